This design comes from an exercise in tuning for small area on the open sky130 flow, not from production work. RTL that was checked went through simulation tests only; none was proved equivalent to the original. Order is by start time. A run may have started before the one above it ended, and the first run may already hold edits. Not every run is shown, and edits may drop behaviour that the tests do not exercise. The RTL of runs 2 and 3 was laid out without a check of its function. No activity file was given, so power comes from the tool's default toggle rates.

$ cat flow/config.mk
export PLATFORM = sky130hd
export DESIGN_NAME = lasd_cpu
export DESIGN_NICKNAME = lasd_cpu
export VERILOG_FILES = /design/flow/design.v
export SDC_FILE = /design/flow/constraint.sdc
export NUM_CORES = 4
export LEC_CHECK = 0
export CAP_MARGIN = 20
export CORE_MARGIN = 2
export CORE_UTILIZATION = 30
export SLEW_MARGIN = 20
$ cat flow/constraint.sdc
create_clock -name core_clock -period 10.0 [get_ports {clk}]
set_input_delay 2.0000 -clock core_clock [delete_from_list [all_inputs] [get_ports {clk}]]
set_output_delay 2.0000 -clock core_clock [all_outputs]
set_load 0.01 [all_outputs]
$ cat flow/run.sh
#!/bin/bash
# synth_recipe.tcl (not shown) runs the flow's synth.tcl, then flattens the netlist and writes it again
# the make line also repeats each setting of config.mk as NAME=value (left out here)
make -C /OpenROAD-flow-scripts/flow DESIGN_CONFIG=/design/flow/config.mk WORK_HOME=/design/flow/orfs CLKGATE_MAP_FILE= SYNTH_SCRIPT=/design/flow/synth_recipe.tcl finish
$ cat flow/design.v
module mux_2x1 #(parameter N=8) 
(input [N-1:0] it0,it1, 
input sel, 
output[N-1:0] out);
assign out = (sel==1'b1)?it1:it0;  
endmodule
module mux_4x1 #(parameter N=12) 
(input [N-1:0] it0,it1, it2, it3,
input [1:0] sel, 
output reg [N-1:0] out);
always @(*) begin
case(sel)
2'b00 : out = it0;
2'b01 : out = it1;
2'b10 : out = it2;
2'b11 : out = it3;
default : out = 0;
endcase
end
endmodule
module ULA (input [7:0] SrcA, SrcB,
input [2:0] ULAControl,
output Z,
output reg [7:0] ULAResult);
always @(*) begin		
	case (ULAControl)  
		3'b000 : ULAResult <= SrcA + SrcB; 
		3'b001 : ULAResult <= SrcA + (~SrcB) +1;
		3'b010 : ULAResult <= SrcA & SrcB;  
		3'b011: ULAResult <= SrcA | SrcB;  
      3'b100: ULAResult <= SrcA ^ SrcB;
		3'b101 : ULAResult <= (SrcA<SrcB)?1:0;
		3'b110 : ULAResult <= SrcA >> SrcB;  
		default :	ULAResult = 0;
	endcase
end
assign Z = (ULAResult==1'b0)?1:0;
endmodule
module ControlUnit (input [6:0] OP, Funct7,
input [2:0] Funct3,
output reg [2:0] ULAControl,
output reg ULASrc, RegWrite, MemWrite,Branch, Jump, Jr,
output reg [1:0] ImmSrc, ResultSrc);
always @(*) begin
casex({OP,Funct3,Funct7})
17'b0110011_000_0000000 :{RegWrite,ImmSrc,ULASrc,ULAControl,MemWrite,ResultSrc,Branch,Jump, Jr} = 13'b1000000000000;
17'b0110011_000_0100000 :{RegWrite,ImmSrc,ULASrc,ULAControl,MemWrite,ResultSrc,Branch,Jump, Jr} = 13'b1000001000000;
17'b0110011_111_0000000 :{RegWrite,ImmSrc,ULASrc,ULAControl,MemWrite,ResultSrc,Branch,Jump, Jr} = 13'b1000010000000;
17'b0110011_110_0000000 :{RegWrite,ImmSrc,ULASrc,ULAControl,MemWrite,ResultSrc,Branch,Jump, Jr} = 13'b1000011000000;
17'b0110011_100_0000000 :{RegWrite,ImmSrc,ULASrc,ULAControl,MemWrite,ResultSrc,Branch,Jump, Jr} = 13'b1000100000000;
17'b0110011_010_0000000 :{RegWrite,ImmSrc,ULASrc,ULAControl,MemWrite,ResultSrc,Branch,Jump, Jr} = 13'b1000101000000;
17'b0010011_000_xxxxxxx :{RegWrite,ImmSrc,ULASrc,ULAControl,MemWrite,ResultSrc,Branch,Jump, Jr} = 13'b1001000000000;
17'b0000011_000_xxxxxxx :{RegWrite,ImmSrc,ULASrc,ULAControl,MemWrite,ResultSrc,Branch,Jump, Jr} = 13'b1001000001000;
17'b0100011_000_xxxxxxx :{RegWrite,ImmSrc,ULASrc,ULAControl,MemWrite,ResultSrc,Branch,Jump, Jr} = 13'b0011000100000;
17'b1100011_000_xxxxxxx :{RegWrite,ImmSrc,ULASrc,ULAControl,MemWrite,ResultSrc,Branch,Jump, Jr} = 13'b0100001000100;
17'b1101111_xxx_xxxxxxx :{RegWrite,ImmSrc,ULASrc,ULAControl,MemWrite,ResultSrc,Branch,Jump, Jr} = 13'b1110000010010;  
17'b0010011_110_xxxxxxx :{RegWrite,ImmSrc,ULASrc,ULAControl,MemWrite,ResultSrc,Branch,Jump, Jr} = 13'b1001011000000;  
17'b0010011_111_xxxxxxx :{RegWrite,ImmSrc,ULASrc,ULAControl,MemWrite,ResultSrc,Branch,Jump, Jr} = 13'b1001010000000; 
17'b0110011_101_0000000 :{RegWrite,ImmSrc,ULASrc,ULAControl,MemWrite,ResultSrc,Branch,Jump, Jr} = 13'b1000110000000; 
17'b1100111_000_xxxxxxx :{RegWrite,ImmSrc,ULASrc,ULAControl,MemWrite,ResultSrc,Branch,Jump, Jr} = 13'b0000000000011;  
default : {RegWrite,ImmSrc,ULASrc,ULAControl,MemWrite,ResultSrc,Branch,Jump, Jr} = 13'b0000_0000_0000_0;
endcase
end
endmodule
module Program_Counter(input clk,
input rst,
input[7:0] PCin,
output reg [7:0] PC);
always @ (posedge clk or negedge rst)
begin
	if(!rst)
	PC <=0;
	else
	PC <= PCin;
end
endmodule
module registrars_bank 
(input [7:0] wd3,
input [2:0] wa3,
input we3, clk,
input [2:0]  ra1, ra2,
input rst,
output [7:0] rd1, rd2,
output [7:0] saida_0, saida_1, saida_2, saida_3, saida_4, saida_5, saida_6, saida_7);
reg [7:0] register [7:0];
integer i;
always @ (posedge clk or negedge rst)
begin
		if (!rst)  
		begin
			for(i=0;i<8;i=i+1)
			begin
			register[i]<=0;
			end
		end
		else if (we3==1 && wa3 != 0)
			register[wa3]<=wd3;
		else 
		register[0] <=0;
end
 assign rd1 = register[ra1];
 assign rd2 = register[ra2];
 assign saida_0 = register[0];
 assign saida_1 = register[1];
 assign saida_2= register[2];
 assign saida_3= register[3];
 assign saida_4 = register[4];
 assign saida_5 = register[5];
 assign saida_6 = register[6];
 assign saida_7 = register[7];
 endmodule
module Data_mem (input [7:0] A, WD,
input rst, WE, clk,
output [7:0] RD);
reg [7:0] armazen [255:0];
integer i;
always @ (posedge clk or negedge rst)
begin
		if (!rst)  
		begin
			for(i=0;i<256;i=i+1)
			begin
			armazen[i]<=0;
			end
		end
		else if (WE==1)
			armazen[A]<=WD;
end
assign RD = armazen[A];
endmodule
module parallel_in
(input [7:0] Data_in,
input [7:0] Address, MemData,
output reg [7:0] RegData);
always @ (*)
begin
	if(Address == 	8'hFF)
	RegData <= Data_in;
	else
	RegData <= MemData;
end	
endmodule	
module parallel_out
(input [7:0] RegData,
input [7:0] Address,
input EN, clk,
input rst,
output reg [7:0] Data_Out);
wire enable;
always @ (posedge clk or negedge rst)
begin
	if(!rst)
		Data_Out <= 0;
	else if(EN == 1 && Address == 8'hFF)
		Data_Out <= RegData;
end	
endmodule	
`default_nettype none
module lasd_cpu (
input wire clk,
input wire rst_n,
output wire [7:0] instr_addr,
input wire [31:0] instr,
input wire [7:0] sw_in,
output wire [7:0] data_out,
output wire [7:0] reg_x1, reg_x2, reg_x3, reg_x4, reg_x5, reg_x6, reg_x7
);
wire w_ULASrc, w_RegWrite, w_MemWrite, w_Branch, w_PCSrc, w_Zero, clock, w_Jump, w_JR;
wire [1:0] w_ImmSrc, w_ResultSrc;
wire [2:0] w_ULAControl;
wire [7:0] w_PCp4, w_PC, w_rd1SrcA, w_rd2, w_SrcB, w_ULAResult, w_Wd3, w_RData, w_PCn, w_ImmPC, w_outJR;
wire [11:0] w_Imm12;
wire [7:0] w_Imm;
wire [31:0] w_Inst;
wire [7:0] w_DataOut, w_Data_in, w_RegData;
wire [7:0] w_x0;
assign clock = clk;
assign w_Inst = instr;
assign instr_addr = w_PC;
assign w_Data_in = sw_in;
assign data_out = w_DataOut;
assign w_Imm = w_Imm12[7:0];
mux_2x1 #(.N(8)) MuxJr (.it0(w_PC), .it1(w_rd1SrcA), .sel(w_JR), .out(w_outJR) );
assign w_ImmPC = w_Imm + w_outJR;
registrars_bank registradores(.wd3(w_Wd3), .wa3(w_Inst[9:7]), .we3(w_RegWrite), .clk(clock), .ra1(w_Inst[17:15]), .ra2(w_Inst[22:20]),
.rst(rst_n),
.rd1(w_rd1SrcA), .rd2(w_rd2), .saida_0(w_x0), .saida_1(reg_x1), .saida_2(reg_x2), .saida_3(reg_x3), .saida_4(reg_x4), .saida_5(reg_x5), .saida_6(reg_x6), .saida_7(reg_x7)  ) ;
assign w_PCp4 = w_PC+8'd4;
Program_Counter CONTADOR_PROGRAMA (.clk(clock), .rst(rst_n), .PCin(w_PCn), .PC(w_PC) );
ControlUnit unidade_controle (.OP(w_Inst[6:0]), .Funct7(w_Inst[31:25]),
.Funct3(w_Inst[14:12]),
.ULAControl(w_ULAControl[2:0]), .ImmSrc(w_ImmSrc),
.ULASrc(w_ULASrc), .RegWrite(w_RegWrite), .ResultSrc(w_ResultSrc), .MemWrite(w_MemWrite), .Branch(w_Branch), .Jump(w_Jump), .Jr(w_JR));
mux_4x1 #(.N(12)) MuxImmSrc (.it0(w_Inst[31:20]), .it1({w_Inst[31:25],w_Inst[11:7]}), .it2({w_Inst[7], w_Inst[30:25], w_Inst[11:8], 1'b0}), .it3({w_Inst[20], w_Inst[30:21], 1'b0}), .sel(w_ImmSrc), .out(w_Imm12) );
ULA ulinha (.SrcA(w_rd1SrcA), .SrcB(w_SrcB),
.ULAControl(w_ULAControl[2:0]),
.Z(w_Zero),
.ULAResult(w_ULAResult));
mux_2x1 #(.N(8)) MuxULASrc (.it0(w_rd2), .it1(w_Imm), .sel(w_ULASrc), .out(w_SrcB) );
Data_mem memoria_dados (.A(w_ULAResult), .WD(w_rd2), .rst(rst_n),.clk(clock),
.WE(w_MemWrite),.RD(w_RData));
mux_4x1 #(.N(8)) MuxResSrc (.it0(w_ULAResult), .it1(w_RegData), .it2(w_PCp4), .it3(8'h00), .sel(w_ResultSrc), .out(w_Wd3));
assign w_PCSrc = (w_Branch & w_Zero) | w_Jump;
mux_2x1 #(.N(8)) MuxPCSrc (.it0(w_PCp4), .it1(w_ImmPC), .sel(w_PCSrc), .out(w_PCn) );
parallel_out saida (.RegData(w_rd2), .Address(w_ULAResult), .EN(w_MemWrite), .clk(clock), .rst(rst_n),.Data_Out(w_DataOut));
parallel_in entrada (.Data_in(w_Data_in), .Address(w_ULAResult), .MemData(w_RData), .RegData(w_RegData));
endmodule
`default_nettype wire
==> results of run 1 <==
## power by group
part	switching, uW	total [uW]	internal, uW
combinational	2180	3030	847
clock	4390	10200	5790
sequential	52.5	8660	8610
total	6630	21900	15200
## metrics by stage
step	setup WS (ns)	utilization, %	instances	hold slack (ns)	area, um^2
after floorplan	1.74	-	10086	0.442	95400
after CTS	0.358	40.4	16201	0.475	128000
after global placement	-0.403	37.6	15722	0.453	119000
after detailed placement	-0.514	37.6	15723	0.463	119000
after global routing	0.125	40.4	16229	0.495	128000
final	0.242	40.5	16327	0.474	128000
## kinds of logic (layout without fill, tap and decap cells)
| kind of cell | count (synthesis) | after routing | synth area share, % |
|---|---|---|---|
| buffers and inverters | 853 | 2790 | 3.47 |
| adders and majority gates | 35 | 35 | 0.483 |
| and+or+nand+nor | 3495 | 3495 | 15.8 |
| other | 0 | 124 | 0 |
| muxes | 247 | 247 | 2.96 |
| xor gates and xnor gates | 15 | 15 | 0.138 |
| DFF | 2120 | 2120 | 55.6 |
| AOI/OAI and AO/OA | 3321 | 3321 | 21.5 |
## layout make-up
class / instances / area (um^2) / area share (%)
timing repair buffer: 2268 / 21100 / 16.4
tap: 4180 / 5230 / 4.07
clock inverter: 90 / 1080 / 0.841
clock buffer: 388 / 7820 / 6.09
inverter: 44 / 165 / 0.129
antenna: 124 / 310 / 0.242
sequential: 2120 / 53100 / 41.3
multi-input combinational: 7113 / 39700 / 30.9
## metal layers
metal  vias up  routed length (um)  track usage (%)
met2      8406              312000             64.8
met1     51271              298000             59.1
met4        40               87100             44.4
met3      2441              104000             20.6
met5         -                 364                0
li1      39960                   -                -
## registers in the layout, summed over array words and instances (netlist names)
name                    cells
CONTADOR_PROGRAMA.PC        8
memoria_dados.armazen    2040
registradores.register     64
saida.Data_Out              8
## layout by cell type (no fill, tap or decap), types with 30 or more instances in the layout
| cell type | synthesis | layout |
|---|---|---|
| a22o_1 | 87 | 87 |
| nor2_1 | 372 | 358 |
| a2111oi_0 | 36 | 32 |
| a32oi_1 | 167 | 167 |
| a222oi_1 | 53 | 53 |
| clkdlybuf4s50_1 | 0 | 110 |
| buf_12 | 0 | 299 |
| buf_4 | 3 | 1855 |
| a21oi_1 | 154 | 152 |
| a221oi_1 | 65 | 60 |
| inv_1 | 38 | 38 |
| ha_1 | 32 | 32 |
| mux2_2 | 191 | 191 |
| o22ai_1 | 58 | 52 |
| diode_2 | 0 | 124 |
| nor3_1 | 105 | 79 |
| nand2_1 | 2273 | 2270 |
| a32o_1 | 43 | 43 |
| clkbuf_8 | 0 | 53 |
| a22oi_1 | 422 | 422 |
| clkbuf_16 | 0 | 274 |
| and3_1 | 89 | 87 |
| nand3_1 | 222 | 222 |
| o21ai_0 | 1958 | 1957 |
| nand4_1 | 162 | 162 |
| clkbuf_1 | 669 | 61 |
| dfrtp_1 | 2120 | 2120 |
| mux2i_1 | 46 | 46 |
| clkinv_2 | 0 | 51 |
| a211oi_1 | 43 | 39 |
| and4_1 | 30 | 30 |
| nor4_1 | 90 | 64 |
## Yosys cell counts, drive strengths merged, types with 11 or more instances
| cell type | instances |
|---|---|
| and4 | 30 |
| a21oi | 158 |
| mux2i | 47 |
| nor3b | 11 |
| nand4 | 165 |
| nor3 | 105 |
| a2111oi | 37 |
| nand2b | 18 |
| a22oi | 422 |
| dfrtp | 2120 |
| ha | 32 |
| or4 | 26 |
| clkbuf | 669 |
| o22ai | 59 |
| a221o | 17 |
| a211oi | 44 |
| a32o | 43 |
| mux2 | 192 |
| xnor2 | 11 |
| nor2 | 374 |
| and3 | 89 |
| nor4 | 93 |
| a221oi | 65 |
| nand3 | 222 |
| a222oi | 53 |
| and2 | 23 |
| inv | 44 |
| o211ai | 25 |
| nand2 | 2273 |
| o21ai | 1977 |
| a32oi | 167 |
| a31oi | 24 |
| nor2b | 20 |
| buf | 140 |
| o2bb2ai | 21 |
| a22o | 87 |
| or3 | 16 |
## tightest hold or removal path: stages (launching register included)
cell	delay, ns
dfrtp_1	0.34
nand2_1	0.04
o21ai_0	0.06
## worst max-delay path by stage
stage               from                           end  slack (ns)  depth (start not counted)
4_1_cts        instr[12]  registradores.register[1][3]        0.36                         34
5_1_grt        instr[13]  registradores.register[6][2]        0.12                         34
2_1_floorplan  instr[12]  registradores.register[1][3]        1.74                         23
6_report       instr[12]  registradores.register[1][3]        0.24                         34
3_5_place_dp   instr[12]  registradores.register[1][3]       -0.51                         34
3_3_place_gp   instr[12]  registradores.register[4][3]       -0.40                         34
==> flow_metrics.py, run 1 <==
metrics = {
    "critical_path": {
        "rrSetupSlack_ns": 1.84,
        "crit_buf_inv": 13,
        "slowest_stage": "or4b_1",
        "end_kind": "flop",
        "worst_ep_arrival_time_ns": 10.57,
        "reg2regPathDepth": 33,
        "path_class": "primary input to flop",
        "path_max_fanout": 10,
        "rr_endpoint": "registradores.register[6][0]",
        "slowest_delay_ns": 0.64,
        "critPathTopFamily": "buffers and inverters",
        "crit_required_ns": 10.81,
        "worstReg2RegStart": "registradores.register[5][0]",
        "crit_path_start_kind": "primary input",
        "crit_top_cell": "buf_4",
    },
    "clock_tree": {
        "clk_pin_slew_worst_paths_ns": 0.06,
        "clock_latency_ns": 1.01,
        "cts_hold_buf": 0,
        "cts_tree": "yes",
        "postCtsResizedCells": 0,
        "htree_levels": 5,
        "postCtsSetupRepairBufs": 0,
        "clkSinkCount": 2120,
        "cts_root_buffer": "clkbuf_16",
        "cts_max_path_buffers": 4,
        "cts_buffers": 269,
    },
    "grt": {
        "grt_pass1_vias": 92169,
        "grt_first_pass_wirelength_um": 1010000,
        "antenna_found_initial": 156,
        "grtUsageTotal_pct": 48.7,
        "grt_max_degree": 161,
        "overflow": 0,
    },
    "drt": {
        "drt-pass1-iter-count": 9,
        "drt-initial-drc-count": 16577,
        "viasPerCell": 6.25,
        "routed_wl_um": 801000,
        "post_drt_wl_per_cell_um": 49.1,
        "num_vias": 102118,
        "drc": 0,
        "ant_nets": 0,
    },
    "run_status": {
        "status": "finished clean",
    },
    "min_path": {
        "worst_hold_path.endpoint": "memoria_dados.armazen[85][2]",
        "hp-start": "memoria_dados.armazen[85][2]",
        "whs_path_depth": 2,
        "hold_path.class": "flop to flop",
    },
    "sta": {
        "worstMarginPinSlew_ns": 1.26,
        "finalSetupViolations": 0,
        "fin_skew_ns": 0.106,
        "maxSlewViolCount": 0,
        "clock.fmax_ghz": 0.102,
        "period_minus_slack_ns": 9.76,
        "post-route-period-util_pct": 97.6,
        "final-hold-violation-count": 0,
        "setup_tns_ns": 0,
        "rsz0062_at_grt": "false",
        "maxSlewHeadroom_pct": 15.4,
    },
    "die": {
        "die_w_um": 568,
        "core_um2": 317000,
        "initial_core_util_pct": 30.1,
        "num_io_pins": 114,
        "die_height_um": 568,
        "rows": 207,
        "fp.dieArea_um2": 322000,
    },
    "final_layout": {
        "drive_gt1_share_pct": 24.3,
        "fin_nets": 11893,
        "nFillCells": 31866,
        "area_delta_synth_final_pct": 34.6,
    },
    "logic_synthesis": {
        "syn_inst": 10086,
        "synth-edff-count": 0,
        "netlist_top_cells_area": "dfrtp_1 56%, o21ai_0 10%, nand2_1 8.9%",
        "ys_ff_latch": 2120,
        "yosys_warnings": 11,
        "synth_cell_types": 103,
        "ys_seq_area_share_pct": 55.6,
        "synth_ff_type": "dfrtp_1",
        "netlist.area_leader.share_pct": 55.6,
        "syn_nets": 10163,
        "avgSynthCellArea_um2": 9.45,
        "async_reset_ff_share_pct": 100,
        "synth_area_leader_cell": "dfrtp_1",
        "syn_area_um2": 95400,
    },
    "place": {
        "dp_hpwl_um": 626000,
        "io_buffers": 111,
        "place_congestion": 1.13,
    },
    "power_and_ir_drop": {
        "p_total_uw": 21900,
        "vdd_drop_max_mv": 0.181,
        "power_density_nw_per_um2": 170,
        "leakage_uw": 0.0567,
    },
    "run": {
        "maxCapViolations": 0,
    },
}
==> inputs of run 2 (changes only) <==
==> flow/design.v (replaced) <==
module registrars_bank (
  input        clk,
  input        rst,
  input  [7:0] wd3,
  input  [2:0] wa3,
  input        we3,
  input  [2:0] ra1, ra2,
  output [7:0] rd1, rd2,
  output [7:0] saida_1, saida_2, saida_3, saida_4, saida_5, saida_6, saida_7);
  reg [7:0] x1, x2, x3, x4, x5, x6, x7;
  always @(posedge clk or negedge rst)
    if (!rst) begin
      x1 <= 8'd0; x2 <= 8'd0; x3 <= 8'd0; x4 <= 8'd0;
      x5 <= 8'd0; x6 <= 8'd0; x7 <= 8'd0;
    end else if (we3) begin
      case (wa3)
        3'd1: x1 <= wd3;
        3'd2: x2 <= wd3;
        3'd3: x3 <= wd3;
        3'd4: x4 <= wd3;
        3'd5: x5 <= wd3;
        3'd6: x6 <= wd3;
        3'd7: x7 <= wd3;
        default: ;
      endcase
    end
  wire [7:0] regs [0:7];
  assign regs[0] = 8'd0;
  assign regs[1] = x1; assign regs[2] = x2; assign regs[3] = x3;
  assign regs[4] = x4; assign regs[5] = x5; assign regs[6] = x6;
  assign regs[7] = x7;
  assign rd1 = regs[ra1];
  assign rd2 = regs[ra2];
  assign saida_1 = x1; assign saida_2 = x2; assign saida_3 = x3;
  assign saida_4 = x4; assign saida_5 = x5; assign saida_6 = x6;
  assign saida_7 = x7;
endmodule
module Data_mem (
  input        clk,
  input        rst,       
  input  [7:0] A,
  input  [7:0] WD,
  input        WE,
  input  [7:0] sw_in,
  output [7:0] RD);
  reg written;
  always @(posedge clk or negedge rst)
    if (!rst) written <= 1'b0;
    else if (WE) written <= 1'b1;
  wire clr = WE & ~written;
  wire [15:0] lo = 16'b1 << A[3:0];
  wire [15:0] hi = 16'b1 << A[7:4];
  wire [15:0] hi_rd = hi & {16{written}};
  wire [15:0] hi_wr = hi & {16{WE}};
  wire [8*255-1:0] mem;
  reg [7:0] rd_acc;
  integer j;
  genvar i;
  generate
    for (i = 0; i < 255; i = i + 1) begin : byte_g
      wire we   = lo[i % 16] & hi_wr[i / 16];
      wire hold = ~(we | clr);
      mem_byte u (.clk(clk), .we(we), .hold(hold), .d(WD),
        .q(mem[8*i +: 8]));
    end
  endgenerate
  always @(*) begin
    rd_acc = sw_in & {8{lo[15] & hi[15]}};
    for (j = 0; j < 255; j = j + 1)
      rd_acc = rd_acc | (mem[8*j +: 8] & {8{lo[j % 16] & hi_rd[j / 16]}});
  end
  assign RD = rd_acc;
endmodule
module mem_byte (
  input            clk,
  input            we,
  input            hold,
  input      [7:0] d,
  output reg [7:0] q);
  always @(posedge clk)
    q <= (d & {8{we}}) | (q & {8{hold}});
endmodule
`default_nettype none
module lasd_cpu (
input wire clk,
input wire rst_n,
output wire [7:0] instr_addr,
input wire [31:0] instr,
input wire [7:0] sw_in,
output wire [7:0] data_out,
output wire [7:0] reg_x1, reg_x2, reg_x3, reg_x4, reg_x5, reg_x6, reg_x7
);
wire [6:0] op = instr[6:0];
wire [2:0] f3 = instr[14:12];
wire [6:0] f7 = instr[31:25];
wire f3_0  = (f3 == 3'b000);
wire f7_0  = (f7 == 7'b0000000);
wire opR   = (op == 7'b0110011);
wire isR   = opR & ((f7_0 & (f3 != 3'b001) & (f3 != 3'b011)) |
                    ((f7 == 7'b0100000) & f3_0));
wire isI   = (op == 7'b0010011) & (f3_0 | (f3 == 3'b110) | (f3 == 3'b111));
wire isL   = (op == 7'b0000011) & f3_0;
wire isS   = (op == 7'b0100011) & f3_0;
wire isB   = (op == 7'b1100011) & f3_0;
wire isJ   = (op == 7'b1101111);
wire isJR  = (op == 7'b1100111) & f3_0;
wire imm_sb = op[5] & ~op[2];               
wire src_r  = op[5] & op[4];                
wire a_pc   = op[6] & (op[3] | ~op[2]);     
wire sub    = instr[30] | instr[13];        
wire [7:0] pc;
wire [7:0] r1, r2;
wire [7:0] imm;
assign imm[7:5] = instr[27:25];
assign imm[4:1] = imm_sb ? instr[11:8] : instr[24:21];
assign imm[0]   = imm_sb ? (~op[6] & instr[7]) : (~op[3] & instr[20]);
wire [7:0] b    = src_r ? r2 : imm;
wire [7:0] a    = a_pc ? pc : r1;
wire       cin  = src_r & sub;
wire [8:0] sum9 = {1'b0, a} + {1'b0, b ^ {8{cin}}} + {8'd0, cin};
wire [7:0] sum  = sum9[7:0];
wire       ltu  = ~sum9[8];
wire [7:0] srl  = (|b[7:3]) ? 8'd0 : (r1 >> b[2:0]);
reg [7:0] alu;
always @(*) begin
  case (f3)
    3'b111:  alu = r1 & b;
    3'b110:  alu = r1 | b;
    3'b100:  alu = r1 ^ b;
    3'b010:  alu = {7'd0, ltu};
    3'b101:  alu = srl;
    default: alu = sum;
  endcase
end
wire [7:0] pc4 = {pc[7:2] + 6'd1, pc[1:0]};
wire [7:0] ld;
Data_mem memoria_dados (.clk(clk), .rst(rst_n), .A(sum), .WD(r2), .WE(isS),
  .sw_in(sw_in), .RD(ld));
wire [7:0] wd = op[4] ? alu : (op[2] ? pc4 : ld);
wire       we = isR | isI | isL | isJ;
registrars_bank registradores (.clk(clk), .rst(rst_n), .wd3(wd),
  .wa3(instr[9:7]), .we3(we), .ra1(instr[17:15]), .ra2(instr[22:20]),
  .rd1(r1), .rd2(r2),
  .saida_1(reg_x1), .saida_2(reg_x2), .saida_3(reg_x3), .saida_4(reg_x4),
  .saida_5(reg_x5), .saida_6(reg_x6), .saida_7(reg_x7));
wire eq    = (r1 == r2);
wire taken = isJ | isJR | (isB & eq);
reg [7:0] pc_q;
reg [7:0] out_q;
always @(posedge clk or negedge rst_n)
  if (!rst_n) begin
    pc_q  <= 8'd0;
    out_q <= 8'd0;
  end else begin
    pc_q <= taken ? sum : pc4;
    if (isS & (sum == 8'hFF)) out_q <= r2;
  end
assign pc = pc_q;
assign instr_addr = pc_q;
assign data_out = out_q;
endmodule
`default_nettype wire
--- a/flow/config.mk
+++ b/flow/config.mk
@@ -9,3 +9,5 @@
 export CORE_MARGIN = 2
-export CORE_UTILIZATION = 30
+export CORE_UTILIZATION = 50
+export GPL_TIMING_DRIVEN = 0
 export SLEW_MARGIN = 20
+export SYNTH_HIERARCHICAL = 1
==> run 2 against run 1 <==
The flow now stops in global routing. Synthesized cell count shrank 21%. Area after synthesis shrank 9.8%.
==> flow_metrics.py, run 2 <==
metrics = {
    "die": {
        "die_w_um": 419,
        "num_io_pins": 114,
        "die_height_um": 419,
        "initial_core_util_pct": 50.2,
        "rows": 152,
    },
    "logic_synthesis": {
        "netlist.area_leader.share_pct": 47.5,
        "syn_area_um2": 86000,
        "synth_ff_type": "dfxtp_1",
        "synth_cell_types": 99,
        "syn_nets": 8045,
        "ys_ff_latch": 2113,
        "avgSynthCellArea_um2": 10.8,
        "syn_inst": 7978,
        "synth_area_leader_cell": "dfxtp_1",
        "synth-edff-count": 0,
        "synth_commonest_cells": "2123 x a22o_1, 2040 x dfxtp_1, 598 x nor2_1",
        "async_reset_ff_share_pct": 3.45,
        "yosysMostFrequentCell": "a22o_1",
        "yosys_warnings": 10,
        "ys_seq_area_share_pct": 49.6,
        "netlist_top_cells_area": "dfxtp_1 47%, a22o_1 22%, a22oi_1 3.9%",
    },
    "clock_tree": {
        "cts_buffers": 215,
        "cts_max_path_buffers": 3,
        "cts_root_buffer": "clkbuf_16",
        "htree_levels": 4,
        "clkSinkCount": 2113,
    },
    "place": {
        "dp_hpwl_um": 519000,
        "place_congestion": 1.43,
        "dp_cells": 10821,
        "pre_cts_slack_ns": -3.23,
        "io_buffers": 108,
    },
    "grt": {
        "grt_pass1_vias": 101295,
        "overflow": 1670,
        "grt_max_degree": 57,
        "grt_first_pass_wirelength_um": 1050000,
        "grtUsageTotal_pct": 86.7,
    },
    "run_status": {
        "firstError": "[ERROR GRT-0116] Global routing finished with congestion. Check the congestion regions in the DRC Viewer.",
        "status": "did not finish",
        "lastStage": "global routing",
    },
}
[run 2: cell count changes after synthesis, moves of 58 or more]
cell,delta
a21oi_1,-77
a22o_1,+2036
buf_2,+314
buf_6,+265
clkbuf_1,-495
dfrtp_1,-2047
dfxtp_1,+2040
mux2_2,-89
mux2i_1,+58
nand2_1,-2173
nand3_1,-86
nor2_1,+226
o21ai_0,-1915
[run 2: cells by family after synthesis]
logic type      count (synthesis)  synth area share (%)
compound gates               3260                  31.8
flops                        2113                  49.6
simple gates                 1416                  8.33
buf+inv                       929                  7.01
mux                           215                  2.66
fa+ha+maj                      25                 0.372
xor+xnor                       20                 0.212
[run 2: worst min-delay path by stage]
stage                                     start                                to  slack, ns  cells after the start
2_1_floorplan  memoria_dados.byte_g[121].u.q[5]  memoria_dados.byte_g[121].u.q[5]       0.43                      1
3_3_place_gp   memoria_dados.byte_g[217].u.q[5]  memoria_dados.byte_g[217].u.q[5]       0.44                      1
3_5_place_dp   memoria_dados.byte_g[121].u.q[5]  memoria_dados.byte_g[121].u.q[5]       0.45                      1
4_1_cts        memoria_dados.byte_g[121].u.q[5]  memoria_dados.byte_g[121].u.q[5]       0.46                      1
[run 2: Yosys stat by module, one instance, submodules excluded]
module / area, um^2 / copies in the design / flip-flops and latches
Data_mem: 17400 / 1 / 1
lasd_cpu: 2620 / 1 / 16
mem_byte: 246 / 255 / 8
registrars_bank: 3170 / 1 / 56
[run 2: power groups by stage]
stage / Combinational (uW) / Clock [uW] / Sequential, uW
4_1_cts: 3580 / 8430 / 8480
3_5_place_dp: 3450 / 0 / 8660
3_3_place_gp: 3150 / 0 / 8660
2_1_floorplan: 1260 / 0 / 8660
[run 2: through the flow]
stage	power [uW]	area (um^2)
after floorplan	9920	86500
after global placement	11800	90500
after detailed placement	12100	96300
after CTS	20500	105000
[run 2: what timing repair did]
action | CTS
cloned | 1
hold buffers | 0
buffers inserted | 13
setup endpoints to repair | 984
resized for setup | 274
pin swaps | 28
[run 2: routing by layer]
layer  overflow  GRT usage [%]
met5         24           68.7
met4        479           81.5
met3        198           80.9
met2        753           94.0
met1        216           87.7
==> inputs of run 3 (changes only) <==
--- a/flow/design.v
+++ b/flow/design.v
@@ -49,10 +49,11 @@
     else if (WE) written <= 1'b1;
-  wire clr = WE & ~written;
-  wire [15:0] lo = 16'b1 << A[3:0];
-  wire [15:0] hi = 16'b1 << A[7:4];
-  wire [15:0] hi_rd = hi & {16{written}};
+  wire clr_n = ~(WE & ~written);
+  wire [15:0] lo    = 16'b1 << A[3:0];
+  wire [15:0] hi    = 16'b1 << A[7:4];
+  wire [15:0] hi_rd = hi & {lo[15] | written, {15{written}}};
   wire [15:0] hi_wr = hi & {16{WE}};
-  wire [8*255-1:0] mem;
-  reg [7:0] rd_acc;
-  integer j;
+  wire [7:0] wd_n = ~WD;
+  wire [8*256-1:0] data_n;
+  assign data_n[8*255 +: 8] = ~sw_in;
+  wire [15:0] lo_n = ~lo;
   genvar i;
@@ -60,23 +61,69 @@
     for (i = 0; i < 255; i = i + 1) begin : byte_g
-      wire we   = lo[i % 16] & hi_wr[i / 16];
-      wire hold = ~(we | clr);
-      mem_byte u (.clk(clk), .we(we), .hold(hold), .d(WD),
-        .q(mem[8*i +: 8]));
+      wire we_n, hold_n;
+      mem_dec dec (.lo(lo[i % 16]), .hi_wr(hi_wr[i / 16]), .we_n(we_n));
+      mem_hold hld (.we_n(we_n), .clr_n(clr_n), .hold_n(hold_n));
+      mem_byte u (.clk(clk), .we_n(we_n), .hold_n(hold_n), .d_n(wd_n),
+        .q_n(data_n[8*i +: 8]));
     end
   endgenerate
-  always @(*) begin
-    rd_acc = sw_in & {8{lo[15] & hi[15]}};
-    for (j = 0; j < 255; j = j + 1)
-      rd_acc = rd_acc | (mem[8*j +: 8] & {8{lo[j % 16] & hi_rd[j / 16]}});
-  end
-  assign RD = rd_acc;
+  generate
+    for (i = 0; i < 8; i = i + 1) begin : rd_g
+      wire [15:0] grp_n;
+      genvar g, k;
+      for (g = 0; g < 16; g = g + 1) begin : grp_g
+        wire [15:0] col_n;
+        for (k = 0; k < 16; k = k + 1) begin : col_g
+          assign col_n[k] = data_n[8*(16*g + k) + i];
+        end
+        mem_rd_grp r (.lo_n(lo_n), .d_n(col_n), .hi(hi_rd[g]),
+          .y_n(grp_n[g]));
+      end
+      mem_rd_fin f (.y_n(grp_n), .q(RD[i]));
+    end
+  endgenerate
+endmodule
+module mem_dec (
+  input  lo, hi_wr,
+  output we_n);
+  assign we_n = ~(lo & hi_wr);
+endmodule
+module mem_hold (
+  input  we_n, clr_n,
+  output hold_n);
+  assign hold_n = ~(we_n & clr_n);
 endmodule
 module mem_byte (
-  input            clk,
-  input            we,
-  input            hold,
-  input      [7:0] d,
-  output reg [7:0] q);
+  input        clk,
+  input        we_n,
+  input        hold_n,
+  input  [7:0] d_n,
+  output [7:0] q_n);
+  genvar b;
+  generate
+    for (b = 0; b < 8; b = b + 1) begin : bit_g
+      mem_bit u (.clk(clk), .we_n(we_n), .hold_n(hold_n), .d_n(d_n[b]),
+        .q_n(q_n[b]));
+    end
+  endgenerate
+endmodule
+module mem_bit (
+  input      clk,
+  input      we_n,
+  input      hold_n,
+  input      d_n,
+  output reg q_n);
   always @(posedge clk)
-    q <= (d & {8{we}}) | (q & {8{hold}});
+    q_n <= (d_n | we_n) & (q_n | hold_n);
+endmodule
+module mem_rd_grp (
+  input  [15:0] lo_n,
+  input  [15:0] d_n,
+  input         hi,
+  output        y_n);
+  assign y_n = ~(hi & ~&(lo_n | d_n));
+endmodule
+module mem_rd_fin (
+  input  [15:0] y_n,
+  output        q);
+  assign q = ~&y_n;
 endmodule
@@ -122,2 +169,7 @@
 wire       ltu  = ~sum9[8];
+wire [7:0] imm_ls;
+assign imm_ls[7:5] = instr[27:25];
+assign imm_ls[4:1] = op[5] ? instr[11:8] : instr[24:21];
+assign imm_ls[0]   = op[5] ? instr[7] : instr[20];
+wire [7:0] addr = r1 + imm_ls;
 wire [7:0] srl  = (|b[7:3]) ? 8'd0 : (r1 >> b[2:0]);
@@ -136,3 +188,3 @@
 wire [7:0] ld;
-Data_mem memoria_dados (.clk(clk), .rst(rst_n), .A(sum), .WD(r2), .WE(isS),
+Data_mem memoria_dados (.clk(clk), .rst(rst_n), .A(addr), .WD(r2), .WE(isS),
   .sw_in(sw_in), .RD(ld));
@@ -155,3 +207,3 @@
     pc_q <= taken ? sum : pc4;
-    if (isS & (sum == 8'hFF)) out_q <= r2;
+    if (isS & (addr == 8'hFF)) out_q <= r2;
   end
--- a/flow/config.mk
+++ b/flow/config.mk
@@ -9,4 +9,4 @@
 export CORE_MARGIN = 2
-export CORE_UTILIZATION = 50
-export GPL_TIMING_DRIVEN = 0
+export CORE_UTILIZATION = 35
+export CTS_BUF_LIST = sky130_fd_sc_hd__clkbuf_4 sky130_fd_sc_hd__clkbuf_8
 export SLEW_MARGIN = 20
==> run 3 against run 2 <==
The run now finishes clean. Synthesized cell count decreased by 11%. Area after synthesis decreased by 10%.
==> flow_metrics.py, run 3 <==
metrics = {
    "clock_tree": {
        "clock_latency_ns": 1.11,
        "cts_buffers": 354,
        "cts_tree": "yes",
        "clk_pin_slew_worst_paths_ns": 0.06,
        "htree_levels": 5,
        "cts_hold_buf": 0,
        "postCtsSetupRepairBufs": 0,
        "cts_max_path_buffers": 4,
        "postCtsResizedCells": 0,
        "clkSinkCount": 2113,
        "cts_root_buffer": "clkbuf_8",
    },
    "grt": {
        "grt_max_degree": 149,
        "grt_pass1_vias": 64908,
        "grtUsageTotal_pct": 23.4,
        "antenna_found_initial": 8,
        "grt_first_pass_wirelength_um": 406000,
        "overflow": 0,
    },
    "drt": {
        "post_drt_wl_per_cell_um": 25.3,
        "drc": 0,
        "drt-initial-drc-count": 5462,
        "drt-pass1-iter-count": 7,
        "viasPerCell": 6.18,
        "num_vias": 67034,
        "ant_nets": 0,
        "routed_wl_um": 274000,
    },
    "critical_path": {
        "path_max_fanout": 37,
        "end_kind": "flop",
        "path_class": "primary input to flop",
        "worst_ep_arrival_time_ns": 9.30,
        "crit_path_start_kind": "primary input",
        "crit_required_ns": 10.90,
    },
    "min_path": {
        "hold_path.class": "flop to flop",
    },
    "place": {
        "dp_hpwl_um": 171000,
        "io_buffers": 111,
        "place_congestion": 0.919,
        "dp_cells": 10229,
    },
    "power_and_ir_drop": {
        "leakage_uw": 0.0358,
        "power_density_nw_per_um2": 223,
        "internal-power_uw": 14500,
        "vdd_drop_max_mv": 0.155,
        "p_clk_share_pct": 39.5,
        "seqPwrFrac_pct": 44.9,
        "swShare_pct": 28.8,
        "pwr-share-comb_pct": 15.6,
        "p_sw_uw": 5850,
    },
    "logic_synthesis": {
        "synthMuxAreaShare_pct": 2.02,
        "synth_xor_area_share_pct": 0.318,
        "syn_inst": 7129,
        "synth_commonest_cells": "2040 x dfxtp_1, 2040 x o22a_1, 1027 x o22ai_1",
        "ys_seq_area_share_pct": 55.3,
        "synth_simple_gate_area_share_pct": 8.40,
        "netlist.area_leader.share_pct": 52.9,
        "avgSynthCellArea_um2": 10.8,
        "async_reset_ff_share_pct": 3.45,
        "synth_fa_ha_area_share_pct": 0.554,
        "yosys_warnings": 10,
        "syn_nets": 7204,
        "ys_ff_latch": 2113,
        "netlist_top_cells_area": "dfxtp_1 53%, o22a_1 23%, o22ai_1 8.3%",
        "synth-edff-count": 0,
        "synth_cell_types": 81,
        "synth_area_leader_cell": "dfxtp_1",
        "synth_top_family_by_area": "compound AO/OA/AOI/OAI gates",
        "synth_ff_type": "dfxtp_1",
        "syn_area_um2": 77200,
        "synth-compound-area-share_pct": 32.8,
    },
    "sta": {
        "rsz0062_at_grt": "false",
        "fin_skew_ns": 0.0954,
        "period_minus_slack_ns": 8.40,
        "worstMarginPinSlew_ns": 1.12,
        "final-hold-violation-count": 0,
        "post-route-period-util_pct": 84.0,
        "finalSetupViolations": 0,
        "maxSlewViolCount": 0,
        "maxSlewHeadroom_pct": 25.2,
        "clock.fmax_ghz": 0.119,
        "setup_tns_ns": 0,
    },
    "final_layout": {
        "nFillCells": 20916,
        "largest-register": "memoria_dados.byte_g.u.bit_g.u.q_n",
        "largest_reg_flops": 2040,
        "multi_input_comb_area_um2": 34300,
        "fin_nets": 7791,
        "regArea_um2": 42700,
        "most-common-layout-cells": "2040 x o22a_1, 2040 x dfxtp_1, 1027 x o22ai_1",
        "stdcell_count": 10839,
        "drive_gt1_share_pct": 11.7,
        "area_delta_synth_final_pct": 18.0,
    },
    "die": {
        "fp.dieArea_um2": 224000,
        "initial_core_util_pct": 35.2,
        "rows": 172,
        "die_height_um": 474,
        "core_um2": 220000,
        "num_io_pins": 114,
        "die_w_um": 474,
    },
    "run_status": {
        "status": "finished clean",
    },
    "run": {
        "maxCapViolations": 0,
    },
}
## run 3: cell types whose count changed after synthesis, moves of 259 or more
| cell | change |
|---|---|
| buf_6 | -259 |
| o22ai_1 | +942 |
| o22a_1 | +2037 |
| nand2_1 | +581 |
| a22o_1 | -2120 |
| a22oi_1 | -441 |
| buf_2 | -372 |
## run 3: cell type report
class / instances / share of cell area [%]
inverter: 44 / 0.260
tap: 2871 / 3.95
antenna: 5 / 0.0137
clock inverter: 53 / 0.542
multi-input combinational: 4932 / 37.7
clock buffer: 550 / 7.55
sequential: 2113 / 46.9
timing repair buffer: 271 / 3.13
## run 3: critical path, stage by stage
cell,delay [ns]
clkdlybuf4s50_1,0.72
nor2b_1,0.71
a221oi_1,0.19
a221oi_1,0.67
ha_1,0.34
a211oi_1,0.09
nor2_1,0.17
a21oi_2,0.07
buf_4,0.21
and2b_1,0.32
nand2_4,0.42
buf_12,0.28
o22ai_1,0.20
nor2_1,0.18
nand4_1,0.29
nand2_1,0.16
nand4_1,0.34
or4_1,0.79
mux2_2,0.33
o22ai_1,0.14
a31oi_1,0.20
mux2_2,0.40
## run 3: metal layers
layer	GRT usage, %	vias up	routed length, um
met5	0	-	20
met4	11.5	4	12800
met3	4.19	612	20900
met2	36.5	2814	122000
met1	31.0	33437	118000
li1	-	30167	-
## run 3: per-module statistics from Yosys, one instance, submodules excluded, a selection
module           copies in the design  area [um^2]
mem_bit                          2040         28.8
mem_rd_fin                          8         32.5
mem_rd_grp                        128         75.1
mem_dec                           255         3.75
mem_hold                          255         3.75
Data_mem                            1          567
lasd_cpu                            1         2950
registrars_bank                     1         3170
## run 3: cell families after synthesis
family	Yosys count
xor+xnor	28
compound gates	3206
mux	142
flops	2113
buf+inv	84
simple gates	1523
fa+ha+maj	33
## run 3: final timing paths
path,startpoint,to,slack (ns),depth (start not counted)
worst max-delay path,instr[17],registradores.x1[0],1.60,22
worst min-delay path,memoria_dados.byte_g[58].u.bit_g[5].u.q_n,memoria_dados.byte_g[58].u.bit_g[5].u.q_n,0.46,1
worst max register to register,registradores.x4[1],registradores.x1[0],3.46,21
worst min register to register,memoria_dados.byte_g[58].u.bit_g[5].u.q_n,memoria_dados.byte_g[58].u.bit_g[5].u.q_n,0.46,1
max in group asynchronous,rst_n,registradores.x6[1],8.24,1
min in group asynchronous,rst_n,pc_q[7],1.11,1
## run 3: stage by stage
step                instance area, um^2  utilization [%]  total power (uW)  hold WS, ns  setup slack, ns
floorplan                         77200                -             11000        0.437            0.677
global placement                  83600             38.1             12300        0.443            0.792
detailed placement                83600             38.1             12400        0.451            0.764
CTS                               91000             41.5             20400        0.463             1.86
global route                      91000             41.5             21000        0.474             1.34
finish                            91000             41.5             20300        0.460             1.60
## run 3: power by group through the flow
| stage | Clock [uW] | Sequential [uW] | Combinational [uW] |
|---|---|---|---|
| finish | 8020 | 9120 | 3160 |
| CTS | 8150 | 9110 | 3100 |
| detailed placement | 0 | 9290 | 3090 |
| global route | 8520 | 9160 | 3300 |
| floorplan | 0 | 9230 | 1730 |
| global placement | 0 | 9280 | 3050 |
==> inputs of run 4 (changes only) <==
--- a/flow/design.v
+++ b/flow/design.v
@@ -52,3 +52,3 @@
   wire [15:0] hi    = 16'b1 << A[7:4];
-  wire [15:0] hi_rd = hi & {lo[15] | written, {15{written}}};
+  wire [15:0] hi_rd = hi & {16{written}};
   wire [15:0] hi_wr = hi & {16{WE}};
@@ -56,4 +56,5 @@
   wire [8*256-1:0] data_n;
+  wire [255:0]     sel_n;
   assign data_n[8*255 +: 8] = ~sw_in;
-  wire [15:0] lo_n = ~lo;
+  assign sel_n[255] = ~(lo[15] & hi[15]);
   genvar i;
@@ -62,3 +63,4 @@
       wire we_n, hold_n;
-      mem_dec dec (.lo(lo[i % 16]), .hi_wr(hi_wr[i / 16]), .we_n(we_n));
+      mem_dec dec (.lo(lo[i % 16]), .hi_wr(hi_wr[i / 16]),
+        .hi_rd(hi_rd[i / 16]), .we_n(we_n), .sel_n(sel_n[i]));
       mem_hold hld (.we_n(we_n), .clr_n(clr_n), .hold_n(hold_n));
@@ -70,13 +72,8 @@
     for (i = 0; i < 8; i = i + 1) begin : rd_g
-      wire [15:0] grp_n;
-      genvar g, k;
-      for (g = 0; g < 16; g = g + 1) begin : grp_g
-        wire [15:0] col_n;
-        for (k = 0; k < 16; k = k + 1) begin : col_g
-          assign col_n[k] = data_n[8*(16*g + k) + i];
-        end
-        mem_rd_grp r (.lo_n(lo_n), .d_n(col_n), .hi(hi_rd[g]),
-          .y_n(grp_n[g]));
+      wire [255:0] col_n;
+      genvar k;
+      for (k = 0; k < 256; k = k + 1) begin : col_g
+        assign col_n[k] = data_n[8*k + i];
       end
-      mem_rd_fin f (.y_n(grp_n), .q(RD[i]));
+      mem_rd_bit r (.s_n(sel_n), .d_n(col_n), .q(RD[i]));
     end
@@ -85,5 +82,6 @@
 module mem_dec (
-  input  lo, hi_wr,
-  output we_n);
-  assign we_n = ~(lo & hi_wr);
+  input  lo, hi_wr, hi_rd,
+  output we_n, sel_n);
+  assign we_n  = ~(lo & hi_wr);
+  assign sel_n = ~(lo & hi_rd);
 endmodule
@@ -117,13 +115,7 @@
 endmodule
-module mem_rd_grp (
-  input  [15:0] lo_n,
-  input  [15:0] d_n,
-  input         hi,
-  output        y_n);
-  assign y_n = ~(hi & ~&(lo_n | d_n));
-endmodule
-module mem_rd_fin (
-  input  [15:0] y_n,
-  output        q);
-  assign q = ~&y_n;
+module mem_rd_bit (
+  input  [255:0] s_n,
+  input  [255:0] d_n,
+  output         q);
+  assign q = ~&(s_n | d_n);
 endmodule
@@ -169,7 +161,2 @@
 wire       ltu  = ~sum9[8];
-wire [7:0] imm_ls;
-assign imm_ls[7:5] = instr[27:25];
-assign imm_ls[4:1] = op[5] ? instr[11:8] : instr[24:21];
-assign imm_ls[0]   = op[5] ? instr[7] : instr[20];
-wire [7:0] addr = r1 + imm_ls;
 wire [7:0] srl  = (|b[7:3]) ? 8'd0 : (r1 >> b[2:0]);
@@ -188,3 +175,3 @@
 wire [7:0] ld;
-Data_mem memoria_dados (.clk(clk), .rst(rst_n), .A(addr), .WD(r2), .WE(isS),
+Data_mem memoria_dados (.clk(clk), .rst(rst_n), .A(sum), .WD(r2), .WE(isS),
   .sw_in(sw_in), .RD(ld));
@@ -207,3 +194,3 @@
     pc_q <= taken ? sum : pc4;
-    if (isS & (addr == 8'hFF)) out_q <= r2;
+    if (isS & (sum == 8'hFF)) out_q <= r2;
   end
--- a/flow/config.mk
+++ b/flow/config.mk
@@ -10,3 +10,2 @@
 export CORE_UTILIZATION = 35
-export CTS_BUF_LIST = sky130_fd_sc_hd__clkbuf_4 sky130_fd_sc_hd__clkbuf_8
 export SLEW_MARGIN = 20
==> run 4 against run 3 <==
Highest routed layer unchanged. Critical path depth grew 4. Total power shrank 6.0%. Combinational power is 49% lower. Count of clock-buffer cells in the layout shrank 241. Largest power group unchanged.
==> flow_metrics.py, run 4 <==
metrics = {
    "drt": {
        "drt-pass1-iter-count": 8,
        "drt-initial-drc-count": 6470,
        "routed_wl_um": 273000,
        "ant_nets": 0,
        "num_vias": 66800,
        "viasPerCell": 6.23,
        "post_drt_wl_per_cell_um": 25.5,
        "drc": 0,
    },
    "place": {
        "io_buffers": 111,
        "place_congestion": 0.932,
        "dp_hpwl_um": 174000,
    },
    "final_layout": {
        "nFillCells": 20895,
        "most-common-layout-cells": "2040 x o22a_1, 2040 x dfxtp_1, 1028 x o22ai_1",
        "regArea_um2": 42700,
        "largest-register": "memoria_dados.byte_g.u.bit_g.u.q_n",
        "area_delta_synth_final_pct": 17.7,
        "multi_input_comb_area_um2": 34500,
        "fin_nets": 7748,
        "drive_gt1_share_pct": 8.68,
        "largest_reg_flops": 2040,
    },
    "sta": {
        "maxSlewHeadroom_pct": 19.2,
        "post-route-period-util_pct": 95.5,
        "final-hold-violation-count": 0,
        "setup_tns_ns": 0,
        "worstMarginPinSlew_ns": 1.21,
        "maxSlewViolCount": 0,
        "clock.fmax_ghz": 0.105,
        "period_minus_slack_ns": 9.55,
        "finalSetupViolations": 0,
        "rsz0062_at_grt": "false",
        "fin_skew_ns": 0.0476,
    },
    "die": {
        "die_height_um": 474,
        "fp.dieArea_um2": 225000,
        "core_um2": 220000,
        "rows": 172,
        "die_w_um": 474,
        "num_io_pins": 114,
        "initial_core_util_pct": 35.2,
    },
    "clock_tree": {
        "htree_levels": 4,
        "cts_tree": "yes",
        "clk_pin_slew_worst_paths_ns": 0.06,
        "cts_buffers": 215,
        "cts_root_buffer": "clkbuf_16",
        "clkSinkCount": 2113,
        "clock_latency_ns": 0.88,
        "cts_hold_buf": 0,
        "postCtsResizedCells": 0,
        "cts_max_path_buffers": 3,
        "postCtsSetupRepairBufs": 0,
    },
    "grt": {
        "grt_first_pass_wirelength_um": 404000,
        "grtUsageTotal_pct": 23.2,
        "overflow": 0,
        "grt_pass1_vias": 64246,
        "antenna_found_initial": 7,
        "grt_max_degree": 142,
    },
    "logic_synthesis": {
        "synth-edff-count": 0,
        "netlist_top_cells_area": "dfxtp_1 53%, o22a_1 23%, o22ai_1 8.3%",
        "async_reset_ff_share_pct": 3.45,
        "ys_seq_area_share_pct": 55.2,
        "synth_cell_types": 70,
        "synth_commonest_cells": "2040 x dfxtp_1, 2040 x o22a_1, 1028 x o22ai_1",
        "syn_nets": 7295,
        "netlist.area_leader.share_pct": 52.9,
        "synth_ff_type": "dfxtp_1",
        "synth_area_leader_cell": "dfxtp_1",
        "avgSynthCellArea_um2": 10.7,
        "ys_ff_latch": 2113,
        "syn_inst": 7228,
        "yosys_warnings": 10,
        "syn_area_um2": 77300,
    },
    "power_and_ir_drop": {
        "vdd_drop_max_mv": 0.156,
        "p_total_uw": 19100,
        "leakage_uw": 0.0354,
        "power_density_nw_per_um2": 210,
    },
    "run_status": {
        "status": "finished clean",
    },
    "run": {
        "maxCapViolations": 0,
    },
    "critical_path": {
        "path_class": "primary input to flop",
        "path_max_fanout": 14,
        "crit_path_start_kind": "primary input",
        "crit_required_ns": 10.75,
        "end_kind": "flop",
        "worst_ep_arrival_time_ns": 10.30,
        "rrSetupSlack_ns": 2.25,
    },
    "min_path": {
        "hold_path.class": "flop to flop",
    },
}
[run 4: cell types whose count changed after synthesis, moves of 5 or more]
cell	before	now
nand3_1	20	7
nand2_1	681	806
mux2_2	95	90
nor4_1	6	36
or4_1	8	0
inv_1	41	49
xnor2_1	16	8
ha_1	31	24
clkbuf_1	10	15
nand4_1	165	142
[run 4: through the flow]
step | std cells | hold slack, ns | util (%) | cell area (um^2) | setup WS [ns]
4_1_cts | 10725 | 0.464 | 41.4 | 91000 | 0.856
5_1_grt | 10727 | 0.474 | 41.4 | 91000 | 0.310
6_report | 10729 | 0.461 | 41.4 | 91000 | 0.450
2_1_floorplan | 7228 | 0.437 | - | 77300 | 1.38
3_3_place_gp | 10333 | 0.443 | 38.1 | 83600 | -0.0615
3_5_place_dp | 10335 | 0.451 | 38.1 | 83600 | -0.0601
[run 4: kinds of logic (layout without fill, tap and decap cells)]
family | Yosys count | after routing | share of synthesized area, %
xor+xnor | 18 | 18 | 0.204
mux | 139 | 139 | 1.98
other cells | 0 | 4 | 0
flops | 2113 | 2113 | 55.2
buf+inv | 87 | 713 | 0.539
simple gates | 1641 | 1641 | 8.92
fa+ha+maj | 25 | 25 | 0.415
compound gates | 3205 | 3205 | 32.7
[run 4: layout make-up]
class	count	area share, %
multi-input combinational	5028	37.9
antenna	4	0.0110
inverter	51	0.279
clock inverter	81	1.12
clock buffer	309	6.96
sequential	2113	46.9
timing repair buffer	272	2.86
tap	2871	3.95
[run 4: final timing paths]
kind,from,endpoint,cells after the start
worst max-delay path,instr[17],registradores.x1[1],26
worst min-delay path,memoria_dados.byte_g[232].u.bit_g[7].u.q_n,memoria_dados.byte_g[232].u.bit_g[7].u.q_n,1
worst max register to register,registradores.x7[4],registradores.x1[1],29
worst min register to register,memoria_dados.byte_g[232].u.bit_g[7].u.q_n,memoria_dados.byte_g[232].u.bit_g[7].u.q_n,1
max in group asynchronous,rst_n,registradores.x2[6],1
min in group asynchronous,rst_n,registradores.x4[3],1
[run 4: worst max-delay path: stages]
cell,delay [ns]
clkdlybuf4s50_1,0.70
nor2b_1,0.71
a221oi_1,0.20
a221oi_1,0.59
mux2_2,0.28
ha_1,0.30
a21oi_1,0.21
o31a_1,0.16
o21ai_0,0.11
a221o_1,0.31
a311oi_1,0.41
inv_1,0.18
and4_1,0.20
and2_2,0.45
buf_4,0.31
nand2_1,0.24
o22ai_1,0.14
nor2_1,0.16
nand4_1,0.24
nor4_1,1.00
buf_4,0.24
nand4_1,0.12
mux2_2,0.28
o21ai_0,0.20
a21oi_1,0.20
mux2_2,0.34
[run 4: metal layers]
| metal | vias up | global-route usage (%) | wire, um |
|---|---|---|---|
| li1 | 30159 | - | - |
| met1 | 33179 | 31.1 | 118000 |
| met2 | 2814 | 36.2 | 121000 |
| met3 | 642 | 4.34 | 21700 |
| met4 | 6 | 10.7 | 12500 |
| met5 | - | 0 | 38 |
[run 4: power breakdown]
group / internal (uW) / switching (uW) / leakage (uW)
registers: 8880 / 288 / 0.0176
clock network: 4840 / 3470 / 0.00363
logic: 578 / 1040 / 0.0142
[run 4: Yosys stat by module, one instance, submodules excluded, excerpt]
module	cell area, um^2	flops+latches
mem_rd_bit	1170	0
lasd_cpu	2710	16
mem_hold	3.75	0
registrars_bank	3170	56
mem_bit	28.8	1
Data_mem	434	1
mem_dec	7.51	0
==> inputs of run 5 (changes only) <==
--- a/flow/design.v
+++ b/flow/design.v
@@ -9,29 +9,45 @@
   output [7:0] saida_1, saida_2, saida_3, saida_4, saida_5, saida_6, saida_7);
-  reg [7:0] x1, x2, x3, x4, x5, x6, x7;
+  wire [8*8-1:0] x;
+  assign x[7:0] = 8'd0;
+  wire [7:0] wsel = {7'd0, we3} << wa3;
+  wire [7:0] sel1 = 8'd1 << ra1;
+  wire [7:0] sel2 = 8'd1 << ra2;
+  genvar k, b;
+  generate
+    for (k = 1; k < 8; k = k + 1) begin : reg_g
+      wire we = wsel[k];
+      wire hold = ~wsel[k];
+      for (b = 0; b < 8; b = b + 1) begin : bit_g
+        reg_bit u (.clk(clk), .rst(rst), .we(we), .hold(hold), .d(wd3[b]),
+          .q(x[8*k + b]));
+      end
+    end
+    for (b = 0; b < 8; b = b + 1) begin : rd_g
+      reg_rd_bit p1 (.s(sel1[7:1]), .d({x[56+b], x[48+b], x[40+b], x[32+b],
+        x[24+b], x[16+b], x[8+b]}), .q(rd1[b]));
+      reg_rd_bit p2 (.s(sel2[7:1]), .d({x[56+b], x[48+b], x[40+b], x[32+b],
+        x[24+b], x[16+b], x[8+b]}), .q(rd2[b]));
+    end
+  endgenerate
+  assign saida_1 = x[15:8];  assign saida_2 = x[23:16];
+  assign saida_3 = x[31:24]; assign saida_4 = x[39:32];
+  assign saida_5 = x[47:40]; assign saida_6 = x[55:48];
+  assign saida_7 = x[63:56];
+endmodule
+module reg_bit (
+  input      clk,
+  input      rst,
+  input      we,
+  input      hold,
+  input      d,
+  output reg q);
   always @(posedge clk or negedge rst)
-    if (!rst) begin
-      x1 <= 8'd0; x2 <= 8'd0; x3 <= 8'd0; x4 <= 8'd0;
-      x5 <= 8'd0; x6 <= 8'd0; x7 <= 8'd0;
-    end else if (we3) begin
-      case (wa3)
-        3'd1: x1 <= wd3;
-        3'd2: x2 <= wd3;
-        3'd3: x3 <= wd3;
-        3'd4: x4 <= wd3;
-        3'd5: x5 <= wd3;
-        3'd6: x6 <= wd3;
-        3'd7: x7 <= wd3;
-        default: ;
-      endcase
-    end
-  wire [7:0] regs [0:7];
-  assign regs[0] = 8'd0;
-  assign regs[1] = x1; assign regs[2] = x2; assign regs[3] = x3;
-  assign regs[4] = x4; assign regs[5] = x5; assign regs[6] = x6;
-  assign regs[7] = x7;
-  assign rd1 = regs[ra1];
-  assign rd2 = regs[ra2];
-  assign saida_1 = x1; assign saida_2 = x2; assign saida_3 = x3;
-  assign saida_4 = x4; assign saida_5 = x5; assign saida_6 = x6;
-  assign saida_7 = x7;
+    if (!rst) q <= 1'b0;
+    else q <= (d & we) | (q & hold);
+endmodule
+module reg_rd_bit (
+  input  [6:0] s,
+  input  [6:0] d,
+  output       q);
+  assign q = |(s & d);
 endmodule
@@ -52,3 +68,3 @@
   wire [15:0] hi    = 16'b1 << A[7:4];
-  wire [15:0] hi_rd = hi & {16{written}};
+  wire [15:0] hi_rd = hi & {lo[15] | written, {15{written}}};
   wire [15:0] hi_wr = hi & {16{WE}};
@@ -56,5 +72,4 @@
   wire [8*256-1:0] data_n;
-  wire [255:0]     sel_n;
   assign data_n[8*255 +: 8] = ~sw_in;
-  assign sel_n[255] = ~(lo[15] & hi[15]);
+  wire [15:0] lo_n = ~lo;
   genvar i;
@@ -63,4 +78,3 @@
       wire we_n, hold_n;
-      mem_dec dec (.lo(lo[i % 16]), .hi_wr(hi_wr[i / 16]),
-        .hi_rd(hi_rd[i / 16]), .we_n(we_n), .sel_n(sel_n[i]));
+      mem_dec dec (.lo(lo[i % 16]), .hi_wr(hi_wr[i / 16]), .we_n(we_n));
       mem_hold hld (.we_n(we_n), .clr_n(clr_n), .hold_n(hold_n));
@@ -72,8 +86,13 @@
     for (i = 0; i < 8; i = i + 1) begin : rd_g
-      wire [255:0] col_n;
-      genvar k;
-      for (k = 0; k < 256; k = k + 1) begin : col_g
-        assign col_n[k] = data_n[8*k + i];
+      wire [15:0] grp_n;
+      genvar g, k;
+      for (g = 0; g < 16; g = g + 1) begin : grp_g
+        wire [15:0] col_n;
+        for (k = 0; k < 16; k = k + 1) begin : col_g
+          assign col_n[k] = data_n[8*(16*g + k) + i];
+        end
+        mem_rd_grp r (.lo_n(lo_n), .d_n(col_n), .hi(hi_rd[g]),
+          .y_n(grp_n[g]));
       end
-      mem_rd_bit r (.s_n(sel_n), .d_n(col_n), .q(RD[i]));
+      mem_rd_fin f (.y_n(grp_n), .q(RD[i]));
     end
@@ -82,6 +101,5 @@
 module mem_dec (
-  input  lo, hi_wr, hi_rd,
-  output we_n, sel_n);
-  assign we_n  = ~(lo & hi_wr);
-  assign sel_n = ~(lo & hi_rd);
+  input  lo, hi_wr,
+  output we_n);
+  assign we_n = ~(lo & hi_wr);
 endmodule
@@ -115,7 +133,13 @@
 endmodule
-module mem_rd_bit (
-  input  [255:0] s_n,
-  input  [255:0] d_n,
-  output         q);
-  assign q = ~&(s_n | d_n);
+module mem_rd_grp (
+  input  [15:0] lo_n,
+  input  [15:0] d_n,
+  input         hi,
+  output        y_n);
+  assign y_n = ~(hi & ~&(lo_n | d_n));
+endmodule
+module mem_rd_fin (
+  input  [15:0] y_n,
+  output        q);
+  assign q = ~&y_n;
 endmodule
@@ -161,2 +185,7 @@
 wire       ltu  = ~sum9[8];
+wire [7:0] imm_ls;
+assign imm_ls[7:5] = instr[27:25];
+assign imm_ls[4:1] = op[5] ? instr[11:8] : instr[24:21];
+assign imm_ls[0]   = op[5] ? instr[7] : instr[20];
+wire [7:0] addr = r1 + imm_ls;
 wire [7:0] srl  = (|b[7:3]) ? 8'd0 : (r1 >> b[2:0]);
@@ -175,3 +204,3 @@
 wire [7:0] ld;
-Data_mem memoria_dados (.clk(clk), .rst(rst_n), .A(sum), .WD(r2), .WE(isS),
+Data_mem memoria_dados (.clk(clk), .rst(rst_n), .A(addr), .WD(r2), .WE(isS),
   .sw_in(sw_in), .RD(ld));
@@ -194,3 +223,3 @@
     pc_q <= taken ? sum : pc4;
-    if (isS & (sum == 8'hFF)) out_q <= r2;
+    if (isS & (addr == 8'hFF)) out_q <= r2;
   end
==> flow/flow/run.sh (new file) <==
#!/bin/bash
# Layout flow: the standard flow (standard.sh: the standard synthesis and
# ORFS place and route) with three changes to how the layout is made:
#  - ports are buffered with buf_1 instead of a delay cell,
#  - clock tree synthesis uses no dummy loads,
#  - clock tree buffers are clkbuf_16, with clusters of up to 32 sinks.
# Every tool's output is kept in a log file in this folder.
set -e
export BUFFER_PORTS_ARGS="-buffer_cell sky130_fd_sc_hd__buf_1"
export CTS_ARGS="-sink_clustering_enable -repair_clock_nets -dont_use_dummy_load -sink_clustering_size 32 -sink_clustering_max_diameter 80 -buf_list {sky130_fd_sc_hd__clkbuf_16}"
bash standard.sh > standard_flow.log 2>&1
==> flow/standard.sh (new file) <==
#!/bin/bash
# synth_recipe.tcl (not shown) runs the flow's synth.tcl, then flattens the netlist and writes it again
# the make line also repeats each setting of config.mk as NAME=value (left out here)
make -C /OpenROAD-flow-scripts/flow DESIGN_CONFIG=/design/flow/config.mk WORK_HOME=/design/flow/orfs CLKGATE_MAP_FILE= SYNTH_SCRIPT=/design/flow/synth_recipe.tcl "${@:-finish}"
removed: flow/run.sh
==> run 5 against run 4 <==
Core utilization is 2.4 points lower. Largest cell class unchanged. Critical endpoint is now registradores.reg_g[2].bit_g[0].u.q. Worst hold slack hardly changed. Sequential power is 0.5% lower. Final area is 6.6% lower. Still clean.
==> flow_metrics.py, run 5 <==
metrics = {
    "drt": {
        "drt-pass1-iter-count": 9,
        "num_vias": 65434,
        "routed_wl_um": 269000,
        "drt-initial-drc-count": 6725,
        "ant_nets": 0,
        "viasPerCell": 6.35,
        "drc": 0,
        "post_drt_wl_per_cell_um": 26.1,
    },
    "critical_path": {
        "path_max_fanout": 49,
        "crit_buf_inv": 2,
        "critPathTopFamily": "simple AND/OR/NAND/NOR gates",
        "path_class": "primary input to flop",
        "crit_required_ns": 10.69,
        "crit_top_cell": "nand4_1",
        "slowest_stage": "nand4_1",
        "end_kind": "flop",
        "crit_path_start_kind": "primary input",
        "worstPathCellList": "buf_1, nor3b_1, a222oi_1, nand3_1, ha_1, xnor2_2, nand4_1, buf_12, o22ai_1, nor2_1, nand4_1, nand2_1, nand4_1, or4_1, mux2_2, o22ai_1, a21oi_1, a22o_1",
        "worst_ep_arrival_time_ns": 9.38,
        "slowest_delay_ns": 1.09,
    },
    "clock_tree": {
        "clkSinkCount": 2113,
        "cts_root_buffer": "clkbuf_16",
        "cts_buffers": 109,
        "cts_hold_buf": 0,
        "htree_levels": 3,
        "postCtsResizedCells": 0,
        "clock_latency_ns": 0.84,
        "postCtsSetupRepairBufs": 0,
        "cts_max_path_buffers": 3,
        "clk_pin_slew_worst_paths_ns": 0.07,
        "cts_tree": "yes",
    },
    "sta": {
        "maxSlewHeadroom_pct": 17.3,
        "clock.fmax_ghz": 0.115,
        "fin_skew_ns": 0.116,
        "final-hold-violation-count": 0,
        "setup_tns_ns": 0,
        "post-route-period-util_pct": 86.9,
        "period_minus_slack_ns": 8.69,
        "rsz0062_at_grt": "false",
        "finalSetupViolations": 0,
        "worstMarginPinSlew_ns": 1.24,
        "maxSlewViolCount": 0,
    },
    "final_layout": {
        "fin_nets": 7520,
        "largest-register": "memoria_dados.byte_g.u.bit_g.u.q_n",
        "largest_reg_flops": 2040,
        "area_delta_synth_final_pct": 10.8,
        "most-common-layout-cells": "2040 x o22a_1, 2040 x dfxtp_1, 1028 x o22ai_1",
        "stdcell_count": 10299,
        "nFillCells": 21170,
        "drive_gt1_share_pct": 4.37,
        "reg_top3": "memoria_dados.byte_g.u.bit_g.u.q_n: 2040 flops, registradores.reg_g.bit_g.u.q: 56 flops",
    },
    "grt": {
        "grtUsageTotal_pct": 23.0,
        "antenna_found_initial": 6,
        "overflow": 0,
        "grt_pass1_vias": 62144,
        "grt_first_pass_wirelength_um": 398000,
        "grt_max_degree": 165,
    },
    "logic_synthesis": {
        "synthMuxAreaShare_pct": 0.663,
        "netlist.area_leader.share_pct": 53.3,
        "syn_area_um2": 76700,
        "ys_ff_latch": 2113,
        "netlist_top_cells_area": "dfxtp_1 53%, o22a_1 23%, o22ai_1 8.4%",
        "synth_commonest_cells": "2040 x dfxtp_1, 2040 x o22a_1, 1029 x o22ai_1",
        "synth_top_family_by_area": "compound AO/OA/AOI/OAI gates",
        "synth_simple_gate_area_share_pct": 8.61,
        "ys_seq_area_share_pct": 55.6,
        "synth_area_leader_cell": "dfxtp_1",
        "synth_ff_type": "dfxtp_1",
        "synth_fa_ha_area_share_pct": 0.558,
        "synth_xor_area_share_pct": 0.320,
        "syn_nets": 7191,
        "async_reset_ff_share_pct": 3.45,
        "avgSynthCellArea_um2": 10.8,
        "yosys_warnings": 10,
        "synth-edff-count": 0,
        "synth_cell_types": 75,
        "syn_inst": 7116,
        "synth-compound-area-share_pct": 33.8,
    },
    "die": {
        "num_io_pins": 114,
        "initial_core_util_pct": 35.3,
        "core_um2": 217000,
        "die_w_um": 472,
        "die_height_um": 472,
        "fp.dieArea_um2": 223000,
        "rows": 171,
    },
    "place": {
        "io_buffers": 111,
        "dp_hpwl_um": 172000,
        "dp_cells": 10188,
        "place_congestion": 0.925,
    },
    "min_path": {
        "hold_path.class": "flop to flop",
    },
    "run_status": {
        "status": "finished clean",
    },
    "power_and_ir_drop": {
        "power_density_nw_per_um2": 186,
        "leakage_uw": 0.0325,
        "vdd_drop_max_mv": 0.157,
    },
    "run": {
        "maxCapViolations": 0,
    },
}
-- run 5: path summary, 6_finish.rpt --
kind,startpoint,endpoint,slack [ns],depth (start not counted)
worst max register to register,registradores.reg_g[1].bit_g[0].u.q,registradores.reg_g[2].bit_g[0].u.q,2.57,17
worst max-delay path,instr[17],registradores.reg_g[2].bit_g[0].u.q,1.31,18
min in group asynchronous,rst_n,registradores.reg_g[2].bit_g[6].u.q,1.36,1
worst min-delay path,memoria_dados.byte_g[182].u.bit_g[3].u.q_n,memoria_dados.byte_g[182].u.bit_g[3].u.q_n,0.46,1
worst min register to register,memoria_dados.byte_g[182].u.bit_g[3].u.q_n,memoria_dados.byte_g[182].u.bit_g[3].u.q_n,0.46,1
max in group asynchronous,rst_n,pc_q[7],7.90,1
-- run 5: layer usage --
metal	share of wire, %	global-route usage, %
met3	7.1	3.19
met5	0.0048	0
met4	4.3	9.30
met1	44	31.8
met2	44	36.0
-- run 5: layout make-up --
type	instances	area, um^2	area share (%)
antenna	2	5.00	0.00589
timing repair buffer	246	1810	2.13
sequential	2113	42700	50.2
inverter	44	228	0.268
clock buffer	109	2730	3.21
tap	2854	3570	4.20
multi-input combinational	4931	34000	40.0
-- run 5: through the flow --
stage / setup WS [ns] / utilization [%] / power (uW) / cell area (um^2) / hold slack (ns)
global route: 1.13 / 39.1 / 16300 / 85000 / 0.473
floorplan: 0.707 / - / 10400 / 76700 / 0.437
global placement: 0.821 / 37.8 / 11300 / 82200 / 0.443
CTS: 1.54 / 39.1 / 15900 / 84900 / 0.465
finish: 1.31 / 39.1 / 15800 / 85000 / 0.461
detailed placement: 0.744 / 37.8 / 11400 / 82200 / 0.451
-- run 5: cells by family (layout without fill, tap and decap cells) --
family | count (synthesis) | after routing
AND/OR/NAND/NOR | 1544 | 1544
flip-flops | 2113 | 2113
buffers and inverters | 72 | 399
multiplexers | 45 | 45
XOR/XNOR | 28 | 28
AO/OA/AOI/OAI | 3281 | 3281
adder cells (fa/ha/maj) | 33 | 33
other | 0 | 2
-- run 5: power by group --
| part | internal (uW) | leakage [uW] | switching (uW) |
|---|---|---|---|
| logic | 705 | 0.0136 | 1410 |
| registers | 8850 | 0.0176 | 259 |
| clock network | 1930 | 0.00134 | 2670 |
| total | 11500 | 0.0325 | 4340 |
-- run 5: Yosys stat by module, one instance, submodules excluded, excerpt --
module           flip-flops and latches  cells inside  area (um^2)  times used
mem_hold                              0             1         3.75         255
mem_dec                               0             1         3.75         255
mem_rd_fin                            0             5         32.5           8
reg_rd_bit                            0             4         30.0          16
mem_rd_grp                            0            14         75.1         128
registrars_bank                       0            32          292           1
lasd_cpu                             16           369         2950           1
Data_mem                              1           117          567           1
==> inputs of run 6 (changes only) <==
==> flow/flow/run.sh (replaced) <==
#!/bin/bash
# Layout flow: the standard flow (standard.sh: the standard synthesis and
# ORFS place and route) with three changes to how the layout is made:
#  - ports are buffered with buf_1 instead of a delay cell,
#  - clock tree synthesis uses no dummy loads,
#  - clock tree buffers are clkbuf_8, with clusters of up to 16 sinks.
# Every tool's output is kept in a log file in this folder.
set -e
export BUFFER_PORTS_ARGS="-buffer_cell sky130_fd_sc_hd__buf_1"
export CTS_ARGS="-sink_clustering_enable -repair_clock_nets -dont_use_dummy_load -sink_clustering_size 16 -sink_clustering_max_diameter 60 -buf_list {sky130_fd_sc_hd__clkbuf_8}"
bash standard.sh > standard_flow.log 2>&1
==> run 6 against run 5 <==
Still clean on timing, DRC and antenna. Global-route usage increased by 0.14 points. Final area decreased by 0.53%. Flip-flop and latch count unchanged. Synthesized cell count unchanged. Sequential power about the same. Largest power group unchanged.
==> flow_metrics.py, run 6 <==
metrics = {
    "final_layout": {
        "reg_top3": "memoria_dados.byte_g.u.bit_g.u.q_n: 2040 flops, registradores.reg_g.bit_g.u.q: 56 flops",
        "fin_util_pct": 38.9,
        "final_area_um2": 84500,
        "drive_gt1_share_pct": 5.08,
        "largest-register": "memoria_dados.byte_g.u.bit_g.u.q_n",
        "area_delta_synth_final_pct": 10.2,
        "stdcell_count": 10359,
        "most-common-layout-cells": "2040 x o22a_1, 2040 x dfxtp_1, 1028 x o22ai_1",
        "nFillCells": 21222,
        "fin_nets": 7576,
        "largest_reg_flops": 2040,
    },
    "logic_synthesis": {
        "synth_cell_types": 75,
        "yosys_warnings": 10,
        "synth_area_leader_cell": "dfxtp_1",
        "ys_ff_latch": 2113,
        "ys_seq_area_share_pct": 55.6,
        "synth-edff-count": 0,
        "async_reset_ff_share_pct": 3.45,
        "netlist.area_leader.share_pct": 53.3,
        "syn_area_um2": 76700,
        "syn_nets": 7191,
        "syn_inst": 7116,
        "avgSynthCellArea_um2": 10.8,
        "synth_commonest_cells": "2040 x dfxtp_1, 2040 x o22a_1, 1029 x o22ai_1",
        "netlist_top_cells_area": "dfxtp_1 53%, o22a_1 23%, o22ai_1 8.4%",
        "synth_ff_type": "dfxtp_1",
    },
    "power_and_ir_drop": {
        "power_density_nw_per_um2": 182,
        "p_clk_share_pct": 27.0,
        "p_sw_uw": 4340,
        "pwr-share-comb_pct": 13.7,
        "vdd_drop_max_mv": 0.118,
        "seqPwrFrac_pct": 59.3,
        "leakage_uw": 0.0324,
        "internal-power_uw": 11000,
        "p_total_uw": 15400,
        "swShare_pct": 28.2,
    },
    "sta": {
        "finalSetupViolations": 0,
        "post-route-period-util_pct": 86.0,
        "period_minus_slack_ns": 8.60,
        "maxSlewViolCount": 0,
        "worstMarginPinSlew_ns": 1.25,
        "fin_skew_ns": 0.114,
        "setup_tns_ns": 0,
        "final-hold-violation-count": 0,
        "maxSlewHeadroom_pct": 16.6,
        "clock.fmax_ghz": 0.116,
        "rsz0062_at_grt": "false",
    },
    "place": {
        "dp_hpwl_um": 172000,
        "place_congestion": 0.925,
        "place_area_um2": 82200,
        "io_buffers": 111,
        "dp_cells": 10188,
    },
    "clock_tree": {
        "cts_root_buffer": "clkbuf_8",
        "postCtsResizedCells": 0,
        "cts_tree": "yes",
        "cts_max_path_buffers": 3,
        "clk_pin_slew_worst_paths_ns": 0.07,
        "cts_hold_buf": 0,
        "htree_levels": 4,
        "clock_latency_ns": 0.96,
        "postCtsSetupRepairBufs": 0,
        "clkSinkCount": 2113,
        "cts_buffers": 165,
    },
    "critical_path": {
        "worstPathCellList": "buf_1, nor3b_1, a222oi_1, nand3_1, ha_1, fa_1, xor2_2, nand4_1, buf_12, o22ai_1, nor2_1, nand4_1, nand2_1, nand4_1, or4_1, mux2_2, o22ai_1, a21oi_1, a22o_1",
        "end_kind": "flop",
        "path_max_fanout": 49,
        "worst_ep_arrival_time_ns": 9.46,
        "path_class": "primary input to flop",
        "rr_endpoint": "registradores.reg_g[2].bit_g[0].u.q",
        "rrSetupSlack_ns": 2.45,
        "crit_required_ns": 10.87,
        "slowest_delay_ns": 1.12,
        "critPathTopFamily": "simple AND/OR/NAND/NOR gates",
        "reg2regPathDepth": 17,
        "crit_top_cell": "nand4_1",
        "slowest_stage": "nand4_1",
        "worstReg2RegStart": "registradores.reg_g[1].bit_g[0].u.q",
        "crit_path_start_kind": "primary input",
        "crit_buf_inv": 2,
    },
    "die": {
        "initial_core_util_pct": 35.3,
        "num_io_pins": 114,
        "die_height_um": 472,
        "die_w_um": 472,
        "fp.dieArea_um2": 223000,
        "rows": 171,
        "core_um2": 217000,
    },
    "grt": {
        "grt_first_pass_wirelength_um": 399000,
        "antenna_found_initial": 8,
        "grt_max_degree": 165,
        "grtUsageTotal_pct": 23.1,
        "grt_pass1_vias": 62459,
        "overflow": 0,
    },
    "drt": {
        "routed_wl_um": 270000,
        "drt-pass1-iter-count": 8,
        "post_drt_wl_per_cell_um": 26.0,
        "viasPerCell": 6.34,
        "ant_nets": 0,
        "drt-initial-drc-count": 6900,
        "drc": 0,
        "num_vias": 65637,
    },
    "min_path": {
        "whs_path_depth": 1,
        "worst_hold_path.endpoint": "memoria_dados.byte_g[131].u.bit_g[1].u.q_n",
        "hp-start": "memoria_dados.byte_g[131].u.bit_g[1].u.q_n",
        "hold_path.class": "flop to flop",
    },
    "run": {
        "maxCapViolations": 0,
    },
    "run_status": {
        "status": "finished clean",
    },
}
==> run 6: per-layer routing <==
metal | part of all wire (%) | track usage [%] | vias up | routed length, um
met4 | 3.9 | 9.45 | 4 | 10600
met2 | 44 | 36.1 | 2732 | 120000
met3 | 7.4 | 3.60 | 527 | 20000
li1 | - | - | 29488 | -
met5 | 0.011 | 0 | - | 29
met1 | 44 | 31.9 | 32886 | 120000
==> run 6: power by group through the flow <==
stage / Combinational (uW) / Sequential (uW) / Clock, uW
5_1_grt: 2220 / 9160 / 4540
3_5_place_dp: 2060 / 9290 / 0
6_report: 2110 / 9110 / 4150
3_3_place_gp: 2030 / 9280 / 0
2_1_floorplan: 1210 / 9230 / 0
4_1_cts: 2070 / 9100 / 4250
==> run 6: worst max path at each step <==
stage	startpoint	to	slack, ns	cells past startpoint
4_1_cts	instr[15]	registradores.reg_g[2].bit_g[0].u.q	1.74	19
2_1_floorplan	instr[16]	registradores.reg_g[1].bit_g[2].u.q	0.71	18
5_1_grt	instr[15]	registradores.reg_g[5].bit_g[1].u.q	1.32	22
6_report	instr[17]	registradores.reg_g[2].bit_g[0].u.q	1.40	19
3_3_place_gp	instr[15]	registradores.reg_g[4].bit_g[0].u.q	0.82	19
3_5_place_dp	instr[15]	registradores.reg_g[2].bit_g[0].u.q	0.74	19
==> run 6: cell families (layout without fill, tap and decap cells) <==
group	after synthesis	count (layout)	synth area share, %
buf+inv	72	455	0.421
flops	2113	2113	55.6
other cells	0	6	0
fa+ha+maj	33	33	0.558
compound gates	3281	3281	33.8
xor+xnor	28	28	0.320
mux	45	45	0.663
simple gates	1544	1544	8.61
==> run 6: worst reg2reg max path, stage by stage (launching register included) <==
cell and delay (ns):
dfrtp_1 0.47, a222oi_1 0.42, nand3_1 0.43, ha_1 0.42, fa_1 0.47, xor2_2 0.81
nand4_1 1.12, buf_12 0.55, o22ai_1 0.28, nor2_1 0.09, nand4_1 0.22, nand2_1 0.10
nand4_1 0.41, or4_1 0.33, mux2_2 0.20, o22ai_1 0.07, a21oi_1 0.82, a22o_1 0.28
==> run 6: area by class of cell <==
cell class                      count  area, um^2  area share (%)
Antenna cell                        6        15.0          0.0178
Clock buffer                      165        2270            2.69
Inverter                           44         228           0.269
Multi-Input combinational cell   4931       34000            40.2
Sequential cell                  2113       42700            50.5
Tap cell                         2854        3570            4.23
Timing Repair Buffer              246        1810            2.14
==> run 6: per-module statistics from Yosys (local to each module, per instance), a selection <==
module           flops+latches  cell area [um^2]  copies in the design  cells inside
mem_bit                      1              28.8                  2040             2
Data_mem                     1               567                     1           117
lasd_cpu                    16              2950                     1           369
reg_rd_bit                   0              30.0                    16             4
registrars_bank              0               292                     1            32
mem_rd_fin                   0              32.5                     8             5
==> run 6: stage by stage <==
stage	setup slack [ns]	hold slack, ns
after global routing	1.32	0.481
after global placement	0.821	0.443
after CTS	1.74	0.463
after floorplan	0.707	0.437
after detailed placement	0.744	0.451
final	1.40	0.465
==> inputs of run 7 (changes only) <==
==> flow/flow/run.sh (replaced) <==
#!/bin/bash
# Layout flow: the standard flow (standard.sh: the standard synthesis and
# ORFS place and route) with three changes to how the layout is made:
#  - ports are buffered with buf_1 instead of a delay cell,
#  - clock tree synthesis uses no dummy loads,
#  - clock tree buffers are clkbuf_8, with clusters of up to 19 sinks.
# Every tool's output is kept in a log file in this folder.
set -e
export BUFFER_PORTS_ARGS="-buffer_cell sky130_fd_sc_hd__buf_1"
export CTS_ARGS="-sink_clustering_enable -repair_clock_nets -dont_use_dummy_load -sink_clustering_size 19 -sink_clustering_max_diameter 50 -buf_list {sky130_fd_sc_hd__clkbuf_8}"
bash standard.sh > standard_flow.log 2>&1
--- a/flow/config.mk
+++ b/flow/config.mk
@@ -7,6 +7,6 @@
 export LEC_CHECK = 0
-export CAP_MARGIN = 20
+export CAP_MARGIN = 10
 export CORE_MARGIN = 2
 export CORE_UTILIZATION = 35
-export SLEW_MARGIN = 20
+export SLEW_MARGIN = 10
 export SYNTH_HIERARCHICAL = 1
==> run 7 against run 6 <==
Still clean on timing, DRC and antenna. Sequential share of layout area decreased by 0.13 points. Worst hold slack got worse by 0.0038 ns. Clock skew decreased by 0.0044 ns. Die area unchanged. First-iteration DRC count decreased by 1.7%. Maximum frequency increased by 0.73%. Total power increased by 1.1%. Final area increased by 0.26%. Area after synthesis unchanged. Highest routed layer unchanged.
==> flow_metrics.py, run 7 <==
metrics = {
    "run_status": {
        "status": "finished clean",
    },
    "drt": {
        "num_vias": 65944,
        "ant_nets": 0,
        "drc": 0,
        "viasPerCell": 6.36,
        "drt-pass1-iter-count": 7,
        "routed_wl_um": 270000,
        "drt-initial-drc-count": 6784,
        "post_drt_wl_per_cell_um": 26.0,
    },
    "sta": {
        "final-hold-violation-count": 0,
        "worstMarginPinSlew_ns": 1.34,
        "maxSlewHeadroom_pct": 10.6,
        "finalSetupViolations": 0,
        "post-route-period-util_pct": 85.3,
        "maxSlewViolCount": 0,
        "clock.fmax_ghz": 0.117,
        "setup_tns_ns": 0,
        "fin_skew_ns": 0.109,
        "rsz0062_at_grt": "false",
        "period_minus_slack_ns": 8.53,
    },
    "logic_synthesis": {
        "netlist_top_cells_area": "dfxtp_1 53%, o22a_1 23%, o22ai_1 8.4%",
        "syn_inst": 7116,
        "syn_nets": 7191,
        "ys_seq_area_share_pct": 55.6,
        "avgSynthCellArea_um2": 10.8,
        "yosys_warnings": 10,
        "synth_area_leader_cell": "dfxtp_1",
        "synth_cell_types": 75,
        "synth_commonest_cells": "2040 x dfxtp_1, 2040 x o22a_1, 1029 x o22ai_1",
        "synth-edff-count": 0,
        "syn_area_um2": 76700,
        "async_reset_ff_share_pct": 3.45,
        "synth_ff_type": "dfxtp_1",
        "netlist.area_leader.share_pct": 53.3,
        "ys_ff_latch": 2113,
    },
    "final_layout": {
        "area_delta_synth_final_pct": 10.5,
        "drive_gt1_share_pct": 5.27,
        "largest_reg_flops": 2040,
        "largest-register": "memoria_dados.byte_g.u.bit_g.u.q_n",
        "final_area_um2": 84700,
        "most-common-layout-cells": "2040 x o22a_1, 2040 x dfxtp_1, 1029 x o22ai_1",
        "fin_nets": 7594,
        "reg_top3": "memoria_dados.byte_g.u.bit_g.u.q_n: 2040 flops, registradores.reg_g.bit_g.u.q: 56 flops",
    },
    "grt": {
        "grt_pass1_vias": 62779,
        "grtUsageTotal_pct": 23.1,
        "grt_max_degree": 165,
        "grt_first_pass_wirelength_um": 400000,
        "overflow": 0,
        "antenna_found_initial": 10,
    },
    "die": {
        "die_height_um": 472,
        "initial_core_util_pct": 35.3,
        "rows": 171,
        "num_io_pins": 114,
        "core_um2": 217000,
        "fp.dieArea_um2": 223000,
        "die_w_um": 472,
    },
    "power_and_ir_drop": {
        "swShare_pct": 28.1,
        "p_total_uw": 15500,
        "p_sw_uw": 4370,
        "internal-power_uw": 11200,
        "p_clk_share_pct": 27.8,
        "seqPwrFrac_pct": 58.6,
        "vdd_drop_max_mv": 0.104,
        "pwr-share-comb_pct": 13.5,
        "leakage_uw": 0.0325,
        "power_density_nw_per_um2": 183,
    },
    "clock_tree": {
        "postCtsSetupRepairBufs": 0,
        "clock_latency_ns": 0.98,
        "cts_buffers": 182,
        "htree_levels": 4,
        "cts_hold_buf": 0,
        "clk_pin_slew_worst_paths_ns": 0.06,
        "postCtsResizedCells": 0,
        "clkSinkCount": 2113,
        "cts_tree": "yes",
        "cts_max_path_buffers": 3,
        "cts_root_buffer": "clkbuf_8",
    },
    "critical_path": {
        "worstPathCellList": "buf_1, nor3b_1, a222oi_1, nand3_1, ha_1, fa_1, xor2_2, nand4_1, buf_4, o22ai_1, nor2_1, nand4_1, nand2_1, nand4_1, or4_1, mux2_2, o22ai_1, a21oi_1, a22o_1",
        "path_class": "primary input to flop",
        "end_kind": "flop",
        "crit_required_ns": 10.89,
        "worst_ep_arrival_time_ns": 9.42,
        "crit_path_start_kind": "primary input",
        "slowest_stage": "nand4_1",
        "crit_top_cell": "nand4_1",
        "slowest_delay_ns": 1.16,
        "path_max_fanout": 31,
    },
    "min_path": {
        "hold_path.class": "flop to flop",
    },
    "place": {
        "dp_hpwl_um": 172000,
        "place_area_um2": 82200,
        "io_buffers": 111,
        "place_congestion": 0.925,
    },
    "run": {
        "maxCapViolations": 0,
    },
}
==> run 7: cell counts after synthesis <==
Identical to the previous run, type by type.
==> run 7: per-layer routing <==
layer,up-vias,global-route usage [%],wire length [um]
met4,2,10.6,12500
met5,-,0,13
li1,29549,-,-
met3,585,3.22,19300
met1,33031,31.8,119000
met2,2777,36.0,119000
==> run 7: path summary, 6_finish.rpt <==
kind	from	depth (start not counted)	slack [ns]	endpoint
worst max-delay path	instr[17]	19	1.47	registradores.reg_g[2].bit_g[0].u.q
worst min-delay path	memoria_dados.byte_g[104].u.bit_g[7].u.q_n	1	0.46	memoria_dados.byte_g[104].u.bit_g[7].u.q_n
worst max register to register	registradores.reg_g[4].bit_g[0].u.q	17	2.52	registradores.reg_g[2].bit_g[0].u.q
worst min register to register	memoria_dados.byte_g[104].u.bit_g[7].u.q_n	1	0.46	memoria_dados.byte_g[104].u.bit_g[7].u.q_n
max in group asynchronous	rst_n	1	8.06	pc_q[0]
min in group asynchronous	rst_n	1	1.23	registradores.reg_g[1].bit_g[7].u.q
==> run 7: power by group through the flow <==
stage / combinational, uW / sequential, uW / clock [uW]
after floorplan: 1210 / 9230 / 0
after global placement: 2030 / 9280 / 0
after detailed placement: 2060 / 9290 / 0
after CTS: 2070 / 9100 / 4430
after global routing: 2210 / 9160 / 4720
final: 2100 / 9110 / 4330
==> run 7: kinds of logic (layout without fill, tap and decap cells) <==
| family | count (synthesis) | count (layout) | synth area share [%] |
|---|---|---|---|
| mux | 45 | 45 | 0.663 |
| fa+ha+maj | 33 | 33 | 0.558 |
| simple gates | 1544 | 1544 | 8.61 |
| flops | 2113 | 2113 | 55.6 |
| other cells | 0 | 3 | 0 |
| compound gates | 3281 | 3281 | 33.8 |
| xor+xnor | 28 | 28 | 0.320 |
| buf+inv | 72 | 473 | 0.421 |
==> run 7: stage by stage <==
step                hold slack [ns]  worst slack (ns)  std cells  utilization [%]
floorplan                     0.437             0.707       7116                -
global placement              0.443             0.821      10188             37.8
detailed placement            0.451             0.789      10189             37.8
CTS                           0.462              1.80      10371             39.0
global route                  0.473              1.33      10373             39.0
finish                        0.461              1.47      10374             39.0
==> run 7: area by class of cell <==
cell class | instances | area, um^2
Fill cell | 21315 | 133000
Sequential cell | 2113 | 42700
Multi-Input combinational cell | 4931 | 33900
Tap cell | 2854 | 3570
Clock buffer | 182 | 2500
Timing Repair Buffer | 247 | 1820
Inverter | 44 | 228
Antenna cell | 3 | 7.51
==> run 7: critical path: cells and delay by family <==
family,cells,cell delay [ns]
muxes,1,0.20
and+or+nand+nor,8,3.28
adders and majority gates,2,0.56
AOI/OAI and AO/OA,5,1.66
xor gates and xnor gates,1,0.84
buffers and inverters,2,0.83
==> run 7: modules after synthesis (local to each module, per instance), a selection <==
| module | times used | cell area, um^2 | cells | flops+latches |
|---|---|---|---|---|
| Data_mem | 1 | 567 | 117 | 1 |
| lasd_cpu | 1 | 2950 | 369 | 16 |
| mem_hold | 255 | 3.75 | 1 | 0 |
| mem_rd_grp | 128 | 75.1 | 14 | 0 |
| reg_bit | 56 | 33.8 | 2 | 1 |
| reg_rd_bit | 16 | 30.0 | 4 | 0 |
| registrars_bank | 1 | 292 | 32 | 0 |
==> inputs of run 8 (changes only) <==
--- a/flow/config.mk
+++ b/flow/config.mk
@@ -9,3 +9,4 @@
 export CORE_MARGIN = 2
-export CORE_UTILIZATION = 35
+export CORE_UTILIZATION = 40
+export GPL_TIMING_DRIVEN = 0
 export SLEW_MARGIN = 10
==> run 8 against run 7 <==
Still clean. Non-clock buffer count grew 10. Global-route usage grew 3.1 points. Total power shrank 0.42%. Via count shrank 0.12%. Worst hold slack is essentially flat.
==> flow_metrics.py, run 8 <==
metrics = {
    "run_status": {
        "status": "finished clean",
    },
    "final_layout": {
        "final_area_um2": 85200,
        "largest-register": "memoria_dados.byte_g.u.bit_g.u.q_n",
        "drive_gt1_share_pct": 5.39,
        "largest_reg_flops": 2040,
        "most-common-layout-cells": "2040 x o22a_1, 2040 x dfxtp_1, 1029 x o22ai_1",
        "fin_nets": 7596,
        "stdcell_count": 10036,
        "area_delta_synth_final_pct": 11.2,
        "reg_top3": "memoria_dados.byte_g.u.bit_g.u.q_n: 2040 flops, registradores.reg_g.bit_g.u.q: 56 flops",
    },
    "drt": {
        "drt-initial-drc-count": 6392,
        "topRoutingLayerUsed": "met5",
        "wl_met3_um": 20800,
        "drt-pass1-iter-count": 7,
        "viasPerCell": 6.56,
        "num_vias": 65862,
        "routed_wl_um": 268000,
        "wl_met1_um": 118000,
        "dr_wl_met2_um": 117000,
        "post_drt_wl_per_cell_um": 26.7,
        "ant_nets": 0,
        "drc": 0,
    },
    "power_and_ir_drop": {
        "power_density_nw_per_um2": 182,
        "vdd_drop_max_mv": 0.151,
        "leakage_uw": 0.0328,
    },
    "die": {
        "initial_core_util_pct": 40.3,
        "rows": 160,
        "core_um2": 190000,
        "die_height_um": 442,
        "fp.dieArea_um2": 195000,
        "die_w_um": 442,
        "num_io_pins": 114,
    },
    "clock_tree": {
        "cts_buffers": 174,
        "postCtsResizedCells": 0,
        "clk_pin_slew_worst_paths_ns": 0.06,
        "clock_latency_ns": 0.99,
        "cts_tree": "yes",
        "cts_max_path_buffers": 3,
        "htree_levels": 4,
        "cts_hold_buf": 0,
        "cts_root_buffer": "clkbuf_8",
        "clkSinkCount": 2113,
        "postCtsSetupRepairBufs": 0,
    },
    "critical_path": {
        "reg2regPathDepth": 19,
        "path_max_fanout": 48,
        "crit_required_ns": 10.81,
        "worst_ep_arrival_time_ns": 9.61,
        "end_kind": "flop",
        "path_class": "primary input to flop",
        "crit_path_start_kind": "primary input",
    },
    "logic_synthesis": {
        "netlist.area_leader.share_pct": 53.3,
        "avgSynthCellArea_um2": 10.8,
        "synth_simple_gate_area_share_pct": 8.61,
        "synth_cell_types": 75,
        "synth_area_leader_cell": "dfxtp_1",
        "synth-compound-area-share_pct": 33.8,
        "syn_nets": 7191,
        "ys_ff_latch": 2113,
        "syn_area_um2": 76700,
        "synth-edff-count": 0,
        "synth_xor_area_share_pct": 0.320,
        "ys_seq_area_share_pct": 55.6,
        "synth_commonest_cells": "2040 x dfxtp_1, 2040 x o22a_1, 1029 x o22ai_1",
        "synth_ff_type": "dfxtp_1",
        "synth_top_family_by_area": "compound AO/OA/AOI/OAI gates",
        "async_reset_ff_share_pct": 3.45,
        "netlist_top_cells_area": "dfxtp_1 53%, o22a_1 23%, o22ai_1 8.4%",
        "synth_fa_ha_area_share_pct": 0.558,
        "syn_inst": 7116,
        "synthMuxAreaShare_pct": 0.663,
        "yosys_warnings": 10,
    },
    "sta": {
        "worstMarginPinSlew_ns": 1.22,
        "finalHoldWorstSlack_ns": 0.461,
        "post-route-period-util_pct": 88.0,
        "clock.fmax_ghz": 0.114,
        "final-hold-violation-count": 0,
        "maxSlewHeadroom_pct": 18.9,
        "period_minus_slack_ns": 8.80,
        "rsz0062_at_grt": "false",
        "setup_tns_ns": 0,
        "finalSetupViolations": 0,
        "fin_skew_ns": 0.115,
        "maxSlewViolCount": 0,
    },
    "place": {
        "io_buffers": 110,
        "place_congestion": 0.951,
        "place_area_um2": 82800,
        "dp_cells": 9854,
        "dp_hpwl_um": 176000,
    },
    "grt": {
        "grt_pass1_vias": 62431,
        "antenna_found_initial": 11,
        "grt_first_pass_wirelength_um": 399000,
        "overflow": 0,
        "grtUsageTotal_pct": 26.3,
        "grt_max_degree": 109,
    },
    "run": {
        "maxCapViolations": 0,
    },
    "min_path": {
        "hold_path.class": "flop to flop",
        "whs_path_depth": 1,
    },
}
run 8: cell count changes in the layout (fill, tap and decap cells not counted), sizes merged:
| cell | before | now |
|---|---|---|
| clkbuf | 183 | 182 |
| buf | 246 | 249 |
| diode | 3 | 6 |
run 8: report_power, final:
| part | switching (uW) | total (uW) | internal, uW |
|---|---|---|---|
| registers | 257 | 9110 | 8850 |
| logic | 1390 | 2140 | 741 |
| clock network | 2680 | 4230 | 1550 |
run 8: cell type report:
type | count | area [um^2]
Timing Repair Buffer | 229 | 2660
Tap cell | 2511 | 3140
Multi-Input combinational cell | 4931 | 34000
Fill cell | 17845 | 105000
Sequential cell | 2113 | 42700
Clock buffer | 174 | 2390
Buffer | 28 | 158
Antenna cell | 6 | 15.0
Inverter | 44 | 230
run 8: per-stage QoR:
| step | total power (uW) | utilization [%] | setup slack (ns) |
|---|---|---|---|
| final | 15500 | 44.8 | 1.20 |
| after global routing | 16000 | 44.8 | 1.21 |
| after CTS | 15500 | 44.8 | 1.69 |
| after detailed placement | 11400 | 43.5 | 0.675 |
| after global placement | 11300 | 42.1 | -16.40 |
| after floorplan | 10400 | - | 0.707 |
run 8: per-module statistics from Yosys (local to each module, per instance), a selection:
module | cells | copies in the design | flops+latches | area [um^2]
Data_mem | 117 | 1 | 1 | 567
lasd_cpu | 369 | 1 | 16 | 2950
mem_bit | 2 | 2040 | 1 | 28.8
mem_dec | 1 | 255 | 0 | 3.75
mem_hold | 1 | 255 | 0 | 3.75
mem_rd_fin | 5 | 8 | 0 | 32.5
mem_rd_grp | 14 | 128 | 0 | 75.1
reg_bit | 2 | 56 | 1 | 33.8
reg_rd_bit | 4 | 16 | 0 | 30.0
registrars_bank | 32 | 1 | 0 | 292
run 8: worst max-delay path: stages:
cell,delay (ns)
buf_1,0.20
nor3b_1,0.86
a222oi_1,0.23
nand3_1,0.37
ha_1,0.30
fa_1,0.23
xor2_1,0.53
buf_2,0.43
nor2_1,0.22
nand3_4,0.56
buf_16,0.29
o22ai_1,0.19
nor2_1,0.27
nand4_1,0.38
nand2_1,0.18
nand4_1,0.34
or4_1,0.81
mux2_2,0.34
o22ai_1,0.17
a21oi_1,0.22
a22o_1,0.34
run 8: path summary, 6_finish.rpt:
path	start	to	slack, ns
min in group asynchronous	rst_n	out_q[5]	1.00
worst max register to register	registradores.reg_g[1].bit_g[0].u.q	registradores.reg_g[5].bit_g[0].u.q	2.38
worst max-delay path	instr[17]	registradores.reg_g[5].bit_g[0].u.q	1.20
worst min register to register	memoria_dados.byte_g[126].u.bit_g[4].u.q_n	memoria_dados.byte_g[126].u.bit_g[4].u.q_n	0.46
max in group asynchronous	rst_n	out_q[2]	8.38
worst min-delay path	memoria_dados.byte_g[126].u.bit_g[4].u.q_n	memoria_dados.byte_g[126].u.bit_g[4].u.q_n	0.46
run 8: layer usage:
| metal | vias up | track usage, % |
|---|---|---|
| met1 | 32969 | 36.0 |
| met3 | 561 | 4.80 |
| li1 | 29604 | - |
| met5 | - | 0 |
| met2 | 2724 | 40.5 |
| met4 | 4 | 11.5 |
run 8: cell families after synthesis:
group                    Yosys count
AO/OA/AOI/OAI                   3281
flip-flops                      2113
AND/OR/NAND/NOR                 1544
buffers and inverters             72
multiplexers                      45
adder cells (fa/ha/maj)           33
XOR/XNOR                          28
==> inputs of run 9 (changes only) <==
--- a/flow/design.v
+++ b/flow/design.v
@@ -138,3 +138,12 @@
   output        y_n);
-  assign y_n = ~(hi & ~&(lo_n | d_n));
+  wire [1:0] h;
+  mem_rd_half h0 (.lo_n(lo_n[7:0]),  .d_n(d_n[7:0]),  .y(h[0]));
+  mem_rd_half h1 (.lo_n(lo_n[15:8]), .d_n(d_n[15:8]), .y(h[1]));
+  assign y_n = ~(hi & (h[0] | h[1]));
+endmodule
+module mem_rd_half (
+  input  [7:0] lo_n,
+  input  [7:0] d_n,
+  output       y);
+  assign y = ~&(lo_n | d_n);
 endmodule
@@ -216,11 +225,15 @@
 reg [7:0] pc_q;
-reg [7:0] out_q;
 always @(posedge clk or negedge rst_n)
-  if (!rst_n) begin
-    pc_q  <= 8'd0;
-    out_q <= 8'd0;
-  end else begin
-    pc_q <= taken ? sum : pc4;
-    if (isS & (addr == 8'hFF)) out_q <= r2;
+  if (!rst_n) pc_q <= 8'd0;
+  else pc_q <= taken ? sum : pc4;
+wire       out_we = isS & (addr == 8'hFF);
+wire       out_hold = ~out_we;
+wire [7:0] out_q;
+genvar gi;
+generate
+  for (gi = 0; gi < 8; gi = gi + 1) begin : out_g
+    reg_bit u (.clk(clk), .rst(rst_n), .we(out_we), .hold(out_hold),
+      .d(r2[gi]), .q(out_q[gi]));
   end
+endgenerate
 assign pc = pc_q;
==> flow/flow/run.sh (replaced) <==
#!/bin/bash
# Layout flow: the standard flow (standard.sh: the standard synthesis and
# ORFS place and route) with three changes to how the layout is made:
#  - ports are buffered with buf_1 instead of a delay cell,
#  - clock tree synthesis uses no dummy loads,
#  - clock tree buffers are clkbuf_8, with clusters of up to 16 sinks.
# Every tool's output is kept in a log file in this folder.
set -e
export BUFFER_PORTS_ARGS="-buffer_cell sky130_fd_sc_hd__buf_1"
export CTS_ARGS="-sink_clustering_enable -repair_clock_nets -dont_use_dummy_load -sink_clustering_size 16 -sink_clustering_max_diameter 60 -buf_list {sky130_fd_sc_hd__clkbuf_8}"
bash standard.sh > standard_flow.log 2>&1
--- a/flow/config.mk
+++ b/flow/config.mk
@@ -7,7 +7,6 @@
 export LEC_CHECK = 0
-export CAP_MARGIN = 10
+export CAP_MARGIN = 20
 export CORE_MARGIN = 2
-export CORE_UTILIZATION = 40
-export GPL_TIMING_DRIVEN = 0
-export SLEW_MARGIN = 10
+export CORE_UTILIZATION = 35
+export SLEW_MARGIN = 20
 export SYNTH_HIERARCHICAL = 1
==> run 9 against run 8 <==
Still clean on timing, DRC and antenna. Via count fell by 1.4%. Register-to-register slack improved by 0.29 ns. Non-clock buffer count rose by 75. Clock skew shrank 0.0099 ns. Wire length rose by 0.92%. First-iteration DRC count shrank 1.6%. Maximum frequency increased by 2.9%. Clock power is 4% lower. Worst hold slack gained 0.0046 ns. Core utilization decreased by 5.8 points. Largest cell class unchanged.
==> flow_metrics.py, run 9 <==
metrics = {
    "die": {
        "initial_core_util_pct": 35.1,
        "die_height_um": 470,
        "core_um2": 217000,
        "fp.dieArea_um2": 221000,
        "die_w_um": 470,
        "num_io_pins": 114,
        "rows": 171,
    },
    "critical_path": {
        "reg2regPathDepth": 17,
        "critPathTopFamily": "simple AND/OR/NAND/NOR gates",
        "crit_required_ns": 10.82,
        "rrSetupSlack_ns": 2.67,
        "crit_path_start_kind": "primary input",
        "worstPathCellList": "buf_1, nor3b_1, a222oi_1, nand3_1, ha_1, a21o_1, a21oi_1, xnor2_2, and2b_1, nand3_4, o22ai_1, or4_1, o21ai_1, nand4_1, or4_1, nor2_1, a211oi_1, or3_1, o211a_1, a22o_1",
        "end_kind": "flop",
        "path_max_fanout": 18,
        "slowest_delay_ns": 0.83,
        "crit_top_cell": "or4_1",
        "rr_endpoint": "registradores.reg_g[7].bit_g[7].u.q",
        "path_class": "primary input to flop",
        "worst_ep_arrival_time_ns": 9.38,
        "worstReg2RegStart": "registradores.reg_g[1].bit_g[2].u.q",
        "crit_buf_inv": 1,
        "slowest_stage": "xnor2_2",
    },
    "run_status": {
        "status": "finished clean",
    },
    "logic_synthesis": {
        "synth_commonest_cells": "2040 x dfxtp_1, 2040 x o22a_1, 1029 x o22ai_1",
        "syn_nets": 6785,
        "avgSynthCellArea_um2": 11.3,
        "syn_inst": 6710,
        "netlist_top_cells_area": "dfxtp_1 54%, o22a_1 24%, o22ai_1 8.5%",
        "yosys_warnings": 10,
        "syn_area_um2": 76000,
        "synth-edff-count": 0,
        "synth_cell_types": 78,
        "ys_seq_area_share_pct": 56.2,
        "synth_area_leader_cell": "dfxtp_1",
        "async_reset_ff_share_pct": 3.45,
        "ys_ff_latch": 2113,
        "netlist.area_leader.share_pct": 53.8,
        "synth_ff_type": "dfxtp_1",
    },
    "final_layout": {
        "reg_top3": "memoria_dados.byte_g.u.bit_g.u.q_n: 2040 flops, registradores.reg_g.bit_g.u.q: 56 flops",
        "area_delta_synth_final_pct": 11.1,
        "most-common-layout-cells": "2040 x o22a_1, 2040 x dfxtp_1, 1029 x o22ai_1",
        "regArea_um2": 42700,
        "multi_input_comb_area_um2": 33300,
        "largest-register": "memoria_dados.byte_g.u.bit_g.u.q_n",
        "nFillCells": 21026,
        "largest_reg_flops": 2040,
        "drive_gt1_share_pct": 6.50,
        "fin_nets": 7251,
    },
    "sta": {
        "setup_tns_ns": 0,
        "rsz0062_at_grt": "false",
        "final.setup.worst_slack_ns": 1.44,
        "maxSlewViolCount": 0,
        "finalHoldWorstSlack_ns": 0.465,
        "final-hold-violation-count": 0,
        "clock.fmax_ghz": 0.117,
        "maxSlewHeadroom_pct": 19.2,
        "period_minus_slack_ns": 8.56,
        "post-route-period-util_pct": 85.6,
        "finalSetupViolations": 0,
        "worstMarginPinSlew_ns": 1.21,
        "fin_skew_ns": 0.105,
    },
    "drt": {
        "routed_wl_um": 271000,
        "drc": 0,
        "num_vias": 64922,
        "viasPerCell": 6.47,
        "post_drt_wl_per_cell_um": 27.0,
        "ant_nets": 0,
        "drt-pass1-iter-count": 7,
        "drt-initial-drc-count": 6288,
    },
    "clock_tree": {
        "postCtsSetupRepairBufs": 0,
        "clock_latency_ns": 0.99,
        "cts_root_buffer": "clkbuf_8",
        "cts_max_path_buffers": 3,
        "cts_tree": "yes",
        "cts_hold_buf": 0,
        "postCtsResizedCells": 0,
        "clkSinkCount": 2113,
        "clk_pin_slew_worst_paths_ns": 0.08,
        "htree_levels": 4,
        "cts_buffers": 158,
    },
    "min_path": {
        "whs_path_depth": 1,
        "hold_path.class": "flop to flop",
        "worst_hold_path.endpoint": "memoria_dados.byte_g[169].u.bit_g[6].u.q_n",
        "hp-start": "memoria_dados.byte_g[169].u.bit_g[6].u.q_n",
    },
    "place": {
        "dp_hpwl_um": 174000,
        "io_buffers": 111,
        "pre_cts_slack_ns": 0.829,
        "place_congestion": 0.925,
    },
    "run": {
        "maxCapViolations": 0,
    },
    "power_and_ir_drop": {
        "power_density_nw_per_um2": 177,
        "leakage_uw": 0.0329,
        "vdd_drop_max_mv": 0.130,
    },
    "grt": {
        "grtUsageTotal_pct": 23.3,
        "overflow": 0,
        "grt_first_pass_wirelength_um": 400000,
        "grt_max_degree": 153,
        "grt_pass1_vias": 61802,
        "antenna_found_initial": 13,
    },
}
run 9: area by class of cell:
class / instances / area share [%]
tap: 2854 / 4.23
multi-input combinational: 4529 / 39.4
clock buffer: 158 / 2.58
antenna: 7 / 0.0207
sequential: 2113 / 50.5
timing repair buffer: 332 / 2.97
inverter: 42 / 0.264
run 9: Yosys stat by module (local to each module, per instance), a selection:
module           copies in the design  cells  cell area (um^2)
Data_mem                            1    117               567
lasd_cpu                            1    331              2630
mem_bit                          2040      2              28.8
mem_dec                           255      1              3.75
mem_hold                          255      1              3.75
mem_rd_fin                          8      5              32.5
mem_rd_grp                        128      1              5.00
mem_rd_half                       256      5              32.5
reg_bit                            64      2              33.8
reg_rd_bit                         16      4              30.0
registrars_bank                     1     32               292
run 9: power by group:
part           internal [uW]  total, uW  switching [uW]
sequential              8850       9100             255
clock                   1420       4060            2650
combinational            688       1780            1090
total                  11000      14900            3990
run 9: worst max path at each step:
| stage | start | to | slack (ns) | cells past startpoint |
|---|---|---|---|---|
| 2_1_floorplan | instr[16] | registradores.reg_g[1].bit_g[2].u.q | 0.71 | 18 |
| 3_3_place_gp | instr[15] | registradores.reg_g[6].bit_g[7].u.q | 0.98 | 22 |
| 3_5_place_dp | instr[15] | registradores.reg_g[1].bit_g[7].u.q | 0.83 | 22 |
| 4_1_cts | instr[15] | registradores.reg_g[7].bit_g[7].u.q | 1.85 | 22 |
| 5_1_grt | instr[15] | registradores.reg_g[5].bit_g[7].u.q | 1.20 | 21 |
| 6_report | instr[17] | registradores.reg_g[7].bit_g[7].u.q | 1.44 | 20 |
run 9: cell families after synthesis:
kind of cell,count (synthesis),synth area share [%]
AO/OA/AOI/OAI,3396,34.9
flip-flops,2113,56.2
AND/OR/NAND/NOR,1037,7.05
buffers and inverters,68,0.431
multiplexers,35,0.560
adder cells (fa/ha/maj),33,0.563
XOR/XNOR,28,0.323
run 9: routing by layer:
metal  share of wire (%)  vias up  track usage [%]
li1                    -    28865                -
met1                  43    32605             31.4
met2                  44     2807             36.3
met3                 8.0      629             4.57
met4                 4.4       16             10.3
met5               0.040        -                0
run 9: metrics by stage:
stage | total power (uW) | util, % | cells | instance area (um^2)
2_1_floorplan | 10300 | - | 6710 | 76000
3_3_place_gp | 11000 | 38.0 | 9870 | 82200
3_5_place_dp | 11000 | 38.0 | 9870 | 82200
4_1_cts | 15000 | 39.0 | 10028 | 84400
5_1_grt | 15500 | 39.0 | 10031 | 84400
6_report | 14900 | 39.0 | 10035 | 84400
==> inputs of run 10 (changes only) <==
--- a/flow/config.mk
+++ b/flow/config.mk
@@ -10,2 +10,3 @@
 export CORE_UTILIZATION = 35
+export PLACE_DENSITY = 0.7
 export SLEW_MARGIN = 20
==> run 10 against run 9 <==
Largest power group unchanged. Critical endpoint is now registradores.reg_g[4].bit_g[0].u.q. Highest routed layer unchanged. Worst setup slack gained 0.19 ns. Flip-flop and latch count is the same. Non-clock buffer count shrank 45. Clock power is essentially flat. Maximum frequency grew 2.3%. Die area is the same. Clock skew shrank 0.0037 ns. Worst hold slack lost 0.0039 ns. Core utilization shrank 0.13 points.
==> flow_metrics.py, run 10 <==
metrics = {
    "drt": {
        "drc": 0,
        "ant_nets": 0,
        "drt-initial-drc-count": 7442,
        "viasPerCell": 6.58,
        "num_vias": 65704,
        "drt-pass1-iter-count": 9,
        "post_drt_wl_per_cell_um": 26.3,
        "routed_wl_um": 262000,
    },
    "critical_path": {
        "reg2regPathDepth": 17,
        "path_class": "primary input to flop",
        "rrSetupSlack_ns": 2.77,
        "slowest_delay_ns": 0.76,
        "crit_path_start_kind": "primary input",
        "worstReg2RegStart": "registradores.reg_g[1].bit_g[1].u.q",
        "critPathTopFamily": "simple AND/OR/NAND/NOR gates",
        "worstPathCellList": "buf_1, nor3b_1, a222oi_1, nand3_1, ha_1, fa_1, nor2b_1, nand2_4, buf_4, o22ai_1, or4_1, o21ai_1, nand4_1, or4_1, mux2_2, o22ai_1, a31oi_1, a22o_1",
        "end_kind": "flop",
        "path_max_fanout": 22,
        "slowest_stage": "nor3b_1",
        "crit_cells": 18,
        "crit_required_ns": 10.85,
        "rr_endpoint": "registradores.reg_g[4].bit_g[0].u.q",
        "worst_ep_arrival_time_ns": 9.22,
        "crit_buf_inv": 2,
    },
    "final_layout": {
        "final_area_um2": 84100,
        "largest-register": "memoria_dados.byte_g.u.bit_g.u.q_n",
        "multi_input_comb_area_um2": 33300,
        "regArea_um2": 42700,
        "area_delta_synth_final_pct": 10.7,
        "nFillCells": 20872,
        "most-common-layout-cells": "2040 x o22a_1, 2040 x dfxtp_1, 1029 x o22ai_1",
        "reg_top3": "memoria_dados.byte_g.u.bit_g.u.q_n: 2040 flops, registradores.reg_g.bit_g.u.q: 56 flops",
        "drive_gt1_share_pct": 5.95,
        "largest_reg_flops": 2040,
        "fin_nets": 7207,
    },
    "clock_tree": {
        "cts_buffers": 159,
        "postCtsResizedCells": 0,
        "cts_root_buffer": "clkbuf_8",
        "clock_latency_ns": 0.96,
        "cts_tree": "yes",
        "clk_pin_slew_worst_paths_ns": 0.10,
        "cts_hold_buf": 0,
        "postCtsSetupRepairBufs": 0,
        "cts_max_path_buffers": 3,
        "clkSinkCount": 2113,
        "htree_levels": 4,
    },
    "logic_synthesis": {
        "async_reset_ff_share_pct": 3.45,
        "synth_ff_type": "dfxtp_1",
        "ys_ff_latch": 2113,
        "synth_simple_gate_area_share_pct": 7.05,
        "syn_area_um2": 76000,
        "synth_xor_area_share_pct": 0.323,
        "synth-compound-area-share_pct": 34.9,
        "yosys_warnings": 10,
        "syn_nets": 6785,
        "synth_fa_ha_area_share_pct": 0.563,
        "netlist.area_leader.share_pct": 53.8,
        "synth_cell_types": 78,
        "synth_commonest_cells": "2040 x dfxtp_1, 2040 x o22a_1, 1029 x o22ai_1",
        "ys_seq_area_share_pct": 56.2,
        "avgSynthCellArea_um2": 11.3,
        "synth_area_leader_cell": "dfxtp_1",
        "netlist_top_cells_area": "dfxtp_1 54%, o22a_1 24%, o22ai_1 8.5%",
        "synth-edff-count": 0,
        "syn_inst": 6710,
        "synth_top_family_by_area": "compound AO/OA/AOI/OAI gates",
        "synthMuxAreaShare_pct": 0.560,
    },
    "sta": {
        "finalSetupViolations": 0,
        "setup_tns_ns": 0,
        "post-route-period-util_pct": 83.7,
        "clock.fmax_ghz": 0.119,
        "fin_skew_ns": 0.101,
        "period_minus_slack_ns": 8.37,
        "final-hold-violation-count": 0,
        "maxSlewViolCount": 0,
        "worstMarginPinSlew_ns": 1.10,
        "rsz0062_at_grt": "false",
        "maxSlewHeadroom_pct": 26.0,
    },
    "place": {
        "io_buffers": 111,
        "place_congestion": 0.947,
        "dp_hpwl_um": 168000,
        "place_area_um2": 81900,
    },
    "min_path": {
        "hold_path.class": "flop to flop",
        "worst_hold_path.endpoint": "memoria_dados.byte_g[105].u.bit_g[1].u.q_n",
        "whs_path_depth": 1,
        "hp-start": "memoria_dados.byte_g[105].u.bit_g[1].u.q_n",
    },
    "die": {
        "die_height_um": 470,
        "fp.dieArea_um2": 221000,
        "die_w_um": 470,
        "num_io_pins": 114,
        "initial_core_util_pct": 35.1,
        "rows": 171,
        "core_um2": 217000,
    },
    "grt": {
        "grt_pass1_vias": 62560,
        "overflow": 0,
        "grtUsageTotal_pct": 22.6,
        "grt_max_degree": 153,
        "antenna_found_initial": 18,
        "grt_first_pass_wirelength_um": 392000,
    },
    "run": {
        "maxCapViolations": 0,
    },
    "run_status": {
        "status": "finished clean",
    },
    "power_and_ir_drop": {
        "power_density_nw_per_um2": 177,
        "vdd_drop_max_mv": 0.117,
        "leakage_uw": 0.0327,
    },
}
[run 10: cell counts after synthesis]
No cell type changed its count.
[run 10: how the worst max path moves through the flow]
stage                                                to  slack [ns]       from
floorplan           registradores.reg_g[1].bit_g[2].u.q        0.71  instr[16]
global placement    registradores.reg_g[4].bit_g[7].u.q        0.96  instr[15]
detailed placement  registradores.reg_g[4].bit_g[7].u.q        0.97  instr[15]
CTS                 registradores.reg_g[4].bit_g[7].u.q        2.01  instr[15]
global route        registradores.reg_g[7].bit_g[7].u.q        1.54  instr[15]
finish              registradores.reg_g[4].bit_g[0].u.q        1.63  instr[15]
[run 10: power by group]
group          internal, uW  switching (uW)
logic                   680            1080
registers              8850             262
clock network          1420            2630
[run 10: cell type report]
cell class / count / share of cell area (%)
sequential: 2113 / 50.7
multi-input combinational: 4529 / 39.5
tap: 2854 / 4.24
timing repair buffer: 287 / 2.62
clock buffer: 159 / 2.60
inverter: 42 / 0.265
antenna: 9 / 0.0268
[run 10: per-module statistics from Yosys, one instance, submodules excluded, a selection]
module / area, um^2 / copies in the design / flip-flops and latches
lasd_cpu: 2630 / 1 / 8
mem_bit: 28.8 / 2040 / 1
mem_rd_half: 32.5 / 256 / 0
reg_rd_bit: 30.0 / 16 / 0
reg_bit: 33.8 / 64 / 1
mem_hold: 3.75 / 255 / 0
mem_rd_grp: 5.00 / 128 / 0
Data_mem: 567 / 1 / 1
mem_dec: 3.75 / 255 / 0
mem_rd_fin: 32.5 / 8 / 0
registrars_bank: 292 / 1 / 0
[run 10: per-stage QoR]
step / total power [uW] / utilization [%] / instances / hold slack, ns / setup slack, ns
floorplan: 10300 / - / 6710 / 0.437 / 0.712
global placement: 10900 / 37.8 / 9825 / 0.443 / 0.963
detailed placement: 11000 / 37.8 / 9825 / 0.451 / 0.970
CTS: 14900 / 38.8 / 9984 / 0.464 / 2.01
global route: 15400 / 38.9 / 9985 / 0.483 / 1.54
finish: 14900 / 38.9 / 9993 / 0.461 / 1.63
[run 10: kinds of logic after synthesis]
logic type | after synthesis
flip-flops | 2113
multiplexers | 35
XOR/XNOR | 28
AO/OA/AOI/OAI | 3396
buffers and inverters | 68
adder cells (fa/ha/maj) | 33
AND/OR/NAND/NOR | 1037
[run 10: per-layer routing]
metal  wire length [um]  track usage, %  share of wire, %  vias to the layer above
li1                   -               -                 -                    28820
met3              25700            4.58               9.8                      642
met4              12100            10.4               4.6                       14
met5                107               0             0.041                        -
met2             116000            35.1                44                     3630
met1             109000            30.1                41                    32598
==> inputs of run 11 (changes only) <==
--- a/flow/config.mk
+++ b/flow/config.mk
@@ -10,3 +10,3 @@
 export CORE_UTILIZATION = 35
-export PLACE_DENSITY = 0.7
+export PLACE_DENSITY = 0.8
 export SLEW_MARGIN = 20
==> run 11 against run 10 <==
Still clean. Clock power is 2% lower. Core utilization barely moved. Final area hardly changed. Critical endpoint is now registradores.reg_g[7].bit_g[7].u.q.
==> flow_metrics.py, run 11 <==
metrics = {
    "final_layout": {
        "drive_gt1_share_pct": 5.98,
        "most-common-layout-cells": "2040 x o22a_1, 2040 x dfxtp_1, 1029 x o22ai_1",
        "area_delta_synth_final_pct": 10.7,
        "reg_top3": "memoria_dados.byte_g.u.bit_g.u.q_n: 2040 flops, registradores.reg_g.bit_g.u.q: 56 flops",
        "fin_nets": 7213,
        "largest-register": "memoria_dados.byte_g.u.bit_g.u.q_n",
        "largest_reg_flops": 2040,
    },
    "logic_synthesis": {
        "synth_area_leader_cell": "dfxtp_1",
        "synth_ff_type": "dfxtp_1",
        "avgSynthCellArea_um2": 11.3,
        "synth_top_family_by_area": "compound AO/OA/AOI/OAI gates",
        "synth_xor_area_share_pct": 0.323,
        "synth_commonest_cells": "2040 x dfxtp_1, 2040 x o22a_1, 1029 x o22ai_1",
        "yosys_warnings": 10,
        "synth_fa_ha_area_share_pct": 0.563,
        "synth-compound-area-share_pct": 34.9,
        "async_reset_ff_share_pct": 3.45,
        "netlist_top_cells_area": "dfxtp_1 54%, o22a_1 24%, o22ai_1 8.5%",
        "synthMuxAreaShare_pct": 0.560,
        "syn_area_um2": 76000,
        "synth-edff-count": 0,
        "synth_simple_gate_area_share_pct": 7.05,
        "synth_cell_types": 78,
        "netlist.area_leader.share_pct": 53.8,
        "ys_ff_latch": 2113,
        "ys_seq_area_share_pct": 56.2,
        "syn_inst": 6710,
        "syn_nets": 6785,
    },
    "run_status": {
        "status": "finished clean",
    },
    "critical_path": {
        "crit_path_start_kind": "primary input",
        "worst_ep_arrival_time_ns": 8.97,
        "critPathTopFamily": "simple AND/OR/NAND/NOR gates",
        "slowest_stage": "or4_1",
        "path_class": "primary input to flop",
        "worstPathCellList": "buf_1, nor3b_1, buf_4, a222oi_1, nand3_1, buf_4, ha_1, fa_1, xor2_1, buf_4, and2b_1, nand3_4, buf_12, buf_4, o22ai_1, or4_1, o21ai_1, nand4_1, or4_1, nor2_1, a211oi_1, or3_1, o211a_1, a22o_1",
        "crit_top_cell": "buf_4",
        "crit_required_ns": 10.78,
        "path_max_fanout": 46,
        "crit_buf_inv": 6,
        "end_kind": "flop",
        "slowest_delay_ns": 0.71,
    },
    "place": {
        "place_congestion": 0.971,
        "io_buffers": 111,
        "dp_hpwl_um": 165000,
    },
    "sta": {
        "setup_tns_ns": 0,
        "fin_skew_ns": 0.0678,
        "finalSetupViolations": 0,
        "final-hold-violation-count": 0,
        "worstMarginPinSlew_ns": 1.24,
        "rsz0062_at_grt": "false",
        "clock.fmax_ghz": 0.122,
        "period_minus_slack_ns": 8.19,
        "maxSlewHeadroom_pct": 17.2,
        "post-route-period-util_pct": 81.9,
        "maxSlewViolCount": 0,
    },
    "power_and_ir_drop": {
        "swShare_pct": 26.4,
        "leakage_uw": 0.0327,
        "power_density_nw_per_um2": 176,
        "pwr-share-comb_pct": 11.8,
        "p_clk_share_pct": 26.8,
        "seqPwrFrac_pct": 61.4,
        "vdd_drop_max_mv": 0.129,
        "p_total_uw": 14800,
        "internal-power_uw": 10900,
        "p_sw_uw": 3920,
    },
    "clock_tree": {
        "postCtsResizedCells": 0,
        "cts_hold_buf": 0,
        "clock_latency_ns": 0.92,
        "clk_pin_slew_worst_paths_ns": 0.07,
        "cts_buffers": 155,
        "htree_levels": 4,
        "cts_max_path_buffers": 3,
        "clkSinkCount": 2113,
        "cts_root_buffer": "clkbuf_8",
        "cts_tree": "yes",
        "postCtsSetupRepairBufs": 0,
    },
    "drt": {
        "post_drt_wl_per_cell_um": 25.4,
        "drc": 0,
        "drt-pass1-iter-count": 6,
        "drt-initial-drc-count": 8125,
        "num_vias": 66310,
        "routed_wl_um": 254000,
        "ant_nets": 0,
        "viasPerCell": 6.63,
    },
    "die": {
        "num_io_pins": 114,
        "core_um2": 217000,
        "die_height_um": 470,
        "initial_core_util_pct": 35.1,
        "die_w_um": 470,
        "rows": 171,
        "fp.dieArea_um2": 221000,
    },
    "grt": {
        "overflow": 0,
        "grt_max_degree": 153,
        "grtUsageTotal_pct": 21.7,
        "grt_pass1_vias": 62595,
        "antenna_found_initial": 15,
        "grt_first_pass_wirelength_um": 382000,
    },
    "min_path": {
        "hold_path.class": "flop to flop",
    },
    "run": {
        "maxCapViolations": 0,
    },
}
==> run 11: cell counts after synthesis <==
Identical to the previous run, type by type.
==> run 11: layer usage <==
| metal | global-route usage (%) | wire length [um] |
|---|---|---|
| met2 | 33.9 | 112000 |
| met3 | 4.65 | 26600 |
| met5 | 0 | 88 |
| met1 | 27.7 | 99200 |
| met4 | 12.5 | 15800 |
==> run 11: cells by family after synthesis <==
kind of cell	count (synthesis)
compound gates	3396
xor+xnor	28
fa+ha+maj	33
buf+inv	68
flops	2113
mux	35
simple gates	1037
==> run 11: layout make-up <==
type,instances,area [um^2]
Fill cell,20484,132000
Sequential cell,2113,42700
Multi-Input combinational cell,4529,33300
Tap cell,2854,3570
Timing Repair Buffer,297,2250
Clock buffer,155,2130
Inverter,42,223
Antenna cell,12,30.0
==> run 11: worst register-to-register path: cells and delay by family, from the launching register on <==
family	cells	cell delay, ns
AO/OA/AOI/OAI	6	1.48
XOR/XNOR	1	0.30
adder cells (fa/ha/maj)	2	0.67
buffers and inverters	4	1.16
flip-flops	1	0.46
AND/OR/NAND/NOR	8	2.83
==> run 11: per-stage QoR <==
| step | utilization [%] | hold slack, ns | setup WS (ns) | cell area, um^2 | instances |
|---|---|---|---|---|---|
| 6_report | 38.9 | 0.463 | 1.81 | 84100 | 10002 |
| 3_3_place_gp | 37.9 | 0.443 | 1.25 | 82000 | 9835 |
| 2_1_floorplan | - | 0.437 | 0.712 | 76000 | 6710 |
| 3_5_place_dp | 37.9 | 0.451 | 1.21 | 82000 | 9835 |
| 5_1_grt | 38.8 | 0.480 | 1.73 | 84100 | 9995 |
| 4_1_cts | 38.8 | 0.467 | 2.19 | 84100 | 9990 |
==> run 11: final timing paths <==
| path | from | slack (ns) | cells after the start | endpoint |
|---|---|---|---|---|
| min in group asynchronous | rst_n | 1.22 | 1 | registradores.reg_g[1].bit_g[7].u.q |
| worst max-delay path | instr[15] | 1.81 | 24 | registradores.reg_g[7].bit_g[7].u.q |
| worst min-delay path | memoria_dados.byte_g[110].u.bit_g[4].u.q_n | 0.46 | 1 | memoria_dados.byte_g[110].u.bit_g[4].u.q_n |
| max in group asynchronous | rst_n | 8.14 | 1 | out_g[6].u.q |
| worst max register to register | registradores.reg_g[1].bit_g[0].u.q | 2.94 | 21 | registradores.reg_g[7].bit_g[7].u.q |
| worst min register to register | memoria_dados.byte_g[110].u.bit_g[4].u.q_n | 0.46 | 1 | memoria_dados.byte_g[110].u.bit_g[4].u.q_n |
==> run 11: power groups by stage <==
stage          registers (uW)  clock network [uW]  logic, uW
6_report                 9110                3970       1750
5_1_grt                  9160                4310       1820
4_1_cts                  9100                4000       1690
3_5_place_dp             9290                   0       1680
3_3_place_gp             9270                   0       1640
2_1_floorplan            9220                   0       1050
==> run 11: Yosys stat by module, one instance, submodules excluded, excerpt <==
module	copies in the design	cell area, um^2	cells
reg_bit	64	33.8	2
mem_rd_grp	128	5.00	1
mem_rd_fin	8	32.5	5
mem_bit	2040	28.8	2
registrars_bank	1	292	32
reg_rd_bit	16	30.0	4
mem_hold	255	3.75	1
Data_mem	1	567	117
lasd_cpu	1	2630	331
mem_rd_half	256	32.5	5
mem_dec	255	3.75	1
==> inputs of run 12 (changes only) <==
--- a/flow/config.mk
+++ b/flow/config.mk
@@ -10,3 +10,3 @@
 export CORE_UTILIZATION = 35
-export PLACE_DENSITY = 0.8
+export PLACE_DENSITY = 0.9
 export SLEW_MARGIN = 20
==> run 12 against run 11 <==
Sequential share of layout area grew 0.15 points. Flip-flop and latch count is the same. Register-to-register slack lost 0.33 ns. Still clean. Core utilization shrank 0.12 points.
==> flow_metrics.py, run 12 <==
metrics = {
    "drt": {
        "routed_wl_um": 253000,
        "drc": 0,
        "drt-pass1-iter-count": 9,
        "drt-initial-drc-count": 9761,
        "ant_nets": 0,
        "viasPerCell": 6.74,
        "num_vias": 67052,
        "post_drt_wl_per_cell_um": 25.4,
    },
    "die": {
        "die_height_um": 470,
        "rows": 171,
        "die_w_um": 470,
        "core_um2": 217000,
        "fp.dieArea_um2": 221000,
        "initial_core_util_pct": 35.1,
        "num_io_pins": 114,
    },
    "final_layout": {
        "fin_nets": 7170,
        "area_delta_synth_final_pct": 10.4,
        "nFillCells": 20027,
        "reg_top3": "memoria_dados.byte_g.u.bit_g.u.q_n: 2040 flops, registradores.reg_g.bit_g.u.q: 56 flops",
        "most-common-layout-cells": "2040 x o22a_1, 2040 x dfxtp_1, 1029 x o22ai_1",
        "largest_reg_flops": 2040,
        "largest-register": "memoria_dados.byte_g.u.bit_g.u.q_n",
        "drive_gt1_share_pct": 5.41,
    },
    "place": {
        "io_buffers": 111,
        "dp_hpwl_um": 161000,
        "place_congestion": 1.03,
    },
    "logic_synthesis": {
        "synth_simple_gate_area_share_pct": 7.05,
        "netlist_top_cells_area": "dfxtp_1 54%, o22a_1 24%, o22ai_1 8.5%",
        "synth_xor_area_share_pct": 0.323,
        "synth-edff-count": 0,
        "syn_inst": 6710,
        "syn_nets": 6785,
        "avgSynthCellArea_um2": 11.3,
        "async_reset_ff_share_pct": 3.45,
        "ys_ff_latch": 2113,
        "synth_commonest_cells": "2040 x dfxtp_1, 2040 x o22a_1, 1029 x o22ai_1",
        "ys_seq_area_share_pct": 56.2,
        "synth_cell_types": 78,
        "yosys_warnings": 10,
        "synthMuxAreaShare_pct": 0.560,
        "synth-compound-area-share_pct": 34.9,
        "synth_fa_ha_area_share_pct": 0.563,
        "synth_top_family_by_area": "compound AO/OA/AOI/OAI gates",
        "synth_area_leader_cell": "dfxtp_1",
        "synth_ff_type": "dfxtp_1",
        "syn_area_um2": 76000,
        "netlist.area_leader.share_pct": 53.8,
    },
    "critical_path": {
        "crit_required_ns": 10.86,
        "path_max_fanout": 15,
        "worst_ep_arrival_time_ns": 9.48,
        "path_class": "primary input to flop",
        "end_kind": "flop",
        "crit_path_start_kind": "primary input",
    },
    "sta": {
        "post-route-period-util_pct": 86.2,
        "maxSlewViolCount": 0,
        "finalHoldWorstSlack_ns": 0.469,
        "worstMarginPinSlew_ns": 1.36,
        "final-hold-violation-count": 0,
        "clock.fmax_ghz": 0.116,
        "rsz0062_at_grt": "false",
        "maxSlewHeadroom_pct": 9.31,
        "finalSetupViolations": 0,
        "setup_tns_ns": 0,
        "period_minus_slack_ns": 8.62,
        "fin_skew_ns": 0.0692,
    },
    "power_and_ir_drop": {
        "power_density_nw_per_um2": 177,
        "leakage_uw": 0.0325,
        "vdd_drop_max_mv": 0.154,
    },
    "clock_tree": {
        "clkSinkCount": 2113,
        "postCtsResizedCells": 0,
        "cts_tree": "yes",
        "clk_pin_slew_worst_paths_ns": 0.09,
        "cts_hold_buf": 0,
        "cts_root_buffer": "clkbuf_8",
        "htree_levels": 4,
        "cts_buffers": 152,
        "clock_latency_ns": 0.95,
        "postCtsSetupRepairBufs": 0,
        "cts_max_path_buffers": 3,
    },
    "run": {
        "maxCapViolations": 0,
    },
    "grt": {
        "grt_pass1_vias": 63175,
        "grt_max_degree": 167,
        "grtUsageTotal_pct": 21.5,
        "antenna_found_initial": 17,
        "grt_first_pass_wirelength_um": 382000,
        "overflow": 0,
    },
    "min_path": {
        "hold_path.class": "flop to flop",
    },
    "run_status": {
        "status": "finished clean",
    },
}
-- run 12: per-module statistics from Yosys, one instance, submodules excluded, excerpt --
module | copies in the design | area (um^2) | flops+latches
mem_rd_fin | 8 | 32.5 | 0
Data_mem | 1 | 567 | 1
reg_bit | 64 | 33.8 | 1
lasd_cpu | 1 | 2630 | 8
mem_dec | 255 | 3.75 | 0
mem_hold | 255 | 3.75 | 0
registrars_bank | 1 | 292 | 0
mem_rd_half | 256 | 32.5 | 0
-- run 12: cell type report --
type / count / area (um^2) / share of cell area [%]
antenna: 8 / 20.0 / 0.0239
clock buffer: 152 / 2090 / 2.49
inverter: 42 / 223 / 0.266
multi-input combinational: 4529 / 33300 / 39.7
sequential: 2113 / 42700 / 50.9
tap: 2854 / 3570 / 4.26
timing repair buffer: 257 / 2040 / 2.44
-- run 12: worst max-delay path, cell delays in order --
cell and delay (ns):
buf_1 0.20, nor3b_1 0.77, a222oi_1 0.25, nand3_1 0.16
buf_4 0.19, ha_1 0.21, a21o_1 0.14, a21oi_1 0.12
xnor2_2 0.82, nand4_1 0.80, buf_4 0.44, a21oi_1 0.94
o21ai_1 0.31, nand4_1 0.41, or4_1 0.26, nor2_1 0.07
a21oi_1 0.18, nor2_1 0.07, a311oi_2 0.84, a22o_1 0.27
-- run 12: cells by family (layout without fill, tap and decap cells) --
logic type               count (synthesis)  in the layout
adder cells (fa/ha/maj)                 33             33
AO/OA/AOI/OAI                         3396           3396
buffers and inverters                   68            451
multiplexers                            35             35
AND/OR/NAND/NOR                       1037           1037
other                                    0              8
flip-flops                            2113           2113
XOR/XNOR                                28             28
-- run 12: report_power, final --
group          internal (uW)  leakage [uW]  total, uW  switching, uW
Combinational            673        0.0139       1740           1070
Sequential              8850        0.0176       9120            274
Clock                   1370       0.00109       3950           2580
-- run 12: through the flow --
step                worst slack (ns)  instances  util, %  power [uW]  cell area (um^2)
detailed placement             0.918       9794     37.8       11000             81700
finish                          1.38       9955     38.7       14800             83900
global route                    1.41       9950     38.7       15200             83900
CTS                             1.87       9946     38.7       14700             83800
floorplan                      0.712       6710        -       10300             76000
global placement               0.944       9793     37.7       10900             81700
-- run 12: worst paths after layout --
| path | slack, ns | end | from | cells past startpoint |
|---|---|---|---|---|
| min in group asynchronous | 1.28 | registradores.reg_g[3].bit_g[2].u.q | rst_n | 2 |
| max in group asynchronous | 8.10 | registradores.reg_g[2].bit_g[6].u.q | rst_n | 2 |
| worst min register to register | 0.47 | memoria_dados.byte_g[248].u.bit_g[4].u.q_n | memoria_dados.byte_g[248].u.bit_g[4].u.q_n | 1 |
| worst max-delay path | 1.38 | registradores.reg_g[4].bit_g[2].u.q | instr[17] | 20 |
| worst max register to register | 2.61 | registradores.reg_g[4].bit_g[2].u.q | registradores.reg_g[1].bit_g[3].u.q | 16 |
| worst min-delay path | 0.47 | memoria_dados.byte_g[248].u.bit_g[4].u.q_n | memoria_dados.byte_g[248].u.bit_g[4].u.q_n | 1 |
-- run 12: per-layer routing --
| metal | track usage [%] | wire, um |
|---|---|---|
| met3 | 5.63 | 32600 |
| met1 | 27.3 | 93400 |
| met4 | 13.5 | 17800 |
| met5 | 0.238 | 194 |
| met2 | 32.6 | 109000 |
==> inputs of run 13 (changes only) <==
==> flow/flow/run.sh (replaced) <==
#!/bin/bash
# Layout flow: the standard flow (standard.sh: the standard synthesis and
# ORFS place and route) with three changes to how the layout is made:
#  - ports are buffered with buf_1 instead of a delay cell,
#  - clock tree synthesis uses no dummy loads,
#  - clock tree buffers are clkbuf_8, with clusters of up to 18 sinks.
# Every tool's output is kept in a log file in this folder.
set -e
export BUFFER_PORTS_ARGS="-buffer_cell sky130_fd_sc_hd__buf_1"
export CTS_ARGS="-sink_clustering_enable -repair_clock_nets -dont_use_dummy_load -sink_clustering_size 18 -sink_clustering_max_diameter 60 -buf_list {sky130_fd_sc_hd__clkbuf_8}"
bash standard.sh > standard_flow.log 2>&1
--- a/flow/config.mk
+++ b/flow/config.mk
@@ -10,3 +10,3 @@
 export CORE_UTILIZATION = 35
-export PLACE_DENSITY = 0.9
+export PLACE_DENSITY = 0.85
 export SLEW_MARGIN = 20
==> run 13 against run 12 <==
Still clean. Combinational power about the same. Worst setup slack better by 0.17 ns. Worst hold slack worse by 0.0025 ns. Flip-flop and latch count is the same.
==> flow_metrics.py, run 13 <==
metrics = {
    "grt": {
        "grt_pass1_vias": 63139,
        "overflow": 0,
        "grtUsageTotal_pct": 21.8,
        "grt_max_degree": 166,
        "grt_first_pass_wirelength_um": 383000,
        "antenna_found_initial": 8,
    },
    "final_layout": {
        "fin_util_pct": 38.7,
        "largest-register": "memoria_dados.byte_g.u.bit_g.u.q_n",
        "regArea_um2": 42700,
        "drive_gt1_share_pct": 5.56,
        "reg_top3": "memoria_dados.byte_g.u.bit_g.u.q_n: 2040 flops, registradores.reg_g.bit_g.u.q: 56 flops",
        "most-common-layout-cells": "2040 x o22a_1, 2040 x dfxtp_1, 1029 x o22ai_1",
        "largest_reg_flops": 2040,
        "area_delta_synth_final_pct": 10.3,
        "nFillCells": 20443,
        "multi_input_comb_area_um2": 33300,
        "fin_nets": 7178,
    },
    "die": {
        "initial_core_util_pct": 35.1,
        "core_um2": 217000,
        "die_height_um": 470,
        "rows": 171,
        "die_w_um": 470,
        "fp.dieArea_um2": 221000,
        "num_io_pins": 114,
    },
    "drt": {
        "routed_wl_um": 256000,
        "ant_nets": 0,
        "viasPerCell": 6.69,
        "drt-initial-drc-count": 9565,
        "num_vias": 66647,
        "drt-pass1-iter-count": 8,
        "post_drt_wl_per_cell_um": 25.7,
        "drc": 0,
    },
    "clock_tree": {
        "htree_levels": 4,
        "clock_latency_ns": 0.94,
        "clkSinkCount": 2113,
        "postCtsSetupRepairBufs": 0,
        "postCtsResizedCells": 0,
        "cts_tree": "yes",
        "clk_pin_slew_worst_paths_ns": 0.08,
        "cts_root_buffer": "clkbuf_8",
        "cts_max_path_buffers": 3,
        "cts_buffers": 144,
        "cts_hold_buf": 0,
    },
    "critical_path": {
        "worstReg2RegStart": "registradores.reg_g[1].bit_g[2].u.q",
        "crit_buf_inv": 3,
        "crit_required_ns": 10.80,
        "path_max_fanout": 40,
        "path_class": "primary input to flop",
        "slowest_stage": "xnor2_2",
        "timing.critical_path.from": "instr[15]",
        "slowest_delay_ns": 0.81,
        "worst_ep_arrival_time_ns": 9.25,
        "end_kind": "flop",
        "worstPathCellList": "buf_1, nor3b_1, buf_4, a222oi_1, nand3_1, ha_1, a21oi_1, xnor2_2, nor2_1, nand2_4, buf_12, o22ai_1, or4_1, o21ai_1, nand4_1, or4_1, nor2_1, a211oi_1, or3_1, o211a_1, a22o_1",
        "critPathTopFamily": "simple AND/OR/NAND/NOR gates",
        "crit_path_start_kind": "primary input",
    },
    "sta": {
        "worstMarginPinSlew_ns": 1.33,
        "finalSetupViolations": 0,
        "post-route-period-util_pct": 84.5,
        "clock.fmax_ghz": 0.118,
        "rsz0062_at_grt": "false",
        "maxSlewViolCount": 0,
        "maxSlewHeadroom_pct": 11.6,
        "final-hold-violation-count": 0,
        "period_minus_slack_ns": 8.45,
        "setup_tns_ns": 0,
        "fin_skew_ns": 0.118,
    },
    "logic_synthesis": {
        "synth_cell_types": 78,
        "synth_top_family_by_area": "compound AO/OA/AOI/OAI gates",
        "synth_commonest_cells": "2040 x dfxtp_1, 2040 x o22a_1, 1029 x o22ai_1",
        "synth-edff-count": 0,
        "yosys_warnings": 10,
        "synth_xor_area_share_pct": 0.323,
        "async_reset_ff_share_pct": 3.45,
        "avgSynthCellArea_um2": 11.3,
        "syn_area_um2": 76000,
        "netlist.area_leader.share_pct": 53.8,
        "synth-compound-area-share_pct": 34.9,
        "synth_fa_ha_area_share_pct": 0.563,
        "ys_ff_latch": 2113,
        "synth_ff_type": "dfxtp_1",
        "netlist_top_cells_area": "dfxtp_1 54%, o22a_1 24%, o22ai_1 8.5%",
        "synth_simple_gate_area_share_pct": 7.05,
        "ys_seq_area_share_pct": 56.2,
        "synth_area_leader_cell": "dfxtp_1",
        "syn_inst": 6710,
        "synthMuxAreaShare_pct": 0.560,
        "syn_nets": 6785,
    },
    "min_path": {
        "hold_path.class": "flop to flop",
        "hp-start": "memoria_dados.byte_g[223].u.bit_g[2].u.q_n",
    },
    "power_and_ir_drop": {
        "swShare_pct": 26.5,
        "p_sw_uw": 3900,
        "p_clk_share_pct": 26.2,
        "vdd_drop_max_mv": 0.149,
        "internal-power_uw": 10800,
        "seqPwrFrac_pct": 62.0,
        "leakage_uw": 0.0325,
        "power_density_nw_per_um2": 176,
        "pwr-share-comb_pct": 11.9,
    },
    "run": {
        "maxCapViolations": 0,
    },
    "run_status": {
        "status": "finished clean",
    },
    "place": {
        "dp_hpwl_um": 166000,
        "place_congestion": 0.982,
        "io_buffers": 111,
    },
}
run 13: cell count changes in the layout (fill, tap and decap cells not counted), sizes merged:
cell / previous run / this run
buf: 257 / 273
clkinv: 0 / 1
clkbuf: 152 / 144
inv: 42 / 41
diode: 8 / 12
run 13: final timing paths:
| kind | end | slack [ns] | cells past startpoint |
|---|---|---|---|
| worst max-delay path | registradores.reg_g[6].bit_g[7].u.q | 1.55 | 21 |
| worst min-delay path | memoria_dados.byte_g[223].u.bit_g[2].u.q_n | 0.47 | 1 |
| worst max register to register | registradores.reg_g[6].bit_g[7].u.q | 2.62 | 18 |
| worst min register to register | memoria_dados.byte_g[223].u.bit_g[2].u.q_n | 0.47 | 1 |
| max in group asynchronous | pc_q[2] | 8.03 | 1 |
| min in group asynchronous | registradores.reg_g[2].bit_g[6].u.q | 1.18 | 1 |
run 13: power by group through the flow:
stage	registers (uW)	clock network (uW)	logic (uW)
after global routing	9160	4170	1810
after global placement	9270	0	1620
after CTS	9110	3850	1680
after floorplan	9220	0	1050
final	9120	3850	1750
after detailed placement	9300	0	1670
run 13: kinds of logic after synthesis:
logic type / Yosys count
compound gates: 3396
xor+xnor: 28
fa+ha+maj: 33
buf+inv: 68
flops: 2113
mux: 35
simple gates: 1037
run 13: metrics by stage:
| step | cells | power [uW] | hold WS, ns | cell area, um^2 | setup slack [ns] |
|---|---|---|---|---|---|
| 2_1_floorplan | 6710 | 10300 | 0.437 | 76000 | 0.712 |
| 3_3_place_gp | 9809 | 10900 | 0.443 | 81800 | 1.04 |
| 3_5_place_dp | 9809 | 11000 | 0.451 | 81800 | 0.982 |
| 4_1_cts | 9953 | 14600 | 0.469 | 83700 | 1.96 |
| 5_1_grt | 9956 | 15100 | 0.478 | 83800 | 1.44 |
| 6_report | 9967 | 14700 | 0.466 | 83800 | 1.55 |
run 13: Yosys stat by module (local to each module, per instance), excerpt:
module | flops+latches | area (um^2) | cells inside | copies in the design
mem_rd_grp | 0 | 5.00 | 1 | 128
reg_rd_bit | 0 | 30.0 | 4 | 16
mem_rd_fin | 0 | 32.5 | 5 | 8
lasd_cpu | 8 | 2630 | 331 | 1
mem_hold | 0 | 3.75 | 1 | 255
Data_mem | 1 | 567 | 117 | 1
mem_bit | 1 | 28.8 | 2 | 2040
mem_rd_half | 0 | 32.5 | 5 | 256
reg_bit | 1 | 33.8 | 2 | 64
registrars_bank | 0 | 292 | 32 | 1
run 13: area by class of cell:
| cell class | count | share of cell area (%) |
|---|---|---|
| Antenna cell | 12 | 0.0358 |
| Clock buffer | 144 | 2.36 |
| Inverter | 42 | 0.266 |
| Multi-Input combinational cell | 4529 | 39.7 |
| Sequential cell | 2113 | 50.9 |
| Tap cell | 2854 | 4.26 |
| Timing Repair Buffer | 273 | 2.50 |
run 13: routing by layer:
layer  GRT usage [%]  wire length [um]  vias up
met2            33.2            111000     4394
met5               0                25        -
met3            4.77             29800      857
li1                -                 -    28759
met1            28.6            100000    32633
met4            12.0             14900        4
==> inputs of run 14 (changes only) <==
--- a/flow/config.mk
+++ b/flow/config.mk
@@ -10,3 +10,3 @@
 export CORE_UTILIZATION = 35
-export PLACE_DENSITY = 0.85
+export PLACE_DENSITY = 0.9
 export SLEW_MARGIN = 20
==> run 14 against run 13 <==
Still clean on timing, DRC and antenna. Global-route usage shrank 0.29 points. Via count grew 0.54%. Sequential share of layout area grew 0.068 points. Non-clock buffer count shrank 16. Sequential power is essentially flat. Register-to-register slack gained 0.06 ns. Flip-flop and latch count is the same. Combinational power is essentially flat. Critical path type unchanged. Highest routed layer unchanged.
==> flow_metrics.py, run 14 <==
metrics = {
    "logic_synthesis": {
        "yosys_warnings": 10,
        "netlist_top_cells_area": "dfxtp_1 54%, o22a_1 24%, o22ai_1 8.5%",
        "synth_area_leader_cell": "dfxtp_1",
        "synth_top_family_by_area": "compound AO/OA/AOI/OAI gates",
        "synth_commonest_cells": "2040 x dfxtp_1, 2040 x o22a_1, 1029 x o22ai_1",
        "synth-compound-area-share_pct": 34.9,
        "synth_fa_ha_area_share_pct": 0.563,
        "syn_area_um2": 76000,
        "async_reset_ff_share_pct": 3.45,
        "avgSynthCellArea_um2": 11.3,
        "ys_seq_area_share_pct": 56.2,
        "syn_inst": 6710,
        "synth_xor_area_share_pct": 0.323,
        "synthMuxAreaShare_pct": 0.560,
        "ys_ff_latch": 2113,
        "synth_simple_gate_area_share_pct": 7.05,
        "synth_cell_types": 78,
        "netlist.area_leader.share_pct": 53.8,
        "synth-edff-count": 0,
        "syn_nets": 6785,
        "synth_ff_type": "dfxtp_1",
    },
    "grt": {
        "grt_first_pass_wirelength_um": 381000,
        "antenna_found_initial": 16,
        "overflow": 0,
        "grt_max_degree": 167,
        "grt_pass1_vias": 63198,
        "grtUsageTotal_pct": 21.5,
    },
    "sta": {
        "worstMarginPinSlew_ns": 1.31,
        "maxSlewViolCount": 0,
        "rsz0062_at_grt": "false",
        "fin_skew_ns": 0.0934,
        "post-route-period-util_pct": 85.3,
        "clock.fmax_ghz": 0.117,
        "period_minus_slack_ns": 8.53,
        "setup_tns_ns": 0,
        "final-hold-violation-count": 0,
        "finalSetupViolations": 0,
        "maxSlewHeadroom_pct": 12.6,
    },
    "clock_tree": {
        "clk_pin_slew_worst_paths_ns": 0.09,
        "clock_latency_ns": 0.97,
        "clkSinkCount": 2113,
        "cts_max_path_buffers": 3,
        "cts_hold_buf": 0,
        "postCtsSetupRepairBufs": 0,
        "htree_levels": 4,
        "postCtsResizedCells": 0,
        "cts_buffers": 139,
        "cts_root_buffer": "clkbuf_8",
        "cts_tree": "yes",
    },
    "critical_path": {
        "crit_required_ns": 10.81,
        "worst_ep_arrival_time_ns": 9.33,
        "path_max_fanout": 20,
        "crit_buf_inv": 3,
        "slowest_stage": "xnor2_2",
        "end_kind": "flop",
        "slowest_delay_ns": 0.81,
        "crit_path_start_kind": "primary input",
        "worstReg2RegStart": "registradores.reg_g[1].bit_g[2].u.q",
        "timing.critical_path.from": "instr[17]",
        "critPathTopFamily": "simple AND/OR/NAND/NOR gates",
        "rrSetupSlack_ns": 2.68,
        "path_class": "primary input to flop",
        "worstPathCellList": "buf_1, nor3b_1, a222oi_1, nand3_1, buf_4, ha_1, a21o_1, a21oi_1, xnor2_2, and2b_1, nand2_4, buf_4, o22ai_1, or4_1, o21ai_1, nand4_1, or4_1, nor2_1, a211oi_1, or3_1, o211a_1, a22o_1",
    },
    "final_layout": {
        "fin_nets": 7157,
        "largest-register": "memoria_dados.byte_g.u.bit_g.u.q_n",
        "nFillCells": 20100,
        "reg_top3": "memoria_dados.byte_g.u.bit_g.u.q_n: 2040 flops, registradores.reg_g.bit_g.u.q: 56 flops",
        "largest_reg_flops": 2040,
        "fin_util_pct": 38.7,
        "most-common-layout-cells": "2040 x o22a_1, 2040 x dfxtp_1, 1029 x o22ai_1",
        "area_delta_synth_final_pct": 10.2,
        "drive_gt1_share_pct": 5.24,
    },
    "drt": {
        "routed_wl_um": 252000,
        "post_drt_wl_per_cell_um": 25.3,
        "drc": 0,
        "viasPerCell": 6.74,
        "drt-pass1-iter-count": 7,
        "ant_nets": 0,
        "drt-initial-drc-count": 9762,
        "num_vias": 67007,
    },
    "die": {
        "die_w_um": 470,
        "num_io_pins": 114,
        "fp.dieArea_um2": 221000,
        "core_um2": 217000,
        "die_height_um": 470,
        "rows": 171,
        "initial_core_util_pct": 35.1,
    },
    "place": {
        "io_buffers": 111,
        "dp_hpwl_um": 161000,
        "place_congestion": 1.03,
    },
    "power_and_ir_drop": {
        "vdd_drop_max_mv": 0.165,
        "leakage_uw": 0.0325,
        "power_density_nw_per_um2": 175,
    },
    "min_path": {
        "hp-start": "memoria_dados.byte_g[81].u.bit_g[4].u.q_n",
        "hold_path.class": "flop to flop",
    },
    "run_status": {
        "status": "finished clean",
    },
    "run": {
        "maxCapViolations": 0,
    },
}
==> run 14: where the power goes <==
| group | internal [uW] | leakage (uW) | switching [uW] |
|---|---|---|---|
| clock | 1260 | 0.000999 | 2540 |
| sequential | 8850 | 0.0176 | 275 |
| combinational | 673 | 0.0139 | 1070 |
==> run 14: cells by family (layout without fill, tap and decap cells) <==
kind of cell	count (synthesis)	after routing
AO/OA/AOI/OAI	3396	3396
flip-flops	2113	2113
AND/OR/NAND/NOR	1037	1037
buffers and inverters	68	438
multiplexers	35	35
adder cells (fa/ha/maj)	33	33
XOR/XNOR	28	28
other	0	14
==> run 14: worst register-to-register path: cells and delay by family, from the launching register on <==
kind / cells / cell delay (ns)
xor+xnor: 1 / 0.81
simple gates: 8 / 3.35
fa+ha+maj: 1 / 0.48
flops: 1 / 0.47
compound gates: 7 / 1.72
buf+inv: 1 / 0.39
==> run 14: per-stage QoR <==
stage | cell area (um^2) | cells | total power (uW) | setup WS (ns) | hold WS [ns]
floorplan | 76000 | 6710 | 10300 | 0.712 | 0.437
global placement | 81700 | 9793 | 10900 | 0.944 | 0.443
detailed placement | 81700 | 9794 | 11000 | 0.918 | 0.451
CTS | 83700 | 9933 | 14600 | 1.87 | 0.467
global route | 83700 | 9937 | 15000 | 1.44 | 0.482
finish | 83700 | 9948 | 14700 | 1.47 | 0.466
==> run 14: cell type report <==
cell class | count | area, um^2 | share of cell area [%]
flip-flops and latches | 2113 | 42700 | 51.0
well taps | 2854 | 3570 | 4.27
multi-input cells | 4529 | 33300 | 39.7
inverters | 42 | 223 | 0.266
repair buffers | 257 | 2040 | 2.44
diodes | 14 | 35.0 | 0.0419
clock buffers | 139 | 1910 | 2.29
==> run 14: path summary, 6_finish.rpt <==
kind | to | cells after the start
worst max register to register | registradores.reg_g[4].bit_g[7].u.q | 18
min in group asynchronous | registradores.reg_g[2].bit_g[4].u.q | 2
worst min-delay path | memoria_dados.byte_g[81].u.bit_g[4].u.q_n | 1
max in group asynchronous | out_g[3].u.q | 2
worst max-delay path | registradores.reg_g[4].bit_g[7].u.q | 22
worst min register to register | memoria_dados.byte_g[81].u.bit_g[4].u.q_n | 1
==> run 14: metal layers <==
layer  vias up  global-route usage (%)  routed length, um
li1      28691                       -                  -
met1     32479                    27.3              93500
met2      4735                    32.5             108000
met3      1088                    5.35              32000
met4        14                    13.8              17900
met5         -                       0                 85
==> run 14: Yosys stat by module, one instance, submodules excluded, excerpt <==
module,flops+latches,copies in the design,cells inside
mem_rd_half,0,256,5
reg_rd_bit,0,16,4
mem_bit,1,2040,2
reg_bit,1,64,2
mem_hold,0,255,1
mem_rd_fin,0,8,5
registrars_bank,0,1,32
mem_dec,0,255,1
mem_rd_grp,0,128,1
lasd_cpu,8,1,331
Data_mem,1,1,117
==> inputs of run 15 (changes only) <==
--- a/flow/config.mk
+++ b/flow/config.mk
@@ -9,3 +9,3 @@
 export CORE_MARGIN = 2
-export CORE_UTILIZATION = 35
+export CORE_UTILIZATION = 50
 export PLACE_DENSITY = 0.9
==> run 15 against run 14 <==
Still clean on timing, DRC and antenna. Maximum frequency grew 1.1%. Clock skew increased by 0.0028 ns. Sequential share of layout area increased by 0.65 points. Non-clock buffer count unchanged. Flip-flop and latch count did not move.
==> flow_metrics.py, run 15 <==
metrics = {
    "power_and_ir_drop": {
        "p_sw_uw": 3870,
        "power_density_nw_per_um2": 178,
        "pwr-share-comb_pct": 11.7,
        "leakage_uw": 0.0324,
        "internal-power_uw": 10800,
        "swShare_pct": 26.4,
        "seqPwrFrac_pct": 62.2,
        "p_clk_share_pct": 26.1,
        "p_total_uw": 14700,
        "vdd_drop_max_mv": 0.131,
    },
    "critical_path": {
        "rrSetupSlack_ns": 2.56,
        "path_class": "primary input to flop",
        "rr_endpoint": "registradores.reg_g[5].bit_g[7].u.q",
        "worstPathCellList": "buf_1, nor3b_1, a222oi_1, nand3_1, ha_1, a21o_1, a21oi_1, nor2_1, o31a_1, o22ai_1, xnor2_1, nand3b_1, nor2_1, o21ai_1, nand4_1, or4_1, mux2_2, o22ai_1, a31oi_1, a22o_1",
        "reg2regPathDepth": 19,
        "crit_buf_inv": 1,
        "worstReg2RegStart": "registradores.reg_g[1].bit_g[0].u.q",
        "worst_ep_arrival_time_ns": 9.30,
        "critPathTopFamily": "simple AND/OR/NAND/NOR gates",
        "crit_required_ns": 10.87,
        "crit_path_start_kind": "primary input",
        "slowest_delay_ns": 0.87,
        "end_kind": "flop",
        "path_max_fanout": 11,
        "slowest_stage": "nor2_1",
    },
    "clock_tree": {
        "clkSinkCount": 2113,
        "cts_buffers": 142,
        "cts_max_path_buffers": 3,
        "htree_levels": 4,
        "postCtsResizedCells": 0,
        "clk_pin_slew_worst_paths_ns": 0.08,
        "clock_latency_ns": 0.96,
        "cts_hold_buf": 0,
        "postCtsSetupRepairBufs": 0,
        "cts_tree": "yes",
        "cts_root_buffer": "clkbuf_8",
    },
    "sta": {
        "finalSetupViolations": 0,
        "maxSlewViolCount": 0,
        "fin_skew_ns": 0.0962,
        "final-hold-violation-count": 0,
        "finalHoldWorstSlack_ns": 0.469,
        "rsz0062_at_grt": "false",
        "period_minus_slack_ns": 8.43,
        "maxSlewHeadroom_pct": 18.0,
        "setup_tns_ns": 0,
        "post-route-period-util_pct": 84.3,
        "clock.fmax_ghz": 0.119,
        "worstMarginPinSlew_ns": 1.23,
    },
    "final_layout": {
        "largest-register": "memoria_dados.byte_g.u.bit_g.u.q_n",
        "most-common-layout-cells": "2040 x o22a_1, 2040 x dfxtp_1, 1029 x o22ai_1",
        "fin_util_pct": 54.6,
        "reg_top3": "memoria_dados.byte_g.u.bit_g.u.q_n: 2040 flops, registradores.reg_g.bit_g.u.q: 56 flops",
        "final_area_um2": 82700,
        "fin_nets": 7160,
        "largest_reg_flops": 2040,
        "drive_gt1_share_pct": 5.27,
        "area_delta_synth_final_pct": 8.79,
    },
    "die": {
        "die_height_um": 394,
        "rows": 143,
        "num_io_pins": 114,
        "die_w_um": 394,
        "core_um2": 151000,
        "fp.dieArea_um2": 155000,
        "initial_core_util_pct": 50.2,
    },
    "logic_synthesis": {
        "netlist_top_cells_area": "dfxtp_1 54%, o22a_1 24%, o22ai_1 8.5%",
        "async_reset_ff_share_pct": 3.45,
        "synth-edff-count": 0,
        "avgSynthCellArea_um2": 11.3,
        "netlist.area_leader.share_pct": 53.8,
        "syn_inst": 6710,
        "synth_commonest_cells": "2040 x dfxtp_1, 2040 x o22a_1, 1029 x o22ai_1",
        "ys_seq_area_share_pct": 56.2,
        "syn_nets": 6785,
        "yosys_warnings": 10,
        "synth_cell_types": 78,
        "ys_ff_latch": 2113,
        "synth_ff_type": "dfxtp_1",
        "synth_area_leader_cell": "dfxtp_1",
        "syn_area_um2": 76000,
    },
    "run": {
        "maxCapViolations": 0,
    },
    "grt": {
        "grt_use_met2_pct": 45.0,
        "grtUsageTotal_pct": 29.9,
        "grt.busiest_layer": "met2",
        "met1_usage_pct": 37.9,
        "grt_first_pass_wirelength_um": 370000,
        "antenna_found_initial": 12,
        "overflow": 0,
        "grt_max_degree": 161,
        "grt_pass1_vias": 63510,
        "use_met3_pct": 7.34,
    },
    "place": {
        "place_area_um2": 80700,
        "io_buffers": 111,
        "dp_hpwl_um": 155000,
        "place_congestion": 1.03,
    },
    "drt": {
        "viasPerCell": 7.28,
        "drt-initial-drc-count": 8842,
        "drc": 0,
        "routed_wl_um": 245000,
        "post_drt_wl_per_cell_um": 26.9,
        "num_vias": 66412,
        "ant_nets": 0,
        "drt-pass1-iter-count": 9,
    },
    "min_path": {
        "whs_path_depth": 1,
        "worst_hold_path.endpoint": "memoria_dados.byte_g[225].u.bit_g[6].u.q_n",
        "hold_path.class": "flop to flop",
        "hp-start": "memoria_dados.byte_g[225].u.bit_g[6].u.q_n",
    },
    "run_status": {
        "status": "finished clean",
    },
}
-- run 15: per-layer routing --
layer | up-vias | share of wire (%)
li1 | 28677 | -
met1 | 32140 | 38
met2 | 4503 | 43
met3 | 1078 | 12
met4 | 14 | 7.5
met5 | - | 0.042
-- run 15: stage by stage --
step	std cells	worst slack [ns]
floorplan	6710	0.712
global placement	8971	0.981
detailed placement	8971	0.930
CTS	9113	1.90
global route	9116	1.56
finish	9121	1.57
-- run 15: power by group through the flow --
stage | Combinational, uW | Sequential (uW) | Clock, uW
floorplan | 1050 | 9220 | 0
global placement | 1590 | 9270 | 0
detailed placement | 1640 | 9300 | 0
CTS | 1650 | 9110 | 3820
global route | 1780 | 9160 | 4140
finish | 1720 | 9120 | 3830
-- run 15: worst max-delay path by stage --
stage	start	end	slack, ns	cells past startpoint
floorplan	instr[16]	registradores.reg_g[1].bit_g[2].u.q	0.71	18
global placement	instr[15]	registradores.reg_g[4].bit_g[7].u.q	0.98	22
detailed placement	instr[17]	registradores.reg_g[2].bit_g[7].u.q	0.93	22
CTS	instr[15]	registradores.reg_g[5].bit_g[7].u.q	1.90	22
global route	instr[16]	registradores.reg_g[5].bit_g[7].u.q	1.56	22
finish	instr[15]	registradores.reg_g[7].bit_g[0].u.q	1.57	20
-- run 15: logic make-up after synthesis --
logic type	Yosys count	share of synthesized area (%)
simple gates	1037	7.05
xor+xnor	28	0.323
fa+ha+maj	33	0.563
compound gates	3396	34.9
mux	35	0.560
flops	2113	56.2
buf+inv	68	0.431
-- run 15: cell type report --
type                    count  area, um^2
well taps                2030        2540
inverters                  42         223
fillers                 12477       68700
clock buffers             142        1950
repair buffers            257        2000
diodes                      8        20.0
multi-input cells        4529       33200
flip-flops and latches   2113       42700
-- run 15: modules after synthesis (local to each module, per instance), a selection --
module,times used,area [um^2]
Data_mem,1,567
mem_rd_grp,128,5.00
mem_rd_fin,8,32.5
mem_bit,2040,28.8
reg_bit,64,33.8
registrars_bank,1,292
mem_rd_half,256,32.5
reg_rd_bit,16,30.0
mem_hold,255,3.75
lasd_cpu,1,2630
mem_dec,255,3.75

[afterwards: timing with drivers on the ports]
Ports are ideal in the flow. The routed layouts listed here were re-timed in OpenROAD.
Step 1, drivers: a clkbuf_16 drives clk and a buf_2 each remaining input, both assumed.
Step 2 adds t to the input delays and takes it off the output delays; t is the mean of the earliest and latest rising clock arrival at the registers after step 1. Input paths then give back, and output paths get back, about the clock's delay inside the block.
a / b / c = ideal / step 1 / step 2; a / b = the first two.
| run | shift t [ns] | setup slack, ns | hold slack, ns |
|---|---|---|---|
| run 1 | 1.075 | 0.242 / 0.330 / -0.745 | 0.474 / 0.474 / 0.474 |
| run 3 | 1.134 | 1.599 / 1.645 / 0.511 | 0.460 / 0.460 / 0.460 |
| run 4 | 0.951 | 0.450 / 0.515 / -0.435 | 0.461 / 0.461 / 0.461 |
| run 5 | 0.855 | 1.310 / 1.376 / 0.521 | 0.461 / 0.461 / 0.461 |
| run 6 | 1.009 | 1.403 / 1.466 / 0.457 | 0.465 / 0.465 / 0.465 |
| run 7 | 1.035 | 1.465 / 1.525 / 0.489 | 0.461 / 0.461 / 0.461 |
| run 8 | 1.024 | 1.196 / 1.251 / 0.228 | 0.461 / 0.461 / 0.461 |
| run 9 | 1.024 | 1.440 / 1.500 / 0.476 | 0.465 / 0.465 / 0.465 |
| run 10 | 1.000 | 1.630 / 1.695 / 0.695 | 0.461 / 0.461 / 0.461 |
| run 11 | 0.989 | 1.813 / 1.873 / 0.884 | 0.463 / 0.463 / 0.463 |
| run 12 | 1.005 | 1.379 / 1.429 / 0.424 | 0.469 / 0.469 / 0.469 |
| run 13 | 0.974 | 1.549 / 1.612 / 0.638 | 0.466 / 0.466 / 0.466 |
| run 14 | 0.992 | 1.474 / 1.524 / 0.532 | 0.466 / 0.466 / 0.466 |
| run 15 | 0.997 | 1.566 / 1.608 / 0.611 | 0.469 / 0.469 / 0.469 |
With both steps, setup timing fails in run 1 and run 4, where it was met with ideal ports. The setup slack of run 3, which loses most, moves by +0.046 ns with the drivers and by -1.088 ns with both steps.
